What follows belongs to an exercise in optimizing a design on an open flow for small area and a short achievable clock period; a production flow would make more cautious choices. At most, simulation tests tie the RTL to the original design; equivalence was not proved. The runs stand in the order in which they began. Some may have run side by side, so a run need not build on the results above it, and the first need not be the original design. The series may have gaps, and a smaller design here may also do less where the tests do not look. Only the layout flow was run in runs 1 to 8, 12, 15, 19, 20, 26 and 31; the RTL was not checked for function there. Power and IR drop assume default switching activity.

===== run.sh =====
#!/bin/bash
# synth_recipe.tcl (not shown) runs the flow's synth.tcl, then flattens the netlist and writes it again
# the make line also repeats each setting of config.mk as NAME=value (left out here)
make -C /OpenROAD-flow-scripts/flow DESIGN_CONFIG=/design/flow/config.mk WORK_HOME=/design/flow/orfs CLKGATE_MAP_FILE= SYNTH_SCRIPT=/design/flow/synth_recipe.tcl finish

===== design.v =====
module konya(DIN, Resetn, Clock, Run, Done, BusWires);
	input [15:0] DIN;
	input Resetn, Clock, Run;
	output Done;
	output [15:0] BusWires;
	reg [1:0] Tstep;
	reg L, b0;             
	reg [2:0] W, Y;        
	reg [7:0] rsel;        
	reg gsel, dseln;       
	reg Done;
	reg [15:0] R [0:7];
	reg [15:0] A, G;
	reg zf;                
	wire t0 = (Tstep == 2'd0);
	wire t1 = (Tstep == 2'd1);
	wire t2 = (Tstep == 2'd2);
	wire [2:0] op = DIN[15:13];
	wire [2:0] x = DIN[12:10];
	wire [2:0] y = DIN[9:7];
	wire op_mv  = (op == 3'd0);
	wire op_add = (op == 3'd2) | (op == 3'd3);
	wire op_st  = (op == 3'd4) | (op == 3'd5);
	wire op_nz  = (op == 3'd6);
	wire op_long = op_add | (op == 3'd7);
	reg [15:0] Rs;
	integer i;
	always @(*) begin
		Rs = 16'd0;
		for (i = 0; i < 8; i = i + 1)
			Rs = Rs | ({16{rsel[i]}} & R[i]);
	end
	assign BusWires = Rs | ({16{gsel}} & G) | ({16{~dseln}} & DIN);
	reg [1:0] Tn;
	reg [7:0] rsel_n;
	reg gsel_n, dsel_n, Done_n;
	always @(*) begin
		Tn = 2'd0; rsel_n = 8'd0; gsel_n = 1'b0; dsel_n = 1'b1; Done_n = 1'b0;
		case (Tstep)
			2'd0: if (Run) begin
				Tn = 2'd1;
				Done_n = ~op_long;
				if (op_add | op_st) begin
					rsel_n = 8'd1 << x; dsel_n = 1'b0;
				end else if (op_mv | (op_nz & zf)) begin
					rsel_n = 8'd1 << y; dsel_n = 1'b0;
				end
			end
			2'd1: if (L) begin
				Tn = 2'd2;
				rsel_n = 8'd1 << Y; dsel_n = 1'b0;
			end
			2'd2: begin
				Tn = 2'd3;
				gsel_n = b0; dsel_n = ~b0; Done_n = b0;
			end
			2'd3: ;
		endcase
	end
	always @(posedge Clock, negedge Resetn)
		if (!Resetn) begin
			Tstep <= 2'd0; rsel <= 8'd0; gsel <= 1'b0; dseln <= 1'b0; Done <= 1'b0;
		end else begin
			Tstep <= Tn; rsel <= rsel_n; gsel <= gsel_n; dseln <= ~dsel_n; Done <= Done_n;
		end
	wire [15:0] sum = A + BusWires;
	wire [15:0] gv = b0 ? sum : (A ^ BusWires);
	always @(posedge Clock) begin
		if (t0) begin
			L  <= op_long;
			b0 <= op_add;
			W  <= op_st ? y : x;
			Y  <= y;
		end
		if (Done)
			R[W] <= BusWires;
		if (t1 & L & b0)
			A <= BusWires;
		G <= gv;
		if (t2)
			zf <= ~|gv;
	end
endmodule

===== config.mk =====
export PLATFORM = sky130hd
export DESIGN_NAME = konya
export DESIGN_NICKNAME = konya
export VERILOG_FILES = /design/flow/design.v
export SDC_FILE = /design/flow/constraint.sdc
export NUM_CORES = 4
export LEC_CHECK = 0
export CAP_MARGIN = 20
export CORE_MARGIN = 2
export CORE_UTILIZATION = 40
export SLEW_MARGIN = 20

===== constraint.sdc =====
create_clock -name core_clock -period 6.0 [get_ports {Clock}]
set_input_delay 1.2000 -clock core_clock [delete_from_list [all_inputs] [get_ports {Clock}]]
set_output_delay 1.2000 -clock core_clock [all_outputs]
set_load 0.01 [all_outputs]

==> results of run 1 <==
==> worst register-to-register path, delay by kind of cell, from the launching register on <==
family,cells,cell delay [ps]
adder cells (fa/ha/maj),2,840
AO/OA/AOI/OAI,3,820
AND/OR/NAND/NOR,6,1780
flip-flops,1,680
XOR/XNOR,1,150
==> sequential cells by signal, indices dropped and copies added, names as in the netlist, named ones only <==
| signal | cells |
|---|---|
| G | 16 |
| rsel | 8 |
| b0 | 1 |
| A | 16 |
| gsel | 1 |
| dseln | 1 |
| Tstep | 1 |
| W | 3 |
| zf | 1 |
| Y | 3 |
| Done | 1 |
| R | 128 |
| L | 1 |
==> routing by layer <==
metal  GRT usage  up-vias
met5           0        -
met4      0.0709        0
met3      0.0412       29
met2       0.297      216
met1       0.269     2312
li1            -     2044
==> stage by stage <==
stage	worst slack, ps	instance area, µm²	hold WS, ps	utilization	total power, W
global route	1080	8590	547	0.482	0.00440
finish	1370	8590	519	0.482	0.00420
CTS	1340	8590	520	0.482	0.00422
floorplan	1700	7220	465	-	0.00251
global placement	1080	7960	499	0.446	0.00300
detailed placement	952	7960	511	0.446	0.00303
==> power by group through the flow <==
| stage | Sequential [W] | Combinational, W | Clock, W |
|---|---|---|---|
| 2_1_floorplan | 0.00179 | 0.000720 | 0 |
| 3_3_place_gp | 0.00184 | 0.00115 | 0 |
| 3_5_place_dp | 0.00185 | 0.00118 | 0 |
| 4_1_cts | 0.00182 | 0.00119 | 0.00121 |
| 5_1_grt | 0.00184 | 0.00130 | 0.00126 |
| 6_report | 0.00182 | 0.00119 | 0.00120 |
==> cells in the mapped netlist (2+ instances only) <==
| master | n |
|---|---|
| a21o_1 | 4 |
| nor2b_1 | 4 |
| nor3_1 | 10 |
| mux2_2 | 2 |
| nand2b_1 | 8 |
| o32ai_1 | 2 |
| nand4_1 | 17 |
| o31ai_1 | 3 |
| a221oi_1 | 17 |
| xor2_1 | 5 |
| dfxtp_1 | 16 |
| o211a_1 | 2 |
| xnor2_1 | 10 |
| a22o_1 | 13 |
| or2_2 | 2 |
| ha_1 | 15 |
| inv_1 | 9 |
| dfrtp_1 | 13 |
| nor2_1 | 21 |
| a22oi_1 | 48 |
| a32oi_1 | 4 |
| nand3_1 | 5 |
| o21ai_0 | 15 |
| nand2_1 | 21 |
| a21oi_1 | 8 |
| or4_1 | 3 |
| clkbuf_1 | 21 |
| o22ai_1 | 9 |
| edfxtp_1 | 153 |
| a31oi_1 | 5 |
==> kinds of logic after synthesis <==
| family | count (synthesis) |
|---|---|
| flip-flops | 182 |
| AO/OA/AOI/OAI | 136 |
| AND/OR/NAND/NOR | 96 |
| buffers and inverters | 31 |
| adder cells (fa/ha/maj) | 16 |
| XOR/XNOR | 15 |
| multiplexers | 2 |
==> area by class of cell <==
type / count / area, µm² / share of cell area
inverters: 9 / 33.8 / 0.00393
clock buffers: 18 / 429 / 0.0499
clock inverters: 14 / 205 / 0.0239
flip-flops and latches: 182 / 5240 / 0.610
well taps: 229 / 287 / 0.0333
repair buffers: 59 / 531 / 0.0617
multi-input cells: 265 / 1870 / 0.217
==> worst paths after layout <==
check                          from                         end  slack [ps]  depth (start not counted)
hold / removal             Tstep[0]                    Tstep[0]         520                          1
min in group asynchronous    Resetn  asynchronous set/reset pin        1140                          1
hold reg to reg            Tstep[0]                    Tstep[0]         520                          1
setup / recovery             DIN[8]                 BusWires[8]        1370                          6
setup reg to reg            rsel[2]                          zf        1600                         12
max in group asynchronous    Resetn                     rsel[5]        4470                          1
==> implementation parameters, run 1 <==
Parameter                              Value

Place
  RePlAce Congestion ... 0.925
  Buffers on Ports ... 35
  Placed insts ... 744
  Post-DP HPWL ... 11500 µm

Floorplanning
  Floorplan die height ... 138 µm
  Floorplan die area ... 0.0191 mm²
  Core Region ... 0.0178 mm²
  Std-Cell Rows ... 49
  Initial cell density of the core ... 0.404
  DIE WIDTH ... 138 µm
  I/O pin count ... 36

GRT
  Number of antenna violations at the first check in global routing ... 0
  Remaining Overflow, GRT ... 0
  Maximum number of pins on one net before global-route repair ... 17
  Via count of the first global-routing pass ... 4440
  Global router's overall resource usage ... 0.192
  First-pass GRT wire length ... 27300 µm

CTS
  Clock buffer count from CTS ... 17
  Number of buffers added to fix hold violations after cts ... 0
  TritonCTS clock tree ... yes
  Root buffer cell ... clkbuf_16
  TritonCTS Sinks ... 182
  Clock slew seen by the registers of the worst setup and hold paths ... 70 ps
  Insertion delay to the later sink of the worst-skew pair ... 430 ps
  Maximum clock path buffer count ... 2
  Post-CTS resize count ... 0
  H-tree level count ... 4
  Post-CTS setup-driven buffer insertion count ... 0

Worst setup path
  Cell family contributing the most delay on the critical path ... buffers and inverters
  Cell type of the slowest stage on the worst timing path ... clkdlybuf4s50_1
  Critical path cell sequence ... clkdlybuf4s50_1 -> inv_1 -> o21ai_0 -> a221oi_1 -> nand4_1 -> clkdlybuf4s50_1
  Startpoint type of the worst setup path ... input port
  Critical Path End Type ... primary output
  Critical Path Fanout Max ... 11
  Critical path buffer and inverter count ... 3
  Crit path arrival time ... 3430 ps
  Delay of the slowest cell on the worst path ... 660 ps
  CP Data Required Time ... 4800 ps
  Most used cell, CP ... clkdlybuf4s50_1
  Worst Setup Path Type ... input port to primary output

Finish
  Final-stage net count ... 569
  Layout fillers ... 1473
  Syn-to-layout area delta ... 19.1%
  Share of cells above drive strength 1 ... 0.112
  N_diodes ... 0
  Non-filler cells in the finished layout ... 776
  Most frequent cells in the layout ... edfxtp_1, a22oi_1, clkdlybuf4s50_1, buf_4
  Most common cell after layout, fill and taps aside ... edfxtp_1

Drt
  Detailed-route via count ... 4601
  Routed length on met3 ... 1290 µm
  Highest metal used ... met4
  Vias/cell ... 5.93
  Post-route DRC violation count ... 0
  DR WL met2 ... 8490 µm
  M1 wire length ... 7860 µm
  Number of DRC violations after detailed-routing iteration 0 ... 453
  Initial DRT Pass Iterations ... 5
  Routed wire length ... 18000 µm
  ANT nets after route ... 0
  Final routed wire length divided by cell count ... 23.2 µm

Timing
  Share of the cycle needed by the critical path after routing ... 0.771
  Hold Vio Cnt, Final ... 0
  Aggregate negative setup slack ... 0 ps
  Slew HR ... 0.300
  Unrepaired setup endpoints after global routing ... false
  Worst-case clock skew ... 8.55 ps
  Final count of pins violating max slew ... 0
  Slew at the pin closest to its max-slew limit ... 1040 ps
  Upper clock frequency limit ... 0.216 GHz
  Minimum period implied by the final worst setup slack ... 4630 ps
  Final setup violating endpoints ... 0

Power
  Clock network fraction of total power ... 0.284
  Int Power ... 0.00290 W
  Relative contribution of sequential cells to total power ... 0.434
  Combinational cell fraction of total power ... 0.282
  Total net switching power ... 0.00130 W
  Pleak ... 2.90 nW
  VDD IR max ... 0.245 mV
  Switch share ... 0.310
  Ratio of total power to cell area ... 489 mW/mm²

Yosys
  Yosys top cell by area ... edfxtp_1
  Avg Cell Area, Syn ... 15.1 µm²
  Count of mapped cells out of synthesis ... 478
  Mux contribution to synthesized area ... 0.00312
  Main area contributors after synthesis ... edfxtp_1, a22oi_1, dfrtp_1
  EDFF count, synth ... 153
  Largest family of logic cells by synthesized area ... compound AO/OA/AOI/OAI gates
  Async set-reset flop share out of synthesis ... 0.0714
  Seq/Total Area, Yosys ... 0.726
  Simple-gate share of the synthesized area ... 0.0685
  Distinct cell type count after synthesis ... 43
  Synth top area share ... 0.637
  Share of the synthesized netlist area taken by xor and xnor gates ... 0.0182
  Top FF cell, synth ... edfxtp_1
  Compound-gate portion of the synthesized area ... 0.139
  Number of synthesis warnings ... 1
  Count of state elements after synthesis ... 182
  Summed instance area of the synthesized netlist ... 0.00722 mm²
  Adder-cell area share of the yosys netlist ... 0.0288
  Post-Synthesis Net Count ... 513

Run
  Number of max-capacitance violations reported ... 0

Outcome
  Run status ... finished clean

Hold path
  Type of the tightest min-delay check ... flop to flop
==> run 2: changes to the inputs <==
--- a/config.mk
+++ b/config.mk
@@ -9,3 +9,4 @@
 export CORE_MARGIN = 2
 export CORE_UTILIZATION = 40
+export SETUP_SLACK_MARGIN = 2.8
 export SLEW_MARGIN = 20
==> run 2 against run 1 <==
Area after synthesis unchanged; combinational power grew 76%; still clean; critical path type is now input port to flop; first-iteration DRC count grew 4.9%; clock power decreased by 7%; critical path depth grew 6; sequential share of layout area is 8.5 points lower.
==> implementation parameters, run 2 <==
Parameter                              Value

Yosys
  Leading post-synthesis cells by instance count ... edfxtp_1, a22oi_1, clkbuf_1, nand2_1, nor2_1
  Number of synthesis warnings ... 1
  Count of state elements after synthesis ... 182
  Main area contributors after synthesis ... edfxtp_1, a22oi_1, dfrtp_1
  EDFF count, synth ... 153
  Leading cell type by number of instances after synthesis ... edfxtp_1
  Summed instance area of the synthesized netlist ... 0.00722 mm²
  Yosys top cell by area ... edfxtp_1
  Top FF cell, synth ... edfxtp_1
  Distinct cell type count after synthesis ... 43
  Avg Cell Area, Syn ... 15.1 µm²
  Async set-reset flop share out of synthesis ... 0.0714
  Seq/Total Area, Yosys ... 0.726
  Synth top area share ... 0.637
  Post-Synthesis Net Count ... 513
  Count of mapped cells out of synthesis ... 478

Finish
  Most flops, register ... R
  Footprint of the flip-flops and latches ... 0.00525 mm²
  Flip-flop count of the largest register after layout ... 128
  Most frequent cells in the layout ... edfxtp_1, buf_4, buf_6, a22oi_1, nor2_1
  Share of cells above drive strength 1 ... 0.401
  Most common cell after layout, fill and taps aside ... edfxtp_1
  Syn-to-layout area delta ... 38.8%
  Layout fillers ... 1375
  Combined area of the multi-input logic cells ... 0.00227 mm²
  Final Util ... 0.561
  Final-stage net count ... 680
  N_diodes ... 0
  Largest registers ranked by flip-flop count ... R: 128 flops, A: 16 flops, G: 16 flops

Hold path
  Type of the tightest min-delay check ... flop to flop

Timing
  Slew at the pin closest to its max-slew limit ... 1050 ps
  Final setup violating endpoints ... 0
  Tightest hold margin ... 513 ps
  Minimum period implied by the final worst setup slack ... 3900 ps
  Worst setup margin ... 2100 ps
  Hold Vio Cnt, Final ... 0
  Unrepaired setup endpoints after global routing ... true
  Final count of pins violating max slew ... 0
  Share of the cycle needed by the critical path after routing ... 0.649
  Worst-case clock skew ... 7.74 ps
  Upper clock frequency limit ... 0.257 GHz
  Aggregate negative setup slack ... 0 ps
  Slew HR ... 0.291

CTS
  TritonCTS clock tree ... yes
  Number of buffers added to fix hold violations after cts ... 0
  H-tree level count ... 4
  Clock slew seen by the registers of the worst setup and hold paths ... 70 ps
  Clock buffer count from CTS ... 17
  Insertion delay to the later sink of the worst-skew pair ... 430 ps
  TritonCTS Sinks ... 182
  Root buffer cell ... clkbuf_16
  Maximum clock path buffer count ... 2

GRT
  First-pass GRT wire length ... 31600 µm
  Remaining Overflow, GRT ... 0
  Met3 global-route usage ... 0.0478
  Met2 routing resource usage after global routing ... 0.362
  Global router's overall resource usage ... 0.225
  Via count of the first global-routing pass ... 5035
  Number of antenna violations at the first check in global routing ... 0
  Maximum number of pins on one net before global-route repair ... 19
  Met1 global-route usage ... 0.312
  Routing layer with the top usage in global route ... met2

Drt
  ANT nets after route ... 0
  Number of DRC violations after detailed-routing iteration 0 ... 475
  Post-route DRC violation count ... 0
  Routed wire length ... 21700 µm
  Detailed-route via count ... 5198
  Initial DRT Pass Iterations ... 5
  Final routed wire length divided by cell count ... 24.5 µm
  Vias/cell ... 5.86

Floorplanning
  I/O pin count ... 36
  Floorplan die area ... 0.0191 mm²
  Floorplan die height ... 138 µm
  Std-Cell Rows ... 49
  Initial cell density of the core ... 0.404
  Core Region ... 0.0178 mm²
  DIE WIDTH ... 138 µm

Place
  Worst slack at placement ... 930 ps
  RePlAce Congestion ... 0.883
  Post-DP HPWL ... 11800 µm
  Buffers on Ports ... 35

Power
  Total power of the final layout ... 0.00503 W
  VDD IR max ... 0.261 mV
  Ratio of total power to cell area ... 503 mW/mm²
  Pleak ... 3.61 nW

Worst setup path
  Crit path arrival time ... 4190 ps
  CP Data Required Time ... 6300 ps
  Critical Path Fanout Max ... 2
  Startpoint type of the worst setup path ... input port
  Worst Setup Path Type ... input port to flop
  Critical Path End Type ... flop

Outcome
  Run status ... finished clean

Run
  Number of max-capacitance violations reported ... 0
-- run 2: report_power, final --
| part | total, W | internal (W) | switching, W |
|---|---|---|---|
| sequential | 0.00183 | 0.00172 | 0.000108 |
| clock | 0.00111 | 0.000591 | 0.000517 |
| combinational | 0.00210 | 0.00104 | 0.00106 |
-- run 2: routing by layer --
layer	wire length [µm]	vias to the layer above	part of all wire
met5	0	-	0
met4	482	0	0.022
met3	1750	37	0.080
met2	10400	240	0.48
met1	9110	2650	0.42
li1	-	2271	-
-- run 2: critical path: stages --
cell,delay (ps)
buf_6,90
a221oi_2,220
nand4_1,190
ha_2,240
fa_2,370
a211oi_4,230
nor2_1,90
xor2_1,180
or4_1,430
or4_4,540
nor4_2,200
and4b_1,210
-- run 2: logic make-up (layout without fill, tap and decap cells) --
kind of cell	count (synthesis)	in the layout	synth area share
DFF	182	182	0.726
AOI/OAI and AO/OA	136	136	0.139
and+or+nand+nor	96	96	0.0685
buffers and inverters	31	211	0.0163
adders and majority gates	16	16	0.0288
xor gates and xnor gates	15	15	0.0182
muxes	2	2	0.00312
-- run 2: final timing paths --
kind                           from        to  slack [ps]  depth (start not counted)
max                          DIN[0]        zf        2100                         12
min                        Tstep[0]  Tstep[0]         510                          1
max reg2reg                 rsel[1]        zf        2140                         12
min reg2reg                Tstep[0]  Tstep[0]         510                          1
max in group asynchronous    Resetn   rsel[5]        4390                          1
min in group asynchronous    Resetn  Tstep[0]        1150                          1
-- run 2: timing repair --
item / CTS / global route
cloned: 1 / 1
endpoints found under the setup margin: 28 / 24
gates resized for setup: 232 / 49
pin swaps: 48 / 23
buffers inserted: 74 / 38
-- run 2: per-stage QoR --
step	instances	instance area, µm²
5_1_grt	887	10000
4_1_cts	848	9470
2_1_floorplan	478	7280
3_5_place_dp	741	8000
6_report	887	10000
3_3_place_gp	741	8000
-- run 2: cell type report --
class                   count  area share
multi-input cells         265       0.226
well taps                 229      0.0286
clock buffers              17      0.0425
clock inverters            15      0.0164
repair buffers            170       0.155
inverters                   9     0.00600
flip-flops and latches    182       0.525
==> run 3: changes to the inputs <==
--- a/design.v
+++ b/design.v
@@ -13,4 +13,5 @@
 	reg [15:0] A, G;
 	reg zf;                
+	reg gnew;              
 	wire t0 = (Tstep == 2'd0);
 	wire t1 = (Tstep == 2'd1);
@@ -43,5 +44,5 @@
 				if (op_add | op_st) begin
 					rsel_n = 8'd1 << x; dsel_n = 1'b0;
-				end else if (op_mv | (op_nz & zf)) begin
+				end else if (op_mv | (op_nz & zf_now)) begin
 					rsel_n = 8'd1 << y; dsel_n = 1'b0;
 				end
@@ -66,4 +67,5 @@
 	wire [15:0] sum = A + BusWires;
 	wire [15:0] gv = b0 ? sum : (A ^ BusWires);
+	wire zf_now = gnew ? ~|G : zf;
 	always @(posedge Clock) begin
 		if (t0) begin
@@ -78,6 +80,6 @@
 			A <= BusWires;
 		G <= gv;
-		if (t2)
-			zf <= ~|gv;
+		gnew <= t2;
+		zf <= zf_now;
 	end
 endmodule
==> run 3 against run 2 <==
Highest routed layer unchanged; register-to-register slack improved by 680 ps; critical path depth decreased by 5; combinational power decreased by about 30%; final cell count decreased by 4.8%; largest cell class unchanged; flip-flop and latch count increased by 1; non-clock buffer count decreased by 47; still clean on timing, DRC and antenna.
==> implementation parameters, run 3 <==
Parameter                              Value

Yosys
  Top FF cell, synth ... edfxtp_1
  Number of synthesis warnings ... 1
  Yosys top cell by area ... edfxtp_1
  Leading post-synthesis cells by instance count ... edfxtp_1, a22oi_1, nand2_1
  Count of state elements after synthesis ... 183
  Synth top area share ... 0.631
  Leading cell type by number of instances after synthesis ... edfxtp_1
  Async set-reset flop share out of synthesis ... 0.0710
  Count of mapped cells out of synthesis ... 481
  Avg Cell Area, Syn ... 15.0 µm²
  Post-Synthesis Net Count ... 516
  Seq/Total Area, Yosys ... 0.726
  Summed instance area of the synthesized netlist ... 0.00723 mm²
  Main area contributors after synthesis ... edfxtp_1, dfxtp_1, a22oi_1
  Distinct cell type count after synthesis ... 46
  EDFF count, synth ... 152

Worst setup path
  Worst Reg2Reg Path Length in Cells ... 16
  Endpoint of the lowest-slack register-to-register path ... G[15]
  Worst Setup Path Type ... input port to primary output
  Critical Path Fanout Max ... 2
  Crit path arrival time ... 2040 ps
  Setup slack of the worst register-to-register path ... 2820 ps
  CP Data Required Time ... 4800 ps
  Critical Path End Type ... primary output
  Reg2reg start ... rsel[2]
  Startpoint type of the worst setup path ... input port

Timing
  Upper clock frequency limit ... 0.308 GHz
  Slew at the pin closest to its max-slew limit ... 854 ps
  Final count of pins violating max slew ... 0
  Final setup violating endpoints ... 0
  Hold Vio Cnt, Final ... 0
  Slew HR ... 0.429
  Share of the cycle needed by the critical path after routing ... 0.541
  Minimum period implied by the final worst setup slack ... 3240 ps
  Tightest hold margin ... 486 ps
  Unrepaired setup endpoints after global routing ... true
  Worst-case clock skew ... 11.8 ps
  Aggregate negative setup slack ... 0 ps

Floorplanning
  Initial cell density of the core ... 0.405
  Core Region ... 0.0178 mm²
  Floorplan die height ... 138 µm
  I/O pin count ... 36
  DIE WIDTH ... 138 µm
  Floorplan die area ... 0.0192 mm²
  Std-Cell Rows ... 49

Finish
  Flip-flop count of the largest register after layout ... 128
  Area of all placed cells without fillers ... 0.00943 mm²
  Non-filler cells in the finished layout ... 844
  N_diodes ... 0
  Largest registers ranked by flip-flop count ... R: 128 flops, A: 16 flops, G: 16 flops
  Syn-to-layout area delta ... 30.4%
  Final-stage net count ... 637
  Most flops, register ... R
  Most frequent cells in the layout ... edfxtp_1, buf_4, a22oi_1, nand2_1
  Share of cells above drive strength 1 ... 0.354
  Most common cell after layout, fill and taps aside ... edfxtp_1

Outcome
  Run status ... finished clean

Place
  Placed insts ... 734
  Buffers on Ports ... 35
  Post-DP HPWL ... 11300 µm
  RePlAce Congestion ... 0.828
  Cell area reported after detailed placement ... 0.00796 mm²

Power
  Pleak ... 3.31 nW
  Ratio of total power to cell area ... 469 mW/mm²
  VDD IR max ... 0.261 mV

CTS
  Root buffer cell ... clkbuf_16
  Clock buffer count from CTS ... 17
  Insertion delay to the later sink of the worst-skew pair ... 430 ps
  Maximum clock path buffer count ... 2
  TritonCTS Sinks ... 183
  Number of buffers added to fix hold violations after cts ... 0
  Clock slew seen by the registers of the worst setup and hold paths ... 60 ps
  TritonCTS clock tree ... yes
  H-tree level count ... 4

Drt
  Routed wire length ... 20600 µm
  ANT nets after route ... 0
  Final routed wire length divided by cell count ... 24.4 µm
  Vias/cell ... 5.74
  Detailed-route via count ... 4841
  Post-route DRC violation count ... 0
  Number of DRC violations after detailed-routing iteration 0 ... 431
  Initial DRT Pass Iterations ... 5

Hold path
  Launch instance of the worst min-delay path ... A[0]
  Type of the tightest min-delay check ... flop to flop
  Min-Delay Endpoint ... G[0]
  Number of stages on the worst hold path ... 1

GRT
  Number of antenna violations at the first check in global routing ... 0
  Via count of the first global-routing pass ... 4732
  First-pass GRT wire length ... 29900 µm
  Remaining Overflow, GRT ... 0
  Global router's overall resource usage ... 0.214
  Maximum number of pins on one net before global-route repair ... 17

Run
  Number of max-capacitance violations reported ... 0
## run 3: cell types whose count changed in the layout (fill, tap and decap cells not counted), moves of 7 or more
| cell | before | now |
|---|---|---|
| buf_4 | 104 | 77 |
| buf_2 | 5 | 12 |
| nor4_1 | 0 | 10 |
| buf_6 | 47 | 15 |
| nor3_1 | 8 | 0 |
| o21ai_2 | 2 | 9 |
## run 3: what timing repair did
item,CTS,global route
resized for setup,172,63
hold endpoints to repair,0,0
pin swaps,31,29
cloned,0,1
setup endpoints to repair,28,20
setup buffers,48,29
## run 3: layout make-up
type,instances,area [µm²]
Clock buffer,20,447
Clock inverter,12,118
Fill cell,1434,8410
Inverter,11,81.3
Multi-Input combinational cell,266,2160
Sequential cell,183,5280
Tap cell,229,287
Timing Repair Buffer,123,1060
## run 3: critical path: stages
cell,delay [ps]
buf_8,100
inv_4,50
o21ai_2,60
a221oi_2,170
nand4_1,170
buf_4,170
buf_6,110
## run 3: worst max path at each step
stage                     slack, ps    start  depth (start not counted)           end
after floorplan                2750   DIN[0]                         10         G[14]
after detailed placement       1440   DIN[7]                          6   BusWires[7]
final                          2760  DIN[10]                          7  BusWires[10]
after global routing           2650  rsel[2]                         16         G[15]
after CTS                      2670   DIN[7]                          7   BusWires[7]
after global placement         1470   DIN[9]                          6   BusWires[9]
## run 3: routing by layer
layer | part of all wire | GRT usage | wire [µm] | vias to the layer above
met5 | 0 | 0 | 0 | -
met3 | 0.054 | 0.0402 | 1110 | 34
met2 | 0.49 | 0.341 | 10000 | 157
met1 | 0.44 | 0.295 | 8980 | 2462
met4 | 0.022 | 0.0800 | 446 | 0
li1 | - | - | - | 2188
## run 3: per-stage QoR
step                setup slack (ps)  utilization  total power, W
floorplan                       2750            -         0.00251
global placement                1470        0.446         0.00292
detailed placement              1440        0.446         0.00295
CTS                             2670        0.501         0.00425
global route                    2650        0.528         0.00462
finish                          2760        0.528         0.00442
## run 3: power breakdown
part           total, W  internal [W]  switching [W]
Combinational   0.00147      0.000689       0.000784
Clock           0.00106      0.000589       0.000475
Sequential      0.00189       0.00172       0.000163
Total           0.00442       0.00300        0.00142
## run 3: logic make-up (layout without fill, tap and decap cells)
kind of cell / count (synthesis) / count (layout) / share of synthesized area
muxes: 1 / 1 / 0.00156
buffers and inverters: 32 / 166 / 0.0168
DFF: 183 / 183 / 0.726
and+or+nand+nor: 98 / 98 / 0.0705
xor gates and xnor gates: 15 / 15 / 0.0182
AOI/OAI and AO/OA: 136 / 136 / 0.138
adders and majority gates: 16 / 16 / 0.0287
==> run 4: changes to the inputs <==
--- a/config.mk
+++ b/config.mk
@@ -9,4 +9,7 @@
 export CORE_MARGIN = 2
 export CORE_UTILIZATION = 40
+export CTS_BUF_LIST = sky130_fd_sc_hd__clkbuf_8
+export CTS_CLUSTER_DIAMETER = 80
+export CTS_CLUSTER_SIZE = 30
 export SETUP_SLACK_MARGIN = 2.8
 export SLEW_MARGIN = 20
==> run 4 against run 3 <==
Cell area fell by 1.7%; power down 5.5%; largest power group unchanged; clock skew is 4.0 ps higher; die area unchanged; flip-flop and latch count unchanged; via count grew 0.37%; highest routed layer unchanged; final cell count rose by 0.71%.
==> implementation parameters, run 4 <==
Parameter                              Value

CTS
  TritonCTS clock tree ... yes
  Clock buffer count from CTS ... 17
  TritonCTS Sinks ... 183
  Number of buffers added to fix hold violations after cts ... 0
  Insertion delay to the later sink of the worst-skew pair ... 460 ps
  Maximum clock path buffer count ... 2
  Root buffer cell ... clkbuf_8
  Clock slew seen by the registers of the worst setup and hold paths ... 90 ps
  H-tree level count ... 4

Finish
  Syn-to-layout area delta ... 28.1%
  Share of cells above drive strength 1 ... 0.359
  Final-stage net count ... 643
  Flip-flop count of the largest register after layout ... 128
  Area of all placed cells without fillers ... 0.00926 mm²
  Non-filler cells in the finished layout ... 850
  Most frequent cells in the layout ... edfxtp_1, buf_4, a22oi_1, nand2_1, buf_6
  Layout fillers ... 1466
  Most common cell after layout, fill and taps aside ... edfxtp_1
  Most flops, register ... R
  N_diodes ... 0
  Largest registers ranked by flip-flop count ... R: 128 flops, A: 16 flops, G: 16 flops

Hold path
  Type of the tightest min-delay check ... flop to flop

GRT
  Met3 global-route usage ... 0.0388
  First-pass GRT wire length ... 30100 µm
  Remaining Overflow, GRT ... 0
  Maximum number of pins on one net before global-route repair ... 17
  Via count of the first global-routing pass ... 4863
  Met1 global-route usage ... 0.291
  Number of antenna violations at the first check in global routing ... 0
  Global router's overall resource usage ... 0.215
  Routing layer with the top usage in global route ... met2
  Met2 routing resource usage after global routing ... 0.346

Worst setup path
  CP startpoint ... DIN[12]
  Cell family contributing the most delay on the critical path ... buffers and inverters
  Timing endpoint of the critical path ... BusWires[12]
  Crit path arrival time ... 2070 ps
  CP Data Required Time ... 4800 ps
  Worst Setup Path Type ... input port to primary output
  Endpoint of the lowest-slack register-to-register path ... G[14]
  Critical Path End Type ... primary output
  Delay of the slowest cell on the worst path ... 190 ps
  Startpoint type of the worst setup path ... input port
  Critical path buffer and inverter count ... 4
  Reg2reg start ... rsel[2]
  Cell type of the slowest stage on the worst timing path ... a221oi_2
  Setup slack of the worst register-to-register path ... 2920 ps
  Critical Path Fanout Max ... 3
  Critical path cell sequence ... buf_8 -> inv_6 -> o21ai_2 -> a221oi_2 -> nand4_1 -> buf_4 -> buf_6
  Worst Reg2Reg Path Length in Cells ... 15
  Crit path depth ... 7

Timing
  Final setup violating endpoints ... 0
  Hold Vio Cnt, Final ... 0
  Unrepaired setup endpoints after global routing ... true
  Upper clock frequency limit ... 0.306 GHz
  Final count of pins violating max slew ... 0
  Aggregate negative setup slack ... 0 ps
  Minimum period implied by the final worst setup slack ... 3270 ps
  Slew HR ... 0.440
  Worst-case clock skew ... 15.8 ps
  Slew at the pin closest to its max-slew limit ... 836 ps
  Share of the cycle needed by the critical path after routing ... 0.545

Yosys
  Leading post-synthesis cells by instance count ... edfxtp_1, a22oi_1, nand2_1
  Summed instance area of the synthesized netlist ... 0.00723 mm²
  Post-Synthesis Net Count ... 516
  Seq/Total Area, Yosys ... 0.726
  EDFF count, synth ... 152
  Avg Cell Area, Syn ... 15.0 µm²
  Count of state elements after synthesis ... 183
  Synth top area share ... 0.631
  Yosys top cell by area ... edfxtp_1
  Number of synthesis warnings ... 1
  Top FF cell, synth ... edfxtp_1
  Leading cell type by number of instances after synthesis ... edfxtp_1
  Main area contributors after synthesis ... edfxtp_1, dfxtp_1, a22oi_1
  Distinct cell type count after synthesis ... 46
  Count of mapped cells out of synthesis ... 481
  Async set-reset flop share out of synthesis ... 0.0710

Power
  VDD IR max ... 0.197 mV
  Ratio of total power to cell area ... 451 mW/mm²
  Pleak ... 3.25 nW
  Total power of the final layout ... 0.00418 W

Floorplanning
  Floorplan die height ... 138 µm
  DIE WIDTH ... 138 µm
  Floorplan die area ... 0.0192 mm²
  Initial cell density of the core ... 0.405
  Core Region ... 0.0178 mm²
  Std-Cell Rows ... 49
  I/O pin count ... 36

Drt
  Post-route DRC violation count ... 0
  Number of DRC violations after detailed-routing iteration 0 ... 460
  Initial DRT Pass Iterations ... 5
  Detailed-route via count ... 4859
  Vias/cell ... 5.72
  Routed wire length ... 20500 µm
  ANT nets after route ... 0
  Final routed wire length divided by cell count ... 24.1 µm

Place
  Placed insts ... 734
  Buffers on Ports ... 35
  RePlAce Congestion ... 0.828
  Cell area reported after detailed placement ... 0.00796 mm²
  Post-DP HPWL ... 11300 µm

Run
  Number of max-capacitance violations reported ... 0

Outcome
  Run status ... finished clean
run 4: cell counts after synthesis:
No cell type changed its count.
run 4: what timing repair did:
action / in CTS / in global routing
resized for setup: 184 / 51
setup endpoints to repair: 28 / 19
buffers inserted: 64 / 20
hold endpoints to repair: 0 / 0
pin swaps: 33 / 30
run 4: layout make-up:
class                      instances  area (µm²)  share of cell area
tap                              229         287              0.0309
clock inverter                    14         125              0.0135
clock buffer                      18         248              0.0267
timing repair buffer             129        1100               0.118
multi-input combinational        266        2150               0.232
sequential                       183        5280               0.569
inverter                          11        78.8             0.00851
run 4: routing by layer:
| layer | wire, µm | share of wire | vias up |
|---|---|---|---|
| met2 | 9860 | 0.48 | 179 |
| li1 | - | - | 2182 |
| met4 | 560 | 0.027 | 0 |
| met5 | 0 | 0 | - |
| met3 | 1360 | 0.067 | 37 |
| met1 | 8700 | 0.42 | 2461 |
run 4: worst register-to-register path, delay by kind of cell (launching register included):
kind,cells,cell delay [ps]
xor+xnor,1,150
flops,1,530
fa+ha+maj,1,300
buf+inv,5,750
compound gates,4,540
simple gates,4,700
run 4: cell families (layout without fill, tap and decap cells):
group           count (synthesis)  count (layout)  share of synthesized area
compound gates                136             136                      0.138
xor+xnor                       15              15                     0.0182
mux                             1               1                    0.00156
fa+ha+maj                      16              16                     0.0287
flops                         183             183                      0.726
simple gates                   98              98                     0.0705
buf+inv                        32             172                     0.0168
run 4: power by group:
| part | internal, W | leakage [nW] | switching (W) | total [W] |
|---|---|---|---|---|
| clock | 0.000342 | 0.190 | 0.000447 | 0.000789 |
| sequential | 0.00172 | 1.69 | 0.000150 | 0.00187 |
| combinational | 0.000717 | 1.37 | 0.000802 | 0.00152 |
run 4: metrics by stage:
| step | hold slack [ps] | utilization | setup WS [ps] |
|---|---|---|---|
| 2_1_floorplan | 461 | - | 2750 |
| 3_3_place_gp | 468 | 0.446 | 1470 |
| 3_5_place_dp | 476 | 0.446 | 1440 |
| 4_1_cts | 496 | 0.499 | 2660 |
| 5_1_grt | 511 | 0.519 | 2700 |
| 6_report | 494 | 0.519 | 2730 |
run 4: worst min path at each step:
| stage | to | cells after the start | from | slack, ps |
|---|---|---|---|---|
| floorplan | zf | 2 | zf | 460 |
| global placement | G[0] | 1 | A[0] | 470 |
| finish | G[0] | 1 | A[0] | 490 |
| global route | G[0] | 1 | A[0] | 510 |
| CTS | G[0] | 1 | A[0] | 500 |
| detailed placement | zf | 2 | zf | 480 |
==> run 5: changes to the inputs <==
--- a/design.v
+++ b/design.v
@@ -32,5 +32,6 @@
 			Rs = Rs | ({16{rsel[i]}} & R[i]);
 	end
-	assign BusWires = Rs | ({16{gsel}} & G) | ({16{~dseln}} & DIN);
+	wire [15:0] RG = Rs | ({16{gsel}} & G);      
+	assign BusWires = RG | ({16{~dseln}} & DIN);
 	reg [1:0] Tn;
 	reg [7:0] rsel_n;
@@ -65,6 +66,6 @@
 			Tstep <= Tn; rsel <= rsel_n; gsel <= gsel_n; dseln <= ~dsel_n; Done <= Done_n;
 		end
-	wire [15:0] sum = A + BusWires;
-	wire [15:0] gv = b0 ? sum : (A ^ BusWires);
+	wire [15:0] sum = A + RG;
+	wire [15:0] gv = b0 ? sum : (A ^ RG);
 	wire zf_now = gnew ? ~|G : zf;
 	always @(posedge Clock) begin
@@ -78,5 +79,5 @@
 			R[W] <= BusWires;
 		if (t1 & L & b0)
-			A <= BusWires;
+			A <= RG;
 		G <= gv;
 		gnew <= t2;
==> run 5 against run 4 <==
Critical endpoint is now BusWires[13]; count of clock-buffer cells in the layout shrank 1; non-clock buffer count up 6; largest cell class unchanged; clock power increased by 1%.
==> implementation parameters, run 5 <==
Parameter                              Value

Floorplanning
  Floorplan die area ... 0.0195 mm²
  Core Region ... 0.0180 mm²
  Initial cell density of the core ... 0.409
  Floorplan die height ... 140 µm
  Std-Cell Rows ... 49
  DIE WIDTH ... 140 µm
  I/O pin count ... 36

Worst setup path
  Endpoint of the lowest-slack register-to-register path ... G[6]
  Startpoint type of the worst setup path ... flop
  Reg2reg start ... rsel[1]
  CP startpoint ... rsel[1]
  CP Data Required Time ... 4800 ps
  Critical Path End Type ... primary output
  Timing endpoint of the critical path ... BusWires[13]
  Worst Setup Path Type ... flop to primary output
  Setup slack of the worst register-to-register path ... 2860 ps
  Critical Path Fanout Max ... 4
  Crit path arrival time ... 2400 ps
  Worst Reg2Reg Path Length in Cells ... 16

Place
  Worst slack at placement ... 1960 ps
  RePlAce Congestion ... 0.870
  Post-DP HPWL ... 11200 µm
  Buffers on Ports ... 35

GRT
  Number of antenna violations at the first check in global routing ... 0
  Remaining Overflow, GRT ... 0
  Global router's overall resource usage ... 0.207
  Maximum number of pins on one net before global-route repair ... 18
  Via count of the first global-routing pass ... 5064
  First-pass GRT wire length ... 30000 µm

Finish
  Syn-to-layout area delta ... 27.1%
  Layout fillers ... 1523
  Share of cells above drive strength 1 ... 0.308
  Most frequent cells in the layout ... edfxtp_1, buf_4, a22oi_1, nand3_1, buf_6
  Final-stage net count ... 661
  Most flops, register ... R
  N_diodes ... 0
  Final Util ... 0.520
  Largest registers ranked by flip-flop count ... R: 128 flops, A: 16 flops, G: 16 flops
  Flip-flop count of the largest register after layout ... 128
  Most common cell after layout, fill and taps aside ... edfxtp_1

Yosys
  EDFF count, synth ... 152
  Number of synthesis warnings ... 1
  Count of mapped cells out of synthesis ... 496
  Yosys top cell by area ... edfxtp_1
  Leading post-synthesis cells by instance count ... edfxtp_1, a22oi_1, nand3_1
  Main area contributors after synthesis ... edfxtp_1, dfxtp_1, dfrtp_1
  Avg Cell Area, Syn ... 14.9 µm²
  Summed instance area of the synthesized netlist ... 0.00737 mm²
  Seq/Total Area, Yosys ... 0.712
  Top FF cell, synth ... edfxtp_1
  Leading cell type by number of instances after synthesis ... edfxtp_1
  Count of state elements after synthesis ... 183
  Post-Synthesis Net Count ... 532
  Distinct cell type count after synthesis ... 52
  Synth top area share ... 0.619
  Async set-reset flop share out of synthesis ... 0.0710

Timing
  Worst-case clock skew ... 13.9 ps
  Minimum period implied by the final worst setup slack ... 3600 ps
  Final setup violating endpoints ... 0
  Slew at the pin closest to its max-slew limit ... 1000 ps
  Worst setup margin ... 2400 ps
  Share of the cycle needed by the critical path after routing ... 0.601
  Hold Vio Cnt, Final ... 0
  Slew HR ... 0.330
  Final count of pins violating max slew ... 0
  Aggregate negative setup slack ... 0 ps
  Upper clock frequency limit ... 0.277 GHz
  Unrepaired setup endpoints after global routing ... true
  Tightest hold margin ... 507 ps

Drt
  Initial DRT Pass Iterations ... 5
  Vias/cell ... 5.83
  Detailed-route via count ... 5039
  Routed wire length ... 19900 µm
  Final routed wire length divided by cell count ... 23.0 µm
  Number of DRC violations after detailed-routing iteration 0 ... 487
  ANT nets after route ... 0
  Post-route DRC violation count ... 0

Hold path
  Type of the tightest min-delay check ... flop to flop
  Launch instance of the worst min-delay path ... zf

CTS
  H-tree level count ... 4
  Root buffer cell ... clkbuf_8
  TritonCTS Sinks ... 183
  Maximum clock path buffer count ... 2
  Insertion delay to the later sink of the worst-skew pair ... 470 ps
  Clock buffer count from CTS ... 17
  Clock slew seen by the registers of the worst setup and hold paths ... 90 ps
  TritonCTS clock tree ... yes

Power
  Pleak ... 3.42 nW
  Ratio of total power to cell area ... 436 mW/mm²
  VDD IR max ... 0.164 mV
  Total power of the final layout ... 0.00409 W

Run
  Number of max-capacitance violations reported ... 0

Outcome
  Run status ... finished clean
==> run 5: cell count changes in the layout (fill, tap and decap cells not counted), moves of 14 or more <==
cell and delta:
a22oi_1 -22, a221o_1 +15, a221oi_2 -14, a222oi_1 +16, nand4_1 -15, nand3_1 +21
==> run 5: kinds of logic (layout without fill, tap and decap cells) <==
logic type,count (synthesis),after routing,synth area share
compound gates,143,143,0.150
xor+xnor,13,13,0.0154
fa+ha+maj,17,17,0.0299
buf+inv,37,177,0.0207
flops,183,183,0.712
mux,2,2,0.00305
simple gates,101,101,0.0691
==> run 5: through the flow <==
step	cell area, µm²	instances
2_1_floorplan	7370	496
3_3_place_gp	7990	745
3_5_place_dp	7990	745
4_1_cts	9250	856
5_1_grt	9380	865
6_report	9380	865
==> run 5: final cells by class <==
type	count	area, µm²	area share
Clock buffer	17	234	0.0250
Clock inverter	13	131	0.0140
Inverter	12	45.0	0.00480
Multi-Input combinational cell	276	2200	0.234
Sequential cell	183	5280	0.563
Tap cell	229	287	0.0306
Timing Repair Buffer	135	1200	0.129
==> run 5: layer usage <==
metal | up-vias | GRT usage | part of all wire
met5 | - | 0 | 0
met4 | 0 | 0.0605 | 0.013
met3 | 21 | 0.0420 | 0.073
met2 | 245 | 0.340 | 0.50
met1 | 2526 | 0.279 | 0.41
li1 | 2247 | - | -
==> run 5: critical path, stage by stage (launching register included) <==
cell and delay [ps]:
dfrtp_4 520, buf_8 140, buf_6 110, a222oi_1 360
nand3_1 130, a221o_1 320, a21o_4 220, buf_6 130
==> run 5: power breakdown <==
group | switching, W | internal (W) | total, W
Sequential | 0.000155 | 0.00171 | 0.00187
Clock | 0.000435 | 0.000362 | 0.000797
Combinational | 0.000756 | 0.000672 | 0.00143
==> run 5: worst min path at each step <==
stage,slack [ps],endpoint,cells past startpoint
after detailed placement,460,zf,2
final,510,zf,2
after CTS,490,G[0],1
after floorplan,430,zf,2
after global routing,520,zf,2
after global placement,470,zf,2
==> run 5: repair_timing <==
item	4_1_cts	5_1_grt
endpoints found under the setup margin	23	24
gates resized for setup	148	19
setup buffers	81	9
pin swaps	33	20
hold buffers	0	0
==> run 6: changes to the inputs <==
--- a/design.v
+++ b/design.v
@@ -32,6 +32,5 @@
 			Rs = Rs | ({16{rsel[i]}} & R[i]);
 	end
-	wire [15:0] RG = Rs | ({16{gsel}} & G);      
-	assign BusWires = RG | ({16{~dseln}} & DIN);
+	assign BusWires = Rs | ({16{gsel}} & G) | ({16{~dseln}} & DIN);
 	reg [1:0] Tn;
 	reg [7:0] rsel_n;
@@ -66,6 +65,6 @@
 			Tstep <= Tn; rsel <= rsel_n; gsel <= gsel_n; dseln <= ~dsel_n; Done <= Done_n;
 		end
-	wire [15:0] sum = A + RG;
-	wire [15:0] gv = b0 ? sum : (A ^ RG);
+	wire [15:0] sum = A + BusWires;
+	wire [15:0] gv = b0 ? sum : (A ^ BusWires);
 	wire zf_now = gnew ? ~|G : zf;
 	always @(posedge Clock) begin
@@ -79,5 +78,5 @@
 			R[W] <= BusWires;
 		if (t1 & L & b0)
-			A <= RG;
+			A <= BusWires;
 		G <= gv;
 		gnew <= t2;
--- a/config.mk
+++ b/config.mk
@@ -6,4 +6,5 @@
 export NUM_CORES = 4
 export LEC_CHECK = 0
+export ABC_AREA = 1
 export CAP_MARGIN = 20
 export CORE_MARGIN = 2
==> run 6 against run 5 <==
Still clean on timing, DRC and antenna; synthesized cell count is 28% higher; critical endpoint unchanged; sequential power is 4% higher; highest routed layer unchanged; power is 7.5% higher.
==> implementation parameters, run 6 <==
Parameter                              Value

Worst setup path
  Setup slack of the worst register-to-register path ... 3080 ps
  Crit path arrival time ... 1980 ps
  Worst Reg2Reg Path Length in Cells ... 16
  Cell type of the slowest stage on the worst timing path ... dfrtp_4
  Delay of the slowest cell on the worst path ... 560 ps
  Most used cell, CP ... buf_6
  Startpoint type of the worst setup path ... flop
  Critical path buffer and inverter count ... 3
  Worst Setup Path Type ... flop to primary output
  Endpoint of the lowest-slack register-to-register path ... G[12]
  Critical Path Fanout Max ... 6
  Cell family contributing the most delay on the critical path ... flip-flops
  Critical path cell sequence ... buf_6 -> buf_6 -> a22o_1 -> a221oi_2 -> nand2_2 -> buf_6
  CP Data Required Time ... 4800 ps
  Critical Path End Type ... primary output
  Reg2reg start ... rsel[3]

Hold path
  Number of stages on the worst hold path ... 2
  Min-Delay Endpoint ... zf
  Launch instance of the worst min-delay path ... zf
  Type of the tightest min-delay check ... flop to flop

Timing
  Slew at the pin closest to its max-slew limit ... 967 ps
  Worst setup margin ... 2820 ps
  Minimum period implied by the final worst setup slack ... 3180 ps
  Share of the cycle needed by the critical path after routing ... 0.530
  Worst-case clock skew ... 15.4 ps
  Final setup violating endpoints ... 0
  Hold Vio Cnt, Final ... 0
  Final count of pins violating max slew ... 0
  Slew HR ... 0.356
  Unrepaired setup endpoints after global routing ... true
  Upper clock frequency limit ... 0.314 GHz
  Aggregate negative setup slack ... 0 ps

Yosys
  Distinct cell type count after synthesis ... 42
  Count of mapped cells out of synthesis ... 633
  Main area contributors after synthesis ... edfxtp_1, nand2_1, dfxtp_1
  Synth top area share ... 0.592
  Largest family of logic cells by synthesized area ... simple AND/OR/NAND/NOR gates
  Count of state elements after synthesis ... 183
  Summed instance area of the synthesized netlist ... 0.00771 mm²
  Mux contribution to synthesized area ... 0
  Top FF cell, synth ... edfxtp_1
  Share of the synthesized netlist area taken by xor and xnor gates ... 0.0112
  Async set-reset flop share out of synthesis ... 0.0710
  Avg Cell Area, Syn ... 12.2 µm²
  Leading cell type by number of instances after synthesis ... edfxtp_1
  Compound-gate portion of the synthesized area ... 0.101
  Yosys top cell by area ... edfxtp_1
  Post-Synthesis Net Count ... 668
  Adder-cell area share of the yosys netlist ... 0.0269
  Leading post-synthesis cells by instance count ... edfxtp_1, nand2_1, nand3_1
  EDFF count, synth ... 152
  Seq/Total Area, Yosys ... 0.681
  Simple-gate share of the synthesized area ... 0.145
  Number of synthesis warnings ... 1

GRT
  Via count of the first global-routing pass ... 5158
  Global router's overall resource usage ... 0.210
  Maximum number of pins on one net before global-route repair ... 23
  First-pass GRT wire length ... 30700 µm
  Remaining Overflow, GRT ... 0
  Number of antenna violations at the first check in global routing ... 0

Power
  Ratio of total power to cell area ... 470 mW/mm²
  Pleak ... 3.63 nW
  VDD IR max ... 0.250 mV

Finish
  Flip-flop count of the largest register after layout ... 128
  Most common cell after layout, fill and taps aside ... edfxtp_1
  Most frequent cells in the layout ... edfxtp_1, nand2_1, buf_4, inv_1, nand3_1
  Final Util ... 0.497
  Non-filler cells in the finished layout ... 995
  Most flops, register ... R
  Syn-to-layout area delta ... 21.4%
  Largest registers ranked by flip-flop count ... R: 128 flops, A: 16 flops, G: 16 flops
  Final-stage net count ... 757
  Share of cells above drive strength 1 ... 0.248
  N_diodes ... 0

CTS
  Insertion delay to the later sink of the worst-skew pair ... 470 ps
  Number of buffers added to fix hold violations after cts ... 0
  Root buffer cell ... clkbuf_8
  TritonCTS clock tree ... yes
  Clock slew seen by the registers of the worst setup and hold paths ... 90 ps
  Clock buffer count from CTS ... 17
  Maximum clock path buffer count ... 2
  H-tree level count ... 4
  TritonCTS Sinks ... 183

Drt
  Final routed wire length divided by cell count ... 20.9 µm
  Post-route DRC violation count ... 0
  Initial DRT Pass Iterations ... 6
  ANT nets after route ... 0
  Detailed-route via count ... 5379
  Routed wire length ... 20800 µm
  Vias/cell ... 5.41
  Number of DRC violations after detailed-routing iteration 0 ... 513

Floorplanning
  Std-Cell Rows ... 50
  Floorplan die height ... 143 µm
  DIE WIDTH ... 143 µm
  Core Region ... 0.0188 mm²
  Initial cell density of the core ... 0.409
  I/O pin count ... 36
  Floorplan die area ... 0.0204 mm²

Outcome
  Run status ... finished clean

Place
  RePlAce Congestion ... 0.868
  Post-DP HPWL ... 11900 µm
  Buffers on Ports ... 35
  Placed insts ... 916
  Worst slack at placement ... 1790 ps

Run
  Number of max-capacitance violations reported ... 0
run 6: cell count changes in the layout (fill, tap and decap cells not counted), moves of 16 or more:
| cell | previous run | this run |
|---|---|---|
| buf_4 | 82 | 48 |
| a22o_1 | 0 | 23 |
| a22oi_1 | 24 | 1 |
| nand2_1 | 20 | 143 |
| a222oi_1 | 16 | 0 |
| a221oi_2 | 0 | 20 |
| inv_1 | 12 | 39 |
run 6: logic make-up after synthesis:
logic type / Yosys count
and+or+nand+nor: 258
DFF: 183
AOI/OAI and AO/OA: 104
buffers and inverters: 63
adders and majority gates: 16
xor gates and xnor gates: 9
run 6: tightest hold or removal path, cell delays in order (launching register included):
cell     delay (ps)
dfxtp_1         320
nand2_1          60
nand2_1          60
run 6: stage by stage:
stage               hold slack (ps)  total power [W]  cell area [µm²]
finish                          468          0.00440             9360
global route                    500          0.00463             9360
CTS                             469          0.00434             9190
detailed placement              445          0.00329             8350
global placement                437          0.00325             8350
floorplan                       422          0.00276             7710
run 6: how the worst max path moves through the flow:
stage	startpoint	end	slack, ps	cells after the start
after floorplan	DIN[0]	G[12]	3020	12
after global placement	DIN[7]	BusWires[7]	1840	4
after detailed placement	DIN[7]	BusWires[7]	1790	4
after CTS	rsel[0]	BusWires[13]	2710	5
after global routing	rsel[3]	BusWires[13]	2740	6
final	rsel[3]	BusWires[13]	2820	6
run 6: where the power goes:
part	internal (W)	switching, W	total, W
clock	0.000372	0.000450	0.000822
sequential	0.00177	0.000171	0.00194
combinational	0.000644	0.000996	0.00164
total	0.00278	0.00162	0.00440
run 6: repair_timing:
action                                  4_1_cts  5_1_grt
endpoints found under the setup margin       21       13
resized for setup                           153       22
setup buffers                                36       11
pin swaps                                    25       10
run 6: layout make-up:
class                   count  area, µm²
fillers                  1639       9470
flip-flops and latches    183       5280
multi-input cells         387       2400
repair buffers             93        807
well taps                 260        325
clock buffers              17        234
clock inverters            15        155
inverters                  40        155
run 6: metal layers:
| metal | part of all wire | vias up | GRT usage |
|---|---|---|---|
| li1 | - | 2471 | - |
| met3 | 0.073 | 30 | 0.0402 |
| met2 | 0.47 | 209 | 0.331 |
| met1 | 0.44 | 2669 | 0.296 |
| met4 | 0.020 | 0 | 0.0703 |
| met5 | 0 | - | 0 |
==> run 7: changes to the inputs <==
--- a/config.mk
+++ b/config.mk
@@ -6,8 +6,7 @@
 export NUM_CORES = 4
 export LEC_CHECK = 0
-export ABC_AREA = 1
 export CAP_MARGIN = 20
 export CORE_MARGIN = 2
-export CORE_UTILIZATION = 40
+export CORE_UTILIZATION = 60
 export CTS_BUF_LIST = sky130_fd_sc_hd__clkbuf_8
 export CTS_CLUSTER_DIAMETER = 80
==> run 7 against run 6 <==
First-iteration DRC count increased by 0.78%; critical path depth unchanged; area after synthesis is 6.2% lower; setup slack got worse by 110 ps; global-route usage is 10 points higher; register-to-register slack lost 290 ps; sequential power shrank 4%; flip-flop and latch count is the same; clock power decreased by 7.4%; critical endpoint is now BusWires[7].
==> implementation parameters, run 7 <==
Parameter                              Value

Finish
  Most frequent cells in the layout ... edfxtp_1, buf_4, a22oi_1, nand2_1
  Most flops, register ... R
  Final-stage net count ... 651
  Flip-flop count of the largest register after layout ... 128
  Most common cell after layout, fill and taps aside ... edfxtp_1
  Share of cells above drive strength 1 ... 0.358
  Syn-to-layout area delta ... 26.8%
  Layout fillers ... 699
  N_diodes ... 0
  Largest registers ranked by flip-flop count ... R: 128 flops, A: 16 flops, G: 16 flops
  Final Util ... 0.773

GRT
  Remaining Overflow, GRT ... 0
  Maximum number of pins on one net before global-route repair ... 17
  First-pass GRT wire length ... 28600 µm
  Via count of the first global-routing pass ... 4724
  Global router's overall resource usage ... 0.315
  Number of antenna violations at the first check in global routing ... 0

Floorplanning
  Floorplan die area ... 0.0129 mm²
  Std-Cell Rows ... 40
  DIE WIDTH ... 114 µm
  Floorplan die height ... 114 µm
  Core Region ... 0.0119 mm²
  I/O pin count ... 36
  Initial cell density of the core ... 0.609

Worst setup path
  CP Data Required Time ... 4800 ps
  Reg2reg start ... rsel[2]
  Startpoint type of the worst setup path ... input port
  Worst Reg2Reg Path Length in Cells ... 14
  Crit path arrival time ... 2100 ps
  Critical Path Fanout Max ... 2
  Endpoint of the lowest-slack register-to-register path ... G[15]
  Setup slack of the worst register-to-register path ... 2790 ps
  CP startpoint ... DIN[7]
  Worst Setup Path Type ... input port to primary output
  Critical Path End Type ... primary output

Hold path
  Type of the tightest min-delay check ... flop to flop
  Launch instance of the worst min-delay path ... A[0]
  Number of stages on the worst hold path ... 1
  Min-Delay Endpoint ... G[0]

Yosys
  Count of mapped cells out of synthesis ... 481
  Post-Synthesis Net Count ... 516
  Distinct cell type count after synthesis ... 46
  Count of state elements after synthesis ... 183
  Summed instance area of the synthesized netlist ... 0.00723 mm²
  EDFF count, synth ... 152
  Synth top area share ... 0.631
  Seq/Total Area, Yosys ... 0.726
  Async set-reset flop share out of synthesis ... 0.0710
  Top FF cell, synth ... edfxtp_1
  Leading post-synthesis cells by instance count ... edfxtp_1, a22oi_1, nand2_1
  Yosys top cell by area ... edfxtp_1
  Number of synthesis warnings ... 1
  Avg Cell Area, Syn ... 15.0 µm²
  Leading cell type by number of instances after synthesis ... edfxtp_1
  Main area contributors after synthesis ... edfxtp_1, dfxtp_1, a22oi_1

CTS
  Clock buffer count from CTS ... 17
  TritonCTS clock tree ... yes
  Number of buffers added to fix hold violations after cts ... 0
  Clock slew seen by the registers of the worst setup and hold paths ... 90 ps
  TritonCTS Sinks ... 183
  H-tree level count ... 4
  Maximum clock path buffer count ... 2
  Root buffer cell ... clkbuf_8
  Insertion delay to the later sink of the worst-skew pair ... 460 ps

Timing
  Unrepaired setup endpoints after global routing ... true
  Worst-case clock skew ... 9.02 ps
  Tightest hold margin ... 494 ps
  Final count of pins violating max slew ... 0
  Hold Vio Cnt, Final ... 0
  Aggregate negative setup slack ... 0 ps
  Upper clock frequency limit ... 0.303 GHz
  Slew at the pin closest to its max-slew limit ... 898 ps
  Share of the cycle needed by the critical path after routing ... 0.549
  Slew HR ... 0.399
  Minimum period implied by the final worst setup slack ... 3300 ps
  Final setup violating endpoints ... 0

Drt
  ANT nets after route ... 0
  Post-route DRC violation count ... 0
  Detailed-route via count ... 5008
  Initial DRT Pass Iterations ... 6
  Routed wire length ... 20300 µm
  Vias/cell ... 6.45
  Number of DRC violations after detailed-routing iteration 0 ... 517
  Final routed wire length divided by cell count ... 26.1 µm

Power
  VDD IR max ... 0.282 mV
  Pleak ... 3.30 nW
  Ratio of total power to cell area ... 439 mW/mm²

Place
  Post-DP HPWL ... 10800 µm
  Buffers on Ports ... 35
  RePlAce Congestion ... 0.877

Run
  Number of max-capacitance violations reported ... 0

Outcome
  Run status ... finished clean
## run 7: cell types whose count changed after synthesis, sizes merged, moves of 14 or more
cell	previous run	this run
a22oi	7	48
nor2	34	19
nand2	156	26
inv	38	10
nand3	45	3
a22o	23	9
buf	16	1
## run 7: where the power goes
part | internal, W | switching [W] | total (W)
clock | 0.000357 | 0.000404 | 0.000761
combinational | 0.000614 | 0.000774 | 0.00139
sequential | 0.00172 | 0.000154 | 0.00187
total | 0.00269 | 0.00133 | 0.00402
## run 7: cells by family (layout without fill, tap and decap cells)
group,after synthesis,in the layout,synth area share
simple gates,98,98,0.0705
buf+inv,32,180,0.0168
fa+ha+maj,16,16,0.0287
flops,183,183,0.726
mux,1,1,0.00156
compound gates,136,136,0.138
xor+xnor,15,15,0.0182
## run 7: how the worst max path moves through the flow
stage,endpoint,slack (ps),cells after the start
floorplan,G[14],2750,10
global placement,BusWires[11],1490,6
detailed placement,BusWires[11],1340,6
CTS,BusWires[2],2660,4
global route,BusWires[5],2680,6
finish,BusWires[7],2700,6
## run 7: cell type report
| class | instances | area [µm²] | share of cell area |
|---|---|---|---|
| flip-flops and latches | 183 | 5280 | 0.576 |
| repair buffers | 137 | 1140 | 0.124 |
| inverters | 11 | 86.3 | 0.00942 |
| multi-input cells | 266 | 2120 | 0.232 |
| well taps | 147 | 184 | 0.0201 |
| clock buffers | 17 | 234 | 0.0255 |
| clock inverters | 15 | 126 | 0.0138 |
## run 7: routing by layer
layer / global-route usage / vias to the layer above / part of all wire
li1: - / 2201 / -
met1: 0.458 / 2477 / 0.40
met2: 0.472 / 284 / 0.46
met3: 0.0845 / 46 / 0.11
met4: 0.105 / 0 / 0.027
met5: 0 / - / 0
## run 7: through the flow
stage          setup slack, ps  total power [W]  std cells  cell area (µm²)
2_1_floorplan             2750          0.00251        481             7320
5_1_grt                   2680          0.00419        776             9170
3_5_place_dp              1340          0.00294        652             7860
6_report                  2700          0.00402        776             9170
3_3_place_gp              1490          0.00291        652             7860
4_1_cts                   2660          0.00387        750             8780
## run 7: timing repair
| action | in CTS | in global routing |
|---|---|---|
| setup endpoints to repair | 28 | 23 |
| gates resized for setup | 178 | 52 |
| pin swaps | 21 | 24 |
| endpoints found under the hold margin | 0 | 0 |
| setup buffers | 66 | 26 |
## run 7: critical path, cell delays in order
cell      delay, ps
buf_8           100
inv_4            50
o21ai_2          50
a221oi_2        180
nand4_1         270
buf_2           240
==> run 8: changes to the inputs <==
--- a/config.mk
+++ b/config.mk
@@ -6,10 +6,11 @@
 export NUM_CORES = 4
 export LEC_CHECK = 0
+export ABC_AREA = 1
 export CAP_MARGIN = 20
 export CORE_MARGIN = 2
-export CORE_UTILIZATION = 60
+export CORE_UTILIZATION = 40
 export CTS_BUF_LIST = sky130_fd_sc_hd__clkbuf_8
 export CTS_CLUSTER_DIAMETER = 80
 export CTS_CLUSTER_SIZE = 30
-export SETUP_SLACK_MARGIN = 2.8
+export SETUP_SLACK_MARGIN = 3.2
 export SLEW_MARGIN = 20
==> run 8 against run 7 <==
Sequential share of layout area shrank 4.0 points; maximum frequency grew 4.7%; critical path type is now flop to primary output; largest power group is now combinational logic; still clean; register-to-register slack gained 400 ps; clock power shrank 1%.
==> implementation parameters, run 8 <==
Parameter                              Value

Timing
  Slew HR ... 0.417
  Minimum period implied by the final worst setup slack ... 3150 ps
  Final count of pins violating max slew ... 0
  Unrepaired setup endpoints after global routing ... true
  Final setup violating endpoints ... 0
  Share of the cycle needed by the critical path after routing ... 0.524
  Upper clock frequency limit ... 0.318 GHz
  Worst-case clock skew ... 9.87 ps
  Hold Vio Cnt, Final ... 0
  Aggregate negative setup slack ... 0 ps
  Slew at the pin closest to its max-slew limit ... 874 ps

Place
  Post-DP HPWL ... 12300 µm
  Buffers on Ports ... 35
  RePlAce Congestion ... 0.887
  Cell area reported after detailed placement ... 0.00845 mm²

Yosys
  Largest family of logic cells by synthesized area ... simple AND/OR/NAND/NOR gates
  Top FF cell, synth ... edfxtp_1
  Seq/Total Area, Yosys ... 0.681
  Mux contribution to synthesized area ... 0
  Leading post-synthesis cells by instance count ... edfxtp_1, nand2_1, nand3_1
  Simple-gate share of the synthesized area ... 0.145
  Avg Cell Area, Syn ... 12.2 µm²
  Distinct cell type count after synthesis ... 42
  Post-Synthesis Net Count ... 668
  Main area contributors after synthesis ... edfxtp_1, nand2_1, dfxtp_1
  Number of synthesis warnings ... 1
  Leading cell type by number of instances after synthesis ... edfxtp_1
  Compound-gate portion of the synthesized area ... 0.101
  Count of mapped cells out of synthesis ... 633
  Adder-cell area share of the yosys netlist ... 0.0269
  Async set-reset flop share out of synthesis ... 0.0710
  Synth top area share ... 0.592
  EDFF count, synth ... 152
  Summed instance area of the synthesized netlist ... 0.00771 mm²
  Share of the synthesized netlist area taken by xor and xnor gates ... 0.0112
  Count of state elements after synthesis ... 183
  Yosys top cell by area ... edfxtp_1

Drt
  DR WL met2 ... 10200 µm
  Routed wire length ... 21200 µm
  Highest metal used ... met4
  Routed length on met3 ... 1390 µm
  Post-route DRC violation count ... 0
  Vias/cell ... 5.36
  ANT nets after route ... 0
  Detailed-route via count ... 5405
  Initial DRT Pass Iterations ... 5
  Final routed wire length divided by cell count ... 21.0 µm
  Number of DRC violations after detailed-routing iteration 0 ... 567
  M1 wire length ... 9290 µm

GRT
  First-pass GRT wire length ... 31400 µm
  Remaining Overflow, GRT ... 0
  Global router's overall resource usage ... 0.214
  Maximum number of pins on one net before global-route repair ... 23
  Number of antenna violations at the first check in global routing ... 1
  Via count of the first global-routing pass ... 5228

Worst setup path
  CP Data Required Time ... 4800 ps
  Cell family contributing the most delay on the critical path ... flip-flops
  Worst Setup Path Type ... flop to primary output
  Critical Path Fanout Max ... 6
  Critical Path End Type ... primary output
  Critical path cell sequence ... buf_12 -> a22o_1 -> a221oi_2 -> nand3_2 -> buf_6
  Delay of the slowest cell on the worst path ... 500 ps
  Crit path arrival time ... 1950 ps
  Critical path buffer and inverter count ... 2
  Startpoint type of the worst setup path ... flop
  Cell type of the slowest stage on the worst timing path ... dfrtp_4

Floorplanning
  I/O pin count ... 36
  Floorplan die height ... 143 µm
  Std-Cell Rows ... 50
  Initial cell density of the core ... 0.409
  Core Region ... 0.0188 mm²
  Floorplan die area ... 0.0204 mm²
  DIE WIDTH ... 143 µm

Finish
  Final-stage net count ... 770
  Combined area of the multi-input logic cells ... 0.00272 mm²
  Share of cells above drive strength 1 ... 0.330
  Most common cell after layout, fill and taps aside ... edfxtp_1
  Largest registers ranked by flip-flop count ... R: 128 flops, A: 16 flops, G: 16 flops
  Area of all placed cells without fillers ... 0.00985 mm²
  Most flops, register ... R
  Footprint of the flip-flops and latches ... 0.00528 mm²
  Syn-to-layout area delta ... 27.9%
  Flip-flop count of the largest register after layout ... 128
  Layout fillers ... 1589
  Most frequent cells in the layout ... edfxtp_1, nand2_1, buf_4, inv_1, buf_6
  N_diodes ... 0

CTS
  Number of buffers added to fix hold violations after cts ... 0
  Clock slew seen by the registers of the worst setup and hold paths ... 80 ps
  Root buffer cell ... clkbuf_8
  Clock buffer count from CTS ... 17
  Maximum clock path buffer count ... 2
  TritonCTS clock tree ... yes
  Insertion delay to the later sink of the worst-skew pair ... 470 ps
  H-tree level count ... 4
  TritonCTS Sinks ... 183

Power
  Pleak ... 3.73 nW
  Ratio of total power to cell area ... 478 mW/mm²
  VDD IR max ... 0.249 mV

Outcome
  Run status ... finished clean

Hold path
  Type of the tightest min-delay check ... flop to flop

Run
  Number of max-capacitance violations reported ... 0
[run 8: cell types whose count changed after synthesis, sizes merged, moves of 14 or more]
cell / previous run / this run
nand2: 26 / 156
nand3: 3 / 45
a22oi: 48 / 7
inv: 10 / 38
buf: 1 / 16
nor2: 19 / 34
a22o: 9 / 23
[run 8: kinds of logic (layout without fill, tap and decap cells)]
group	after synthesis	in the layout
AO/OA/AOI/OAI	104	104
XOR/XNOR	9	9
adder cells (fa/ha/maj)	16	16
buffers and inverters	63	178
flip-flops	183	183
AND/OR/NAND/NOR	258	258
[run 8: through the flow]
stage / std cells / total power (W) / hold WS (ps) / utilization / setup WS (ps)
3_3_place_gp: 914 / 0.00329 / 438 / 0.449 / 1880
4_1_cts: 994 / 0.00443 / 469 / 0.501 / 2840
3_5_place_dp: 914 / 0.00334 / 448 / 0.449 / 1830
6_report: 1008 / 0.00471 / 474 / 0.523 / 2850
2_1_floorplan: 633 / 0.00280 / 422 / - / 3200
5_1_grt: 1008 / 0.00497 / 510 / 0.523 / 2780
[run 8: timing repair]
| item | in CTS | in global routing |
|---|---|---|
| pin swaps | 36 | 30 |
| endpoints found under the setup margin | 27 | 35 |
| buffers inserted | 48 | 14 |
| hold endpoints to repair | 0 | 0 |
| gates resized for setup | 184 | 75 |
[run 8: layer usage]
| metal | vias up | global-route usage |
|---|---|---|
| met5 | - | 0 |
| met4 | 0 | 0.0657 |
| met3 | 24 | 0.0302 |
| met2 | 195 | 0.344 |
| met1 | 2696 | 0.305 |
| li1 | 2490 | - |
[run 8: worst register-to-register path, stage by stage, from the launching register on]
cell	delay, ps
dfrtp_4	500
buf_12	150
buf_4	140
a22o_1	240
a211oi_2	170
nand2_2	130
buf_4	150
buf_4	170
ha_4	310
nand2_2	90
or2_0	230
nand3_1	90
nand2_1	60
nand2_1	80
nand2_1	50
nand2_1	90
nand2_1	60
[run 8: final cells by class]
type	instances	area share
clock inverters	15	0.0113
inverters	40	0.0157
repair buffers	106	0.104
clock buffers	17	0.0237
flip-flops and latches	183	0.536
multi-input cells	387	0.276
well taps	260	0.0330
[run 8: power by group]
group	switching, W	leakage [nW]	internal, W
logic	0.00112	1.87	0.000887
registers	0.000181	1.69	0.00177
clock network	0.000432	0.177	0.000321
total	0.00173	3.73	0.00298
[run 8: final timing paths]
| check | from | endpoint | slack, ps | depth (start not counted) |
|---|---|---|---|---|
| max | rsel[0] | BusWires[14] | 2850 | 5 |
| min | zf | zf | 470 | 2 |
| min reg2reg | zf | zf | 470 | 2 |
| max in group asynchronous | Resetn | gsel | 4430 | 1 |
| min in group asynchronous | Resetn | rsel[7] | 1110 | 1 |
| max reg2reg | rsel[0] | G[12] | 3190 | 16 |
==> run 9: changes to the inputs <==
==> design.v (replaced) <==
module konya(DIN, Resetn, Clock, Run, Done, BusWires);
	input [15:0] DIN;
	input Resetn, Clock, Run;
	output Done;
	output [15:0] BusWires;
	reg [1:0] Tstep;
	reg L, b0;             
	reg [2:0] W, Y;        
	reg dsel;              
	reg Done;
	reg [15:0] R [0:7];
	reg [15:0] A;
	reg [15:0] BR;         
	reg zf;                
	reg gnew;              
	wire t0 = (Tstep == 2'd0);
	wire t1 = (Tstep == 2'd1);
	wire t2 = (Tstep == 2'd2);
	wire [2:0] op = DIN[15:13];
	wire [2:0] x = DIN[12:10];
	wire [2:0] y = DIN[9:7];
	wire op_mvi = (op == 3'd1);
	wire op_add = (op == 3'd2) | (op == 3'd3);
	wire op_st  = (op == 3'd4) | (op == 3'd5);
	wire op_nz  = (op == 3'd6);
	wire op_long = op_add | (op == 3'd7);
	assign BusWires = dsel ? DIN : BR;
	wire zf_now = gnew ? ~|BR : zf;
	reg [1:0] Tn;
	reg dsel_n, Done_n;
	always @(*) begin
		Tn = 2'd0; dsel_n = 1'b1; Done_n = 1'b0;
		case (Tstep)
			2'd0: if (Run) begin
				Tn = 2'd1;
				Done_n = ~op_long;
				dsel_n = op_mvi | (op == 3'd7) | (op_nz & ~zf_now);
			end
			2'd1: if (L) begin
				Tn = 2'd2;
				dsel_n = 1'b0;
			end
			2'd2: begin
				Tn = 2'd3;
				dsel_n = ~b0; Done_n = b0;
			end
			2'd3: ;
		endcase
	end
	always @(posedge Clock, negedge Resetn)
		if (!Resetn) begin
			Tstep <= 2'd0; dsel <= 1'b1; Done <= 1'b0;
		end else begin
			Tstep <= Tn; dsel <= dsel_n; Done <= Done_n;
		end
	wire [2:0] ridx = t0 ? ((op_add | op_st) ? x : y) : Y;
	wire [7:0] rsel = {8{~t2}} & (8'd1 << ridx);
	wire [15:0] sum = A + BR;
	wire [15:0] gv = b0 ? sum : (A ^ BR);
	wire [15:0] BRn;
	konya_andor9 rd (.sel({t2, rsel}),
		.d({gv, R[7], R[6], R[5], R[4], R[3], R[2], R[1], R[0]}), .q(BRn));
	always @(posedge Clock) begin
		if (t0) begin
			L  <= op_long;
			b0 <= op_add;
			W  <= op_st ? y : x;
			Y  <= y;
		end
		if (Done)
			R[W] <= BusWires;
		if (t1 & L & b0)
			A <= BR;
		BR <= BRn;
		gnew <= t2;
		zf <= zf_now;
	end
endmodule
module konya_andor9(sel, d, q);
	input [8:0] sel;
	input [9*16-1:0] d;
	output [15:0] q;
	reg [15:0] q;
	integer i;
	always @(*) begin
		q = 16'd0;
		for (i = 0; i < 9; i = i + 1)
			q = q | ({16{sel[i]}} & d[16*i +: 16]);
	end
endmodule
--- a/config.mk
+++ b/config.mk
@@ -13,4 +13,6 @@
 export CTS_CLUSTER_DIAMETER = 80
 export CTS_CLUSTER_SIZE = 30
-export SETUP_SLACK_MARGIN = 3.2
+export SETUP_SLACK_MARGIN = 2.8
 export SLEW_MARGIN = 20
+export SYNTH_HIERARCHICAL = 1
+export SYNTH_MINIMUM_KEEP_SIZE = 0
==> run 9 against run 8 <==
Still clean; sequential power down 7%; critical path depth down 2; hold slack worse by 8.9 ps; critical path type is now input port to primary output.
==> implementation parameters, run 9 <==
Parameter                              Value

Outcome
  Run status ... finished clean

Finish
  Layout fillers ... 1836
  Largest registers ranked by flip-flop count ... R: 128 flops, A: 16 flops, BR: 16 flops
  Syn-to-layout area delta ... 15.9%
  Non-filler cells in the finished layout ... 1095
  Most frequent cells in the layout ... nand2_1, edfxtp_1, nor2_1, inv_1, nand3_1
  Area of all placed cells without fillers ... 0.00901 mm²
  N_diodes ... 0
  Most common cell after layout, fill and taps aside ... nand2_1
  Final-stage net count ... 852
  Flip-flop count of the largest register after layout ... 128
  Most flops, register ... R
  Share of cells above drive strength 1 ... 0.166

Power
  Total power of the final layout ... 0.00450 W
  Ratio of total power to cell area ... 500 mW/mm²
  Pleak ... 3.75 nW
  VDD IR max ... 0.193 mV

Timing
  Worst-case clock skew ... 18.1 ps
  Unrepaired setup endpoints after global routing ... false
  Share of the cycle needed by the critical path after routing ... 0.531
  Aggregate negative setup slack ... 0 ps
  Minimum period implied by the final worst setup slack ... 3180 ps
  Final setup violating endpoints ... 0
  Hold Vio Cnt, Final ... 0
  Slew HR ... 0.315
  Upper clock frequency limit ... 0.314 GHz
  Slew at the pin closest to its max-slew limit ... 1030 ps
  Final count of pins violating max slew ... 0

Drt
  Post-route DRC violation count ... 0
  Number of DRC violations after detailed-routing iteration 0 ... 409
  Detailed-route via count ... 5170
  Routed wire length ... 18300 µm
  Final routed wire length divided by cell count ... 16.7 µm
  ANT nets after route ... 0
  Initial DRT Pass Iterations ... 5
  Vias/cell ... 4.72

Worst setup path
  Startpoint type of the worst setup path ... input port
  Critical Path Fanout Max ... 5
  Setup slack of the worst register-to-register path ... 3570 ps
  Critical Path End Type ... primary output
  Worst Setup Path Type ... input port to primary output
  Crit path arrival time ... 1980 ps
  CP Data Required Time ... 4800 ps

Yosys
  Leading post-synthesis cells by instance count ... nand2_1, edfxtp_1, nor2_1
  Top FF cell, synth ... edfxtp_1
  Async set-reset flop share out of synthesis ... 0.0230
  Distinct cell type count after synthesis ... 34
  Number of synthesis warnings ... 8
  EDFF count, synth ... 152
  Avg Cell Area, Syn ... 10.4 µm²
  Count of mapped cells out of synthesis ... 751
  Leading cell type by number of instances after synthesis ... nand2_1
  Summed instance area of the synthesized netlist ... 0.00778 mm²
  Count of state elements after synthesis ... 174
  Post-Synthesis Net Count ... 786
  Seq/Total Area, Yosys ... 0.646
  Synth top area share ... 0.587
  Yosys top cell by area ... edfxtp_1
  Main area contributors after synthesis ... edfxtp_1, nand2_1, dfxtp_1

CTS
  Root buffer cell ... clkbuf_8
  Clock buffer count from CTS ... 17
  TritonCTS clock tree ... yes
  Clock slew seen by the registers of the worst setup and hold paths ... 100 ps
  Maximum clock path buffer count ... 2
  Number of buffers added to fix hold violations after cts ... 0
  TritonCTS Sinks ... 174
  Insertion delay to the later sink of the worst-skew pair ... 470 ps
  H-tree level count ... 4

Floorplanning
  I/O pin count ... 36
  Floorplan die height ... 143 µm
  Initial cell density of the core ... 0.404
  DIE WIDTH ... 143 µm
  Core Region ... 0.0193 mm²
  Floorplan die area ... 0.0206 mm²
  Std-Cell Rows ... 51

GRT
  First-pass GRT wire length ... 28300 µm
  Via count of the first global-routing pass ... 4877
  Global router's overall resource usage ... 0.191
  Number of antenna violations at the first check in global routing ... 0
  Maximum number of pins on one net before global-route repair ... 21
  Remaining Overflow, GRT ... 0

Place
  Cell area reported after detailed placement ... 0.00835 mm²
  Post-DP HPWL ... 11700 µm
  RePlAce Congestion ... 0.834
  Buffers on Ports ... 35
  Placed insts ... 1042

Run
  Number of max-capacitance violations reported ... 0

Hold path
  Type of the tightest min-delay check ... flop to flop
[run 9: metal layers]
| layer | routed length, µm | vias to the layer above | global-route usage | part of all wire |
|---|---|---|---|---|
| met3 | 864 | 25 | 0.0413 | 0.047 |
| met5 | 0 | - | 0 | 0 |
| met4 | 384 | 0 | 0.0645 | 0.021 |
| li1 | - | 2606 | - | - |
| met1 | 8780 | 2427 | 0.272 | 0.48 |
| met2 | 8290 | 112 | 0.292 | 0.45 |
[run 9: timing repair]
| action | 4_1_cts | 5_1_grt |
|---|---|---|
| pin swaps | 2 | 0 |
| gates resized for setup | 111 | 7 |
| gates cloned | 4 | 0 |
| buffers inserted | 14 | 3 |
| endpoints found under the setup margin | 16 | 14 |
[run 9: cell families (layout without fill, tap and decap cells)]
logic type | Yosys count | in the layout | synth area share
AND/OR/NAND/NOR | 441 | 441 | 0.227
flip-flops | 174 | 174 | 0.646
buffers and inverters | 73 | 148 | 0.0534
AO/OA/AOI/OAI | 30 | 30 | 0.0241
adder cells (fa/ha/maj) | 16 | 16 | 0.0267
multiplexers | 10 | 14 | 0.0145
XOR/XNOR | 7 | 7 | 0.00788
[run 9: critical path: stages]
cell	delay, ps
clkdlybuf4s15_2	230
mux2_4	310
clkdlybuf4s15_2	240
[run 9: report_power, final]
part | leakage (nW) | internal, W | total (W) | switching (W)
Combinational | 1.96 | 0.000685 | 0.00186 | 0.00117
Sequential | 1.58 | 0.00167 | 0.00182 | 0.000146
Clock | 0.207 | 0.000384 | 0.000834 | 0.000450
[run 9: cell type report]
type / instances / area [µm²] / area share
tap: 265 / 332 / 0.0368
clock inverter: 15 / 175 / 0.0194
inverter: 50 / 188 / 0.0208
clock buffer: 17 / 234 / 0.0260
timing repair buffer: 66 / 574 / 0.0637
sequential: 174 / 5030 / 0.558
multi-input combinational: 508 / 2480 / 0.275
[run 9: path summary, 6_finish.rpt]
check,depth (start not counted),from,to
min in group asynchronous,1,Resetn,Done
worst max register to register,9,Tstep[0],BR[5]
max in group asynchronous,1,Resetn,dsel
worst max-delay path,3,DIN[11],BusWires[11]
worst min-delay path,2,zf,zf
worst min register to register,2,zf,zf
[run 9: Yosys stat by module, one instance, submodules excluded]
module | cells inside | times used | area (µm²)
konya_andor9 | 274 | 1 | 1190
konya | 477 | 1 | 6590
[run 9: stage by stage]
stage	setup slack (ps)	hold slack [ps]	util
3_5_place_dp	1730	445	0.434
4_1_cts	2800	470	0.467
2_1_floorplan	3150	423	-
6_report	2820	465	0.468
5_1_grt	2800	489	0.468
3_3_place_gp	1790	438	0.434
==> run 10: changes to the inputs <==
--- a/config.mk
+++ b/config.mk
@@ -6,5 +6,4 @@
 export NUM_CORES = 4
 export LEC_CHECK = 0
-export ABC_AREA = 1
 export CAP_MARGIN = 20
 export CORE_MARGIN = 2
==> run 10 against run 9 <==
Still clean; via count shrank 15%; critical path depth is the same; global-route usage shrank 0.35 points; final cell count shrank 30%; sequential share of layout area grew 3.5 points; cell area shrank 6.0%; area after synthesis shrank 7.1%; power shrank 8.1%; wire length shrank 2.8%; flip-flop and latch count is the same; maximum frequency is essentially flat; largest cell class unchanged.
==> implementation parameters, run 10 <==
Parameter                              Value

Timing
  Hold Vio Cnt, Final ... 0
  Slew HR ... 0.299
  Share of the cycle needed by the critical path after routing ... 0.531
  Unrepaired setup endpoints after global routing ... true
  Final count of pins violating max slew ... 0
  Final setup violating endpoints ... 0
  Slew at the pin closest to its max-slew limit ... 1050 ps
  Minimum period implied by the final worst setup slack ... 3190 ps
  Worst setup margin ... 2810 ps
  Tightest hold margin ... 460 ps
  Upper clock frequency limit ... 0.314 GHz
  Aggregate negative setup slack ... 0 ps
  Worst-case clock skew ... 12.5 ps

Finish
  Flip-flop count of the largest register after layout ... 128
  Most frequent cells in the layout ... edfxtp_1, buf_4, nor2_1, nand3_1
  Syn-to-layout area delta ... 17.2%
  Most flops, register ... R
  Final-stage net count ... 563
  Most common cell after layout, fill and taps aside ... edfxtp_1
  Largest registers ranked by flip-flop count ... R: 128 flops, A: 16 flops, BR: 16 flops
  Non-filler cells in the finished layout ... 770
  N_diodes ... 0
  Share of cells above drive strength 1 ... 0.238

Yosys
  Seq/Total Area, Yosys ... 0.695
  Distinct cell type count after synthesis ... 56
  Number of synthesis warnings ... 8
  Summed instance area of the synthesized netlist ... 0.00723 mm²
  Count of mapped cells out of synthesis ... 466
  Count of state elements after synthesis ... 174
  Top FF cell, synth ... edfxtp_1
  Async set-reset flop share out of synthesis ... 0.0230
  Leading cell type by number of instances after synthesis ... edfxtp_1
  EDFF count, synth ... 152
  Post-Synthesis Net Count ... 501
  Yosys top cell by area ... edfxtp_1
  Main area contributors after synthesis ... edfxtp_1, dfxtp_1, mux2_2
  Synth top area share ... 0.631
  Leading post-synthesis cells by instance count ... edfxtp_1, nor2_1, mux2_2
  Avg Cell Area, Syn ... 15.5 µm²

Worst setup path
  Endpoint of the lowest-slack register-to-register path ... BR[15]
  CP startpoint ... DIN[3]
  Critical Path Fanout Max ... 2
  Worst Reg2Reg Path Length in Cells ... 6
  Worst Setup Path Type ... input port to primary output
  Setup slack of the worst register-to-register path ... 3170 ps
  Critical Path End Type ... primary output
  Startpoint type of the worst setup path ... input port
  Crit path arrival time ... 1990 ps
  Reg2reg start ... Tstep[0]
  CP Data Required Time ... 4800 ps
  Timing endpoint of the critical path ... BusWires[3]

Place
  Worst slack at placement ... 1870 ps
  Placed insts ... 722
  RePlAce Congestion ... 0.781
  Buffers on Ports ... 35
  Post-DP HPWL ... 11000 µm

GRT
  Number of antenna violations at the first check in global routing ... 0
  Maximum number of pins on one net before global-route repair ... 21
  First-pass GRT wire length ... 26700 µm
  Global router's overall resource usage ... 0.188
  Remaining Overflow, GRT ... 0
  Via count of the first global-routing pass ... 4448

Drt
  ANT nets after route ... 0
  Initial DRT Pass Iterations ... 6
  Final routed wire length divided by cell count ... 23.1 µm
  Post-route DRC violation count ... 0
  Detailed-route via count ... 4416
  Routed wire length ... 17800 µm
  Number of DRC violations after detailed-routing iteration 0 ... 367
  Vias/cell ... 5.74

CTS
  TritonCTS clock tree ... yes
  H-tree level count ... 4
  TritonCTS Sinks ... 174
  Clock slew seen by the registers of the worst setup and hold paths ... 90 ps
  Maximum clock path buffer count ... 2
  Clock buffer count from CTS ... 17
  Insertion delay to the later sink of the worst-skew pair ... 460 ps
  Root buffer cell ... clkbuf_8

Run
  Number of max-capacitance violations reported ... 0

Power
  Clock network fraction of total power ... 0.210
  Switch share ... 0.351
  Combinational cell fraction of total power ... 0.355
  Relative contribution of sequential cells to total power ... 0.435
  Int Power ... 0.00269 W
  Total net switching power ... 0.00145 W
  VDD IR max ... 0.229 mV
  Pleak ... 3.03 nW
  Ratio of total power to cell area ... 489 mW/mm²

Floorplanning
  DIE WIDTH ... 138 µm
  Floorplan die height ... 138 µm
  Core Region ... 0.0178 mm²
  Initial cell density of the core ... 0.405
  Std-Cell Rows ... 49
  I/O pin count ... 36
  Floorplan die area ... 0.0192 mm²

Outcome
  Run status ... finished clean

Hold path
  Type of the tightest min-delay check ... flop to flop
[run 10: cell types whose count changed after synthesis, moves of 12 or more]
cell	before	now
a22oi_1	0	18
inv_1	35	2
nand2_1	321	18
nor2_1	69	23
nand3_1	35	19
inv_2	12	0
buf_6	17	4
a222oi_1	0	16
a22o_1	0	12
[run 10: layer usage]
layer | part of all wire | track usage
met1 | 0.42 | 0.253
met2 | 0.50 | 0.314
met3 | 0.066 | 0.0281
met4 | 0.017 | 0.0628
met5 | 0 | 0
[run 10: power by group through the flow]
stage / sequential (W) / combinational [W] / clock (W)
2_1_floorplan: 0.00170 / 0.000965 / 0
6_report: 0.00180 / 0.00147 / 0.000870
3_5_place_dp: 0.00182 / 0.00137 / 0
3_3_place_gp: 0.00182 / 0.00134 / 0
5_1_grt: 0.00183 / 0.00158 / 0.000924
4_1_cts: 0.00180 / 0.00145 / 0.000880
[run 10: worst min-delay path by stage]
stage	cells past startpoint	slack [ps]	end	startpoint
floorplan	2	420	zf	zf
global placement	2	450	BR[14]	R[7][14]
detailed placement	2	450	BR[14]	R[7][14]
CTS	2	470	BR[14]	R[7][14]
global route	2	480	BR[14]	R[7][14]
finish	2	460	BR[14]	R[7][14]
[run 10: cell type report]
type | instances | area [µm²]
sequential | 174 | 5030
timing repair buffer | 67 | 578
fill | 1507 | 9370
inverter | 2 | 7.51
clock inverter | 15 | 194
tap | 229 | 287
clock buffer | 17 | 234
multi-input combinational | 266 | 2140
[run 10: metrics by stage]
stage	cell area [µm²]	utilization	power [W]
2_1_floorplan	7230	-	0.00267
3_3_place_gp	7870	0.441	0.00316
3_5_place_dp	7870	0.441	0.00319
4_1_cts	8460	0.474	0.00413
5_1_grt	8470	0.475	0.00433
6_report	8470	0.475	0.00414
[run 10: worst max-delay path, stage by stage]
cell,delay [ps]
clkdlybuf4s50_1,390
mux2_4,270
buf_6,120
[run 10: modules after synthesis (local to each module, per instance)]
module,times used,flip-flops and latches
konya_andor9,1,0
konya,1,174
[run 10: cell families (layout without fill, tap and decap cells)]
kind of cell	after synthesis	in the layout	synth area share
buffers and inverters	26	101	0.0204
AO/OA/AOI/OAI	118	118	0.133
multiplexers	24	24	0.0381
adder cells (fa/ha/maj)	16	16	0.0287
flip-flops	174	174	0.695
AND/OR/NAND/NOR	93	93	0.0653
XOR/XNOR	15	15	0.0192
[run 10: timing repair]
item | 4_1_cts | 5_1_grt
hold endpoints to repair | 0 | 0
gates cloned | 0 | 0
pin swaps | 0 | 0
gates resized for setup | 93 | 13
setup buffers | 16 | 0
hold buffers | 0 | 0
endpoints found under the setup margin | 32 | 26
==> run 11: changes to the inputs <==
--- a/config.mk
+++ b/config.mk
@@ -12,5 +12,5 @@
 export CTS_CLUSTER_DIAMETER = 80
 export CTS_CLUSTER_SIZE = 30
-export SETUP_SLACK_MARGIN = 2.8
+export SETUP_SLACK_MARGIN = 3.3
 export SLEW_MARGIN = 20
 export SYNTH_HIERARCHICAL = 1
==> run 11 against run 10 <==
Final cell count up 3.4%; wire length up 0.11%; area after synthesis unchanged; still clean on timing, DRC and antenna; non-clock buffer count up 26; clock power down 16%.
==> implementation parameters, run 11 <==
Parameter                              Value

Outcome
  Run status ... finished clean

Run
  Number of max-capacitance violations reported ... 0

Timing
  Final setup violating endpoints ... 0
  Aggregate negative setup slack ... 0 ps
  Slew at the pin closest to its max-slew limit ... 1010 ps
  Final count of pins violating max slew ... 0
  Worst setup margin ... 2980 ps
  Slew HR ... 0.325
  Minimum period implied by the final worst setup slack ... 3020 ps
  Upper clock frequency limit ... 0.331 GHz
  Unrepaired setup endpoints after global routing ... true
  Share of the cycle needed by the critical path after routing ... 0.503
  Worst-case clock skew ... 9.62 ps
  Hold Vio Cnt, Final ... 0

Finish
  Share of cells above drive strength 1 ... 0.316
  Flip-flop count of the largest register after layout ... 128
  Final-stage net count ... 589
  Non-filler cells in the finished layout ... 796
  Most common cell after layout, fill and taps aside ... edfxtp_1
  Largest registers ranked by flip-flop count ... R: 128 flops, A: 16 flops, BR: 16 flops
  N_diodes ... 0
  Layout fillers ... 1466
  Combined area of the multi-input logic cells ... 0.00229 mm²
  Most flops, register ... R
  Area of all placed cells without fillers ... 0.00887 mm²
  Footprint of the flip-flops and latches ... 0.00503 mm²
  Syn-to-layout area delta ... 22.7%
  Most frequent cells in the layout ... edfxtp_1, buf_4, buf_6, clkbuf_8, nand3_1

Worst setup path
  Startpoint type of the worst setup path ... flop
  Worst Setup Path Type ... flop to primary output
  CP Data Required Time ... 4800 ps
  Setup slack of the worst register-to-register path ... 3470 ps
  Worst Reg2Reg Path Length in Cells ... 10
  Endpoint of the lowest-slack register-to-register path ... BR[14]
  Critical Path Fanout Max ... 6
  Critical Path End Type ... primary output
  Crit path arrival time ... 1820 ps
  Critical path cell sequence ... buf_8 -> mux2_4 -> buf_6
  Delay of the slowest cell on the worst path ... 710 ps
  Reg2reg start ... A[0]
  Cell type of the slowest stage on the worst timing path ... dfstp_4

Drt
  Post-route DRC violation count ... 0
  Number of DRC violations after detailed-routing iteration 0 ... 398
  ANT nets after route ... 0
  Final routed wire length divided by cell count ... 22.4 µm
  Routed wire length ... 17800 µm
  Vias/cell ... 5.59
  Initial DRT Pass Iterations ... 5
  Detailed-route via count ... 4452

Yosys
  EDFF count, synth ... 152
  Yosys top cell by area ... edfxtp_1
  Leading cell type by number of instances after synthesis ... edfxtp_1
  Summed instance area of the synthesized netlist ... 0.00723 mm²
  Distinct cell type count after synthesis ... 56
  Synth top area share ... 0.631
  Post-Synthesis Net Count ... 501
  Seq/Total Area, Yosys ... 0.695
  Main area contributors after synthesis ... edfxtp_1, dfxtp_1, mux2_2
  Count of state elements after synthesis ... 174
  Number of synthesis warnings ... 8
  Leading post-synthesis cells by instance count ... edfxtp_1, nor2_1, mux2_2
  Async set-reset flop share out of synthesis ... 0.0230
  Count of mapped cells out of synthesis ... 466
  Top FF cell, synth ... edfxtp_1
  Avg Cell Area, Syn ... 15.5 µm²

Hold path
  Number of stages on the worst hold path ... 2
  Min-Delay Endpoint ... BR[11]
  Launch instance of the worst min-delay path ... R[5][11]
  Type of the tightest min-delay check ... flop to flop

CTS
  H-tree level count ... 4
  Root buffer cell ... clkbuf_8
  Insertion delay to the later sink of the worst-skew pair ... 460 ps
  Number of buffers added to fix hold violations after cts ... 0
  Clock slew seen by the registers of the worst setup and hold paths ... 80 ps
  Maximum clock path buffer count ... 2
  Clock buffer count from CTS ... 17
  TritonCTS Sinks ... 174
  TritonCTS clock tree ... yes

Place
  Placed insts ... 720
  Worst slack at placement ... 1690 ps
  Buffers on Ports ... 35
  Post-DP HPWL ... 11300 µm
  Cell area reported after detailed placement ... 0.00797 mm²
  RePlAce Congestion ... 0.784

Power
  Pleak ... 3.18 nW
  VDD IR max ... 0.253 mV
  Ratio of total power to cell area ... 482 mW/mm²

GRT
  Global router's overall resource usage ... 0.185
  Number of antenna violations at the first check in global routing ... 0
  Maximum number of pins on one net before global-route repair ... 21
  Via count of the first global-routing pass ... 4465
  Remaining Overflow, GRT ... 0
  First-pass GRT wire length ... 26600 µm

Floorplanning
  Floorplan die height ... 138 µm
  Initial cell density of the core ... 0.405
  Std-Cell Rows ... 49
  Core Region ... 0.0178 mm²
  DIE WIDTH ... 138 µm
  Floorplan die area ... 0.0192 mm²
  I/O pin count ... 36
==> run 11: timing repair <==
item / CTS / global route
setup endpoints to repair: 32 / 33
pin swaps: 7 / 17
resized for setup: 150 / 26
buffers inserted: 31 / 11
cloned: 0 / 2
==> run 11: through the flow <==
stage | hold WS, ps | util | power (W)
global placement | 457 | 0.446 | 0.00320
finish | 479 | 0.497 | 0.00428
detailed placement | 464 | 0.447 | 0.00324
floorplan | 422 | - | 0.00273
CTS | 480 | 0.485 | 0.00416
global route | 493 | 0.497 | 0.00449
==> run 11: kinds of logic after synthesis <==
| group | count (synthesis) | synth area share |
|---|---|---|
| adder cells (fa/ha/maj) | 16 | 0.0287 |
| flip-flops | 174 | 0.695 |
| AND/OR/NAND/NOR | 93 | 0.0653 |
| buffers and inverters | 26 | 0.0204 |
| AO/OA/AOI/OAI | 118 | 0.133 |
| XOR/XNOR | 15 | 0.0192 |
| multiplexers | 24 | 0.0381 |
==> run 11: metal layers <==
metal	share of wire	GRT usage
met3	0.066	0.0471
met2	0.48	0.301
met5	0	0
met4	0.020	0.0575
met1	0.43	0.247
==> run 11: modules after synthesis (local to each module, per instance) <==
module | flip-flops and latches | cell area [µm²]
konya | 174 | 6430
konya_andor9 | 0 | 801
==> run 11: cell type report <==
cell class | count | area share
clock buffers | 20 | 0.0310
clock inverters | 12 | 0.00931
inverters | 2 | 0.000847
multi-input cells | 266 | 0.259
flip-flops and latches | 174 | 0.567
well taps | 229 | 0.0323
repair buffers | 93 | 0.100
==> run 11: power breakdown <==
group,internal (W),switching (W),total (W)
Combinational,0.000798,0.000959,0.00176
Sequential,0.00161,0.000170,0.00178
Clock,0.000350,0.000386,0.000735
==> run 11: critical path, delay by kind of cell (launching register included) <==
family	cells	cell delay (ps)
flops	1	710
mux	1	360
buf+inv	2	300
==> run 11: worst max path at each step <==
stage,start,end,cells past startpoint
after detailed placement,DIN[14],BR[14],9
after CTS,dsel,BusWires[14],3
after global placement,DIN[14],BR[14],9
after floorplan,DIN[14],BR[10],10
final,dsel,BusWires[14],3
after global routing,dsel,BusWires[14],3
==> run 12: changes to the inputs <==
--- a/design.v
+++ b/design.v
@@ -56,6 +56,11 @@
 	wire [2:0] ridx = t0 ? ((op_add | op_st) ? x : y) : Y;
 	wire [7:0] rsel = {8{~t2}} & (8'd1 << ridx);
-	wire [15:0] sum = A + BR;
-	wire [15:0] gv = b0 ? sum : (A ^ BR);
+	wire [16:0] c;
+	assign c[0] = 1'b0;
+	genvar k;
+	generate for (k = 0; k < 16; k = k + 1) begin : add
+		assign c[k+1] = (A[k] & BR[k]) | (c[k] & (A[k] ^ BR[k]));
+	end endgenerate
+	wire [15:0] gv = A ^ BR ^ (c[15:0] & {16{b0}});
 	wire [15:0] BRn;
 	konya_andor9 rd (.sel({t2, rsel}),
@@ -81,10 +86,16 @@
 	input [9*16-1:0] d;
 	output [15:0] q;
-	reg [15:0] q;
-	integer i;
-	always @(*) begin
-		q = 16'd0;
-		for (i = 0; i < 9; i = i + 1)
-			q = q | ({16{sel[i]}} & d[16*i +: 16]);
-	end
+	genvar b;
+	generate for (b = 0; b < 16; b = b + 1) begin : bt
+		wire [2:0] n;
+		konya_aoi222 g0 (.s(sel[2:0]), .d({d[32+b], d[16+b], d[b]}), .y(n[0]));
+		konya_aoi222 g1 (.s(sel[5:3]), .d({d[80+b], d[64+b], d[48+b]}), .y(n[1]));
+		konya_aoi222 g2 (.s(sel[8:6]), .d({d[128+b], d[112+b], d[96+b]}), .y(n[2]));
+		assign q[b] = ~&n;
+	end endgenerate
 endmodule
+module konya_aoi222(s, d, y);
+	input [2:0] s, d;
+	output y;
+	assign y = ~|(s & d);
+endmodule
==> run 12 against run 11 <==
Still clean; die area is 4.2% lower; register-to-register slack better by 60 ps; setup slack improved by 2.9 ps; cell area down 2.6%; final cell count is 4.6% lower; area after synthesis shrank 4.3%; clock power grew 3.7%; non-clock buffer count shrank 2; power fell by 3.1%; clock skew rose by 2.4 ps; synthesized cell count decreased by 11%; critical path type is now input port to primary output.
==> implementation parameters, run 12 <==
Parameter                              Value

Finish
  Most flops, register ... R
  Syn-to-layout area delta ... 24.8%
  Final-stage net count ... 555
  Most common cell after layout, fill and taps aside ... edfxtp_1
  N_diodes ... 0
  Final Util ... 0.504
  Largest registers ranked by flip-flop count ... R: 128 flops, A: 16 flops, BR: 16 flops
  Share of cells above drive strength 1 ... 0.292
  Flip-flop count of the largest register after layout ... 128
  Most frequent cells in the layout ... edfxtp_1, a222oi_1, buf_4, nand3_1, nand2_1
  Footprint of the flip-flops and latches ... 0.00503 mm²
  Layout fillers ... 1427
  Combined area of the multi-input logic cells ... 0.00202 mm²

Drt
  Post-route DRC violation count ... 0
  Final routed wire length divided by cell count ... 23.3 µm
  Vias/cell ... 5.75
  Number of DRC violations after detailed-routing iteration 0 ... 604
  Initial DRT Pass Iterations ... 7
  Routed wire length ... 17700 µm
  ANT nets after route ... 0
  Detailed-route via count ... 4363

Timing
  Aggregate negative setup slack ... 0 ps
  Final setup violating endpoints ... 0
  Hold Vio Cnt, Final ... 0
  Minimum period implied by the final worst setup slack ... 3010 ps
  Slew at the pin closest to its max-slew limit ... 1040 ps
  Unrepaired setup endpoints after global routing ... true
  Tightest hold margin ... 472 ps
  Worst-case clock skew ... 12.0 ps
  Share of the cycle needed by the critical path after routing ... 0.502
  Slew HR ... 0.304
  Upper clock frequency limit ... 0.332 GHz
  Final count of pins violating max slew ... 0

Yosys
  Top FF cell, synth ... edfxtp_1
  Distinct cell type count after synthesis ... 54
  Number of synthesis warnings ... 7
  Leading cell type by number of instances after synthesis ... edfxtp_1
  Avg Cell Area, Syn ... 16.6 µm²
  Summed instance area of the synthesized netlist ... 0.00692 mm²
  Synth top area share ... 0.660
  EDFF count, synth ... 152
  Leading post-synthesis cells by instance count ... edfxtp_1, a222oi_1, nor2_1
  Count of state elements after synthesis ... 174
  Async set-reset flop share out of synthesis ... 0.0230
  Main area contributors after synthesis ... edfxtp_1, a222oi_1, dfxtp_1
  Count of mapped cells out of synthesis ... 416
  Yosys top cell by area ... edfxtp_1
  Seq/Total Area, Yosys ... 0.726
  Post-Synthesis Net Count ... 450

Worst setup path
  Worst Setup Path Type ... input port to primary output
  Cell type of the slowest stage on the worst timing path ... mux2_4
  Critical Path End Type ... primary output
  Crit path arrival time ... 1810 ps
  Critical path cell sequence ... dlygate4sd2_1 -> mux2_4 -> buf_6
  CP Data Required Time ... 4800 ps
  Critical Path Fanout Max ... 2
  Delay of the slowest cell on the worst path ... 260 ps
  Startpoint type of the worst setup path ... input port

Place
  RePlAce Congestion ... 0.848
  Buffers on Ports ... 35
  Post-DP HPWL ... 10400 µm

Power
  Total power of the final layout ... 0.00415 W
  Pleak ... 3.06 nW
  VDD IR max ... 0.197 mV
  Ratio of total power to cell area ... 480 mW/mm²

Outcome
  Run status ... finished clean

Floorplanning
  Core Region ... 0.0171 mm²
  Floorplan die area ... 0.0184 mm²
  Floorplan die height ... 136 µm
  I/O pin count ... 36
  Initial cell density of the core ... 0.404
  DIE WIDTH ... 136 µm
  Std-Cell Rows ... 48

Hold path
  Type of the tightest min-delay check ... flop to flop

GRT
  Number of antenna violations at the first check in global routing ... 0
  Remaining Overflow, GRT ... 0
  Via count of the first global-routing pass ... 4299
  Maximum number of pins on one net before global-route repair ... 21
  Global router's overall resource usage ... 0.198
  First-pass GRT wire length ... 26100 µm

CTS
  Maximum clock path buffer count ... 2
  Clock buffer count from CTS ... 17
  TritonCTS Sinks ... 174
  Clock slew seen by the registers of the worst setup and hold paths ... 80 ps
  H-tree level count ... 4
  Root buffer cell ... clkbuf_8
  Number of buffers added to fix hold violations after cts ... 0
  TritonCTS clock tree ... yes
  Insertion delay to the later sink of the worst-skew pair ... 450 ps

Run
  Number of max-capacitance violations reported ... 0
## run 12: changes by cell type in the layout (fill, tap and decap cells not counted), moves of 4 or more
cell	change
a21oi_1	-7
nor2_4	+4
a222oi_1	+32
and3_1	-4
a22oi_1	-12
nand4_1	-4
o21ai_0	-11
buf_6	-8
a22o_1	-11
buf_12	+5
a22o_2	-6
a221oi_2	-16
## run 12: cells by family (layout without fill, tap and decap cells)
logic type      after synthesis  count (layout)  share of synthesized area
compound gates               89              89                      0.117
xor+xnor                     17              17                     0.0226
buf+inv                       9             127                    0.00687
flops                       174             174                      0.726
simple gates                 89              89                     0.0629
fa+ha+maj                    15              15                     0.0271
mux                          23              23                     0.0374
## run 12: worst max-delay path: cells and delay by family
family,cells,cell delay [ps]
buf+inv,2,350
mux,1,260
## run 12: stage by stage
step / instance area, µm² / worst slack (ps) / instances
after floorplan: 6990 / 3270 / 416
after global placement: 7670 / 1940 / 680
after detailed placement: 7670 / 1860 / 680
after CTS: 8450 / 2980 / 748
after global routing: 8630 / 2950 / 759
final: 8630 / 2990 / 759
## run 12: worst paths after layout
kind / depth (start not counted) / slack (ps) / endpoint / startpoint
worst max-delay path: 3 / 2990 / BusWires[4] / DIN[4]
worst min-delay path: 2 / 470 / zf / zf
worst max register to register: 7 / 3530 / BR[9] / b0
worst min register to register: 2 / 470 / zf / zf
max in group asynchronous: 1 / 4800 / dsel / Resetn
min in group asynchronous: 1 / 940 / Done / Resetn
## run 12: power breakdown
group | internal [W] | total (W) | switching, W
registers | 0.00161 | 0.00176 | 0.000147
clock network | 0.000359 | 0.000762 | 0.000402
logic | 0.000749 | 0.00163 | 0.000876
total | 0.00272 | 0.00415 | 0.00143
## run 12: area by class of cell
type                            count  area share
Tap cell                          225      0.0326
Clock inverter                     15      0.0149
Inverter                            4     0.00174
Timing Repair Buffer               91       0.107
Multi-Input combinational cell    233       0.234
Clock buffer                       17      0.0271
Sequential cell                   174       0.583
## run 12: per-module statistics from Yosys (local to each module, per instance)
module | cell area [µm²] | copies in the design
konya_aoi222 | 10.0 | 48
konya_andor9 | 80.1 | 1
konya | 6360 | 1
## run 12: repair_timing
action                                  in CTS  in global routing
pin swaps                                    4                 22
hold endpoints to repair                     0                  0
endpoints found under the setup margin      32                 29
buffers inserted                            36                 10
gates resized for setup                    151                 14
cloned                                       0                  1
## run 12: per-layer routing
layer  track usage  share of wire  wire [µm]  vias up
met2         0.324           0.50       8800      162
met5             0              0          0        -
li1              -              -          -     1957
met4        0.0660          0.018        310        0
met3        0.0412          0.064       1140       25
met1         0.265           0.42       7420     2219
==> run 13: changes to the inputs <==
--- a/design.v
+++ b/design.v
@@ -8,4 +8,5 @@
 	reg [2:0] W, Y;        
 	reg dsel;              
+	reg dn;                
 	reg Done;
 	reg [15:0] R [0:7];
@@ -25,5 +26,8 @@
 	wire op_nz  = (op == 3'd6);
 	wire op_long = op_add | (op == 3'd7);
-	assign BusWires = dsel ? DIN : BR;
+	wire [15:0] nd, nb;
+	konya_nand2 bus_d [15:0] (.a(DIN), .b({16{dsel}}), .y(nd));
+	konya_nand2 bus_b [15:0] (.a(BR), .b({16{dn}}), .y(nb));
+	konya_nand2 bus_o [15:0] (.a(nd), .b(nb), .y(BusWires));
 	wire zf_now = gnew ? ~|BR : zf;
 	reg [1:0] Tn;
@@ -50,7 +54,7 @@
 	always @(posedge Clock, negedge Resetn)
 		if (!Resetn) begin
-			Tstep <= 2'd0; dsel <= 1'b1; Done <= 1'b0;
+			Tstep <= 2'd0; dsel <= 1'b1; dn <= 1'b0; Done <= 1'b0;
 		end else begin
-			Tstep <= Tn; dsel <= dsel_n; Done <= Done_n;
+			Tstep <= Tn; dsel <= dsel_n; dn <= ~dsel_n; Done <= Done_n;
 		end
 	wire [2:0] ridx = t0 ? ((op_add | op_st) ? x : y) : Y;
@@ -100,2 +104,7 @@
 	assign y = ~|(s & d);
 endmodule
+module konya_nand2(a, b, y);
+	input a, b;
+	output y;
+	assign y = ~(a & b);
+endmodule
==> flow/run.sh (new file) <==
#!/bin/bash
# The standard layout (standard.sh: the ORFS flow, with the standard
# synthesis), with three changes to how the layout is made:
#  - the port buffers are buf_4 cells instead of the delay cells that
#    buffer_ports picks by default,
#  - the timing repair may resize a cell to one with another footprint,
#  - clock tree synthesis adds no dummy loads.
# make's own output goes to standard.log; each ORFS step keeps its log
# under orfs/logs.
set -euo pipefail
bash standard.sh \
  "BUFFER_PORTS_ARGS=-buffer_cell sky130_fd_sc_hd__buf_4" \
  "MATCH_CELL_FOOTPRINT=0" \
  "CTS_ARGS=-sink_clustering_enable -repair_clock_nets -dont_use_dummy_load -sink_clustering_size 30 -sink_clustering_max_diameter 80 -buf_list sky130_fd_sc_hd__clkbuf_8" \
  finish > standard.log 2>&1
==> standard.sh (new file) <==
#!/bin/bash
# synth_recipe.tcl (not shown) runs the flow's synth.tcl, then flattens the netlist and writes it again
# the make line also repeats each setting of config.mk as NAME=value (left out here)
make -C /OpenROAD-flow-scripts/flow DESIGN_CONFIG=/design/flow/config.mk WORK_HOME=/design/flow/orfs CLKGATE_MAP_FILE= SYNTH_SCRIPT=/design/flow/synth_recipe.tcl "${@:-finish}"
removed: run.sh
==> run 13 against run 12 <==
First-iteration DRC count up 21%; via count grew 6.2%; hold slack worse by 11 ps; sequential power about the same; count of clock-buffer cells in the layout unchanged; area after synthesis fell by 0.54%; synthesized cell count rose by 7.5%; combinational power is 9% higher; cell area grew 0.90%; wire length increased by 1.5%; maximum frequency up 7.7%; clock skew rose by 4.7 ps; critical path type is now input port to flop; critical endpoint is now BR[6]; highest routed layer unchanged.
==> implementation parameters, run 13 <==
Parameter                              Value

GRT
  Global router's overall resource usage ... 0.197
  Remaining Overflow, GRT ... 0
  Maximum number of pins on one net before global-route repair ... 23
  First-pass GRT wire length ... 26200 µm
  Number of antenna violations at the first check in global routing ... 0
  Via count of the first global-routing pass ... 4430

Yosys
  Leading cell type by number of instances after synthesis ... edfxtp_1
  Async set-reset flop share out of synthesis ... 0.0286
  Distinct cell type count after synthesis ... 51
  Top FF cell, synth ... edfxtp_1
  Number of synthesis warnings ... 7
  Yosys top cell by area ... edfxtp_1
  Post-Synthesis Net Count ... 481
  Synth top area share ... 0.663
  Count of mapped cells out of synthesis ... 447
  Leading post-synthesis cells by instance count ... edfxtp_1, nand2_1, a222oi_1
  Seq/Total Area, Yosys ... 0.734
  Avg Cell Area, Syn ... 15.4 µm²
  Summed instance area of the synthesized netlist ... 0.00688 mm²
  Count of state elements after synthesis ... 175
  Main area contributors after synthesis ... edfxtp_1, a222oi_1, dfxtp_1
  EDFF count, synth ... 152

Finish
  Most flops, register ... R
  Share of cells above drive strength 1 ... 0.322
  Most common cell after layout, fill and taps aside ... edfxtp_1
  Most frequent cells in the layout ... edfxtp_1, buf_4, a222oi_1, nand2_1
  Largest registers ranked by flip-flop count ... R: 128 flops, A: 16 flops, BR: 16 flops
  Layout fillers ... 1357
  Syn-to-layout area delta ... 26.6%
  Final-stage net count ... 595
  Non-filler cells in the finished layout ... 779
  N_diodes ... 0
  Flip-flop count of the largest register after layout ... 128

CTS
  Clock slew seen by the registers of the worst setup and hold paths ... 80 ps
  Insertion delay to the later sink of the worst-skew pair ... 450 ps
  Clock buffer count from CTS ... 17
  Maximum clock path buffer count ... 2
  H-tree level count ... 4
  TritonCTS Sinks ... 175
  Number of buffers added to fix hold violations after cts ... 0
  TritonCTS clock tree ... yes
  Root buffer cell ... clkbuf_8

Floorplanning
  Core Region ... 0.0167 mm²
  Floorplan die area ... 0.0183 mm²
  Std-Cell Rows ... 47
  I/O pin count ... 36
  Floorplan die height ... 135 µm
  DIE WIDTH ... 135 µm
  Initial cell density of the core ... 0.412

Drt
  Post-route DRC violation count ... 0
  Final routed wire length divided by cell count ... 23.0 µm
  Routed wire length ... 17900 µm
  ANT nets after route ... 0
  Detailed-route via count ... 4634
  Number of DRC violations after detailed-routing iteration 0 ... 731
  Initial DRT Pass Iterations ... 6
  Vias/cell ... 5.95

Timing
  Minimum period implied by the final worst setup slack ... 2800 ps
  Upper clock frequency limit ... 0.357 GHz
  Worst-case clock skew ... 16.7 ps
  Slew at the pin closest to its max-slew limit ... 789 ps
  Share of the cycle needed by the critical path after routing ... 0.466
  Aggregate negative setup slack ... 0 ps
  Final count of pins violating max slew ... 0
  Slew HR ... 0.474
  Hold Vio Cnt, Final ... 0
  Final setup violating endpoints ... 0
  Unrepaired setup endpoints after global routing ... true

Worst setup path
  Crit path arrival time ... 3110 ps
  Reg2reg start ... Tstep[0]
  Critical path buffer and inverter count ... 1
  Endpoint of the lowest-slack register-to-register path ... BR[15]
  Setup slack of the worst register-to-register path ... 3420 ps
  Critical Path End Type ... flop
  Cell family contributing the most delay on the critical path ... compound AO/OA/AOI/OAI gates
  Worst Reg2Reg Path Length in Cells ... 8
  Worst Setup Path Type ... input port to flop
  Cell type of the slowest stage on the worst timing path ... a222oi_1
  Critical Path Fanout Max ... 8
  Startpoint type of the worst setup path ... input port
  Delay of the slowest cell on the worst path ... 600 ps
  Critical path cell sequence ... buf_12 -> xnor2_4 -> mux2_4 -> a22oi_2 -> or2_4 -> nor2_4 -> a222oi_1 -> nand3_1
  CP Data Required Time ... 6320 ps

Place
  Post-DP HPWL ... 10700 µm
  Buffers on Ports ... 35
  RePlAce Congestion ... 0.765
  Placed insts ... 709

Hold path
  Type of the tightest min-delay check ... flop to flop
  Launch instance of the worst min-delay path ... R[4][11]
  Min-Delay Endpoint ... BR[11]
  Number of stages on the worst hold path ... 2

Power
  Pleak ... 3.13 nW
  Ratio of total power to cell area ... 477 mW/mm²
  Total power of the final layout ... 0.00415 W
  VDD IR max ... 0.159 mV

Outcome
  Run status ... finished clean

Run
  Number of max-capacitance violations reported ... 0
==> run 13: changes by cell type in the layout (fill, tap and decap cells not counted), moves of 6 or more <==
cell,delta
buf_2,-7
buf_4,+13
buf_6,+15
clkdlybuf4s15_1,-6
mux2_4,-16
nand2_1,+14
nand2_4,+29
==> run 13: logic make-up (layout without fill, tap and decap cells) <==
| family | Yosys count | in the layout | share of synthesized area |
|---|---|---|---|
| flip-flops | 175 | 175 | 0.734 |
| AND/OR/NAND/NOR | 138 | 139 | 0.0889 |
| multiplexers | 7 | 7 | 0.0115 |
| AO/OA/AOI/OAI | 89 | 89 | 0.112 |
| buffers and inverters | 6 | 117 | 0.00345 |
| adder cells (fa/ha/maj) | 15 | 15 | 0.0273 |
| XOR/XNOR | 17 | 17 | 0.0227 |
==> run 13: final cells by class <==
type	instances	area, µm²	area share
clock buffers	17	234	0.0269
multi-input cells	267	2180	0.250
repair buffers	97	960	0.110
inverters	3	11.3	0.00129
well taps	220	275	0.0316
flip-flops and latches	175	5060	0.580
==> run 13: timing repair <==
action                                  CTS  global route
pin swaps                                34            24
setup buffers                            37            15
endpoints found under the setup margin   32            32
gates cloned                              0             1
gates resized for setup                 108            18
==> run 13: modules after synthesis, one instance, submodules excluded <==
module	copies in the design	area [µm²]	flip-flops and latches	cells inside
konya	1	6140	175	335
konya_andor9	1	80.1	0	16
konya_aoi222	48	10.0	0	1
konya_nand2	48	3.75	0	1
==> run 13: worst max-delay path by stage <==
stage / endpoint / slack [ps] / depth (start not counted) / from
6_report: BR[6] / 3200 / 8 / DIN[14]
5_1_grt: BR[15] / 3160 / 9 / DIN[14]
4_1_cts: BusWires[7] / 3210 / 4 / dsel
3_5_place_dp: BR[15] / 2520 / 8 / DIN[14]
3_3_place_gp: BR[15] / 2550 / 7 / DIN[14]
2_1_floorplan: BR[0] / 3200 / 7 / DIN[14]
==> run 13: worst min-delay path, stage by stage (launching register included) <==
cell	delay, ps
edfxtp_1	320
a222oi_1	60
nand3_1	60
==> run 13: stage by stage <==
step / setup slack [ps] / utilization / hold slack, ps / instance area [µm²]
6_report: 3200 / 0.522 / 461 / 8710
2_1_floorplan: 3200 / - / 419 / 6930
4_1_cts: 3210 / 0.509 / 463 / 8500
3_5_place_dp: 2520 / 0.452 / 454 / 7540
5_1_grt: 3160 / 0.522 / 490 / 8710
3_3_place_gp: 2550 / 0.452 / 446 / 7540
==> run 13: power by group <==
group,switching [W],leakage [nW],internal [W],total [W]
combinational,0.00100,1.41,0.000762,0.00177
sequential,0.000160,1.60,0.00163,0.00179
clock,0.000347,0.122,0.000250,0.000598
==> run 13: layer usage <==
metal,GRT usage,routed length (µm),vias to the layer above
met4,0.0747,329,0
met3,0.0464,1260,25
met5,0,0,-
met2,0.303,8530,216
met1,0.275,7820,2350
li1,-,-,2043
==> run 14: changes to the inputs <==
==> run.sh (new file) <==
#!/bin/bash
# synth_recipe.tcl (not shown) runs the flow's synth.tcl, then flattens the netlist and writes it again
# the make line also repeats each setting of config.mk as NAME=value (left out here)
make -C /OpenROAD-flow-scripts/flow DESIGN_CONFIG=/design/flow/config.mk WORK_HOME=/design/flow/orfs CLKGATE_MAP_FILE= SYNTH_SCRIPT=/design/flow/synth_recipe.tcl finish
removed: flow/run.sh
removed: standard.sh
==> run 14 against run 13 <==
Still clean on timing, DRC and antenna; count of clock-buffer cells in the layout stayed put; wire length down 4.0%; combinational power fell by 7%; non-clock buffer count fell by 23; die area is the same; maximum frequency rose by 0.62%; final cell count shrank 1.2%; critical endpoint is now BusWires[10]; largest power group unchanged; highest routed layer unchanged.
==> implementation parameters, run 14 <==
Parameter                              Value

Outcome
  Run status ... finished clean

Drt
  Final routed wire length divided by cell count ... 22.4 µm
  Detailed-route via count ... 4432
  Initial DRT Pass Iterations ... 5
  Vias/cell ... 5.76
  Post-route DRC violation count ... 0
  Routed wire length ... 17200 µm
  Number of DRC violations after detailed-routing iteration 0 ... 534
  ANT nets after route ... 0

Timing
  Final count of pins violating max slew ... 0
  Minimum period implied by the final worst setup slack ... 2780 ps
  Share of the cycle needed by the critical path after routing ... 0.464
  Final setup violating endpoints ... 0
  Slew HR ... 0.298
  Hold Vio Cnt, Final ... 0
  Upper clock frequency limit ... 0.360 GHz
  Worst-case clock skew ... 11.6 ps
  Tightest hold margin ... 472 ps
  Slew at the pin closest to its max-slew limit ... 1050 ps
  Aggregate negative setup slack ... 0 ps
  Worst setup margin ... 3220 ps
  Unrepaired setup endpoints after global routing ... true

Power
  Pleak ... 3.09 nW
  Ratio of total power to cell area ... 497 mW/mm²
  Relative contribution of sequential cells to total power ... 0.417
  VDD IR max ... 0.208 mV
  Total net switching power ... 0.00154 W
  Clock network fraction of total power ... 0.204
  Int Power ... 0.00279 W
  Switch share ... 0.355
  Combinational cell fraction of total power ... 0.378

Finish
  Flip-flop count of the largest register after layout ... 128
  Most common cell after layout, fill and taps aside ... edfxtp_1
  Largest registers ranked by flip-flop count ... R: 128 flops, A: 16 flops, BR: 16 flops
  Syn-to-layout area delta ... 26.4%
  Non-filler cells in the finished layout ... 770
  Final-stage net count ... 571
  Most frequent cells in the layout ... edfxtp_1, a222oi_1, nand2_1, nand2_4, buf_4
  N_diodes ... 0
  Share of cells above drive strength 1 ... 0.300
  Most flops, register ... R

Yosys
  Avg Cell Area, Syn ... 15.4 µm²
  Largest family of logic cells by synthesized area ... compound AO/OA/AOI/OAI gates
  Compound-gate portion of the synthesized area ... 0.112
  Count of state elements after synthesis ... 175
  Leading post-synthesis cells by instance count ... edfxtp_1, nand2_1, a222oi_1
  Top FF cell, synth ... edfxtp_1
  Simple-gate share of the synthesized area ... 0.0889
  Count of mapped cells out of synthesis ... 447
  Post-Synthesis Net Count ... 481
  Seq/Total Area, Yosys ... 0.734
  Async set-reset flop share out of synthesis ... 0.0286
  Yosys top cell by area ... edfxtp_1
  Synth top area share ... 0.663
  EDFF count, synth ... 152
  Distinct cell type count after synthesis ... 51
  Summed instance area of the synthesized netlist ... 0.00688 mm²
  Adder-cell area share of the yosys netlist ... 0.0273
  Main area contributors after synthesis ... edfxtp_1, a222oi_1, dfxtp_1
  Share of the synthesized netlist area taken by xor and xnor gates ... 0.0227
  Leading cell type by number of instances after synthesis ... edfxtp_1
  Number of synthesis warnings ... 7
  Mux contribution to synthesized area ... 0.0115

Floorplanning
  Std-Cell Rows ... 47
  Core Region ... 0.0167 mm²
  I/O pin count ... 36
  Floorplan die area ... 0.0183 mm²
  Initial cell density of the core ... 0.412
  Floorplan die height ... 135 µm
  DIE WIDTH ... 135 µm

GRT
  Via count of the first global-routing pass ... 4480
  Maximum number of pins on one net before global-route repair ... 20
  First-pass GRT wire length ... 25700 µm
  Number of antenna violations at the first check in global routing ... 0
  Global router's overall resource usage ... 0.194
  Remaining Overflow, GRT ... 0

CTS
  Number of buffers added to fix hold violations after cts ... 0
  Insertion delay to the later sink of the worst-skew pair ... 450 ps
  Root buffer cell ... clkbuf_8
  Clock slew seen by the registers of the worst setup and hold paths ... 80 ps
  TritonCTS clock tree ... yes
  H-tree level count ... 4
  Clock buffer count from CTS ... 17
  TritonCTS Sinks ... 175
  Maximum clock path buffer count ... 2

Worst setup path
  Worst Reg2Reg Path Length in Cells ... 8
  Worst Setup Path Type ... input port to primary output
  Endpoint of the lowest-slack register-to-register path ... BR[9]
  CP startpoint ... DIN[10]
  Startpoint type of the worst setup path ... input port
  Crit path arrival time ... 1580 ps
  Reg2reg start ... A[1]
  CP Data Required Time ... 4800 ps
  Setup slack of the worst register-to-register path ... 3440 ps
  Timing endpoint of the critical path ... BusWires[10]
  Critical Path End Type ... primary output
  Critical Path Fanout Max ... 3

Place
  RePlAce Congestion ... 0.761
  Buffers on Ports ... 35
  Post-DP HPWL ... 10500 µm
  Worst slack at placement ... 1890 ps
  Placed insts ... 704

Run
  Number of max-capacitance violations reported ... 0

Hold path
  Type of the tightest min-delay check ... flop to flop
==> run 14: critical path, stage by stage <==
cell	delay [ps]
buf_6	100
nand2_4	80
nand2_4	70
buf_6	120
==> run 14: how the worst min path moves through the flow <==
stage | start | endpoint | depth (start not counted)
after CTS | R[4][9] | BR[9] | 2
after global routing | R[4][2] | BR[2] | 2
final | R[4][9] | BR[9] | 2
after floorplan | zf | zf | 2
after detailed placement | R[4][9] | BR[9] | 2
after global placement | R[4][8] | BR[8] | 2
==> run 14: cell families (layout without fill, tap and decap cells) <==
family,after synthesis,after routing
AOI/OAI and AO/OA,89,89
xor gates and xnor gates,17,17
adders and majority gates,15,15
buffers and inverters,6,109
DFF,175,175
muxes,7,7
and+or+nand+nor,138,138
==> run 14: area by class of cell <==
cell class | count | area (µm²)
Tap cell | 220 | 275
Sequential cell | 175 | 5060
Inverter | 3 | 11.3
Clock buffer | 17 | 234
Timing Repair Buffer | 74 | 744
Fill cell | 1354 | 8000
Clock inverter | 15 | 204
Multi-Input combinational cell | 266 | 2170
==> run 14: metal layers <==
| layer | global-route usage | vias up | part of all wire |
|---|---|---|---|
| met5 | 0 | - | 0 |
| met2 | 0.331 | 142 | 0.51 |
| met1 | 0.251 | 2260 | 0.41 |
| li1 | - | 2010 | - |
| met4 | 0.0648 | 0 | 0.015 |
| met3 | 0.0367 | 20 | 0.062 |
==> run 14: modules after synthesis (local to each module, per instance) <==
module	cells inside	copies in the design	cell area, µm²
konya_nand2	1	48	3.75
konya_andor9	16	1	80.1
konya	335	1	6140
konya_aoi222	1	48	10.0
==> run 14: metrics by stage <==
stage / total power (W) / area, µm² / util
6_report: 0.00432 / 8700 / 0.521
5_1_grt: 0.00453 / 8700 / 0.521
4_1_cts: 0.00429 / 8630 / 0.517
3_5_place_dp: 0.00310 / 7610 / 0.456
3_3_place_gp: 0.00306 / 7610 / 0.456
2_1_floorplan: 0.00258 / 6930 / -
==> run 14: power groups by stage <==
stage / Combinational, W / Clock [W] / Sequential, W
5_1_grt: 0.00176 / 0.000945 / 0.00182
3_5_place_dp: 0.00126 / 0 / 0.00184
3_3_place_gp: 0.00123 / 0 / 0.00183
2_1_floorplan: 0.000843 / 0 / 0.00174
4_1_cts: 0.00159 / 0.000898 / 0.00180
6_report: 0.00164 / 0.000884 / 0.00180
==> run 14: repair_timing <==
item	4_1_cts	5_1_grt
setup buffers	31	3
setup endpoints to repair	32	32
pin swaps	38	13
resized for setup	236	12
==> run 15: changes to the inputs <==
--- a/design.v
+++ b/design.v
@@ -58,6 +58,9 @@
 			Tstep <= Tn; dsel <= dsel_n; dn <= ~dsel_n; Done <= Done_n;
 		end
-	wire [2:0] ridx = t0 ? ((op_add | op_st) ? x : y) : Y;
-	wire [7:0] rsel = {8{~t2}} & (8'd1 << ridx);
+	wire rxf = op[2] ^ op[1];
+	wire [7:0] xdec = 8'd1 << x;
+	wire [7:0] ydec = 8'd1 << y;
+	wire [7:0] Ydec = 8'd1 << Y;
+	wire [7:0] rsel = t0 ? (rxf ? xdec : ydec) : ({8{~t2}} & Ydec);
 	wire [16:0] c;
 	assign c[0] = 1'b0;
==> run 15 against run 14 <==
Still clean; first-iteration DRC count decreased by 8.4%; hold slack about the same; power decreased by 6.2%; count of clock-buffer cells in the layout unchanged; critical path type unchanged; largest cell class unchanged; largest power group unchanged.
==> implementation parameters, run 15 <==
Parameter                              Value

Floorplanning
  DIE WIDTH ... 136 µm
  Floorplan die area ... 0.0184 mm²
  Core Region ... 0.0171 mm²
  I/O pin count ... 36
  Std-Cell Rows ... 48
  Initial cell density of the core ... 0.404
  Floorplan die height ... 136 µm

Yosys
  Distinct cell type count after synthesis ... 51
  Count of mapped cells out of synthesis ... 450
  Seq/Total Area, Yosys ... 0.730
  Synth top area share ... 0.659
  EDFF count, synth ... 152
  Leading post-synthesis cells by instance count ... edfxtp_1, nand2_1, a222oi_1
  Main area contributors after synthesis ... edfxtp_1, a222oi_1, dfxtp_1
  Count of state elements after synthesis ... 175
  Number of synthesis warnings ... 7
  Async set-reset flop share out of synthesis ... 0.0286
  Leading cell type by number of instances after synthesis ... edfxtp_1
  Yosys top cell by area ... edfxtp_1
  Top FF cell, synth ... edfxtp_1
  Avg Cell Area, Syn ... 15.4 µm²
  Post-Synthesis Net Count ... 484
  Summed instance area of the synthesized netlist ... 0.00692 mm²

Power
  Ratio of total power to cell area ... 457 mW/mm²
  Total power of the final layout ... 0.00406 W
  Pleak ... 3.15 nW
  VDD IR max ... 0.225 mV

Worst setup path
  Crit path arrival time ... 1580 ps
  CP Data Required Time ... 4800 ps
  Worst Setup Path Type ... input port to primary output
  Critical Path End Type ... primary output
  Startpoint type of the worst setup path ... input port
  Critical Path Fanout Max ... 5

Timing
  Share of the cycle needed by the critical path after routing ... 0.464
  Upper clock frequency limit ... 0.359 GHz
  Final count of pins violating max slew ... 0
  Slew at the pin closest to its max-slew limit ... 966 ps
  Tightest hold margin ... 472 ps
  Unrepaired setup endpoints after global routing ... true
  Worst-case clock skew ... 13.7 ps
  Minimum period implied by the final worst setup slack ... 2780 ps
  Final setup violating endpoints ... 0
  Hold Vio Cnt, Final ... 0
  Slew HR ... 0.356
  Aggregate negative setup slack ... 0 ps

Drt
  Detailed-route via count ... 4616
  Vias/cell ... 5.75
  Initial DRT Pass Iterations ... 5
  Final routed wire length divided by cell count ... 22.4 µm
  Number of DRC violations after detailed-routing iteration 0 ... 489
  Routed wire length ... 18000 µm
  ANT nets after route ... 0
  Post-route DRC violation count ... 0

CTS
  Maximum clock path buffer count ... 2
  TritonCTS Sinks ... 175
  TritonCTS clock tree ... yes
  Clock slew seen by the registers of the worst setup and hold paths ... 80 ps
  Clock buffer count from CTS ... 17
  H-tree level count ... 4
  Root buffer cell ... clkbuf_8
  Insertion delay to the later sink of the worst-skew pair ... 470 ps
  Number of buffers added to fix hold violations after cts ... 0

Place
  Post-DP HPWL ... 10300 µm
  RePlAce Congestion ... 0.843
  Buffers on Ports ... 35

Finish
  Flip-flop count of the largest register after layout ... 128
  Final-stage net count ... 599
  Most common cell after layout, fill and taps aside ... edfxtp_1
  Syn-to-layout area delta ... 28.3%
  Share of cells above drive strength 1 ... 0.324
  Final Util ... 0.519
  N_diodes ... 0
  Most flops, register ... R
  Largest registers ranked by flip-flop count ... R: 128 flops, A: 16 flops, BR: 16 flops
  Most frequent cells in the layout ... edfxtp_1, buf_4, a222oi_1, nand2_1

Hold path
  Type of the tightest min-delay check ... flop to flop

GRT
  First-pass GRT wire length ... 27100 µm
  Number of antenna violations at the first check in global routing ... 0
  Remaining Overflow, GRT ... 0
  Global router's overall resource usage ... 0.206
  Via count of the first global-routing pass ... 4630
  Maximum number of pins on one net before global-route repair ... 24

Run
  Number of max-capacitance violations reported ... 0

Outcome
  Run status ... finished clean
[run 15: cells by family after synthesis]
kind of cell	Yosys count	share of synthesized area
flops	175	0.730
xor+xnor	17	0.0226
fa+ha+maj	15	0.0271
simple gates	133	0.0866
compound gates	98	0.121
buf+inv	7	0.00488
mux	5	0.00777
[run 15: cell type report]
type	instances	area, µm²
Multi-Input combinational cell	269	2240
Clock inverter	15	125
Inverter	5	18.8
Sequential cell	175	5060
Clock buffer	17	234
Fill cell	1425	8230
Tap cell	225	282
Timing Repair Buffer	97	921
[run 15: path summary, 6_finish.rpt]
check	cells after the start	endpoint	startpoint	slack, ps
setup / recovery	4	BusWires[9]	DIN[9]	3220
hold / removal	2	BR[4]	R[4][4]	470
setup reg to reg	7	BR[13]	b0	3460
hold reg to reg	2	BR[4]	R[4][4]	470
max in group asynchronous	1	dsel	Resetn	4800
min in group asynchronous	1	Done	Resetn	950
[run 15: power by group]
| group | leakage [nW] | total [W] | internal (W) | switching (W) |
|---|---|---|---|---|
| clock network | 0.173 | 0.000752 | 0.000298 | 0.000454 |
| registers | 1.60 | 0.00179 | 0.00163 | 0.000160 |
| logic | 1.39 | 0.00151 | 0.000674 | 0.000839 |
[run 15: routing by layer]
| layer | global-route usage | wire [µm] |
|---|---|---|
| met2 | 0.331 | 8820 |
| met1 | 0.274 | 7720 |
| met4 | 0.0770 | 482 |
| met5 | 0 | 0 |
| met3 | 0.0468 | 994 |
[run 15: repair_timing]
item | CTS | global route
pin swaps | 36 | 12
setup buffers | 35 | 17
cloned | 1 | 0
setup endpoints to repair | 32 | 32
resized for setup | 235 | 9
[run 15: stage by stage]
step                std cells  cell area, µm²  setup slack [ps]
floorplan                 450            6990              3300
global placement          718            7720              1980
detailed placement        718            7720              1940
CTS                       786            8670              3230
global route              803            8880              3190
finish                    803            8880              3220
[run 15: per-module statistics from Yosys, one instance, submodules excluded]
module	cells inside	area, µm²	times used
konya	338	6180	1
konya_aoi222	1	10.0	48
konya_andor9	16	80.1	1
konya_nand2	1	3.75	48
[run 15: worst max-delay path: stages]
cell	delay (ps)
buf_6	110
nand2_4	70
nand2_4	70
buf_6	120
==> run 16: changes to the inputs <==
--- a/design.v
+++ b/design.v
@@ -58,9 +58,6 @@
 			Tstep <= Tn; dsel <= dsel_n; dn <= ~dsel_n; Done <= Done_n;
 		end
-	wire rxf = op[2] ^ op[1];
-	wire [7:0] xdec = 8'd1 << x;
-	wire [7:0] ydec = 8'd1 << y;
-	wire [7:0] Ydec = 8'd1 << Y;
-	wire [7:0] rsel = t0 ? (rxf ? xdec : ydec) : ({8{~t2}} & Ydec);
+	wire [2:0] ridx = t0 ? ((op_add | op_st) ? x : y) : Y;
+	wire [7:0] rsel = {8{~t2}} & (8'd1 << ridx);
 	wire [16:0] c;
 	assign c[0] = 1'b0;
--- a/config.mk
+++ b/config.mk
@@ -12,5 +12,5 @@
 export CTS_CLUSTER_DIAMETER = 80
 export CTS_CLUSTER_SIZE = 30
-export SETUP_SLACK_MARGIN = 3.3
+export SETUP_SLACK_MARGIN = 3.15
 export SLEW_MARGIN = 20
 export SYNTH_HIERARCHICAL = 1
==> run 16 against run 15 <==
Sequential share of layout area up 3.0 points; still clean on timing, DRC and antenna; clock skew down 4.1 ps; maximum frequency down 1.9%; non-clock buffer count down 28; count of clock-buffer cells in the layout unchanged; largest cell class unchanged; power up 2.7%; area after synthesis down 0.60%; largest power group unchanged; critical path depth unchanged; combinational power up 3%.
==> implementation parameters, run 16 <==
Parameter                              Value

Power
  Pleak ... 2.97 nW
  Ratio of total power to cell area ... 493 mW/mm²
  VDD IR max ... 0.232 mV

Finish
  Syn-to-layout area delta ... 22.7%
  Most frequent cells in the layout ... edfxtp_1, a222oi_1, nand2_1, buf_4, nand3_1
  Final-stage net count ... 566
  Share of cells above drive strength 1 ... 0.270
  Most common cell after layout, fill and taps aside ... edfxtp_1
  Most flops, register ... R
  N_diodes ... 0
  Layout fillers ... 1455
  Non-filler cells in the finished layout ... 765
  Final Util ... 0.505
  Flip-flop count of the largest register after layout ... 128
  Largest registers ranked by flip-flop count ... R: 128 flops, A: 16 flops, BR: 16 flops

Worst setup path
  Worst Setup Path Type ... input port to primary output
  Reg2reg start ... BR[1]
  Endpoint of the lowest-slack register-to-register path ... BR[14]
  Worst Reg2Reg Path Length in Cells ... 8
  Crit path arrival time ... 1640 ps
  CP Data Required Time ... 4800 ps
  Setup slack of the worst register-to-register path ... 3420 ps
  Startpoint type of the worst setup path ... input port
  Critical Path Fanout Max ... 2
  Critical Path End Type ... primary output

Place
  Post-DP HPWL ... 10300 µm
  Placed insts ... 704
  RePlAce Congestion ... 0.750
  Buffers on Ports ... 35

Timing
  Final count of pins violating max slew ... 0
  Aggregate negative setup slack ... 0 ps
  Worst-case clock skew ... 9.61 ps
  Hold Vio Cnt, Final ... 0
  Slew at the pin closest to its max-slew limit ... 1050 ps
  Minimum period implied by the final worst setup slack ... 2840 ps
  Upper clock frequency limit ... 0.353 GHz
  Slew HR ... 0.296
  Share of the cycle needed by the critical path after routing ... 0.473
  Tightest hold margin ... 470 ps
  Unrepaired setup endpoints after global routing ... false
  Final setup violating endpoints ... 0

Yosys
  Distinct cell type count after synthesis ... 51
  EDFF count, synth ... 152
  Yosys top cell by area ... edfxtp_1
  Adder-cell area share of the yosys netlist ... 0.0273
  Count of mapped cells out of synthesis ... 447
  Leading cell type by number of instances after synthesis ... edfxtp_1
  Post-Synthesis Net Count ... 481
  Leading post-synthesis cells by instance count ... edfxtp_1, nand2_1, a222oi_1
  Async set-reset flop share out of synthesis ... 0.0286
  Avg Cell Area, Syn ... 15.4 µm²
  Seq/Total Area, Yosys ... 0.734
  Largest family of logic cells by synthesized area ... compound AO/OA/AOI/OAI gates
  Count of state elements after synthesis ... 175
  Top FF cell, synth ... edfxtp_1
  Simple-gate share of the synthesized area ... 0.0889
  Share of the synthesized netlist area taken by xor and xnor gates ... 0.0227
  Number of synthesis warnings ... 7
  Main area contributors after synthesis ... edfxtp_1, a222oi_1, dfxtp_1
  Compound-gate portion of the synthesized area ... 0.112
  Summed instance area of the synthesized netlist ... 0.00688 mm²
  Synth top area share ... 0.663
  Mux contribution to synthesized area ... 0.0115

Floorplanning
  Floorplan die height ... 135 µm
  I/O pin count ... 36
  DIE WIDTH ... 135 µm
  Std-Cell Rows ... 47
  Initial cell density of the core ... 0.412
  Core Region ... 0.0167 mm²
  Floorplan die area ... 0.0183 mm²

Drt
  Number of DRC violations after detailed-routing iteration 0 ... 442
  Post-route DRC violation count ... 0
  Initial DRT Pass Iterations ... 6
  Vias/cell ... 5.73
  Routed wire length ... 16900 µm
  Detailed-route via count ... 4382
  Final routed wire length divided by cell count ... 22.1 µm
  ANT nets after route ... 0

CTS
  TritonCTS Sinks ... 175
  Maximum clock path buffer count ... 2
  H-tree level count ... 4
  Insertion delay to the later sink of the worst-skew pair ... 460 ps
  Number of buffers added to fix hold violations after cts ... 0
  TritonCTS clock tree ... yes
  Clock slew seen by the registers of the worst setup and hold paths ... 90 ps
  Clock buffer count from CTS ... 17
  Root buffer cell ... clkbuf_8

GRT
  First-pass GRT wire length ... 25300 µm
  Remaining Overflow, GRT ... 0
  Number of antenna violations at the first check in global routing ... 0
  Global router's overall resource usage ... 0.191
  Via count of the first global-routing pass ... 4445
  Maximum number of pins on one net before global-route repair ... 23

Run
  Number of max-capacitance violations reported ... 0

Outcome
  Run status ... finished clean

Hold path
  Launch instance of the worst min-delay path ... R[4][6]
  Number of stages on the worst hold path ... 2
  Type of the tightest min-delay check ... flop to flop
  Min-Delay Endpoint ... BR[6]
-- run 16: Yosys stat by module, one instance, submodules excluded --
module	copies in the design	cells inside	area, µm²
konya_andor9	1	16	80.1
konya	1	335	6140
konya_aoi222	48	1	10.0
konya_nand2	48	1	3.75
-- run 16: critical path, cell delays in order --
cell,delay [ps]
clkdlybuf4s15_1,190
nand2_2,80
nand2_4,50
buf_6,110
-- run 16: layer usage --
metal,wire [µm],up-vias,GRT usage
met4,333,0,0.0741
met5,0,-,0
met1,7070,2205,0.250
met3,1060,24,0.0333
met2,8430,151,0.321
li1,-,2002,-
-- run 16: how the worst max path moves through the flow --
stage               startpoint  cells past startpoint            to  slack (ps)
global route           DIN[15]                      4  BusWires[15]        3160
global placement       DIN[15]                      4  BusWires[15]        1930
CTS                    DIN[14]                      8        BR[11]        3150
detailed placement     DIN[15]                      4  BusWires[15]        1870
finish                  DIN[2]                      4   BusWires[2]        3160
floorplan              DIN[14]                      7         BR[0]        3160
-- run 16: power breakdown --
part           switching, W  internal [W]  total [W]
clock              0.000411      0.000410   0.000821
sequential         0.000163       0.00163    0.00179
combinational      0.000909      0.000642    0.00155
total               0.00148       0.00268    0.00417
-- run 16: layout make-up --
class,count,area (µm²),area share
well taps,220,275,0.0326
clock buffers,17,234,0.0277
clock inverters,15,166,0.0197
multi-input cells,266,2080,0.247
flip-flops and latches,175,5060,0.599
repair buffers,69,614,0.0728
inverters,3,11.3,0.00133
-- run 16: through the flow --
| stage | instance area (µm²) | setup slack (ps) | total power (W) |
|---|---|---|---|
| floorplan | 6930 | 3160 | 0.00258 |
| CTS | 8370 | 3150 | 0.00411 |
| detailed placement | 7610 | 1870 | 0.00309 |
| finish | 8440 | 3160 | 0.00417 |
| global route | 8440 | 3160 | 0.00437 |
| global placement | 7610 | 1930 | 0.00306 |
-- run 16: logic make-up after synthesis --
family,Yosys count
buffers and inverters,6
muxes,7
AOI/OAI and AO/OA,89
xor gates and xnor gates,17
adders and majority gates,15
and+or+nand+nor,138
DFF,175
-- run 16: repair_timing --
item / in CTS / in global routing
pin swaps: 29 / 6
resized for setup: 189 / 6
endpoints found under the setup margin: 32 / 18
setup buffers: 24 / 5
==> run 17: changes to the inputs <==
--- a/config.mk
+++ b/config.mk
@@ -12,5 +12,5 @@
 export CTS_CLUSTER_DIAMETER = 80
 export CTS_CLUSTER_SIZE = 30
-export SETUP_SLACK_MARGIN = 3.15
+export SETUP_SLACK_MARGIN = 3.0
 export SLEW_MARGIN = 20
 export SYNTH_HIERARCHICAL = 1
==> run 17 against run 16 <==
Still clean on timing, DRC and antenna; area after synthesis stayed put; sequential power is essentially flat; global-route usage about the same; clock skew is 3.2 ps higher; synthesized cell count is the same; first-iteration DRC count fell by 6.1%; setup slack worse by 320 ps; non-clock buffer count is 1 higher; power down 2.0%; combinational power fell by 7%; critical path depth stayed put; highest routed layer unchanged.
==> implementation parameters, run 17 <==
Parameter                              Value

Timing
  Aggregate negative setup slack ... 0 ps
  Hold Vio Cnt, Final ... 0
  Minimum period implied by the final worst setup slack ... 3150 ps
  Slew at the pin closest to its max-slew limit ... 1000 ps
  Slew HR ... 0.329
  Share of the cycle needed by the critical path after routing ... 0.526
  Unrepaired setup endpoints after global routing ... true
  Final count of pins violating max slew ... 0
  Worst-case clock skew ... 12.8 ps
  Tightest hold margin ... 477 ps
  Upper clock frequency limit ... 0.317 GHz
  Final setup violating endpoints ... 0

Power
  Pleak ... 2.98 nW
  Int Power ... 0.00265 W
  Clock network fraction of total power ... 0.203
  Combinational cell fraction of total power ... 0.352
  Total net switching power ... 0.00143 W
  Switch share ... 0.351
  Relative contribution of sequential cells to total power ... 0.445
  Ratio of total power to cell area ... 488 mW/mm²
  VDD IR max ... 0.230 mV

Finish
  Final Util ... 0.500
  Most frequent cells in the layout ... edfxtp_1, a222oi_1, nand2_1, buf_4, nor2_1
  N_diodes ... 0
  Final-stage net count ... 567
  Largest registers ranked by flip-flop count ... R: 128 flops, A: 16 flops, BR: 16 flops
  Syn-to-layout area delta ... 21.4%
  Most flops, register ... R
  Most common cell after layout, fill and taps aside ... edfxtp_1
  Share of cells above drive strength 1 ... 0.245
  Flip-flop count of the largest register after layout ... 128
  Non-filler cells in the finished layout ... 766

CTS
  Number of buffers added to fix hold violations after cts ... 0
  Maximum clock path buffer count ... 2
  TritonCTS Sinks ... 175
  Root buffer cell ... clkbuf_8
  Insertion delay to the later sink of the worst-skew pair ... 450 ps
  H-tree level count ... 4
  Clock buffer count from CTS ... 17
  Clock slew seen by the registers of the worst setup and hold paths ... 80 ps
  TritonCTS clock tree ... yes

Yosys
  Top FF cell, synth ... edfxtp_1
  Distinct cell type count after synthesis ... 51
  Post-Synthesis Net Count ... 481
  Summed instance area of the synthesized netlist ... 0.00688 mm²
  Yosys top cell by area ... edfxtp_1
  Number of synthesis warnings ... 7
  Count of mapped cells out of synthesis ... 447
  Async set-reset flop share out of synthesis ... 0.0286
  Main area contributors after synthesis ... edfxtp_1, a222oi_1, dfxtp_1
  Leading post-synthesis cells by instance count ... edfxtp_1, nand2_1, a222oi_1
  Count of state elements after synthesis ... 175
  Avg Cell Area, Syn ... 15.4 µm²
  Seq/Total Area, Yosys ... 0.734
  EDFF count, synth ... 152
  Synth top area share ... 0.663
  Leading cell type by number of instances after synthesis ... edfxtp_1

GRT
  Global router's overall resource usage ... 0.192
  Remaining Overflow, GRT ... 0
  Via count of the first global-routing pass ... 4392
  Maximum number of pins on one net before global-route repair ... 23
  Number of antenna violations at the first check in global routing ... 0
  First-pass GRT wire length ... 25500 µm

Place
  Buffers on Ports ... 35
  Post-DP HPWL ... 10500 µm
  RePlAce Congestion ... 0.824
  Placed insts ... 710

Drt
  Final routed wire length divided by cell count ... 22.1 µm
  ANT nets after route ... 0
  Post-route DRC violation count ... 0
  Detailed-route via count ... 4432
  Vias/cell ... 5.79
  Initial DRT Pass Iterations ... 7
  Number of DRC violations after detailed-routing iteration 0 ... 415
  Routed wire length ... 16900 µm

Worst setup path
  Critical Path End Type ... primary output
  Delay of the slowest cell on the worst path ... 470 ps
  Startpoint type of the worst setup path ... input port
  Critical path buffer and inverter count ... 2
  Critical Path Fanout Max ... 2
  Cell type of the slowest stage on the worst timing path ... clkdlybuf4s50_1
  Cell family contributing the most delay on the critical path ... buffers and inverters
  Crit path arrival time ... 1950 ps
  Critical path cell sequence ... clkdlybuf4s50_1 -> nand2_1 -> nand2_4 -> buf_6
  Worst Setup Path Type ... input port to primary output
  CP Data Required Time ... 4800 ps

Outcome
  Run status ... finished clean

Hold path
  Type of the tightest min-delay check ... flop to flop

Floorplanning
  Initial cell density of the core ... 0.412
  Floorplan die height ... 135 µm
  Floorplan die area ... 0.0183 mm²
  I/O pin count ... 36
  Std-Cell Rows ... 47
  DIE WIDTH ... 135 µm
  Core Region ... 0.0167 mm²

Run
  Number of max-capacitance violations reported ... 0
[run 17: logic make-up (layout without fill, tap and decap cells)]
kind of cell,Yosys count,in the layout,synth area share
DFF,175,175,0.734
and+or+nand+nor,138,138,0.0889
AOI/OAI and AO/OA,89,89,0.112
xor gates and xnor gates,17,17,0.0227
adders and majority gates,15,15,0.0273
muxes,7,7,0.0115
buffers and inverters,6,105,0.00345
[run 17: final timing paths]
path                               endpoint  depth (start not counted)  startpoint  slack (ps)
worst max-delay path            BusWires[5]                          4      DIN[5]        2850
worst min-delay path                  BR[8]                          2     R[4][8]         480
worst max register to register       BR[11]                          7          b0        3280
worst min register to register        BR[8]                          2     R[4][8]         480
max in group asynchronous              dsel                          1      Resetn        4770
min in group asynchronous          Tstep[0]                          1      Resetn         970
[run 17: Yosys stat by module, one instance, submodules excluded]
| module | flops+latches | cell area [µm²] | cells | copies in the design |
|---|---|---|---|---|
| konya_nand2 | 0 | 3.75 | 1 | 48 |
| konya_aoi222 | 0 | 10.0 | 1 | 48 |
| konya_andor9 | 0 | 80.1 | 16 | 1 |
| konya | 175 | 6140 | 335 | 1 |
[run 17: final cells by class]
cell class / instances / area (µm²)
fillers: 1447 / 8340
flip-flops and latches: 175 / 5060
multi-input cells: 266 / 2020
repair buffers: 70 / 591
well taps: 220 / 275
clock buffers: 19 / 262
clock inverters: 13 / 146
inverters: 3 / 11.3
[run 17: power by group through the flow]
stage	sequential [W]	clock [W]	combinational [W]
floorplan	0.00174	0	0.000821
finish	0.00182	0.000828	0.00144
CTS	0.00181	0.000840	0.00140
detailed placement	0.00184	0	0.00126
global placement	0.00183	0	0.00122
global route	0.00184	0.000879	0.00156
[run 17: tightest hold or removal path, delay by kind of cell (launching register included)]
kind | cells | cell delay [ps]
simple gates | 1 | 60
flops | 1 | 330
compound gates | 1 | 60
[run 17: metrics by stage]
stage	area (µm²)	total power, W	worst slack (ps)
global placement	7610	0.00306	1990
floorplan	6890	0.00256	3040
global route	8360	0.00428	2840
CTS	8290	0.00405	2750
detailed placement	7610	0.00309	1940
finish	8360	0.00408	2850
[run 17: layer usage]
layer	routed length (µm)	vias to the layer above	track usage
met5	0	-	0
met4	388	0	0.0845
met3	1030	30	0.0355
met2	8190	168	0.307
met1	7300	2229	0.258
li1	-	2005	-
[run 17: what timing repair did]
action	CTS	global route
setup endpoints to repair	32	25
buffers inserted	19	5
gates resized for setup	138	15
pin swaps	20	7
==> run 18: changes to the inputs <==
--- a/config.mk
+++ b/config.mk
@@ -8,9 +8,9 @@
 export CAP_MARGIN = 20
 export CORE_MARGIN = 2
-export CORE_UTILIZATION = 40
+export CORE_UTILIZATION = 55
 export CTS_BUF_LIST = sky130_fd_sc_hd__clkbuf_8
 export CTS_CLUSTER_DIAMETER = 80
 export CTS_CLUSTER_SIZE = 30
-export SETUP_SLACK_MARGIN = 3.0
+export SETUP_SLACK_MARGIN = 3.15
 export SLEW_MARGIN = 20
 export SYNTH_HIERARCHICAL = 1
==> run 18 against run 17 <==
Still clean; critical endpoint is now BusWires[9]; wire length down 3.5%; flip-flop and latch count unchanged; core utilization increased by 20 points; setup slack better by 320 ps; via count decreased by 0.29%; cell area grew 0.82%; final cell count is 5.9% lower; synthesized cell count did not move.
==> implementation parameters, run 18 <==
Parameter                              Value

Finish
  Most common cell after layout, fill and taps aside ... edfxtp_1
  Final Util ... 0.696
  Final-stage net count ... 575
  Combined area of the multi-input logic cells ... 0.00208 mm²
  Most frequent cells in the layout ... edfxtp_1, a222oi_1, buf_4, nand2_1, nand3_1
  Footprint of the flip-flops and latches ... 0.00506 mm²
  Largest registers ranked by flip-flop count ... R: 128 flops, A: 16 flops, BR: 16 flops
  Share of cells above drive strength 1 ... 0.284
  Most flops, register ... R
  Flip-flop count of the largest register after layout ... 128
  Syn-to-layout area delta ... 22.4%
  Layout fillers ... 841
  N_diodes ... 0

Worst setup path
  Cell family contributing the most delay on the critical path ... buffers and inverters
  Delay of the slowest cell on the worst path ... 140 ps
  CP Data Required Time ... 4800 ps
  Critical Path End Type ... primary output
  Crit path arrival time ... 1630 ps
  Cell type of the slowest stage on the worst timing path ... buf_2
  Startpoint type of the worst setup path ... input port
  Critical path cell sequence ... buf_2 -> nand2_2 -> nand2_4 -> buf_2
  Worst Setup Path Type ... input port to primary output
  Most used cell, CP ... buf_2
  Critical Path Fanout Max ... 4
  Critical path buffer and inverter count ... 2

Yosys
  EDFF count, synth ... 152
  Number of synthesis warnings ... 7
  Share of the synthesized netlist area taken by xor and xnor gates ... 0.0227
  Leading post-synthesis cells by instance count ... edfxtp_1, nand2_1, a222oi_1
  Post-Synthesis Net Count ... 481
  Summed instance area of the synthesized netlist ... 0.00688 mm²
  Top FF cell, synth ... edfxtp_1
  Yosys top cell by area ... edfxtp_1
  Leading cell type by number of instances after synthesis ... edfxtp_1
  Synth top area share ... 0.663
  Mux contribution to synthesized area ... 0.0115
  Simple-gate share of the synthesized area ... 0.0889
  Count of state elements after synthesis ... 175
  Compound-gate portion of the synthesized area ... 0.112
  Count of mapped cells out of synthesis ... 447
  Avg Cell Area, Syn ... 15.4 µm²
  Main area contributors after synthesis ... edfxtp_1, a222oi_1, dfxtp_1
  Distinct cell type count after synthesis ... 51
  Largest family of logic cells by synthesized area ... compound AO/OA/AOI/OAI gates
  Adder-cell area share of the yosys netlist ... 0.0273
  Seq/Total Area, Yosys ... 0.734
  Async set-reset flop share out of synthesis ... 0.0286

Power
  Relative contribution of sequential cells to total power ... 0.434
  Int Power ... 0.00267 W
  Combinational cell fraction of total power ... 0.378
  Switch share ... 0.358
  Clock network fraction of total power ... 0.188
  VDD IR max ... 0.299 mV
  Total net switching power ... 0.00148 W
  Ratio of total power to cell area ... 493 mW/mm²
  Pleak ... 3.02 nW

Place
  RePlAce Congestion ... 0.810
  Buffers on Ports ... 35
  Post-DP HPWL ... 10100 µm

GRT
  Via count of the first global-routing pass ... 4499
  Met3 global-route usage ... 0.0842
  Met1 global-route usage ... 0.344
  Routing layer with the top usage in global route ... met2
  First-pass GRT wire length ... 24800 µm
  Global router's overall resource usage ... 0.259
  Met2 routing resource usage after global routing ... 0.403
  Number of antenna violations at the first check in global routing ... 0
  Remaining Overflow, GRT ... 0
  Maximum number of pins on one net before global-route repair ... 23

Timing
  Final count of pins violating max slew ... 0
  Slew HR ... 0.364
  Minimum period implied by the final worst setup slack ... 2830 ps
  Upper clock frequency limit ... 0.353 GHz
  Unrepaired setup endpoints after global routing ... false
  Slew at the pin closest to its max-slew limit ... 951 ps
  Hold Vio Cnt, Final ... 0
  Worst-case clock skew ... 14.8 ps
  Share of the cycle needed by the critical path after routing ... 0.472
  Final setup violating endpoints ... 0
  Aggregate negative setup slack ... 0 ps

Drt
  Vias/cell ... 6.13
  Routed wire length ... 16300 µm
  Final routed wire length divided by cell count ... 22.6 µm
  ANT nets after route ... 0
  Initial DRT Pass Iterations ... 8
  Detailed-route via count ... 4419
  Post-route DRC violation count ... 0
  Number of DRC violations after detailed-routing iteration 0 ... 520

CTS
  Insertion delay to the later sink of the worst-skew pair ... 450 ps
  Number of buffers added to fix hold violations after cts ... 0
  Root buffer cell ... clkbuf_8
  H-tree level count ... 4
  Maximum clock path buffer count ... 2
  Clock slew seen by the registers of the worst setup and hold paths ... 80 ps
  TritonCTS Sinks ... 175
  Clock buffer count from CTS ... 17
  TritonCTS clock tree ... yes

Floorplanning
  DIE WIDTH ... 116 µm
  I/O pin count ... 36
  Floorplan die area ... 0.0134 mm²
  Floorplan die height ... 116 µm
  Core Region ... 0.0121 mm²
  Initial cell density of the core ... 0.568
  Std-Cell Rows ... 40

Outcome
  Run status ... finished clean

Run
  Number of max-capacitance violations reported ... 0

Hold path
  Type of the tightest min-delay check ... flop to flop
run 18: cell types whose count changed in the layout (fill, tap and decap cells not counted), moves of 4 or more:
cell,previous run,this run
buf_12,0,6
buf_4,36,40
clkdlybuf4s15_1,0,5
nor2_1,22,18
inv_6,0,5
nor2_4,2,8
clkdlybuf4s15_2,8,0
buf_6,7,11
nand2_1,40,35
buf_2,8,13
run 18: logic make-up (layout without fill, tap and decap cells):
kind of cell             after synthesis  in the layout
AO/OA/AOI/OAI                         89             89
XOR/XNOR                              17             17
adder cells (fa/ha/maj)               15             15
buffers and inverters                  6            112
flip-flops                           175            175
multiplexers                           7              7
AND/OR/NAND/NOR                      138            138
run 18: cell type report:
| type | count | share of cell area |
|---|---|---|
| sequential | 175 | 0.600 |
| multi-input combinational | 266 | 0.247 |
| timing repair buffer | 78 | 0.0818 |
| clock buffer | 17 | 0.0278 |
| tap | 168 | 0.0249 |
| clock inverter | 14 | 0.0172 |
| inverter | 3 | 0.00134 |
run 18: modules after synthesis (local to each module, per instance):
module        cell area (µm²)  cells  copies in the design
konya_nand2              3.75      1                    48
konya_andor9             80.1     16                     1
konya_aoi222             10.0      1                    48
konya                    6140    335                     1
run 18: worst register-to-register path, cell delays in order, from the launching register on:
cell and delay [ps]:
edfxtp_1 370, ha_1 350, a211o_1 160, nand3_1 140, o21ai_1 490, a41oi_1 220
xnor2_1 240, a222oi_1 480, nand3_1 120
run 18: through the flow:
stage | setup WS (ps) | hold slack, ps | instances | instance area (µm²) | total power [W]
after floorplan | 3160 | 419 | 447 | 6930 | 0.00258
final | 3170 | 470 | 721 | 8430 | 0.00415
after detailed placement | 1920 | 454 | 656 | 7560 | 0.00308
after global placement | 1960 | 447 | 656 | 7560 | 0.00305
after global routing | 3150 | 495 | 721 | 8430 | 0.00436
after CTS | 3110 | 470 | 711 | 8290 | 0.00405
run 18: path summary, 6_finish.rpt:
kind	start	end	slack, ps	cells after the start
min in group asynchronous	Resetn	Tstep[0]	970	1
worst max-delay path	DIN[9]	BusWires[9]	3170	4
worst min-delay path	R[4][1]	BR[1]	470	2
max in group asynchronous	Resetn	dsel	4770	1
worst min register to register	R[4][1]	BR[1]	470	2
worst max register to register	A[1]	BR[10]	3310	8
run 18: power by group through the flow:
stage | clock network, W | registers [W] | logic [W]
floorplan | 0 | 0.00174 | 0.000841
global placement | 0 | 0.00183 | 0.00122
detailed placement | 0 | 0.00183 | 0.00124
CTS | 0.000794 | 0.00180 | 0.00145
global route | 0.000832 | 0.00182 | 0.00171
finish | 0.000781 | 0.00180 | 0.00157
run 18: per-layer routing:
| metal | wire length, µm | vias to the layer above |
|---|---|---|
| met5 | 0 | - |
| met4 | 276 | 0 |
| met3 | 1160 | 27 |
| met2 | 8040 | 153 |
| met1 | 6840 | 2218 |
| li1 | - | 2021 |
run 18: repair_timing:
action / CTS / global route
endpoints found under the setup margin: 32 / 26
buffers inserted: 24 / 10
pin swaps: 28 / 7
resized for setup: 187 / 11
cloned: 0 / 0
==> run 19: changes to the inputs <==
--- a/design.v
+++ b/design.v
@@ -66,5 +66,6 @@
 		assign c[k+1] = (A[k] & BR[k]) | (c[k] & (A[k] ^ BR[k]));
 	end endgenerate
-	wire [15:0] gv = A ^ BR ^ (c[15:0] & {16{b0}});
+	wire [15:0] p = A ^ BR;
+	wire [15:0] gv = p ^ c[15:0];
 	wire [15:0] BRn;
 	konya_andor9 rd (.sel({t2, rsel}),
@@ -82,6 +83,6 @@
 			A <= BR;
 		BR <= BRn;
-		gnew <= t2;
-		zf <= zf_now;
+		gnew <= t2 & b0;
+		zf <= (t2 & ~b0) ? ~|p : zf_now;
 	end
 endmodule
--- a/config.mk
+++ b/config.mk
@@ -8,5 +8,5 @@
 export CAP_MARGIN = 20
 export CORE_MARGIN = 2
-export CORE_UTILIZATION = 55
+export CORE_UTILIZATION = 40
 export CTS_BUF_LIST = sky130_fd_sc_hd__clkbuf_8
 export CTS_CLUSTER_DIAMETER = 80
==> run 19 against run 18 <==
The layout now fails its checks (negative setup slack); area after synthesis fell by 1.8%; wire length is 5.8% higher; critical path depth increased by 16; critical endpoint is now BR[15]; clock skew is 2.6 ps lower; largest cell class unchanged; flip-flop and latch count is the same; hold slack improved by 11 ps; setup slack got worse by 3200 ps; synthesized cell count fell by 11%; global-route usage down 5.8 points; sequential power about the same; maximum frequency down 53%.
==> implementation parameters, run 19 <==
Parameter                              Value

Yosys
  Avg Cell Area, Syn ... 16.9 µm²
  Count of mapped cells out of synthesis ... 399
  Main area contributors after synthesis ... edfxtp_1, a222oi_1, dfxtp_1
  Distinct cell type count after synthesis ... 36
  EDFF count, synth ... 152
  Count of state elements after synthesis ... 175
  Yosys top cell by area ... edfxtp_1
  Top FF cell, synth ... edfxtp_1
  Async set-reset flop share out of synthesis ... 0.0286
  Seq/Total Area, Yosys ... 0.747
  Leading cell type by number of instances after synthesis ... edfxtp_1
  Summed instance area of the synthesized netlist ... 0.00676 mm²
  Leading post-synthesis cells by instance count ... edfxtp_1, nand2_1, a222oi_1
  Number of synthesis warnings ... 7
  Post-Synthesis Net Count ... 447
  Synth top area share ... 0.675

Floorplanning
  Floorplan die area ... 0.0180 mm²
  Std-Cell Rows ... 47
  Core Region ... 0.0165 mm²
  Floorplan die height ... 134 µm
  DIE WIDTH ... 134 µm
  I/O pin count ... 36
  Initial cell density of the core ... 0.409

Finish
  Flip-flop count of the largest register after layout ... 128
  Syn-to-layout area delta ... 24.5%
  Area of all placed cells without fillers ... 0.00841 mm²
  Footprint of the flip-flops and latches ... 0.00506 mm²
  Non-filler cells in the finished layout ... 733
  Share of cells above drive strength 1 ... 0.345
  Most frequent cells in the layout ... edfxtp_1, buf_4, a222oi_1, nand2_1, dfxtp_1
  Final Util ... 0.509
  Largest registers ranked by flip-flop count ... R: 128 flops, A: 16 flops, BR: 16 flops
  Layout fillers ... 1328
  Most common cell after layout, fill and taps aside ... edfxtp_1
  Most flops, register ... R
  Final-stage net count ... 548
  Combined area of the multi-input logic cells ... 0.00196 mm²
  N_diodes ... 0

Power
  Total net switching power ... 0.00143 W
  Pleak ... 2.98 nW
  Switch share ... 0.347
  VDD IR max ... 0.191 mV
  Combinational cell fraction of total power ... 0.345
  Total power of the final layout ... 0.00411 W
  Int Power ... 0.00269 W
  Ratio of total power to cell area ... 489 mW/mm²
  Relative contribution of sequential cells to total power ... 0.438
  Clock network fraction of total power ... 0.217

GRT
  Maximum number of pins on one net before global-route repair ... 18
  Number of antenna violations at the first check in global routing ... 0
  Via count of the first global-routing pass ... 4238
  Global router's overall resource usage ... 0.201
  Remaining Overflow, GRT ... 0
  First-pass GRT wire length ... 25700 µm

CTS
  Number of buffers added to fix hold violations after cts ... 0
  Root buffer cell ... clkbuf_8
  TritonCTS Sinks ... 175
  Insertion delay to the later sink of the worst-skew pair ... 460 ps
  TritonCTS clock tree ... yes
  Maximum clock path buffer count ... 2
  Clock slew seen by the registers of the worst setup and hold paths ... 90 ps
  Clock buffer count from CTS ... 17
  H-tree level count ... 4

Place
  Placed insts ... 669
  Post-DP HPWL ... 10300 µm
  RePlAce Congestion ... 0.813
  Buffers on Ports ... 35
  Cell area reported after detailed placement ... 0.00760 mm²

Timing
  Minimum period implied by the final worst setup slack ... 6040 ps
  Share of the cycle needed by the critical path after routing ... 1.01
  Final count of pins violating max slew ... 0
  Unrepaired setup endpoints after global routing ... true
  Hold Vio Cnt, Final ... 0
  Worst-case clock skew ... 12.1 ps
  Slew HR ... 0.489
  Final setup violating endpoints ... 1
  Worst setup margin ... -42.0 ps
  Upper clock frequency limit ... 0.166 GHz
  Slew at the pin closest to its max-slew limit ... 766 ps

Worst setup path
  Critical Path Fanout Max ... 1
  Cell type of the slowest stage on the worst timing path ... edfxtp_1
  Delay of the slowest cell on the worst path ... 390 ps
  Cell family contributing the most delay on the critical path ... adder cells
  Worst Setup Path Type ... flop to flop
  Startpoint type of the worst setup path ... flop
  Critical path cell sequence ... ha_2 -> fa_2 -> fa_2 -> fa_2 -> fa_2 -> fa_2 -> fa_2 -> fa_2 -> fa_2 -> fa_2 -> fa_2 -> fa_2 -> inv_2 -> fa_2 -> inv_2 -> fa_2 -> fa_2 -> xnor2_1 -> a222oi_1 -> nand3_1
  Setup slack of the worst register-to-register path ... -40 ps
  Most used cell, CP ... fa_2
  Crit path arrival time ... 6380 ps
  Critical path buffer and inverter count ... 2
  Critical Path End Type ... flop
  CP Data Required Time ... 6340 ps

Drt
  Vias/cell ... 5.69
  Number of DRC violations after detailed-routing iteration 0 ... 689
  ANT nets after route ... 0
  Final routed wire length divided by cell count ... 23.5 µm
  Detailed-route via count ... 4169
  Initial DRT Pass Iterations ... 7
  Routed wire length ... 17300 µm
  Post-route DRC violation count ... 0

Outcome
  Run status ... failed layout checks
  Layout Check Fails ... negative setup slack

Hold path
  Type of the tightest min-delay check ... flop to flop

Run
  Number of max-capacitance violations reported ... 0
run 19: cell count changes after synthesis, moves of 8 or more:
cell | before | now
xnor2_1 | 14 | 2
nand2_1 | 67 | 55
fa_1 | 0 | 14
nor3_1 | 2 | 11
nor2_1 | 26 | 14
a21oi_1 | 10 | 2
run 19: power by group through the flow:
stage	Clock [W]	Combinational, W	Sequential (W)
after floorplan	0	0.000662	0.00178
after global placement	0	0.00114	0.00184
after detailed placement	0	0.00116	0.00185
after CTS	0.000901	0.00135	0.00183
after global routing	0.000955	0.00154	0.00183
final	0.000891	0.00142	0.00180
run 19: kinds of logic (layout without fill, tap and decap cells):
logic type,after synthesis,after routing,synth area share
AOI/OAI and AO/OA,62,62,0.0868
xor gates and xnor gates,3,3,0.00500
adders and majority gates,29,29,0.0692
buffers and inverters,9,123,0.00500
DFF,175,175,0.747
muxes,6,6,0.0102
and+or+nand+nor,115,115,0.0766
run 19: per-stage QoR:
stage	setup slack (ps)	hold WS, ps	setup TNS [ps]
2_1_floorplan	213	440	0
3_3_place_gp	89.1	445	0
3_5_place_dp	-49.7	456	-49.7
4_1_cts	-61.0	478	-61.0
5_1_grt	-258	508	-421
6_report	-42.0	481	-42.0
run 19: worst reg2reg max path, stage by stage, from the launching register on:
cell      delay, ps
edfxtp_1        390
ha_2            210
fa_2            350
fa_2            350
fa_2            350
fa_2            350
fa_2            340
fa_2            360
fa_2            360
fa_2            350
fa_2            350
fa_2            340
fa_2            340
inv_2            60
fa_2            190
inv_2            40
fa_2            340
fa_2            350
xnor2_1         130
a222oi_1        290
nand3_1         110
run 19: modules after synthesis, one instance, submodules excluded:
module	area (µm²)	copies in the design	cells inside	flip-flops and latches
konya	6020	1	287	175
konya_andor9	80.1	1	16	0
konya_aoi222	10.0	48	1	0
konya_nand2	3.75	48	1	0
run 19: area by class of cell:
type / count / share of cell area
sequential: 175 / 0.601
clock inverter: 15 / 0.0245
clock buffer: 17 / 0.0278
tap: 220 / 0.0327
timing repair buffer: 82 / 0.0770
multi-input combinational: 215 / 0.233
inverter: 9 / 0.00401
run 19: timing repair:
action                     4_1_cts  5_1_grt
gates resized for setup        186        8
cloned                           0        0
pin swaps                       28       14
setup buffers                   28        4
setup endpoints to repair       32       27
run 19: final timing paths:
check,from,to,depth (start not counted)
worst max-delay path,A[0],BR[15],20
worst min-delay path,R[7][6],BR[6],2
worst max register to register,A[0],BR[15],20
worst min register to register,R[7][6],BR[6],2
max in group asynchronous,Resetn,dsel,1
min in group asynchronous,Resetn,Done,1
run 19: routing by layer:
metal  track usage  wire [µm]  up-vias
met5             0          0        -
li1              -          -     1832
met2         0.329       8530      157
met1         0.265       7250     2147
met3        0.0408       1030       33
met4        0.0762        448        0
==> run 20: changes to the inputs <==
==> flow/run.sh (new file) <==
#!/bin/bash
set -euo pipefail
bash standard.sh \
  "CTS_ARGS=-sink_clustering_enable -repair_clock_nets -dont_use_dummy_load -sink_clustering_size 30 -sink_clustering_max_diameter 80 -buf_list sky130_fd_sc_hd__clkbuf_8" \
  finish > standard.log 2>&1
==> standard.sh (new file) <==
#!/bin/bash
# synth_recipe.tcl (not shown) runs the flow's synth.tcl, then flattens the netlist and writes it again
# the make line also repeats each setting of config.mk as NAME=value (left out here)
make -C /OpenROAD-flow-scripts/flow DESIGN_CONFIG=/design/flow/config.mk WORK_HOME=/design/flow/orfs CLKGATE_MAP_FILE= SYNTH_SCRIPT=/design/flow/synth_recipe.tcl "${@:-finish}"
removed: run.sh
==> run 20 against run 19 <==
The layout still fails its checks (negative setup slack); register-to-register slack hardly changed; critical path depth did not move; hold slack lost 24 ps; count of clock-buffer cells in the layout unchanged; final cell count is 2.3% lower; synthesized cell count is the same; sequential share of layout area rose by 0.99 points; highest routed layer unchanged.
==> implementation parameters, run 20 <==
Parameter                              Value

CTS
  H-tree level count ... 4
  Root buffer cell ... clkbuf_8
  Insertion delay to the later sink of the worst-skew pair ... 470 ps
  Clock buffer count from CTS ... 17
  Maximum clock path buffer count ... 2
  TritonCTS Sinks ... 175
  Number of buffers added to fix hold violations after cts ... 0
  Clock slew seen by the registers of the worst setup and hold paths ... 80 ps
  TritonCTS clock tree ... yes

Yosys
  Async set-reset flop share out of synthesis ... 0.0286
  Share of the synthesized netlist area taken by xor and xnor gates ... 0.00500
  Post-Synthesis Net Count ... 447
  Adder-cell area share of the yosys netlist ... 0.0692
  Simple-gate share of the synthesized area ... 0.0766
  Mux contribution to synthesized area ... 0.0102
  Seq/Total Area, Yosys ... 0.747
  Count of mapped cells out of synthesis ... 399
  Compound-gate portion of the synthesized area ... 0.0868
  Yosys top cell by area ... edfxtp_1
  Summed instance area of the synthesized netlist ... 0.00676 mm²
  Top FF cell, synth ... edfxtp_1
  Main area contributors after synthesis ... edfxtp_1, a222oi_1, dfxtp_1
  EDFF count, synth ... 152
  Distinct cell type count after synthesis ... 36
  Synth top area share ... 0.675
  Largest family of logic cells by synthesized area ... compound AO/OA/AOI/OAI gates
  Leading post-synthesis cells by instance count ... edfxtp_1, nand2_1, a222oi_1
  Avg Cell Area, Syn ... 16.9 µm²
  Count of state elements after synthesis ... 175
  Leading cell type by number of instances after synthesis ... edfxtp_1
  Number of synthesis warnings ... 7

Timing
  Share of the cycle needed by the critical path after routing ... 1.01
  Worst-case clock skew ... 28.3 ps
  Slew at the pin closest to its max-slew limit ... 753 ps
  Tightest hold margin ... 457 ps
  Unrepaired setup endpoints after global routing ... true
  Hold Vio Cnt, Final ... 0
  Final setup violating endpoints ... 1
  Minimum period implied by the final worst setup slack ... 6040 ps
  Upper clock frequency limit ... 0.166 GHz
  Worst setup margin ... -36.7 ps
  Slew HR ... 0.498
  Final count of pins violating max slew ... 0

GRT
  Global router's overall resource usage ... 0.199
  Via count of the first global-routing pass ... 4203
  First-pass GRT wire length ... 25400 µm
  Number of antenna violations at the first check in global routing ... 0
  Maximum number of pins on one net before global-route repair ... 18
  Remaining Overflow, GRT ... 0

Drt
  Initial DRT Pass Iterations ... 8
  ANT nets after route ... 0
  Number of DRC violations after detailed-routing iteration 0 ... 616
  Final routed wire length divided by cell count ... 23.8 µm
  Vias/cell ... 5.71
  Post-route DRC violation count ... 0
  Routed wire length ... 17100 µm
  Detailed-route via count ... 4089

Power
  Ratio of total power to cell area ... 465 mW/mm²
  VDD IR max ... 0.188 mV
  Pleak ... 2.91 nW

Worst setup path
  Crit path arrival time ... 6360 ps
  Startpoint type of the worst setup path ... flop
  CP Data Required Time ... 6330 ps
  Worst Setup Path Type ... flop to flop
  Critical Path End Type ... flop
  Critical Path Fanout Max ... 1

Place
  Buffers on Ports ... 35
  RePlAce Congestion ... 0.813
  Cell area reported after detailed placement ... 0.00760 mm²
  Post-DP HPWL ... 10300 µm

Run
  Number of max-capacitance violations reported ... 0

Finish
  Layout fillers ... 1342
  Largest registers ranked by flip-flop count ... R: 128 flops, A: 16 flops, BR: 16 flops
  Area of all placed cells without fillers ... 0.00828 mm²
  Footprint of the flip-flops and latches ... 0.00506 mm²
  Share of cells above drive strength 1 ... 0.333
  Combined area of the multi-input logic cells ... 0.00204 mm²
  Flip-flop count of the largest register after layout ... 128
  Final-stage net count ... 546
  Most flops, register ... R
  Syn-to-layout area delta ... 22.5%
  Most common cell after layout, fill and taps aside ... edfxtp_1
  Most frequent cells in the layout ... edfxtp_1, buf_4, a222oi_1, nand2_1, nand2_4
  N_diodes ... 0

Floorplanning
  I/O pin count ... 36
  Floorplan die height ... 134 µm
  DIE WIDTH ... 134 µm
  Initial cell density of the core ... 0.409
  Core Region ... 0.0165 mm²
  Std-Cell Rows ... 47
  Floorplan die area ... 0.0180 mm²

Outcome
  Run status ... failed layout checks
  Layout Check Fails ... negative setup slack

Hold path
  Type of the tightest min-delay check ... flop to flop
[run 20: Yosys stat by module, one instance, submodules excluded]
module | flops+latches | cells inside | area (µm²) | copies in the design
konya | 175 | 287 | 6020 | 1
konya_aoi222 | 0 | 1 | 10.0 | 48
konya_nand2 | 0 | 1 | 3.75 | 48
konya_andor9 | 0 | 16 | 80.1 | 1
[run 20: power breakdown]
part	switching (W)	internal (W)
Clock	0.000355	0.000250
Sequential	0.000181	0.00164
Combinational	0.000823	0.000598
[run 20: metrics by stage]
stage	TNS [ps]	total power, W	utilization	instances	worst slack (ps)
detailed placement	-49.7	0.00300	0.460	669	-49.7
floorplan	0	0.00244	-	399	213
finish	-36.7	0.00385	0.501	716	-36.7
global route	-416	0.00405	0.501	716	-255
global placement	0	0.00297	0.460	669	89.1
CTS	-56.8	0.00378	0.493	713	-56.8
[run 20: final timing paths]
| kind | start | to | slack (ps) | depth (start not counted) |
|---|---|---|---|---|
| worst min register to register | R[4][8] | BR[8] | 460 | 2 |
| worst min-delay path | R[4][8] | BR[8] | 460 | 2 |
| worst max register to register | A[0] | BR[15] | -40 | 20 |
| worst max-delay path | A[0] | BR[15] | -40 | 20 |
| min in group asynchronous | Resetn | Done | 970 | 1 |
| max in group asynchronous | Resetn | dsel | 4770 | 1 |
[run 20: area by class of cell]
type	count	area share
clock buffers	17	0.0283
well taps	220	0.0333
inverters	9	0.00408
flip-flops and latches	175	0.611
multi-input cells	215	0.246
repair buffers	80	0.0775
[run 20: repair_timing]
action	4_1_cts	5_1_grt
gates resized for setup	185	29
pin swaps	29	20
gates cloned	0	0
setup buffers	27	3
setup endpoints to repair	32	21
[run 20: layer usage]
layer | vias to the layer above | GRT usage | part of all wire
met5 | - | 0 | 0
met4 | 0 | 0.0762 | 0.029
met3 | 38 | 0.0446 | 0.057
met2 | 162 | 0.326 | 0.49
met1 | 2072 | 0.261 | 0.43
li1 | 1817 | - | -
[run 20: kinds of logic after synthesis]
group | Yosys count
buffers and inverters | 9
XOR/XNOR | 3
AND/OR/NAND/NOR | 115
adder cells (fa/ha/maj) | 29
AO/OA/AOI/OAI | 62
multiplexers | 6
flip-flops | 175
[run 20: worst max-delay path: stages (launching register included)]
cell	delay, ps
edfxtp_1	380
ha_2	200
fa_2	350
fa_2	350
fa_2	350
fa_2	350
fa_2	340
fa_2	360
fa_2	350
fa_2	350
fa_2	350
fa_2	340
fa_2	340
inv_2	60
fa_2	190
inv_2	40
fa_2	340
fa_2	350
xnor2_1	130
a222oi_1	290
nand3_1	100
==> run 21: changes to the inputs <==
--- a/design.v
+++ b/design.v
@@ -66,6 +66,5 @@
 		assign c[k+1] = (A[k] & BR[k]) | (c[k] & (A[k] ^ BR[k]));
 	end endgenerate
-	wire [15:0] p = A ^ BR;
-	wire [15:0] gv = p ^ c[15:0];
+	wire [15:0] gv = A ^ BR ^ (c[15:0] & {16{b0}});
 	wire [15:0] BRn;
 	konya_andor9 rd (.sel({t2, rsel}),
@@ -83,6 +82,6 @@
 			A <= BR;
 		BR <= BRn;
-		gnew <= t2 & b0;
-		zf <= (t2 & ~b0) ? ~|p : zf_now;
+		gnew <= t2;
+		zf <= zf_now;
 	end
 endmodule
==> run 21 against run 20 <==
The run now finishes clean; non-clock buffer count down 11; critical path type is now input port to primary output; wire length down 1.9%; power up 2.4%; critical endpoint is now BusWires[2]; combinational power up 8%; global-route usage down 1.0 points; sequential power about the same; synthesized cell count up 12%; flip-flop and latch count unchanged; via count up 6.2%.
==> implementation parameters, run 21 <==
Parameter                              Value

Yosys
  Main area contributors after synthesis ... edfxtp_1, a222oi_1, dfxtp_1
  Yosys top cell by area ... edfxtp_1
  Summed instance area of the synthesized netlist ... 0.00688 mm²
  Avg Cell Area, Syn ... 15.4 µm²
  Top FF cell, synth ... edfxtp_1
  Number of synthesis warnings ... 7
  Synth top area share ... 0.663
  Async set-reset flop share out of synthesis ... 0.0286
  Leading post-synthesis cells by instance count ... edfxtp_1, nand2_1, a222oi_1
  EDFF count, synth ... 152
  Count of mapped cells out of synthesis ... 447
  Count of state elements after synthesis ... 175
  Post-Synthesis Net Count ... 481
  Distinct cell type count after synthesis ... 51
  Seq/Total Area, Yosys ... 0.734
  Leading cell type by number of instances after synthesis ... edfxtp_1

GRT
  Global router's overall resource usage ... 0.188
  Via count of the first global-routing pass ... 4329
  First-pass GRT wire length ... 24900 µm
  Number of antenna violations at the first check in global routing ... 0
  Maximum number of pins on one net before global-route repair ... 23
  Remaining Overflow, GRT ... 0

Finish
  Syn-to-layout area delta ... 20.2%
  Final-stage net count ... 566
  Footprint of the flip-flops and latches ... 0.00506 mm²
  Most common cell after layout, fill and taps aside ... edfxtp_1
  Largest registers ranked by flip-flop count ... R: 128 flops, A: 16 flops, BR: 16 flops
  Flip-flop count of the largest register after layout ... 128
  N_diodes ... 0
  Most frequent cells in the layout ... edfxtp_1, a222oi_1, nand2_1, buf_4, nand3_1
  Final Util ... 0.495
  Most flops, register ... R
  Share of cells above drive strength 1 ... 0.257
  Combined area of the multi-input logic cells ... 0.00208 mm²
  Layout fillers ... 1463

Floorplanning
  Floorplan die height ... 135 µm
  Std-Cell Rows ... 47
  DIE WIDTH ... 135 µm
  Initial cell density of the core ... 0.412
  Core Region ... 0.0167 mm²
  Floorplan die area ... 0.0183 mm²
  I/O pin count ... 36

Worst setup path
  Cell type of the slowest stage on the worst timing path ... clkdlybuf4s15_1
  Startpoint type of the worst setup path ... input port
  CP Data Required Time ... 4800 ps
  Delay of the slowest cell on the worst path ... 190 ps
  Timing endpoint of the critical path ... BusWires[2]
  Crit path arrival time ... 1640 ps
  Reg2reg start ... BR[1]
  Setup slack of the worst register-to-register path ... 3390 ps
  Worst Reg2Reg Path Length in Cells ... 8
  Critical path cell sequence ... clkdlybuf4s15_1 -> nand2_2 -> nand2_4 -> buf_6
  Critical Path Fanout Max ... 2
  CP startpoint ... DIN[2]
  Endpoint of the lowest-slack register-to-register path ... BR[14]
  Critical Path End Type ... primary output
  Worst Setup Path Type ... input port to primary output

Drt
  Number of DRC violations after detailed-routing iteration 0 ... 511
  Initial DRT Pass Iterations ... 7
  Vias/cell ... 5.79
  Final routed wire length divided by cell count ... 22.3 µm
  ANT nets after route ... 0
  Routed wire length ... 16700 µm
  Post-route DRC violation count ... 0
  Detailed-route via count ... 4341

CTS
  Maximum clock path buffer count ... 2
  Root buffer cell ... clkbuf_8
  H-tree level count ... 4
  Insertion delay to the later sink of the worst-skew pair ... 460 ps
  Number of buffers added to fix hold violations after cts ... 0
  TritonCTS clock tree ... yes
  TritonCTS Sinks ... 175
  Clock buffer count from CTS ... 17
  Clock slew seen by the registers of the worst setup and hold paths ... 80 ps

Power
  Ratio of total power to cell area ... 476 mW/mm²
  VDD IR max ... 0.229 mV
  Pleak ... 2.89 nW

Timing
  Minimum period implied by the final worst setup slack ... 2840 ps
  Final count of pins violating max slew ... 0
  Worst-case clock skew ... 23.9 ps
  Aggregate negative setup slack ... 0 ps
  Final setup violating endpoints ... 0
  Slew HR ... 0.283
  Unrepaired setup endpoints after global routing ... false
  Hold Vio Cnt, Final ... 0
  Slew at the pin closest to its max-slew limit ... 1070 ps
  Share of the cycle needed by the critical path after routing ... 0.473
  Upper clock frequency limit ... 0.352 GHz

Outcome
  Run status ... finished clean

Run
  Number of max-capacitance violations reported ... 0

Place
  Post-DP HPWL ... 10300 µm
  Buffers on Ports ... 35
  RePlAce Congestion ... 0.750

Hold path
  Type of the tightest min-delay check ... flop to flop
run 21: modules after synthesis, one instance, submodules excluded:
module,cells,cell area [µm²]
konya,335,6140
konya_andor9,16,80.1
konya_aoi222,1,10.0
konya_nand2,1,3.75
run 21: what timing repair did:
action / CTS / global route
resized for setup: 189 / 6
endpoints found under the setup margin: 32 / 24
setup buffers: 20 / 9
pin swaps: 29 / 6
gates cloned: 0 / 0
run 21: per-layer routing:
metal / routed length, µm / GRT usage / vias to the layer above
met3: 1420 / 0.0344 / 20
met5: 0 / 0 / -
li1: - / - / 1984
met4: 293 / 0.0718 / 0
met2: 8220 / 0.311 / 193
met1: 6810 / 0.250 / 2144
run 21: through the flow:
step	hold slack (ps)	total power (W)	area, µm²	setup WS, ps	std cells
final	465	0.00394	8270	3160	750
after global placement	452	0.00306	7610	1930	704
after global routing	489	0.00414	8270	3150	750
after CTS	453	0.00386	8170	3150	741
after floorplan	419	0.00258	6930	3160	447
after detailed placement	452	0.00309	7610	1870	704
run 21: area by class of cell:
cell class,instances,area share
flip-flops and latches,175,0.611
multi-input cells,266,0.252
repair buffers,69,0.0742
well taps,220,0.0333
clock buffers,17,0.0283
inverters,3,0.00136
run 21: report_power, final:
part	leakage [nW]	internal, W	switching (W)
logic	1.17	0.000641	0.000900
clock network	0.122	0.000250	0.000347
registers	1.60	0.00163	0.000170
total	2.89	0.00252	0.00142
run 21: worst min-delay path by stage:
stage / from / endpoint / slack, ps / cells after the start
2_1_floorplan: zf / zf / 420 / 2
3_3_place_gp: R[4][6] / BR[6] / 450 / 2
3_5_place_dp: R[4][6] / BR[6] / 450 / 2
4_1_cts: R[4][12] / BR[12] / 450 / 2
5_1_grt: R[4][12] / BR[12] / 490 / 2
6_report: R[4][12] / BR[12] / 460 / 2
run 21: cells by family after synthesis:
kind of cell / share of synthesized area
xor+xnor: 0.0227
flops: 0.734
fa+ha+maj: 0.0273
simple gates: 0.0889
compound gates: 0.112
buf+inv: 0.00345
mux: 0.0115
run 21: critical path, delay by kind of cell:
family	cells	cell delay, ps
buffers and inverters	2	300
and+or+nand+nor	2	140
==> run 22: changes to the inputs <==
==> run.sh (new file) <==
#!/bin/bash
# synth_recipe.tcl (not shown) runs the flow's synth.tcl, then flattens the netlist and writes it again
# the make line also repeats each setting of config.mk as NAME=value (left out here)
make -C /OpenROAD-flow-scripts/flow DESIGN_CONFIG=/design/flow/config.mk WORK_HOME=/design/flow/orfs CLKGATE_MAP_FILE= SYNTH_SCRIPT=/design/flow/synth_recipe.tcl finish
--- a/config.mk
+++ b/config.mk
@@ -12,5 +12,5 @@
 export CTS_CLUSTER_DIAMETER = 80
 export CTS_CLUSTER_SIZE = 30
-export SETUP_SLACK_MARGIN = 3.15
+export SETUP_SLACK_MARGIN = 3.22
 export SLEW_MARGIN = 20
 export SYNTH_HIERARCHICAL = 1
removed: flow/run.sh
removed: standard.sh
==> run 22 against run 21 <==
Still clean; setup slack better by 59 ps; highest routed layer unchanged; die area unchanged; synthesized cell count unchanged; core utilization up 1.8 points.
==> implementation parameters, run 22 <==
Parameter                              Value

Outcome
  Run status ... finished clean

Power
  Total net switching power ... 0.00152 W
  Ratio of total power to cell area ... 499 mW/mm²
  Clock network fraction of total power ... 0.207
  VDD IR max ... 0.208 mV
  Switch share ... 0.355
  Total power of the final layout ... 0.00428 W
  Relative contribution of sequential cells to total power ... 0.421
  Pleak ... 3.03 nW
  Int Power ... 0.00276 W
  Combinational cell fraction of total power ... 0.372

Timing
  Hold Vio Cnt, Final ... 0
  Worst setup margin ... 3220 ps
  Share of the cycle needed by the critical path after routing ... 0.463
  Tightest hold margin ... 473 ps
  Slew HR ... 0.301
  Slew at the pin closest to its max-slew limit ... 1050 ps
  Unrepaired setup endpoints after global routing ... true
  Worst-case clock skew ... 13.5 ps
  Upper clock frequency limit ... 0.360 GHz
  Final count of pins violating max slew ... 0
  Final setup violating endpoints ... 0
  Minimum period implied by the final worst setup slack ... 2780 ps
  Aggregate negative setup slack ... 0 ps

CTS
  Clock buffer count from CTS ... 17
  Maximum clock path buffer count ... 2
  Insertion delay to the later sink of the worst-skew pair ... 450 ps
  H-tree level count ... 4
  Clock slew seen by the registers of the worst setup and hold paths ... 90 ps
  Root buffer cell ... clkbuf_8
  TritonCTS clock tree ... yes
  TritonCTS Sinks ... 175

Hold path
  Type of the tightest min-delay check ... flop to flop

Finish
  Most common cell after layout, fill and taps aside ... edfxtp_1
  Area of all placed cells without fillers ... 0.00857 mm²
  Most frequent cells in the layout ... edfxtp_1, a222oi_1, nand2_1, buf_4, nand2_4
  Final-stage net count ... 565
  Layout fillers ... 1378
  Footprint of the flip-flops and latches ... 0.00506 mm²
  Flip-flop count of the largest register after layout ... 128
  Share of cells above drive strength 1 ... 0.283
  Syn-to-layout area delta ... 24.6%
  Most flops, register ... R
  Largest registers ranked by flip-flop count ... R: 128 flops, A: 16 flops, BR: 16 flops
  N_diodes ... 0
  Combined area of the multi-input logic cells ... 0.00212 mm²

Yosys
  Leading cell type by number of instances after synthesis ... edfxtp_1
  Count of mapped cells out of synthesis ... 447
  Main area contributors after synthesis ... edfxtp_1, a222oi_1, dfxtp_1
  Leading post-synthesis cells by instance count ... edfxtp_1, nand2_1, a222oi_1
  Avg Cell Area, Syn ... 15.4 µm²
  Top FF cell, synth ... edfxtp_1
  Number of synthesis warnings ... 7
  Synth top area share ... 0.663
  Seq/Total Area, Yosys ... 0.734
  EDFF count, synth ... 152
  Distinct cell type count after synthesis ... 51
  Post-Synthesis Net Count ... 481
  Count of state elements after synthesis ... 175
  Yosys top cell by area ... edfxtp_1
  Summed instance area of the synthesized netlist ... 0.00688 mm²
  Async set-reset flop share out of synthesis ... 0.0286

GRT
  First-pass GRT wire length ... 25200 µm
  Maximum number of pins on one net before global-route repair ... 23
  Global router's overall resource usage ... 0.190
  Remaining Overflow, GRT ... 0
  Number of antenna violations at the first check in global routing ... 0
  Via count of the first global-routing pass ... 4385

Place
  Worst slack at placement ... 1890 ps
  Buffers on Ports ... 35
  RePlAce Congestion ... 0.761
  Cell area reported after detailed placement ... 0.00761 mm²
  Post-DP HPWL ... 10500 µm

Worst setup path
  Cell type of the slowest stage on the worst timing path ... buf_6
  Critical path cell sequence ... buf_6 -> nand2_4 -> nand2_4 -> buf_6
  Worst Setup Path Type ... input port to primary output
  Critical Path Fanout Max ... 3
  Crit path arrival time ... 1580 ps
  Delay of the slowest cell on the worst path ... 120 ps
  Critical path buffer and inverter count ... 2
  CP Data Required Time ... 4800 ps
  Cell family contributing the most delay on the critical path ... buffers and inverters
  Critical Path End Type ... primary output
  Startpoint type of the worst setup path ... input port

Floorplanning
  DIE WIDTH ... 135 µm
  Floorplan die height ... 135 µm
  Initial cell density of the core ... 0.412
  Floorplan die area ... 0.0183 mm²
  I/O pin count ... 36
  Core Region ... 0.0167 mm²
  Std-Cell Rows ... 47

Drt
  ANT nets after route ... 0
  Vias/cell ... 5.74
  Initial DRT Pass Iterations ... 7
  Routed wire length ... 17000 µm
  Post-route DRC violation count ... 0
  Number of DRC violations after detailed-routing iteration 0 ... 475
  Detailed-route via count ... 4384
  Final routed wire length divided by cell count ... 22.3 µm

Run
  Number of max-capacitance violations reported ... 0
## run 22: cell types whose count changed in the layout (fill, tap and decap cells not counted), moves of 2 or more
cell and delta:
buf_6 +8, nand2_2 -7, nand2_4 +7, inv_6 +5
bufinv_16 +4, clkdlybuf4s15_1 -4, buf_2 -3, buf_4 -3
clkinvlp_4 +3, buf_12 +2, clkbuf_2 -2
## run 22: layout make-up
type,instances,share of cell area
inverters,3,0.00131
multi-input cells,266,0.247
repair buffers,68,0.0784
flip-flops and latches,175,0.590
well taps,220,0.0321
clock buffers,17,0.0273
clock inverters,15,0.0238
## run 22: final timing paths
kind / start / endpoint / slack [ps] / depth (start not counted)
setup / recovery: DIN[10] / BusWires[10] / 3220 / 4
hold / removal: R[4][12] / BR[12] / 470 / 2
setup reg to reg: A[1] / BR[14] / 3370 / 8
hold reg to reg: R[4][12] / BR[12] / 470 / 2
max in group asynchronous: Resetn / dsel / 4780 / 1
min in group asynchronous: Resetn / Tstep[0] / 960 / 1
## run 22: cells by family after synthesis
logic type	after synthesis	synth area share
buffers and inverters	6	0.00345
AOI/OAI and AO/OA	89	0.112
adders and majority gates	15	0.0273
and+or+nand+nor	138	0.0889
xor gates and xnor gates	17	0.0227
muxes	7	0.0115
DFF	175	0.734
## run 22: tightest hold or removal path, delay by kind of cell, from the launching register on
kind,cells,cell delay (ps)
AO/OA/AOI/OAI,1,60
AND/OR/NAND/NOR,1,70
flip-flops,1,330
## run 22: per-stage QoR
stage / utilization / std cells
after floorplan: - / 447
after global placement: 0.456 / 704
after detailed placement: 0.456 / 704
after CTS: 0.507 / 760
after global routing: 0.513 / 764
final: 0.513 / 764
## run 22: routing by layer
| layer | GRT usage | up-vias | wire length [µm] |
|---|---|---|---|
| li1 | - | 1995 | - |
| met1 | 0.248 | 2234 | 7080 |
| met2 | 0.321 | 132 | 8660 |
| met3 | 0.0374 | 23 | 963 |
| met4 | 0.0642 | 0 | 319 |
| met5 | 0 | - | 0 |
## run 22: what timing repair did
action                                  in CTS  in global routing
hold buffers                                 0                  0
gates cloned                                 0                  0
pin swaps                                   35                 10
endpoints found under the setup margin      32                 24
resized for setup                          217                 12
buffers inserted                            24                  4
## run 22: power by group through the flow
stage | Clock (W) | Combinational [W] | Sequential, W
after floorplan | 0 | 0.000843 | 0.00174
after global placement | 0 | 0.00123 | 0.00183
after detailed placement | 0 | 0.00126 | 0.00184
after CTS | 0.000898 | 0.00153 | 0.00180
after global routing | 0.000946 | 0.00171 | 0.00182
final | 0.000884 | 0.00159 | 0.00180
## run 22: Yosys stat by module, one instance, submodules excluded
module	cell area (µm²)	cells inside	flops+latches	copies in the design
konya_nand2	3.75	1	0	48
konya	6140	335	175	1
konya_andor9	80.1	16	0	1
konya_aoi222	10.0	1	0	48
==> run 23: changes to the inputs <==
==> flow/run.sh (new file) <==
#!/bin/bash
set -euo pipefail
bash standard.sh \
  "CTS_ARGS=-sink_clustering_enable -repair_clock_nets -dont_use_dummy_load -sink_clustering_size 30 -sink_clustering_max_diameter 80 -buf_list sky130_fd_sc_hd__clkbuf_8" \
  finish > standard.log 2>&1
==> standard.sh (new file) <==
#!/bin/bash
# synth_recipe.tcl (not shown) runs the flow's synth.tcl, then flattens the netlist and writes it again
# the make line also repeats each setting of config.mk as NAME=value (left out here)
make -C /OpenROAD-flow-scripts/flow DESIGN_CONFIG=/design/flow/config.mk WORK_HOME=/design/flow/orfs CLKGATE_MAP_FILE= SYNTH_SCRIPT=/design/flow/synth_recipe.tcl "${@:-finish}"
removed: run.sh
==> run 23 against run 22 <==
Critical path depth is the same; area after synthesis unchanged; synthesized cell count unchanged; power decreased by 6.9%; final cell count down 1.7%; combinational power barely moved; highest routed layer unchanged.
==> implementation parameters, run 23 <==
Parameter                              Value

Worst setup path
  Worst Setup Path Type ... input port to primary output
  Reg2reg start ... A[1]
  Critical Path Fanout Max ... 4
  Most used cell, CP ... nand2_4
  Crit path arrival time ... 1590 ps
  Delay of the slowest cell on the worst path ... 130 ps
  Critical Path End Type ... primary output
  CP startpoint ... DIN[8]
  Critical path buffer and inverter count ... 2
  Cell type of the slowest stage on the worst timing path ... buf_4
  Startpoint type of the worst setup path ... input port
  CP Data Required Time ... 4800 ps
  Cell family contributing the most delay on the critical path ... buffers and inverters
  Critical path cell sequence ... buf_4 -> nand2_4 -> nand2_4 -> buf_6

GRT
  Global router's overall resource usage ... 0.191
  Number of antenna violations at the first check in global routing ... 0
  Remaining Overflow, GRT ... 0
  Maximum number of pins on one net before global-route repair ... 23
  Met1 global-route usage ... 0.248
  Met2 routing resource usage after global routing ... 0.320
  First-pass GRT wire length ... 25200 µm
  Via count of the first global-routing pass ... 4418
  Met3 global-route usage ... 0.0393
  Routing layer with the top usage in global route ... met2

Yosys
  Seq/Total Area, Yosys ... 0.734
  Top FF cell, synth ... edfxtp_1
  Leading cell type by number of instances after synthesis ... edfxtp_1
  Count of state elements after synthesis ... 175
  Synth top area share ... 0.663
  Avg Cell Area, Syn ... 15.4 µm²
  Summed instance area of the synthesized netlist ... 0.00688 mm²
  Yosys top cell by area ... edfxtp_1
  Post-Synthesis Net Count ... 481
  Leading post-synthesis cells by instance count ... edfxtp_1, nand2_1, a222oi_1
  Distinct cell type count after synthesis ... 51
  Main area contributors after synthesis ... edfxtp_1, a222oi_1, dfxtp_1
  Count of mapped cells out of synthesis ... 447
  Number of synthesis warnings ... 7
  EDFF count, synth ... 152
  Async set-reset flop share out of synthesis ... 0.0286

CTS
  H-tree level count ... 4
  TritonCTS Sinks ... 175
  Clock buffer count from CTS ... 17
  TritonCTS clock tree ... yes
  Maximum clock path buffer count ... 2
  Insertion delay to the later sink of the worst-skew pair ... 460 ps
  Number of buffers added to fix hold violations after cts ... 0
  Root buffer cell ... clkbuf_8
  Clock slew seen by the registers of the worst setup and hold paths ... 80 ps

Drt
  Post-route DRC violation count ... 0
  Vias/cell ... 5.84
  Routed wire length ... 16900 µm
  Detailed-route via count ... 4385
  ANT nets after route ... 0
  Number of DRC violations after detailed-routing iteration 0 ... 451
  Initial DRT Pass Iterations ... 8
  Final routed wire length divided by cell count ... 22.4 µm

Place
  Worst slack at placement ... 1890 ps
  RePlAce Congestion ... 0.761
  Cell area reported after detailed placement ... 0.00761 mm²
  Post-DP HPWL ... 10500 µm
  Buffers on Ports ... 35

Hold path
  Launch instance of the worst min-delay path ... R[4][12]
  Type of the tightest min-delay check ... flop to flop

Floorplanning
  DIE WIDTH ... 135 µm
  Core Region ... 0.0167 mm²
  Floorplan die height ... 135 µm
  Std-Cell Rows ... 47
  Initial cell density of the core ... 0.412
  I/O pin count ... 36
  Floorplan die area ... 0.0183 mm²

Finish
  Most common cell after layout, fill and taps aside ... edfxtp_1
  N_diodes ... 0
  Largest registers ranked by flip-flop count ... R: 128 flops, A: 16 flops, BR: 16 flops
  Share of cells above drive strength 1 ... 0.269
  Most flops, register ... R
  Flip-flop count of the largest register after layout ... 128
  Syn-to-layout area delta ... 21.2%
  Final-stage net count ... 567
  Area of all placed cells without fillers ... 0.00834 mm²
  Layout fillers ... 1414
  Combined area of the multi-input logic cells ... 0.00211 mm²
  Footprint of the flip-flops and latches ... 0.00506 mm²
  Most frequent cells in the layout ... edfxtp_1, a222oi_1, nand2_1, buf_4, nand2_4

Run
  Number of max-capacitance violations reported ... 0

Timing
  Aggregate negative setup slack ... 0 ps
  Worst-case clock skew ... 27.9 ps
  Share of the cycle needed by the critical path after routing ... 0.465
  Unrepaired setup endpoints after global routing ... true
  Upper clock frequency limit ... 0.358 GHz
  Slew HR ... 0.327
  Worst setup margin ... 3210 ps
  Hold Vio Cnt, Final ... 0
  Minimum period implied by the final worst setup slack ... 2790 ps
  Final setup violating endpoints ... 0
  Slew at the pin closest to its max-slew limit ... 1010 ps
  Final count of pins violating max slew ... 0

Outcome
  Run status ... finished clean

Power
  Pleak ... 2.93 nW
  Ratio of total power to cell area ... 477 mW/mm²
  VDD IR max ... 0.195 mV
## run 23: changes by cell type in the layout (fill, tap and decap cells not counted), sizes merged
| cell | before | now |
|---|---|---|
| buf | 65 | 67 |
| bufinv | 4 | 0 |
| clkinv | 3 | 0 |
| clkinvlp | 3 | 0 |
| inv | 8 | 3 |
## run 23: repair_timing
item | CTS | global route
endpoints found under the hold margin | 0 | 0
resized for setup | 209 | 9
endpoints found under the setup margin | 32 | 31
pin swaps | 31 | 6
buffers inserted | 24 | 6
## run 23: path summary, 6_finish.rpt
check                         endpoint  depth (start not counted)  slack [ps]
hold / removal                  BR[12]                          2         460
setup reg to reg                BR[14]                          8        3410
max in group asynchronous         dsel                          1        4780
hold reg to reg                 BR[12]                          2         460
min in group asynchronous     Tstep[0]                          1         970
setup / recovery           BusWires[8]                          4        3210
## run 23: logic make-up after synthesis
family,after synthesis,synth area share
buffers and inverters,6,0.00345
XOR/XNOR,17,0.0227
AO/OA/AOI/OAI,89,0.112
AND/OR/NAND/NOR,138,0.0889
adder cells (fa/ha/maj),15,0.0273
flip-flops,175,0.734
multiplexers,7,0.0115
## run 23: metal layers
metal  vias up  routed length [µm]
met4         0                 303
met5         -                   0
li1       1988                   -
met2       170                8520
met1      2200                6730
met3        27                1300
## run 23: report_power, final
group          internal, W  switching [W]  leakage [nW]
logic             0.000668       0.000910          1.21
registers          0.00163       0.000170          1.60
clock network     0.000250       0.000348         0.122
## run 23: cell type report
type / count / area share
Clock buffer: 17 / 0.0281
Inverter: 3 / 0.00135
Multi-Input combinational cell: 266 / 0.253
Sequential cell: 175 / 0.606
Tap cell: 220 / 0.0330
Timing Repair Buffer: 70 / 0.0786
## run 23: through the flow
stage,instances,power (W),hold slack (ps),utilization
2_1_floorplan,447,0.00258,419,-
5_1_grt,751,0.00419,491,0.499
6_report,751,0.00398,461,0.499
4_1_cts,745,0.00392,464,0.493
3_3_place_gp,704,0.00306,450,0.456
3_5_place_dp,704,0.00310,451,0.456
## run 23: worst min-delay path, cell delays in order, from the launching register on
cell      delay (ps)
edfxtp_1         320
a222oi_1          60
nand3_1           70
## run 23: modules after synthesis (local to each module, per instance)
| module | flip-flops and latches | times used |
|---|---|---|
| konya | 175 | 1 |
| konya_andor9 | 0 | 1 |
| konya_aoi222 | 0 | 48 |
| konya_nand2 | 0 | 48 |
==> run 24: changes to the inputs <==
==> flow/run.sh (replaced) <==
#!/bin/bash
set -euo pipefail
bash standard.sh \
  "BUFFER_PORTS_ARGS=-buffer_cell sky130_fd_sc_hd__buf_4" \
  "CTS_ARGS=-sink_clustering_enable -repair_clock_nets -dont_use_dummy_load -sink_clustering_size 30 -sink_clustering_max_diameter 80 -buf_list sky130_fd_sc_hd__clkbuf_8" \
  finish > standard.log 2>&1
==> run 24 against run 23 <==
Flip-flop and latch count is the same; maximum frequency shrank 0.27%; sequential power is essentially flat; combinational power grew 8%; critical path type unchanged; critical endpoint is now BusWires[15]; largest cell class unchanged.
==> implementation parameters, run 24 <==
Parameter                              Value

Outcome
  Run status ... finished clean

Finish
  Flip-flop count of the largest register after layout ... 128
  Most frequent cells in the layout ... edfxtp_1, buf_4, a222oi_1, nand2_1, nand2_4
  Most flops, register ... R
  Footprint of the flip-flops and latches ... 0.00506 mm²
  Share of cells above drive strength 1 ... 0.305
  Non-filler cells in the finished layout ... 771
  Area of all placed cells without fillers ... 0.00853 mm²
  Final Util ... 0.511
  Final-stage net count ... 587
  Syn-to-layout area delta ... 24.0%
  Largest registers ranked by flip-flop count ... R: 128 flops, A: 16 flops, BR: 16 flops
  Layout fillers ... 1377
  Combined area of the multi-input logic cells ... 0.00214 mm²
  N_diodes ... 0
  Most common cell after layout, fill and taps aside ... edfxtp_1

CTS
  Clock buffer count from CTS ... 17
  TritonCTS clock tree ... yes
  TritonCTS Sinks ... 175
  Insertion delay to the later sink of the worst-skew pair ... 450 ps
  Root buffer cell ... clkbuf_8
  Number of buffers added to fix hold violations after cts ... 0
  Maximum clock path buffer count ... 2
  H-tree level count ... 4
  Clock slew seen by the registers of the worst setup and hold paths ... 70 ps

Worst setup path
  Setup slack of the worst register-to-register path ... 3370 ps
  Timing endpoint of the critical path ... BusWires[15]
  Startpoint type of the worst setup path ... input port
  Critical Path Fanout Max ... 6
  Critical path cell sequence ... buf_6 -> nand2_4 -> nand2_4 -> buf_6
  Crit path arrival time ... 1600 ps
  Reg2reg start ... BR[1]
  Endpoint of the lowest-slack register-to-register path ... BR[14]
  CP startpoint ... DIN[15]
  Delay of the slowest cell on the worst path ... 120 ps
  CP Data Required Time ... 4800 ps
  Worst Reg2Reg Path Length in Cells ... 8
  Worst Setup Path Type ... input port to primary output
  Critical Path End Type ... primary output
  Cell type of the slowest stage on the worst timing path ... buf_6

Yosys
  Distinct cell type count after synthesis ... 51
  Avg Cell Area, Syn ... 15.4 µm²
  Post-Synthesis Net Count ... 481
  Yosys top cell by area ... edfxtp_1
  EDFF count, synth ... 152
  Main area contributors after synthesis ... edfxtp_1, a222oi_1, dfxtp_1
  Top FF cell, synth ... edfxtp_1
  Count of state elements after synthesis ... 175
  Leading post-synthesis cells by instance count ... edfxtp_1, nand2_1, a222oi_1
  Seq/Total Area, Yosys ... 0.734
  Number of synthesis warnings ... 7
  Count of mapped cells out of synthesis ... 447
  Leading cell type by number of instances after synthesis ... edfxtp_1
  Async set-reset flop share out of synthesis ... 0.0286
  Synth top area share ... 0.663
  Summed instance area of the synthesized netlist ... 0.00688 mm²

Floorplanning
  DIE WIDTH ... 135 µm
  I/O pin count ... 36
  Initial cell density of the core ... 0.412
  Floorplan die area ... 0.0183 mm²
  Core Region ... 0.0167 mm²
  Floorplan die height ... 135 µm
  Std-Cell Rows ... 47

GRT
  Via count of the first global-routing pass ... 4308
  Remaining Overflow, GRT ... 0
  Maximum number of pins on one net before global-route repair ... 23
  Number of antenna violations at the first check in global routing ... 0
  Global router's overall resource usage ... 0.193
  First-pass GRT wire length ... 25600 µm

Timing
  Unrepaired setup endpoints after global routing ... true
  Minimum period implied by the final worst setup slack ... 2800 ps
  Slew HR ... 0.450
  Aggregate negative setup slack ... 0 ps
  Worst-case clock skew ... 16.7 ps
  Upper clock frequency limit ... 0.357 GHz
  Final setup violating endpoints ... 0
  Final count of pins violating max slew ... 0
  Slew at the pin closest to its max-slew limit ... 825 ps
  Hold Vio Cnt, Final ... 0
  Share of the cycle needed by the critical path after routing ... 0.467

Drt
  Final routed wire length divided by cell count ... 22.5 µm
  Post-route DRC violation count ... 0
  ANT nets after route ... 0
  Detailed-route via count ... 4510
  Initial DRT Pass Iterations ... 5
  Vias/cell ... 5.85
  Number of DRC violations after detailed-routing iteration 0 ... 557
  Routed wire length ... 17400 µm

Power
  VDD IR max ... 0.178 mV
  Ratio of total power to cell area ... 478 mW/mm²
  Pleak ... 3.06 nW

Place
  Cell area reported after detailed placement ... 0.00754 mm²
  Placed insts ... 709
  Buffers on Ports ... 35
  RePlAce Congestion ... 0.765
  Post-DP HPWL ... 10700 µm

Hold path
  Type of the tightest min-delay check ... flop to flop
  Number of stages on the worst hold path ... 2

Run
  Number of max-capacitance violations reported ... 0
[run 24: changes by cell type in the layout (fill, tap and decap cells not counted), sizes merged]
cell / previous run / this run
buf: 67 / 90
clkdlybuf4s50: 3 / 0
[run 24: repair_timing]
action / 4_1_cts / 5_1_grt
setup buffers: 22 / 23
setup endpoints to repair: 32 / 32
pin swaps: 18 / 17
resized for setup: 58 / 38
[run 24: area by class of cell]
class,count,area share
multi-input combinational,266,0.251
timing repair buffer,90,0.0957
inverter,3,0.00132
sequential,175,0.593
tap,220,0.0323
clock buffer,17,0.0274
[run 24: worst max-delay path, delay by kind of cell]
| family | cells | cell delay [ps] |
|---|---|---|
| AND/OR/NAND/NOR | 2 | 150 |
| buffers and inverters | 2 | 240 |
[run 24: modules after synthesis (local to each module, per instance)]
module,copies in the design,cells inside,area (µm²)
konya,1,335,6140
konya_andor9,1,16,80.1
konya_aoi222,48,1,10.0
konya_nand2,48,1,3.75
[run 24: per-layer routing]
layer / up-vias / track usage / wire length, µm
li1: 2027 / - / -
met1: 2240 / 0.273 / 7300
met2: 219 / 0.294 / 8240
met3: 24 / 0.0408 / 1470
met4: 0 / 0.0752 / 342
met5: - / 0 / 0
[run 24: power by group]
part           switching [W]  internal (W)
logic               0.000971      0.000725
registers           0.000151       0.00163
clock network       0.000348      0.000250
[run 24: stage by stage]
step                setup slack [ps]  total power [W]  hold WS, ps
CTS                             3130          0.00387          463
detailed placement              2520          0.00307          454
finish                          3200          0.00408          459
floorplan                       3200          0.00258          419
global route                    3150          0.00427          490
global placement                2550          0.00303          446
[run 24: cell families (layout without fill, tap and decap cells)]
logic type / after synthesis / after routing / synth area share
mux: 7 / 7 / 0.0115
buf+inv: 6 / 110 / 0.00345
simple gates: 138 / 138 / 0.0889
flops: 175 / 175 / 0.734
compound gates: 89 / 89 / 0.112
fa+ha+maj: 15 / 15 / 0.0273
xor+xnor: 17 / 17 / 0.0227
[run 24: worst min path at each step]
stage             start  endpoint
2_1_floorplan        zf        zf
3_5_place_dp   R[4][11]    BR[11]
6_report       R[4][11]    BR[11]
5_1_grt        R[4][11]    BR[11]
3_3_place_gp    R[4][4]     BR[4]
4_1_cts        R[4][11]    BR[11]
==> run 25: changes to the inputs <==
==> flow/run.sh (replaced) <==
#!/bin/bash
set -euo pipefail
bash standard.sh \
  "CTS_ARGS=-sink_clustering_enable -repair_clock_nets -dont_use_dummy_load -sink_clustering_size 30 -sink_clustering_max_diameter 80 -buf_list sky130_fd_sc_hd__clkbuf_8" \
  finish > standard.log 2>&1
--- a/config.mk
+++ b/config.mk
@@ -12,5 +12,5 @@
 export CTS_CLUSTER_DIAMETER = 80
 export CTS_CLUSTER_SIZE = 30
-export SETUP_SLACK_MARGIN = 3.22
+export SETUP_SLACK_MARGIN = 3.3
 export SLEW_MARGIN = 20
 export SYNTH_HIERARCHICAL = 1
==> run 25 against run 24 <==
Core utilization rose by 0.46 points; via count fell by 1.5%; clock skew rose by 11 ps; first-iteration DRC count fell by 15%; sequential share of layout area fell by 0.51 points; global-route usage rose by 0.40 points; largest cell class unchanged.
==> implementation parameters, run 25 <==
Parameter                              Value

Worst setup path
  CP Data Required Time ... 4800 ps
  Setup slack of the worst register-to-register path ... 3570 ps
  Worst Setup Path Type ... input port to primary output
  Critical Path Fanout Max ... 4
  Endpoint of the lowest-slack register-to-register path ... BR[9]
  Delay of the slowest cell on the worst path ... 120 ps
  Most used cell, CP ... nand2_4
  Cell type of the slowest stage on the worst timing path ... buf_12
  Worst Reg2Reg Path Length in Cells ... 8
  Crit path arrival time ... 1580 ps
  Critical Path End Type ... primary output
  Startpoint type of the worst setup path ... input port
  Critical path cell sequence ... buf_12 -> nand2_4 -> nand2_4 -> buf_6
  Reg2reg start ... BR[1]

Power
  Combinational cell fraction of total power ... 0.413
  Ratio of total power to cell area ... 475 mW/mm²
  Switch share ... 0.360
  Relative contribution of sequential cells to total power ... 0.441
  VDD IR max ... 0.195 mV
  Int Power ... 0.00262 W
  Total net switching power ... 0.00147 W
  Clock network fraction of total power ... 0.146
  Pleak ... 3.06 nW

Hold path
  Type of the tightest min-delay check ... flop to flop
  Number of stages on the worst hold path ... 2
  Launch instance of the worst min-delay path ... R[4][3]
  Min-Delay Endpoint ... BR[3]

Finish
  Most flops, register ... R
  Most frequent cells in the layout ... edfxtp_1, a222oi_1, buf_4, nand2_1, nand2_4
  Area of all placed cells without fillers ... 0.00861 mm²
  Syn-to-layout area delta ... 25.1%
  Largest registers ranked by flip-flop count ... R: 128 flops, A: 16 flops, BR: 16 flops
  Final-stage net count ... 582
  Share of cells above drive strength 1 ... 0.300
  Flip-flop count of the largest register after layout ... 128
  Most common cell after layout, fill and taps aside ... edfxtp_1
  N_diodes ... 0

Yosys
  Yosys top cell by area ... edfxtp_1
  EDFF count, synth ... 152
  Async set-reset flop share out of synthesis ... 0.0286
  Avg Cell Area, Syn ... 15.4 µm²
  Post-Synthesis Net Count ... 481
  Main area contributors after synthesis ... edfxtp_1, a222oi_1, dfxtp_1
  Leading post-synthesis cells by instance count ... edfxtp_1, nand2_1, a222oi_1
  Count of state elements after synthesis ... 175
  Synth top area share ... 0.663
  Distinct cell type count after synthesis ... 51
  Top FF cell, synth ... edfxtp_1
  Summed instance area of the synthesized netlist ... 0.00688 mm²
  Number of synthesis warnings ... 7
  Leading cell type by number of instances after synthesis ... edfxtp_1
  Seq/Total Area, Yosys ... 0.734
  Count of mapped cells out of synthesis ... 447

Drt
  Number of DRC violations after detailed-routing iteration 0 ... 474
  ANT nets after route ... 0
  Final routed wire length divided by cell count ... 22.6 µm
  Initial DRT Pass Iterations ... 7
  Detailed-route via count ... 4444
  Routed wire length ... 17300 µm
  Post-route DRC violation count ... 0
  Vias/cell ... 5.80

Floorplanning
  I/O pin count ... 36
  DIE WIDTH ... 135 µm
  Core Region ... 0.0167 mm²
  Std-Cell Rows ... 47
  Initial cell density of the core ... 0.412
  Floorplan die height ... 135 µm
  Floorplan die area ... 0.0183 mm²

Place
  Buffers on Ports ... 35
  Post-DP HPWL ... 10500 µm
  RePlAce Congestion ... 0.761
  Cell area reported after detailed placement ... 0.00761 mm²

CTS
  Root buffer cell ... clkbuf_8
  Clock slew seen by the registers of the worst setup and hold paths ... 80 ps
  Clock buffer count from CTS ... 17
  TritonCTS Sinks ... 175
  TritonCTS clock tree ... yes
  Maximum clock path buffer count ... 2
  H-tree level count ... 4
  Number of buffers added to fix hold violations after cts ... 0
  Insertion delay to the later sink of the worst-skew pair ... 460 ps

Timing
  Share of the cycle needed by the critical path after routing ... 0.463
  Final setup violating endpoints ... 0
  Slew HR ... 0.280
  Unrepaired setup endpoints after global routing ... true
  Aggregate negative setup slack ... 0 ps
  Minimum period implied by the final worst setup slack ... 2780 ps
  Upper clock frequency limit ... 0.360 GHz
  Slew at the pin closest to its max-slew limit ... 1080 ps
  Final count of pins violating max slew ... 0
  Worst-case clock skew ... 27.8 ps
  Hold Vio Cnt, Final ... 0

GRT
  Global router's overall resource usage ... 0.197
  Via count of the first global-routing pass ... 4546
  Number of antenna violations at the first check in global routing ... 0
  Maximum number of pins on one net before global-route repair ... 20
  Remaining Overflow, GRT ... 0
  First-pass GRT wire length ... 26100 µm

Run
  Number of max-capacitance violations reported ... 0

Outcome
  Run status ... finished clean
## run 25: critical path, delay by kind of cell
family | cells | cell delay, ps
buf+inv | 2 | 240
simple gates | 2 | 140
## run 25: worst max-delay path by stage
stage / to / start / slack, ps
3_5_place_dp: BusWires[15] / DIN[15] / 1890
3_3_place_gp: BusWires[15] / DIN[15] / 1930
6_report: BusWires[15] / DIN[15] / 3220
4_1_cts: BusWires[15] / DIN[15] / 3230
5_1_grt: BusWires[4] / dsel / 3200
2_1_floorplan: BR[0] / DIN[14] / 3200
## run 25: power groups by stage
stage,Sequential (W),Combinational (W),Clock [W]
3_5_place_dp,0.00184,0.00126,0
3_3_place_gp,0.00183,0.00123,0
2_1_floorplan,0.00174,0.000843,0
6_report,0.00180,0.00169,0.000597
5_1_grt,0.00182,0.00182,0.000653
4_1_cts,0.00180,0.00160,0.000608
## run 25: kinds of logic (layout without fill, tap and decap cells)
logic type      Yosys count  in the layout  share of synthesized area
flops                   175            175                      0.734
compound gates           89             89                      0.112
simple gates            138            138                     0.0889
buf+inv                   6            105                    0.00345
mux                       7              7                     0.0115
fa+ha+maj                15             15                     0.0273
xor+xnor                 17             17                     0.0227
## run 25: metal layers
layer | track usage | vias up | wire [µm]
li1 | - | 2020 | -
met1 | 0.255 | 2230 | 7030
met2 | 0.336 | 166 | 8710
met3 | 0.0370 | 28 | 1190
met4 | 0.0631 | 0 | 374
met5 | 0 | - | 0
## run 25: metrics by stage
step | setup slack (ps) | hold WS [ps] | utilization | instances | power (W)
floorplan | 3200 | 419 | - | 447 | 0.00258
global placement | 1930 | 450 | 0.456 | 704 | 0.00306
detailed placement | 1890 | 451 | 0.456 | 704 | 0.00310
CTS | 3230 | 464 | 0.507 | 756 | 0.00401
global route | 3200 | 509 | 0.516 | 766 | 0.00430
finish | 3220 | 469 | 0.516 | 766 | 0.00409
## run 25: what timing repair did
action,CTS,global route
setup buffers,35,10
endpoints found under the setup margin,32,33
resized for setup,240,10
gates cloned,0,0
pin swaps,38,11
## run 25: area by class of cell
type,count,area (µm²)
inverters,3,11.3
fillers,1372,8090
repair buffers,85,866
flip-flops and latches,175,5060
clock buffers,17,234
multi-input cells,266,2170
well taps,220,275
## run 25: Yosys stat by module (local to each module, per instance)
module | times used | flip-flops and latches | cells inside | cell area [µm²]
konya | 1 | 175 | 335 | 6140
konya_andor9 | 1 | 0 | 16 | 80.1
konya_aoi222 | 48 | 0 | 1 | 10.0
konya_nand2 | 48 | 0 | 1 | 3.75
==> run 26: changes to the inputs <==
--- a/design.v
+++ b/design.v
@@ -10,5 +10,5 @@
 	reg dn;                
 	reg Done;
-	reg [15:0] R [0:7];
+	reg [127:0] Rf;        
 	reg [15:0] A;
 	reg [15:0] BR;         
@@ -69,16 +69,22 @@
 	wire [15:0] BRn;
 	konya_andor9 rd (.sel({t2, rsel}),
-		.d({gv, R[7], R[6], R[5], R[4], R[3], R[2], R[1], R[0]}), .q(BRn));
+		.d({gv, Rf}), .q(BRn));
+	wire [7:0] rwe = {8{Done}} & (8'd1 << W);
+	wire [127:0] rwe_b, Rfn;
+	genvar r;
+	generate for (r = 0; r < 8; r = r + 1) begin : rw
+		assign rwe_b[16*r +: 16] = {16{rwe[r]}};
+	end endgenerate
+	konya_hold hR [127:0] (.d({8{BusWires}}), .we(rwe_b), .q(Rf), .wen(~rwe_b), .y(Rfn));
+	wire awe = t1 & L & b0;
+	wire [15:0] An;
+	konya_hold hA [15:0] (.d(BR), .we({16{awe}}), .q(A), .wen({16{~awe}}), .y(An));
+	wire [7:0] In;
+	konya_hold hI [7:0] (.d({op_long, op_add, (op_st ? y : x), y}), .we({8{t0}}),
+		.q({L, b0, W, Y}), .wen({8{~t0}}), .y(In));
 	always @(posedge Clock) begin
-		if (t0) begin
-			L  <= op_long;
-			b0 <= op_add;
-			W  <= op_st ? y : x;
-			Y  <= y;
-		end
-		if (Done)
-			R[W] <= BusWires;
-		if (t1 & L & b0)
-			A <= BR;
+		{L, b0, W, Y} <= In;
+		Rf <= Rfn;
+		A <= An;
 		BR <= BRn;
 		gnew <= t2;
@@ -109,2 +115,7 @@
 	assign y = ~(a & b);
 endmodule
+module konya_hold(d, we, q, wen, y);
+	input d, we, q, wen;
+	output y;
+	assign y = (d & we) | (q & wen);
+endmodule
--- a/config.mk
+++ b/config.mk
@@ -12,5 +12,5 @@
 export CTS_CLUSTER_DIAMETER = 80
 export CTS_CLUSTER_SIZE = 30
-export SETUP_SLACK_MARGIN = 3.3
+export SETUP_SLACK_MARGIN = 3.22
 export SLEW_MARGIN = 20
 export SYNTH_HIERARCHICAL = 1
==> run 26 against run 25 <==
Sequential share of layout area shrank 16 points; combinational power grew 13%; via count grew 36%; setup slack lost 3.0 ps; final cell count grew 23%; cell area shrank 3.3%; maximum frequency shrank 0.11%; critical path depth is the same; power grew 15%; critical path type unchanged.
==> implementation parameters, run 26 <==
Parameter                              Value

Outcome
  Run status ... finished clean

GRT
  Maximum number of pins on one net before global-route repair ... 26
  Via count of the first global-routing pass ... 5638
  Number of antenna violations at the first check in global routing ... 0
  Remaining Overflow, GRT ... 0
  Global router's overall resource usage ... 0.234
  First-pass GRT wire length ... 32800 µm

Worst setup path
  Startpoint type of the worst setup path ... input port
  Critical path buffer and inverter count ... 2
  Cell family contributing the most delay on the critical path ... buffers and inverters
  Cell type of the slowest stage on the worst timing path ... buf_6
  Critical Path Fanout Max ... 4
  Crit path arrival time ... 1580 ps
  Worst Setup Path Type ... input port to primary output
  Critical path cell sequence ... buf_6 -> nand2_4 -> nand2_4 -> buf_6
  Reg2reg start ... BR[1]
  CP startpoint ... DIN[7]
  CP Data Required Time ... 4800 ps
  Critical Path End Type ... primary output
  Delay of the slowest cell on the worst path ... 120 ps

Hold path
  Launch instance of the worst min-delay path ... Rf[125]
  Type of the tightest min-delay check ... flop to flop

Drt
  Vias/cell ... 6.44
  Initial DRT Pass Iterations ... 7
  Detailed-route via count ... 6061
  Final routed wire length divided by cell count ... 22.6 µm
  Number of DRC violations after detailed-routing iteration 0 ... 999
  Post-route DRC violation count ... 0
  Routed wire length ... 21300 µm
  ANT nets after route ... 0

Finish
  Final-stage net count ... 757
  Most frequent cells in the layout ... dfxtp_1, a22o_1, a222oi_1, nand2_1, buf_4
  Area of all placed cells without fillers ... 0.00832 mm²
  N_diodes ... 0
  Layout fillers ... 1478
  Combined area of the multi-input logic cells ... 0.00350 mm²
  Most common cell after layout, fill and taps aside ... dfxtp_1
  Share of cells above drive strength 1 ... 0.201
  Flip-flop count of the largest register after layout ... 128
  Largest registers ranked by flip-flop count ... Rf: 128 flops, A: 16 flops, BR: 16 flops
  Footprint of the flip-flops and latches ... 0.00354 mm²
  Most flops, register ... Rf
  Syn-to-layout area delta ... 21.4%

Floorplanning
  Core Region ... 0.0166 mm²
  Std-Cell Rows ... 47
  Floorplan die area ... 0.0182 mm²
  I/O pin count ... 36
  Initial cell density of the core ... 0.412
  Floorplan die height ... 135 µm
  DIE WIDTH ... 135 µm

CTS
  Maximum clock path buffer count ... 2
  Root buffer cell ... clkbuf_8
  H-tree level count ... 4
  Clock slew seen by the registers of the worst setup and hold paths ... 70 ps
  Number of buffers added to fix hold violations after cts ... 0
  Insertion delay to the later sink of the worst-skew pair ... 460 ps
  TritonCTS Sinks ... 175
  TritonCTS clock tree ... yes
  Clock buffer count from CTS ... 17

Yosys
  Post-Synthesis Net Count ... 663
  Count of mapped cells out of synthesis ... 629
  Leading cell type by number of instances after synthesis ... dfxtp_1
  Leading post-synthesis cells by instance count ... dfxtp_1, a22o_1, nand2_1
  Yosys top cell by area ... dfxtp_1
  Main area contributors after synthesis ... dfxtp_1, a22o_1, a222oi_1
  EDFF count, synth ... 0
  Top FF cell, synth ... dfxtp_1
  Count of state elements after synthesis ... 175
  Number of synthesis warnings ... 7
  Async set-reset flop share out of synthesis ... 0.0286
  Avg Cell Area, Syn ... 10.9 µm²
  Summed instance area of the synthesized netlist ... 0.00685 mm²
  Synth top area share ... 0.497
  Seq/Total Area, Yosys ... 0.515
  Distinct cell type count after synthesis ... 52

Power
  Pleak ... 3.64 nW
  Ratio of total power to cell area ... 564 mW/mm²
  Total power of the final layout ... 0.00469 W
  VDD IR max ... 0.193 mV

Place
  Buffers on Ports ... 35
  Post-DP HPWL ... 13700 µm
  Cell area reported after detailed placement ... 0.00759 mm²
  RePlAce Congestion ... 0.868
  Worst slack at placement ... 1910 ps

Timing
  Unrepaired setup endpoints after global routing ... true
  Slew at the pin closest to its max-slew limit ... 689 ps
  Worst-case clock skew ... 30.3 ps
  Slew HR ... 0.540
  Upper clock frequency limit ... 0.360 GHz
  Final setup violating endpoints ... 0
  Share of the cycle needed by the critical path after routing ... 0.463
  Hold Vio Cnt, Final ... 0
  Tightest hold margin ... 477 ps
  Final count of pins violating max slew ... 0
  Minimum period implied by the final worst setup slack ... 2780 ps
  Aggregate negative setup slack ... 0 ps
  Worst setup margin ... 3220 ps

Run
  Number of max-capacitance violations reported ... 0
## run 26: cell types whose count changed after synthesis, sizes merged, moves of 4 or more
| cell | delta |
|---|---|
| a22o | +152 |
| dfxtp | +152 |
| edfxtp | -152 |
| inv | +11 |
| nand2 | +8 |
| o21ai | +7 |
| xnor2 | -6 |
| a22oi | -5 |
| nor2b | +5 |
| a21oi | +4 |
## run 26: area by class of cell
| type | count | share of cell area |
|---|---|---|
| Clock buffer | 17 | 0.0281 |
| Tap cell | 220 | 0.0331 |
| Multi-Input combinational cell | 437 | 0.420 |
| Sequential cell | 175 | 0.425 |
| Inverter | 14 | 0.00631 |
| Timing Repair Buffer | 78 | 0.0874 |
## run 26: stage by stage
| step | cells | utilization |
|---|---|---|
| 2_1_floorplan | 629 | - |
| 3_3_place_gp | 897 | 0.456 |
| 3_5_place_dp | 897 | 0.456 |
| 4_1_cts | 936 | 0.493 |
| 5_1_grt | 941 | 0.500 |
| 6_report | 941 | 0.500 |
## run 26: metal layers
layer	part of all wire	up-vias	GRT usage
met5	0	-	0
met4	0.022	0	0.0801
met3	0.11	43	0.0702
met2	0.42	360	0.323
met1	0.45	2948	0.343
li1	-	2710	-
## run 26: kinds of logic after synthesis
group	count (synthesis)	share of synthesized area
muxes	7	0.0108
xor gates and xnor gates	14	0.0190
AOI/OAI and AO/OA	251	0.320
buffers and inverters	18	0.0104
DFF	175	0.515
adders and majority gates	15	0.0274
and+or+nand+nor	149	0.0970
## run 26: what timing repair did
item                                    in CTS  in global routing
pin swaps                                   24                  9
setup buffers                               21                  5
gates cloned                                 1                  0
endpoints found under the setup margin      32                 24
gates resized for setup                    220                 16
## run 26: Yosys stat by module (local to each module, per instance)
module        copies in the design  cells  cell area [µm²]
konya                            1    365             4780
konya_aoi222                    48      1             10.0
konya_nand2                     48      1             3.75
konya_andor9                     1     16             80.1
konya_hold                     152      1             8.76
## run 26: worst paths after layout
kind,end,slack [ps],cells past startpoint
hold / removal,Rf[125],480,1
setup reg to reg,BR[14],3480,8
max in group asynchronous,dsel,4770,1
setup / recovery,BusWires[7],3220,4
hold reg to reg,Rf[125],480,1
min in group asynchronous,Done,970,1
## run 26: where the power goes
group	switching, W	internal [W]
clock network	0.000363	0.000251
registers	0.000424	0.00174
logic	0.00101	0.000901
total	0.00180	0.00290
==> run 27: changes to the inputs <==
--- a/design.v
+++ b/design.v
@@ -10,5 +10,5 @@
 	reg dn;                
 	reg Done;
-	reg [127:0] Rf;        
+	reg [15:0] R [0:7];
 	reg [15:0] A;
 	reg [15:0] BR;         
@@ -69,22 +69,16 @@
 	wire [15:0] BRn;
 	konya_andor9 rd (.sel({t2, rsel}),
-		.d({gv, Rf}), .q(BRn));
-	wire [7:0] rwe = {8{Done}} & (8'd1 << W);
-	wire [127:0] rwe_b, Rfn;
-	genvar r;
-	generate for (r = 0; r < 8; r = r + 1) begin : rw
-		assign rwe_b[16*r +: 16] = {16{rwe[r]}};
-	end endgenerate
-	konya_hold hR [127:0] (.d({8{BusWires}}), .we(rwe_b), .q(Rf), .wen(~rwe_b), .y(Rfn));
-	wire awe = t1 & L & b0;
-	wire [15:0] An;
-	konya_hold hA [15:0] (.d(BR), .we({16{awe}}), .q(A), .wen({16{~awe}}), .y(An));
-	wire [7:0] In;
-	konya_hold hI [7:0] (.d({op_long, op_add, (op_st ? y : x), y}), .we({8{t0}}),
-		.q({L, b0, W, Y}), .wen({8{~t0}}), .y(In));
+		.d({gv, R[7], R[6], R[5], R[4], R[3], R[2], R[1], R[0]}), .q(BRn));
 	always @(posedge Clock) begin
-		{L, b0, W, Y} <= In;
-		Rf <= Rfn;
-		A <= An;
+		if (t0) begin
+			L  <= op_long;
+			b0 <= op_add;
+			W  <= op_st ? y : x;
+			Y  <= y;
+		end
+		if (Done)
+			R[W] <= BusWires;
+		if (t1 & L & b0)
+			A <= BR;
 		BR <= BRn;
 		gnew <= t2;
@@ -115,7 +109,2 @@
 	assign y = ~(a & b);
 endmodule
-module konya_hold(d, we, q, wen, y);
-	input d, we, q, wen;
-	output y;
-	assign y = (d & we) | (q & wen);
-endmodule
--- a/config.mk
+++ b/config.mk
@@ -16,2 +16,3 @@
 export SYNTH_HIERARCHICAL = 1
 export SYNTH_MINIMUM_KEEP_SIZE = 0
+export TNS_END_PERCENT = 10
==> run 27 against run 26 <==
Still clean on timing, DRC and antenna; wire length fell by 21%; count of clock-buffer cells in the layout did not move; cell area fell by 0.35%; maximum frequency fell by 0.99%; critical path depth did not move; core utilization fell by 0.35 points; critical path type unchanged; combinational power fell by 18%; synthesized cell count fell by 29%; sequential power fell by 17%; flip-flop and latch count did not move; first-iteration DRC count fell by 50%; sequential share of layout area rose by 18 points; critical endpoint is now BusWires[10].
==> implementation parameters, run 27 <==
Parameter                              Value

Floorplanning
  Std-Cell Rows ... 47
  Core Region ... 0.0167 mm²
  Floorplan die height ... 135 µm
  Floorplan die area ... 0.0183 mm²
  Initial cell density of the core ... 0.412
  I/O pin count ... 36
  DIE WIDTH ... 135 µm

Worst setup path
  Worst Setup Path Type ... input port to primary output
  Startpoint type of the worst setup path ... input port
  Reg2reg start ... BR[1]
  Crit path arrival time ... 1610 ps
  Critical Path Fanout Max ... 3
  Critical Path End Type ... primary output
  CP Data Required Time ... 4800 ps
  CP startpoint ... DIN[10]

Drt
  Routed wire length ... 16700 µm
  Vias/cell ... 5.77
  ANT nets after route ... 0
  Post-route DRC violation count ... 0
  Initial DRT Pass Iterations ... 5
  Final routed wire length divided by cell count ... 22.2 µm
  Detailed-route via count ... 4339
  Number of DRC violations after detailed-routing iteration 0 ... 498

Yosys
  Synth top area share ... 0.663
  Count of mapped cells out of synthesis ... 447
  Main area contributors after synthesis ... edfxtp_1, a222oi_1, dfxtp_1
  Count of state elements after synthesis ... 175
  Top FF cell, synth ... edfxtp_1
  EDFF count, synth ... 152
  Leading post-synthesis cells by instance count ... edfxtp_1, nand2_1, a222oi_1
  Summed instance area of the synthesized netlist ... 0.00688 mm²
  Number of synthesis warnings ... 7
  Post-Synthesis Net Count ... 481
  Seq/Total Area, Yosys ... 0.734
  Avg Cell Area, Syn ... 15.4 µm²
  Distinct cell type count after synthesis ... 51
  Leading cell type by number of instances after synthesis ... edfxtp_1
  Yosys top cell by area ... edfxtp_1
  Async set-reset flop share out of synthesis ... 0.0286

Power
  VDD IR max ... 0.195 mV
  Ratio of total power to cell area ... 478 mW/mm²
  Pleak ... 2.91 nW
  Total power of the final layout ... 0.00397 W

Hold path
  Type of the tightest min-delay check ... flop to flop
  Launch instance of the worst min-delay path ... R[4][12]

Place
  Buffers on Ports ... 35
  RePlAce Congestion ... 0.761
  Post-DP HPWL ... 10500 µm

Finish
  Footprint of the flip-flops and latches ... 0.00506 mm²
  Layout fillers ... 1424
  Most flops, register ... R
  N_diodes ... 0
  Final-stage net count ... 568
  Share of cells above drive strength 1 ... 0.271
  Most common cell after layout, fill and taps aside ... edfxtp_1
  Largest registers ranked by flip-flop count ... R: 128 flops, A: 16 flops, BR: 16 flops
  Combined area of the multi-input logic cells ... 0.00210 mm²
  Syn-to-layout area delta ... 20.5%
  Most frequent cells in the layout ... edfxtp_1, a222oi_1, nand2_1, buf_4, nand3_1
  Flip-flop count of the largest register after layout ... 128

GRT
  Via count of the first global-routing pass ... 4426
  Maximum number of pins on one net before global-route repair ... 23
  First-pass GRT wire length ... 25100 µm
  Number of antenna violations at the first check in global routing ... 0
  Remaining Overflow, GRT ... 0
  Global router's overall resource usage ... 0.190

Timing
  Aggregate negative setup slack ... 0 ps
  Slew HR ... 0.333
  Share of the cycle needed by the critical path after routing ... 0.468
  Final setup violating endpoints ... 0
  Upper clock frequency limit ... 0.356 GHz
  Slew at the pin closest to its max-slew limit ... 999 ps
  Worst-case clock skew ... 27.6 ps
  Minimum period implied by the final worst setup slack ... 2810 ps
  Tightest hold margin ... 463 ps
  Hold Vio Cnt, Final ... 0
  Unrepaired setup endpoints after global routing ... true
  Final count of pins violating max slew ... 0

Run
  Number of max-capacitance violations reported ... 0

CTS
  Maximum clock path buffer count ... 2
  TritonCTS Sinks ... 175
  Number of buffers added to fix hold violations after cts ... 0
  Clock buffer count from CTS ... 17
  Root buffer cell ... clkbuf_8
  Insertion delay to the later sink of the worst-skew pair ... 460 ps
  TritonCTS clock tree ... yes
  H-tree level count ... 4
  Clock slew seen by the registers of the worst setup and hold paths ... 80 ps

Outcome
  Run status ... finished clean
-- run 27: cell count changes after synthesis, moves of 6 or more --
cell,before,now
o21ai_0,7,1
edfxtp_1,0,152
a22o_1,153,1
inv_1,14,3
nand2_1,75,67
dfxtp_1,170,18
-- run 27: per-layer routing --
metal	wire (µm)	track usage
met1	6900	0.246
met4	297	0.0654
met2	8450	0.320
met3	1070	0.0393
met5	0	0
-- run 27: timing repair --
action,4_1_cts,5_1_grt
pin swaps,30,9
endpoints found under the hold margin,0,0
endpoints found under the setup margin,32,32
cloned,0,0
buffers inserted,23,8
resized for setup,194,10
-- run 27: per-stage QoR --
step	setup WS (ps)	utilization	instance area, µm²	instances
after floorplan	3200	-	6930	447
after global placement	1930	0.456	7610	704
after detailed placement	1890	0.456	7610	704
after CTS	3180	0.492	8220	744
after global routing	3180	0.497	8290	752
final	3190	0.497	8290	752
-- run 27: logic make-up (layout without fill, tap and decap cells) --
logic type / count (synthesis) / in the layout / share of synthesized area
and+or+nand+nor: 138 / 138 / 0.0889
DFF: 175 / 175 / 0.734
xor gates and xnor gates: 17 / 17 / 0.0227
AOI/OAI and AO/OA: 89 / 89 / 0.112
buffers and inverters: 6 / 91 / 0.00345
adders and majority gates: 15 / 15 / 0.0273
muxes: 7 / 7 / 0.0115
-- run 27: where the power goes --
part,internal (W),switching (W),total [W]
sequential,0.00163,0.000171,0.00180
clock,0.000250,0.000350,0.000600
combinational,0.000658,0.000905,0.00156
-- run 27: cell type report --
class / instances / share of cell area
sequential: 175 / 0.610
multi-input combinational: 266 / 0.253
timing repair buffer: 71 / 0.0745
tap: 220 / 0.0332
clock buffer: 17 / 0.0282
inverter: 3 / 0.00136
-- run 27: worst paths after layout --
kind	end	slack [ps]	depth (start not counted)
max	BusWires[10]	3190	4
min	BR[12]	460	2
max reg2reg	BR[14]	3430	8
min reg2reg	BR[12]	460	2
max in group asynchronous	dsel	4780	1
min in group asynchronous	Tstep[0]	960	1
-- run 27: modules after synthesis, one instance, submodules excluded --
module / area, µm² / flops+latches / copies in the design
konya: 6140 / 175 / 1
konya_andor9: 80.1 / 0 / 1
konya_aoi222: 10.0 / 0 / 48
konya_nand2: 3.75 / 0 / 48
-- run 27: critical path, cell delays in order --
cell     delay, ps
buf_2          130
nand2_4         80
nand2_4         70
buf_6          120
==> run 28: changes to the inputs <==
--- a/config.mk
+++ b/config.mk
@@ -12,7 +12,7 @@
 export CTS_CLUSTER_DIAMETER = 80
 export CTS_CLUSTER_SIZE = 30
+export PLACE_DENSITY = 0.75
 export SETUP_SLACK_MARGIN = 3.22
 export SLEW_MARGIN = 20
 export SYNTH_HIERARCHICAL = 1
 export SYNTH_MINIMUM_KEEP_SIZE = 0
-export TNS_END_PERCENT = 10
==> run 28 against run 27 <==
Area after synthesis did not move; clock power fell by 1%; flip-flop and latch count did not move; first-iteration DRC count rose by 27%; via count rose by 4.1%; cell area rose by 1.9%; combinational power rose by 4%; non-clock buffer count rose by 9; clock skew fell by 11 ps; sequential power barely moved; count of clock-buffer cells in the layout did not move.
==> implementation parameters, run 28 <==
Parameter                              Value

Power
  Combinational cell fraction of total power ... 0.405
  Total net switching power ... 0.00144 W
  Relative contribution of sequential cells to total power ... 0.448
  VDD IR max ... 0.170 mV
  Int Power ... 0.00258 W
  Switch share ... 0.358
  Clock network fraction of total power ... 0.147
  Pleak ... 2.99 nW
  Ratio of total power to cell area ... 476 mW/mm²

Finish
  Share of cells above drive strength 1 ... 0.286
  Most flops, register ... R
  Footprint of the flip-flops and latches ... 0.00506 mm²
  Combined area of the multi-input logic cells ... 0.00211 mm²
  Flip-flop count of the largest register after layout ... 128
  N_diodes ... 0
  Most common cell after layout, fill and taps aside ... edfxtp_1
  Largest registers ranked by flip-flop count ... R: 128 flops, A: 16 flops, BR: 16 flops
  Layout fillers ... 1336
  Syn-to-layout area delta ... 22.7%
  Final-stage net count ... 578
  Most frequent cells in the layout ... edfxtp_1, a222oi_1, buf_4, nand2_1, nand2_4

Yosys
  Leading cell type by number of instances after synthesis ... edfxtp_1
  EDFF count, synth ... 152
  Synth top area share ... 0.663
  Summed instance area of the synthesized netlist ... 0.00688 mm²
  Seq/Total Area, Yosys ... 0.734
  Top FF cell, synth ... edfxtp_1
  Main area contributors after synthesis ... edfxtp_1, a222oi_1, dfxtp_1
  Async set-reset flop share out of synthesis ... 0.0286
  Post-Synthesis Net Count ... 481
  Avg Cell Area, Syn ... 15.4 µm²
  Number of synthesis warnings ... 7
  Count of state elements after synthesis ... 175
  Yosys top cell by area ... edfxtp_1
  Distinct cell type count after synthesis ... 51
  Leading post-synthesis cells by instance count ... edfxtp_1, nand2_1, a222oi_1
  Count of mapped cells out of synthesis ... 447

Floorplanning
  Floorplan die area ... 0.0183 mm²
  Core Region ... 0.0167 mm²
  I/O pin count ... 36
  Initial cell density of the core ... 0.412
  Std-Cell Rows ... 47
  DIE WIDTH ... 135 µm
  Floorplan die height ... 135 µm

CTS
  Number of buffers added to fix hold violations after cts ... 0
  TritonCTS Sinks ... 175
  TritonCTS clock tree ... yes
  Root buffer cell ... clkbuf_8
  Clock buffer count from CTS ... 17
  H-tree level count ... 4
  Maximum clock path buffer count ... 2
  Insertion delay to the later sink of the worst-skew pair ... 440 ps
  Clock slew seen by the registers of the worst setup and hold paths ... 70 ps

GRT
  Global router's overall resource usage ... 0.184
  Number of antenna violations at the first check in global routing ... 0
  Via count of the first global-routing pass ... 4444
  First-pass GRT wire length ... 24800 µm
  Remaining Overflow, GRT ... 0
  Maximum number of pins on one net before global-route repair ... 23

Drt
  ANT nets after route ... 0
  Routed wire length ... 16800 µm
  Final routed wire length divided by cell count ... 22.0 µm
  Number of DRC violations after detailed-routing iteration 0 ... 630
  Initial DRT Pass Iterations ... 7
  Post-route DRC violation count ... 0
  Detailed-route via count ... 4515
  Vias/cell ... 5.93

Timing
  Hold Vio Cnt, Final ... 0
  Worst-case clock skew ... 16.8 ps
  Aggregate negative setup slack ... 0 ps
  Tightest hold margin ... 461 ps
  Minimum period implied by the final worst setup slack ... 2820 ps
  Upper clock frequency limit ... 0.354 GHz
  Share of the cycle needed by the critical path after routing ... 0.471
  Slew at the pin closest to its max-slew limit ... 1020 ps
  Slew HR ... 0.319
  Final setup violating endpoints ... 0
  Unrepaired setup endpoints after global routing ... true
  Final count of pins violating max slew ... 0

Place
  Post-DP HPWL ... 10600 µm
  Buffers on Ports ... 35
  RePlAce Congestion ... 0.822

Worst setup path
  Setup slack of the worst register-to-register path ... 3420 ps
  Startpoint type of the worst setup path ... input port
  Reg2reg start ... BR[1]
  Worst Setup Path Type ... input port to flop
  Critical Path End Type ... flop
  Crit path arrival time ... 3120 ps
  Endpoint of the lowest-slack register-to-register path ... BR[14]
  CP Data Required Time ... 6300 ps
  Critical Path Fanout Max ... 16
  Worst Reg2Reg Path Length in Cells ... 8

Hold path
  Min-Delay Endpoint ... BR[9]
  Number of stages on the worst hold path ... 2
  Launch instance of the worst min-delay path ... R[4][9]
  Type of the tightest min-delay check ... flop to flop

Run
  Number of max-capacitance violations reported ... 0

Outcome
  Run status ... finished clean
run 28: cell counts after synthesis:
Identical to the previous run, type by type.
run 28: power groups by stage:
stage / Sequential [W] / Combinational (W) / Clock, W
2_1_floorplan: 0.00174 / 0.000843 / 0
3_3_place_gp: 0.00182 / 0.00120 / 0
3_5_place_dp: 0.00183 / 0.00125 / 0
4_1_cts: 0.00181 / 0.00146 / 0.000597
5_1_grt: 0.00182 / 0.00175 / 0.000638
6_report: 0.00180 / 0.00163 / 0.000592
run 28: logic make-up after synthesis:
family | share of synthesized area
adder cells (fa/ha/maj) | 0.0273
flip-flops | 0.734
AO/OA/AOI/OAI | 0.112
AND/OR/NAND/NOR | 0.0889
XOR/XNOR | 0.0227
multiplexers | 0.0115
buffers and inverters | 0.00345
run 28: modules after synthesis (local to each module, per instance):
module,flops+latches,cell area [µm²],cells
konya_nand2,0,3.75,1
konya_andor9,0,80.1,16
konya,175,6140,335
konya_aoi222,0,10.0,1
run 28: worst max-delay path by stage:
stage / start / endpoint / slack (ps) / depth (start not counted)
2_1_floorplan: DIN[14] / BR[0] / 3200 / 7
3_3_place_gp: DIN[15] / BusWires[15] / 1940 / 4
3_5_place_dp: DIN[15] / BusWires[15] / 1910 / 4
4_1_cts: DIN[15] / BusWires[15] / 3170 / 4
5_1_grt: DIN[14] / BR[13] / 3130 / 8
6_report: DIN[14] / BR[13] / 3180 / 8
run 28: metrics by stage:
| step | cells | total power [W] | setup WS [ps] | instance area [µm²] | util |
|---|---|---|---|---|---|
| final | 762 | 0.00402 | 3180 | 8450 | 0.506 |
| after global routing | 762 | 0.00420 | 3130 | 8450 | 0.506 |
| after CTS | 749 | 0.00387 | 3170 | 8230 | 0.493 |
| after detailed placement | 706 | 0.00308 | 1910 | 7610 | 0.456 |
| after global placement | 706 | 0.00302 | 1940 | 7610 | 0.456 |
| after floorplan | 447 | 0.00258 | 3200 | 6930 | - |
run 28: repair_timing:
action | CTS | global route
setup buffers | 25 | 13
pin swaps | 21 | 12
gates resized for setup | 213 | 18
setup endpoints to repair | 32 | 29
cloned | 1 | 0
run 28: layer usage:
metal,GRT usage,share of wire,up-vias,routed length [µm]
met3,0.0355,0.084,24,1410
met4,0.0677,0.022,0,367
li1,-,-,2014,-
met5,0,0,-,0
met1,0.226,0.38,2245,6390
met2,0.324,0.51,232,8640
run 28: area by class of cell:
class | count | area share
sequential | 175 | 0.599
multi-input combinational | 267 | 0.250
timing repair buffer | 80 | 0.0895
tap | 220 | 0.0326
inverter | 3 | 0.00133
clock buffer | 17 | 0.0277
run 28: critical path, cell delays in order:
cell      delay [ps]
buf_6            120
xnor2_4          240
mux2_4           350
a22oi_2          280
or2_4            220
nor2_4           100
a222oi_1         460
nand3_1          140
==> run 29: changes to the inputs <==
--- a/config.mk
+++ b/config.mk
@@ -6,5 +6,5 @@
 export NUM_CORES = 4
 export LEC_CHECK = 0
-export CAP_MARGIN = 20
+export CAP_MARGIN = 5
 export CORE_MARGIN = 2
 export CORE_UTILIZATION = 40
@@ -12,7 +12,6 @@
 export CTS_CLUSTER_DIAMETER = 80
 export CTS_CLUSTER_SIZE = 30
-export PLACE_DENSITY = 0.75
 export SETUP_SLACK_MARGIN = 3.22
-export SLEW_MARGIN = 20
+export SLEW_MARGIN = 5
 export SYNTH_HIERARCHICAL = 1
 export SYNTH_MINIMUM_KEEP_SIZE = 0
==> run 29 against run 28 <==
Still clean; setup slack better by 32 ps; maximum frequency is 1.1% higher; sequential share of layout area is 0.76 points higher; die area stayed put; largest cell class unchanged.
==> implementation parameters, run 29 <==
Parameter                              Value

Outcome
  Run status ... finished clean

CTS
  Clock buffer count from CTS ... 17
  Root buffer cell ... clkbuf_8
  Number of buffers added to fix hold violations after cts ... 0
  Clock slew seen by the registers of the worst setup and hold paths ... 80 ps
  H-tree level count ... 4
  Insertion delay to the later sink of the worst-skew pair ... 460 ps
  TritonCTS Sinks ... 175
  TritonCTS clock tree ... yes
  Maximum clock path buffer count ... 2

Hold path
  Launch instance of the worst min-delay path ... R[4][12]
  Min-Delay Endpoint ... BR[12]
  Type of the tightest min-delay check ... flop to flop
  Number of stages on the worst hold path ... 2

Yosys
  EDFF count, synth ... 152
  Yosys top cell by area ... edfxtp_1
  Post-Synthesis Net Count ... 481
  Main area contributors after synthesis ... edfxtp_1, a222oi_1, dfxtp_1
  Number of synthesis warnings ... 7
  Async set-reset flop share out of synthesis ... 0.0286
  Leading cell type by number of instances after synthesis ... edfxtp_1
  Top FF cell, synth ... edfxtp_1
  Count of state elements after synthesis ... 175
  Synth top area share ... 0.663
  Avg Cell Area, Syn ... 15.4 µm²
  Leading post-synthesis cells by instance count ... edfxtp_1, nand2_1, a222oi_1
  Summed instance area of the synthesized netlist ... 0.00688 mm²
  Seq/Total Area, Yosys ... 0.734
  Count of mapped cells out of synthesis ... 447
  Distinct cell type count after synthesis ... 51

GRT
  First-pass GRT wire length ... 25200 µm
  Number of antenna violations at the first check in global routing ... 0
  Global router's overall resource usage ... 0.191
  Remaining Overflow, GRT ... 0
  Via count of the first global-routing pass ... 4418
  Maximum number of pins on one net before global-route repair ... 23

Drt
  Routed wire length ... 16900 µm
  Post-route DRC violation count ... 0
  ANT nets after route ... 0
  Final routed wire length divided by cell count ... 22.4 µm
  Detailed-route via count ... 4385
  Number of DRC violations after detailed-routing iteration 0 ... 451
  Vias/cell ... 5.84
  Initial DRT Pass Iterations ... 8

Timing
  Final count of pins violating max slew ... 0
  Slew at the pin closest to its max-slew limit ... 1010 ps
  Upper clock frequency limit ... 0.358 GHz
  Share of the cycle needed by the critical path after routing ... 0.465
  Worst setup margin ... 3210 ps
  Minimum period implied by the final worst setup slack ... 2790 ps
  Hold Vio Cnt, Final ... 0
  Unrepaired setup endpoints after global routing ... true
  Aggregate negative setup slack ... 0 ps
  Worst-case clock skew ... 27.9 ps
  Final setup violating endpoints ... 0
  Slew HR ... 0.327

Worst setup path
  Worst Setup Path Type ... input port to primary output
  Endpoint of the lowest-slack register-to-register path ... BR[14]
  Worst Reg2Reg Path Length in Cells ... 8
  Critical Path End Type ... primary output
  Setup slack of the worst register-to-register path ... 3410 ps
  Startpoint type of the worst setup path ... input port
  Reg2reg start ... A[1]
  CP Data Required Time ... 4800 ps
  Crit path arrival time ... 1590 ps
  Critical Path Fanout Max ... 4

Floorplanning
  Initial cell density of the core ... 0.412
  Std-Cell Rows ... 47
  I/O pin count ... 36
  Floorplan die area ... 0.0183 mm²
  DIE WIDTH ... 135 µm
  Floorplan die height ... 135 µm
  Core Region ... 0.0167 mm²

Finish
  Most flops, register ... R
  Most common cell after layout, fill and taps aside ... edfxtp_1
  Share of cells above drive strength 1 ... 0.269
  N_diodes ... 0
  Flip-flop count of the largest register after layout ... 128
  Most frequent cells in the layout ... edfxtp_1, a222oi_1, nand2_1, buf_4, nand2_4
  Largest registers ranked by flip-flop count ... R: 128 flops, A: 16 flops, BR: 16 flops
  Syn-to-layout area delta ... 21.2%
  Final-stage net count ... 567

Power
  Pleak ... 2.93 nW
  Ratio of total power to cell area ... 477 mW/mm²
  VDD IR max ... 0.195 mV

Place
  Post-DP HPWL ... 10500 µm
  RePlAce Congestion ... 0.761
  Worst slack at placement ... 1890 ps
  Buffers on Ports ... 35

Run
  Number of max-capacitance violations reported ... 0
[run 29: changes by cell type in the layout (fill, tap and decap cells not counted), sizes merged]
| cell | change |
|---|---|
| nand2 | -1 |
| buf | -10 |
[run 29: worst max path at each step]
stage / startpoint / endpoint / slack [ps] / cells past startpoint
6_report: DIN[8] / BusWires[8] / 3210 / 4
5_1_grt: dsel / BusWires[6] / 3180 / 4
4_1_cts: dsel / BusWires[6] / 3180 / 4
3_5_place_dp: DIN[15] / BusWires[15] / 1890 / 4
3_3_place_gp: DIN[15] / BusWires[15] / 1930 / 4
2_1_floorplan: DIN[14] / BR[0] / 3200 / 7
[run 29: per-module statistics from Yosys, one instance, submodules excluded]
module,flip-flops and latches,area [µm²],copies in the design
konya_andor9,0,80.1,1
konya,175,6140,1
konya_aoi222,0,10.0,48
konya_nand2,0,3.75,48
[run 29: routing by layer]
layer	vias up	routed length (µm)	global-route usage
met2	170	8520	0.320
met4	0	303	0.0654
met5	-	0	0
met1	2200	6730	0.248
li1	1988	-	-
met3	27	1300	0.0393
[run 29: power by group]
| part | leakage (nW) | switching (W) | internal [W] | total (W) |
|---|---|---|---|---|
| registers | 1.60 | 0.000170 | 0.00163 | 0.00180 |
| clock network | 0.122 | 0.000348 | 0.000250 | 0.000599 |
| logic | 1.21 | 0.000910 | 0.000668 | 0.00158 |
| total | 2.93 | 0.00143 | 0.00255 | 0.00398 |
[run 29: critical path, stage by stage]
cell and delay [ps]:
buf_4 130, nand2_4 70, nand2_4 60, buf_6 120
[run 29: layout make-up]
type | count | area (µm²)
tap | 220 | 275
multi-input combinational | 266 | 2110
timing repair buffer | 70 | 656
fill | 1414 | 8360
clock buffer | 17 | 234
inverter | 3 | 11.3
sequential | 175 | 5060
[run 29: logic make-up after synthesis]
kind of cell	after synthesis	synth area share
buffers and inverters	6	0.00345
adders and majority gates	15	0.0273
DFF	175	0.734
xor gates and xnor gates	17	0.0227
muxes	7	0.0115
AOI/OAI and AO/OA	89	0.112
and+or+nand+nor	138	0.0889
[run 29: through the flow]
stage	power (W)	std cells	cell area (µm²)	hold slack (ps)	util
3_5_place_dp	0.00310	704	7610	451	0.456
6_report	0.00398	751	8340	461	0.499
3_3_place_gp	0.00306	704	7610	450	0.456
4_1_cts	0.00392	745	8230	464	0.493
5_1_grt	0.00419	751	8340	491	0.499
2_1_floorplan	0.00258	447	6930	419	-
[run 29: timing repair]
item                       in CTS  in global routing
setup buffers                  24                  6
pin swaps                      31                  6
setup endpoints to repair      32                 31
resized for setup             209                  9
==> run 30: changes to the inputs <==
--- a/config.mk
+++ b/config.mk
@@ -6,5 +6,5 @@
 export NUM_CORES = 4
 export LEC_CHECK = 0
-export CAP_MARGIN = 5
+export CAP_MARGIN = 20
 export CORE_MARGIN = 2
 export CORE_UTILIZATION = 40
@@ -12,6 +12,8 @@
 export CTS_CLUSTER_DIAMETER = 80
 export CTS_CLUSTER_SIZE = 30
+export GPL_ROUTABILITY_DRIVEN = 0
 export SETUP_SLACK_MARGIN = 3.22
-export SLEW_MARGIN = 5
+export SLEW_MARGIN = 20
 export SYNTH_HIERARCHICAL = 1
 export SYNTH_MINIMUM_KEEP_SIZE = 0
+export TNS_END_PERCENT = 10
==> run 30 against run 29 <==
Global-route usage decreased by 0.089 points; count of clock-buffer cells in the layout unchanged; critical endpoint is now BusWires[10]; highest routed layer unchanged; clock skew about the same; combinational power about the same; core utilization decreased by 0.28 points; register-to-register slack improved by 20 ps.
==> implementation parameters, run 30 <==
Parameter                              Value

Yosys
  Async set-reset flop share out of synthesis ... 0.0286
  Count of mapped cells out of synthesis ... 447
  Distinct cell type count after synthesis ... 51
  Synth top area share ... 0.663
  Leading post-synthesis cells by instance count ... edfxtp_1, nand2_1, a222oi_1
  Leading cell type by number of instances after synthesis ... edfxtp_1
  Summed instance area of the synthesized netlist ... 0.00688 mm²
  Post-Synthesis Net Count ... 481
  Main area contributors after synthesis ... edfxtp_1, a222oi_1, dfxtp_1
  Avg Cell Area, Syn ... 15.4 µm²
  EDFF count, synth ... 152
  Seq/Total Area, Yosys ... 0.734
  Number of synthesis warnings ... 7
  Top FF cell, synth ... edfxtp_1
  Yosys top cell by area ... edfxtp_1
  Count of state elements after synthesis ... 175

Floorplanning
  Core Region ... 0.0167 mm²
  Floorplan die height ... 135 µm
  DIE WIDTH ... 135 µm
  I/O pin count ... 36
  Std-Cell Rows ... 47
  Initial cell density of the core ... 0.412
  Floorplan die area ... 0.0183 mm²

Timing
  Worst-case clock skew ... 27.6 ps
  Hold Vio Cnt, Final ... 0
  Aggregate negative setup slack ... 0 ps
  Final count of pins violating max slew ... 0
  Slew at the pin closest to its max-slew limit ... 999 ps
  Minimum period implied by the final worst setup slack ... 2810 ps
  Final setup violating endpoints ... 0
  Share of the cycle needed by the critical path after routing ... 0.468
  Slew HR ... 0.333
  Upper clock frequency limit ... 0.356 GHz
  Unrepaired setup endpoints after global routing ... true

Power
  Clock network fraction of total power ... 0.151
  Int Power ... 0.00254 W
  Total net switching power ... 0.00143 W
  Pleak ... 2.91 nW
  VDD IR max ... 0.195 mV
  Switch share ... 0.359
  Relative contribution of sequential cells to total power ... 0.455
  Ratio of total power to cell area ... 478 mW/mm²
  Combinational cell fraction of total power ... 0.394

GRT
  Via count of the first global-routing pass ... 4426
  Maximum number of pins on one net before global-route repair ... 23
  Number of antenna violations at the first check in global routing ... 0
  First-pass GRT wire length ... 25100 µm
  Global router's overall resource usage ... 0.190
  Remaining Overflow, GRT ... 0

CTS
  Root buffer cell ... clkbuf_8
  Maximum clock path buffer count ... 2
  TritonCTS Sinks ... 175
  TritonCTS clock tree ... yes
  Clock slew seen by the registers of the worst setup and hold paths ... 80 ps
  Clock buffer count from CTS ... 17
  Insertion delay to the later sink of the worst-skew pair ... 460 ps
  H-tree level count ... 4

Drt
  ANT nets after route ... 0
  Detailed-route via count ... 4339
  Initial DRT Pass Iterations ... 5
  Final routed wire length divided by cell count ... 22.2 µm
  Number of DRC violations after detailed-routing iteration 0 ... 498
  Vias/cell ... 5.77
  Post-route DRC violation count ... 0
  Routed wire length ... 16700 µm

Finish
  Syn-to-layout area delta ... 20.5%
  Non-filler cells in the finished layout ... 752
  Final Util ... 0.497
  Share of cells above drive strength 1 ... 0.271
  Most flops, register ... R
  Most common cell after layout, fill and taps aside ... edfxtp_1
  Most frequent cells in the layout ... edfxtp_1, a222oi_1, nand2_1, buf_4, nand3_1
  Final-stage net count ... 568
  Largest registers ranked by flip-flop count ... R: 128 flops, A: 16 flops, BR: 16 flops
  Flip-flop count of the largest register after layout ... 128
  N_diodes ... 0

Worst setup path
  Cell type of the slowest stage on the worst timing path ... buf_2
  Startpoint type of the worst setup path ... input port
  Critical path cell sequence ... buf_2 -> nand2_4 -> nand2_4 -> buf_6
  Reg2reg start ... BR[1]
  Worst Setup Path Type ... input port to primary output
  CP Data Required Time ... 4800 ps
  Critical Path End Type ... primary output
  CP startpoint ... DIN[10]
  Delay of the slowest cell on the worst path ... 130 ps
  Crit path arrival time ... 1610 ps
  Critical Path Fanout Max ... 3
  Most used cell, CP ... nand2_4

Place
  Post-DP HPWL ... 10500 µm
  Placed insts ... 704
  Buffers on Ports ... 35

Hold path
  Launch instance of the worst min-delay path ... R[4][12]
  Type of the tightest min-delay check ... flop to flop

Run
  Number of max-capacitance violations reported ... 0

Outcome
  Run status ... finished clean
## run 30: cell count changes in the layout (fill, tap and decap cells not counted), sizes merged
cell,previous run,this run
buf,67,62
clkbuf,17,23
## run 30: layout make-up
type                            count  area [µm²]
Timing Repair Buffer               71         618
Inverter                            3        11.3
Clock buffer                       17         234
Sequential cell                   175        5060
Tap cell                          220         275
Multi-Input combinational cell    266        2100
Fill cell                        1424        8410
## run 30: worst max-delay path, delay by kind of cell
family / cells / cell delay (ps)
simple gates: 2 / 150
buf+inv: 2 / 250
## run 30: final timing paths
kind / slack [ps] / endpoint / cells after the start
max reg2reg: 3430 / BR[14] / 8
max: 3190 / BusWires[10] / 4
max in group asynchronous: 4780 / dsel / 1
min reg2reg: 460 / BR[12] / 2
min: 460 / BR[12] / 2
min in group asynchronous: 960 / Tstep[0] / 1
## run 30: cell families after synthesis
family | share of synthesized area
adder cells (fa/ha/maj) | 0.0273
AND/OR/NAND/NOR | 0.0889
XOR/XNOR | 0.0227
multiplexers | 0.0115
flip-flops | 0.734
AO/OA/AOI/OAI | 0.112
buffers and inverters | 0.00345
## run 30: stage by stage
step / cell area (µm²) / power, W / setup WS [ps] / hold WS, ps
after global routing: 8290 / 0.00417 / 3180 / 491
final: 8290 / 0.00397 / 3190 / 463
after detailed placement: 7610 / 0.00310 / 1890 / 451
after CTS: 8220 / 0.00390 / 3180 / 464
after global placement: 7610 / 0.00306 / 1930 / 450
after floorplan: 6930 / 0.00258 / 3200 / 419
## run 30: what timing repair did
item	CTS	global route
hold endpoints to repair	0	0
hold buffers	0	0
pin swaps	30	9
setup buffers	23	8
endpoints found under the setup margin	32	32
resized for setup	194	10
## run 30: layer usage
| layer | part of all wire | vias up | GRT usage |
|---|---|---|---|
| li1 | - | 1988 | - |
| met1 | 0.41 | 2191 | 0.246 |
| met2 | 0.51 | 135 | 0.320 |
| met3 | 0.064 | 25 | 0.0393 |
| met4 | 0.018 | 0 | 0.0654 |
| met5 | 0 | - | 0 |
## run 30: power groups by stage
stage	clock network (W)	logic, W	registers [W]
2_1_floorplan	0	0.000843	0.00174
3_3_place_gp	0	0.00123	0.00183
3_5_place_dp	0	0.00126	0.00184
4_1_cts	0.000608	0.00149	0.00181
5_1_grt	0.000654	0.00169	0.00183
6_report	0.000600	0.00156	0.00180
## run 30: Yosys stat by module, one instance, submodules excluded
module / flip-flops and latches / cell area [µm²] / cells inside / times used
konya_andor9: 0 / 80.1 / 16 / 1
konya: 175 / 6140 / 335 / 1
konya_nand2: 0 / 3.75 / 1 / 48
konya_aoi222: 0 / 10.0 / 1 / 48
==> run 31: changes to the inputs <==
--- a/design.v
+++ b/design.v
@@ -30,4 +30,6 @@
 	konya_nand2 bus_b [15:0] (.a(BR), .b({16{dn}}), .y(nb));
 	konya_nand2 bus_o [15:0] (.a(nd), .b(nb), .y(BusWires));
+	wire [15:0] wd;
+	konya_nand2 bus_w [15:0] (.a(nd), .b(nb), .y(wd));
 	wire zf_now = gnew ? ~|BR : zf;
 	reg [1:0] Tn;
@@ -78,5 +80,5 @@
 		end
 		if (Done)
-			R[W] <= BusWires;
+			R[W] <= wd;
 		if (t1 & L & b0)
 			A <= BR;
--- a/config.mk
+++ b/config.mk
@@ -12,8 +12,6 @@
 export CTS_CLUSTER_DIAMETER = 80
 export CTS_CLUSTER_SIZE = 30
-export GPL_ROUTABILITY_DRIVEN = 0
 export SETUP_SLACK_MARGIN = 3.22
 export SLEW_MARGIN = 20
 export SYNTH_HIERARCHICAL = 1
 export SYNTH_MINIMUM_KEEP_SIZE = 0
-export TNS_END_PERCENT = 10
==> run 31 against run 30 <==
Count of clock-buffer cells in the layout stayed put; final cell count is 7.6% higher; sequential share of layout area is 1.7 points lower; hold slack worse by 7.3 ps; die area is 0.85% higher; sequential power hardly changed; non-clock buffer count is 36 higher; synthesized cell count is 3.6% higher; register-to-register slack worse by 140 ps; clock skew is 3.1 ps lower; global-route usage is 0.054 points lower; critical path type is now flop to primary output; largest power group unchanged.
==> implementation parameters, run 31 <==
Parameter                              Value

Outcome
  Run status ... finished clean

Floorplanning
  DIE WIDTH ... 136 µm
  Floorplan die height ... 136 µm
  Std-Cell Rows ... 48
  Core Region ... 0.0171 mm²
  Floorplan die area ... 0.0184 mm²
  I/O pin count ... 36
  Initial cell density of the core ... 0.406

Yosys
  Leading post-synthesis cells by instance count ... edfxtp_1, nand2_1, a222oi_1
  Count of mapped cells out of synthesis ... 463
  Count of state elements after synthesis ... 175
  Top FF cell, synth ... edfxtp_1
  Summed instance area of the synthesized netlist ... 0.00694 mm²
  EDFF count, synth ... 152
  Distinct cell type count after synthesis ... 51
  Seq/Total Area, Yosys ... 0.728
  Post-Synthesis Net Count ... 497
  Main area contributors after synthesis ... edfxtp_1, a222oi_1, dfxtp_1
  Yosys top cell by area ... edfxtp_1
  Synth top area share ... 0.658
  Async set-reset flop share out of synthesis ... 0.0286
  Number of synthesis warnings ... 7
  Avg Cell Area, Syn ... 15.0 µm²
  Leading cell type by number of instances after synthesis ... edfxtp_1

Power
  VDD IR max ... 0.149 mV
  Switch share ... 0.357
  Int Power ... 0.00255 W
  Total power of the final layout ... 0.00397 W
  Clock network fraction of total power ... 0.151
  Pleak ... 3.13 nW
  Total net switching power ... 0.00142 W
  Combinational cell fraction of total power ... 0.396
  Ratio of total power to cell area ... 465 mW/mm²
  Relative contribution of sequential cells to total power ... 0.453

CTS
  Number of buffers added to fix hold violations after cts ... 0
  Maximum clock path buffer count ... 2
  Root buffer cell ... clkbuf_8
  TritonCTS Sinks ... 175
  Insertion delay to the later sink of the worst-skew pair ... 450 ps
  Clock buffer count from CTS ... 17
  TritonCTS clock tree ... yes
  Clock slew seen by the registers of the worst setup and hold paths ... 90 ps
  H-tree level count ... 4

Worst setup path
  Crit path arrival time ... 1620 ps
  Worst Setup Path Type ... flop to primary output
  Startpoint type of the worst setup path ... flop
  Critical Path Fanout Max ... 16
  Critical Path End Type ... primary output
  CP Data Required Time ... 4800 ps

Drt
  Number of DRC violations after detailed-routing iteration 0 ... 672
  Initial DRT Pass Iterations ... 6
  Post-route DRC violation count ... 0
  Routed wire length ... 16900 µm
  ANT nets after route ... 0
  Final routed wire length divided by cell count ... 20.8 µm
  Vias/cell ... 5.63
  Detailed-route via count ... 4558

Finish
  Non-filler cells in the finished layout ... 809
  Final-stage net count ... 620
  Most flops, register ... R
  Most common cell after layout, fill and taps aside ... edfxtp_1
  N_diodes ... 0
  Flip-flop count of the largest register after layout ... 128
  Most frequent cells in the layout ... edfxtp_1, buf_4, nand2_1, a222oi_1, nand3_1
  Syn-to-layout area delta ... 23.0%
  Largest registers ranked by flip-flop count ... R: 128 flops, A: 16 flops, BR: 16 flops
  Share of cells above drive strength 1 ... 0.291

Hold path
  Type of the tightest min-delay check ... flop to flop

Place
  Placed insts ... 730
  Post-DP HPWL ... 10700 µm
  RePlAce Congestion ... 0.797
  Worst slack at placement ... 2130 ps
  Buffers on Ports ... 35

GRT
  Global router's overall resource usage ... 0.189
  Number of antenna violations at the first check in global routing ... 0
  Maximum number of pins on one net before global-route repair ... 23
  Via count of the first global-routing pass ... 4561
  First-pass GRT wire length ... 25400 µm
  Remaining Overflow, GRT ... 0

Timing
  Minimum period implied by the final worst setup slack ... 2820 ps
  Worst setup margin ... 3180 ps
  Worst-case clock skew ... 24.6 ps
  Final setup violating endpoints ... 0
  Aggregate negative setup slack ... 0 ps
  Tightest hold margin ... 456 ps
  Share of the cycle needed by the critical path after routing ... 0.469
  Slew at the pin closest to its max-slew limit ... 755 ps
  Upper clock frequency limit ... 0.355 GHz
  Final count of pins violating max slew ... 0
  Hold Vio Cnt, Final ... 0
  Slew HR ... 0.496
  Unrepaired setup endpoints after global routing ... true

Run
  Number of max-capacitance violations reported ... 0
==> run 31: routing by layer <==
| metal | global-route usage | part of all wire | vias to the layer above | routed length, µm |
|---|---|---|---|---|
| met3 | 0.0389 | 0.063 | 27 | 1060 |
| li1 | - | - | 2108 | - |
| met5 | 0 | 0 | - | 0 |
| met4 | 0.0706 | 0.024 | 0 | 402 |
| met2 | 0.325 | 0.51 | 174 | 8660 |
| met1 | 0.236 | 0.40 | 2249 | 6730 |
==> run 31: worst max-delay path, stage by stage, from the launching register on <==
cell and delay [ps]:
dfstp_4 770, buf_4 170, nand2_4 70, nand2_4 70, buf_6 100
==> run 31: area by class of cell <==
class                   count  area [µm²]
inverters                   3        11.3
multi-input cells         282        2060
fillers                  1413        8580
repair buffers            107         890
flip-flops and latches    175        5060
clock buffers              17         234
well taps                 225         282
==> run 31: worst paths after layout <==
kind                         start          end  slack (ps)  cells after the start
min                        R[4][4]        BR[4]         460                      2
max in group asynchronous   Resetn         dsel        4770                      1
max                           dsel  BusWires[7]        3180                      4
min reg2reg                R[4][4]        BR[4]         460                      2
max reg2reg                   dsel     R[1][11]        3290                     13
min in group asynchronous   Resetn           dn         980                      1
==> run 31: what timing repair did <==
item / in CTS / in global routing
endpoints found under the setup margin: 32 / 62
pin swaps: 22 / 6
setup buffers: 56 / 6
resized for setup: 178 / 12
==> run 31: per-stage QoR <==
stage               area (µm²)  utilization
floorplan                 6990            -
global placement          7690        0.450
detailed placement        7690        0.450
CTS                       8430        0.492
global route              8540        0.499
finish                    8540        0.499
==> run 31: Yosys stat by module (local to each module, per instance) <==
module	flops+latches	cells	cell area, µm²	times used
konya	175	335	6140	1
konya_andor9	0	16	80.1	1
konya_aoi222	0	1	10.0	48
konya_nand2	0	1	3.75	64
==> run 31: power groups by stage <==
stage / Clock [W] / Combinational (W) / Sequential (W)
floorplan: 0 / 0.000863 / 0.00174
global placement: 0 / 0.00125 / 0.00181
CTS: 0.000598 / 0.00148 / 0.00180
detailed placement: 0 / 0.00129 / 0.00182
global route: 0.000657 / 0.00170 / 0.00182
finish: 0.000598 / 0.00157 / 0.00180
==> run 31: logic make-up (layout without fill, tap and decap cells) <==
group,count (synthesis),in the layout,share of synthesized area
buffers and inverters,6,127,0.00342
AOI/OAI and AO/OA,89,89,0.111
xor gates and xnor gates,17,17,0.0225
and+or+nand+nor,154,154,0.0968
DFF,175,175,0.728
muxes,7,7,0.0114
adders and majority gates,15,15,0.0270
==> run 32: changes to the inputs <==
--- a/design.v
+++ b/design.v
@@ -30,6 +30,4 @@
 	konya_nand2 bus_b [15:0] (.a(BR), .b({16{dn}}), .y(nb));
 	konya_nand2 bus_o [15:0] (.a(nd), .b(nb), .y(BusWires));
-	wire [15:0] wd;
-	konya_nand2 bus_w [15:0] (.a(nd), .b(nb), .y(wd));
 	wire zf_now = gnew ? ~|BR : zf;
 	reg [1:0] Tn;
@@ -80,5 +78,5 @@
 		end
 		if (Done)
-			R[W] <= wd;
+			R[W] <= BusWires;
 		if (t1 & L & b0)
 			A <= BR;
--- a/config.mk
+++ b/config.mk
@@ -8,10 +8,11 @@
 export CAP_MARGIN = 20
 export CORE_MARGIN = 2
-export CORE_UTILIZATION = 40
+export CORE_UTILIZATION = 35
 export CTS_BUF_LIST = sky130_fd_sc_hd__clkbuf_8
 export CTS_CLUSTER_DIAMETER = 80
 export CTS_CLUSTER_SIZE = 30
-export SETUP_SLACK_MARGIN = 3.22
+export SETUP_SLACK_MARGIN = 3.25
 export SLEW_MARGIN = 20
 export SYNTH_HIERARCHICAL = 1
 export SYNTH_MINIMUM_KEEP_SIZE = 0
+export TNS_END_PERCENT = 10
==> run 32 against run 31 <==
Still clean on timing, DRC and antenna; area after synthesis down 0.87%; die area is 13% higher; combinational power rose by 4%; critical path depth did not move; sequential share of layout area rose by 0.18 points; register-to-register slack improved by 200 ps; via count is 5.7% lower; clock power decreased by 1%; count of clock-buffer cells in the layout did not move; largest cell class unchanged.
==> implementation parameters, run 32 <==
Parameter                              Value

Outcome
  Run status ... finished clean

Drt
  Routed wire length ... 16700 µm
  Post-route DRC violation count ... 0
  Initial DRT Pass Iterations ... 8
  ANT nets after route ... 0
  Vias/cell ... 5.34
  Detailed-route via count ... 4296
  Final routed wire length divided by cell count ... 20.7 µm
  Number of DRC violations after detailed-routing iteration 0 ... 482

Timing
  Upper clock frequency limit ... 0.359 GHz
  Hold Vio Cnt, Final ... 0
  Minimum period implied by the final worst setup slack ... 2790 ps
  Share of the cycle needed by the critical path after routing ... 0.464
  Worst setup margin ... 3210 ps
  Final count of pins violating max slew ... 0
  Slew at the pin closest to its max-slew limit ... 1110 ps
  Final setup violating endpoints ... 0
  Unrepaired setup endpoints after global routing ... true
  Aggregate negative setup slack ... 0 ps
  Worst-case clock skew ... 26.5 ps
  Slew HR ... 0.261

Worst setup path
  Worst Reg2Reg Path Length in Cells ... 9
  Worst Setup Path Type ... input port to primary output
  Startpoint type of the worst setup path ... input port
  Critical Path End Type ... primary output
  Critical Path Fanout Max ... 5
  Crit path arrival time ... 1590 ps
  CP Data Required Time ... 4800 ps

CTS
  Root buffer cell ... clkbuf_8
  Maximum clock path buffer count ... 2
  Clock buffer count from CTS ... 17
  H-tree level count ... 4
  Number of buffers added to fix hold violations after cts ... 0
  Insertion delay to the later sink of the worst-skew pair ... 430 ps
  TritonCTS Sinks ... 175
  TritonCTS clock tree ... yes
  Clock slew seen by the registers of the worst setup and hold paths ... 80 ps

Run
  Number of max-capacitance violations reported ... 0

Yosys
  Count of mapped cells out of synthesis ... 447
  Async set-reset flop share out of synthesis ... 0.0286
  EDFF count, synth ... 152
  Seq/Total Area, Yosys ... 0.734
  Leading cell type by number of instances after synthesis ... edfxtp_1
  Count of state elements after synthesis ... 175
  Yosys top cell by area ... edfxtp_1
  Synth top area share ... 0.663
  Post-Synthesis Net Count ... 481
  Number of synthesis warnings ... 7
  Leading post-synthesis cells by instance count ... edfxtp_1, nand2_1, a222oi_1
  Summed instance area of the synthesized netlist ... 0.00688 mm²
  Main area contributors after synthesis ... edfxtp_1, a222oi_1, dfxtp_1
  Avg Cell Area, Syn ... 15.4 µm²
  Distinct cell type count after synthesis ... 51
  Top FF cell, synth ... edfxtp_1

Floorplanning
  DIE WIDTH ... 144 µm
  Core Region ... 0.0194 mm²
  I/O pin count ... 36
  Floorplan die height ... 144 µm
  Floorplan die area ... 0.0208 mm²
  Std-Cell Rows ... 51
  Initial cell density of the core ... 0.355

Hold path
  Number of stages on the worst hold path ... 2
  Type of the tightest min-delay check ... flop to flop

Finish
  Layout fillers ... 1759
  Largest registers ranked by flip-flop count ... R: 128 flops, A: 16 flops, BR: 16 flops
  Syn-to-layout area delta ... 23.7%
  Final-stage net count ... 576
  Most flops, register ... R
  Area of all placed cells without fillers ... 0.00852 mm²
  Most common cell after layout, fill and taps aside ... edfxtp_1
  Share of cells above drive strength 1 ... 0.289
  N_diodes ... 0
  Flip-flop count of the largest register after layout ... 128
  Most frequent cells in the layout ... edfxtp_1, a222oi_1, nand2_1, buf_4

GRT
  Met3 global-route usage ... 0.0301
  Met1 global-route usage ... 0.208
  Maximum number of pins on one net before global-route repair ... 23
  Global router's overall resource usage ... 0.166
  Remaining Overflow, GRT ... 0
  Met2 routing resource usage after global routing ... 0.294
  Number of antenna violations at the first check in global routing ... 0
  Routing layer with the top usage in global route ... met2
  Via count of the first global-routing pass ... 4488
  First-pass GRT wire length ... 25300 µm

Place
  Post-DP HPWL ... 10400 µm
  Worst slack at placement ... 1880 ps
  Cell area reported after detailed placement ... 0.00767 mm²
  RePlAce Congestion ... 0.741
  Buffers on Ports ... 35

Power
  Total power of the final layout ... 0.00401 W
  Ratio of total power to cell area ... 471 mW/mm²
  VDD IR max ... 0.158 mV
  Pleak ... 2.98 nW
-- run 32: cell types whose count changed after synthesis, sizes merged --
cell   change
nand2     -16
-- run 32: final cells by class --
cell class	instances	area, µm²	share of cell area
well taps	265	332	0.0389
inverters	3	11.3	0.00132
flip-flops and latches	175	5060	0.594
repair buffers	76	731	0.0858
clock buffers	17	234	0.0275
multi-input cells	269	2150	0.252
-- run 32: timing repair --
item	CTS	global route
pin swaps	31	7
gates cloned	3	0
gates resized for setup	223	4
buffers inserted	25	10
setup endpoints to repair	32	32
-- run 32: routing by layer --
layer,part of all wire,wire length (µm),vias to the layer above
met2,0.52,8700,129
met4,0.014,227,0
li1,-,-,2007
met5,0,0,-
met1,0.41,6800,2150
met3,0.056,933,10
-- run 32: cells by family after synthesis --
group                      synth area share
DFF                                   0.734
xor gates and xnor gates             0.0227
and+or+nand+nor                      0.0889
AOI/OAI and AO/OA                     0.112
adders and majority gates            0.0273
muxes                                0.0115
buffers and inverters               0.00345
-- run 32: per-stage QoR --
stage               hold WS [ps]  cells  utilization
CTS                          460    795        0.432
detailed placement           452    750        0.396
global route                 489    805        0.439
finish                       461    805        0.439
global placement             449    750        0.396
floorplan                    419    447            -
-- run 32: critical path, cell delays in order --
cell and delay, ps:
buf_8 100, nand2_4 80, nand2_4 70, buf_6 130
-- run 32: per-module statistics from Yosys, one instance, submodules excluded --
module | cells | cell area, µm²
konya_aoi222 | 1 | 10.0
konya_andor9 | 16 | 80.1
konya_nand2 | 1 | 3.75
konya | 335 | 6140
-- run 32: worst paths after layout --
path                       startpoint     endpoint  slack [ps]
hold reg to reg              R[4][13]       BR[13]         460
setup reg to reg             Tstep[0]        BR[9]        3490
hold / removal               R[4][13]       BR[13]         460
min in group asynchronous      Resetn         Done        1000
max in group asynchronous      Resetn         dsel        4750
setup / recovery               DIN[7]  BusWires[7]        3210
-- run 32: report_power, final --
group | total, W | switching, W | internal (W) | leakage [nW]
Clock | 0.000591 | 0.000340 | 0.000251 | 0.122
Sequential | 0.00179 | 0.000157 | 0.00163 | 1.60
Combinational | 0.00163 | 0.000929 | 0.000702 | 1.26

-- afterwards: timing with drivers on the ports --
Ports are ideal in the flow. The routed layouts listed here were re-timed in OpenROAD. Step 1 (the two cells are an assumption about what drives the block):
set clk [get_ports {Clock}]
set_driving_cell -lib_cell sky130_fd_sc_hd__clkbuf_16 $clk
set_driving_cell -lib_cell sky130_fd_sc_hd__buf_2 [delete_from_list [all_inputs] $clk]
Step 2 adds t to the input delays and takes it off the output delays; t is the mean of the earliest and latest rising clock arrival at the registers after step 1. Input paths then give back, and output paths get back, about the clock's delay inside the block. Three values: no drivers, after step 1, after step 2; two values: the first two.
run | t (ns) | setup slack, ns | worst setup path after step 2 | worst register clock-pin slew, ns | pins driven straight from the clock port
run 1 | 0.464 | 1.372 / 1.341 / 0.959 | input to register | 0.07 / 0.07 | 1
run 2 | 0.471 | 2.105 / 2.117 / 1.646 | input to register | 0.07 / 0.07 | 1
run 3 | 0.465 | 2.755 / 2.715 / 2.300 | input to register | 0.07 / 0.07 | 1
run 4 | 0.497 | 2.730 / 2.692 / 2.273 | input to register | 0.10 / 0.10 | 1
run 5 | 0.498 | 2.396 / 2.358 / 2.578 | input to output | 0.09 / 0.09 | 1
run 6 | 0.500 | 2.818 / 2.779 / 2.605 | input to register | 0.10 / 0.10 | 1
run 7 | 0.494 | 2.704 / 2.663 / 2.298 | input to register | 0.09 / 0.09 | 1
run 8 | 0.496 | 2.853 / 2.819 / 2.685 | input to register | 0.09 / 0.09 | 1
run 9 | 0.494 | 2.816 / 2.787 / 2.529 | input to register | 0.10 / 0.10 | 1
run 10 | 0.495 | 2.813 / 2.785 / 2.347 | input to register | 0.09 / 0.09 | 1
run 11 | 0.491 | 2.982 / 2.944 / 2.846 | input to register | 0.08 / 0.08 | 1
run 12 | 0.482 | 2.985 / 2.968 / 2.679 | input to register | 0.09 / 0.09 | 1
run 13 | 0.483 | 3.201 / 3.178 / 2.712 | input to register | 0.08 / 0.08 | 1
run 14 | 0.481 | 3.219 / 3.186 / 2.848 | input to register | 0.09 / 0.09 | 1
run 15 | 0.499 | 3.217 / 3.161 / 2.784 | input to register | 0.10 / 0.10 | 1
run 16 | 0.484 | 3.163 / 3.136 / 2.766 | input to register | 0.09 / 0.09 | 1
run 17 | 0.480 | 2.846 / 2.822 / 2.608 | input to register | 0.09 / 0.09 | 1
run 18 | 0.481 | 3.170 / 3.149 / 2.732 | input to register | 0.09 / 0.09 | 1
run 19 | 0.493 | -0.042 / -0.042 / -0.042 | register to register | 0.09 / 0.09 | 1
run 20 | 0.486 | -0.037 / -0.037 / -0.037 | register to register | 0.09 / 0.09 | 1
run 21 | 0.482 | 3.162 / 3.140 / 2.697 | input to register | 0.09 / 0.09 | 1
run 22 | 0.479 | 3.221 / 3.174 / 2.794 | input to register | 0.09 / 0.09 | 1
run 23 | 0.478 | 3.207 / 3.177 / 2.809 | input to register | 0.09 / 0.09 | 1
run 24 | 0.484 | 3.200 / 3.168 / 2.749 | input to register | 0.08 / 0.08 | 1
run 25 | 0.479 | 3.224 / 3.177 / 2.859 | input to register | 0.09 / 0.09 | 1
run 26 | 0.480 | 3.221 / 3.179 / 2.743 | input to register | 0.09 / 0.09 | 1
run 27 | 0.478 | 3.193 / 3.162 / 2.794 | input to register | 0.09 / 0.09 | 1
run 28 | 0.467 | 3.175 / 3.180 / 2.714 | input to register | 0.08 / 0.08 | 1
run 29 | 0.478 | 3.207 / 3.177 / 2.809 | input to register | 0.09 / 0.09 | 1
run 30 | 0.478 | 3.193 / 3.162 / 2.794 | input to register | 0.09 / 0.09 | 1
run 31 | 0.471 | 3.184 / 3.145 / 2.774 | input to register | 0.09 / 0.09 | 1
run 32 | 0.450 | 3.214 / 3.172 / 2.850 | input to register | 0.09 / 0.09 | 1
For run 13, which loses most, drivers alone change the setup slack by -0.023 ns; drivers and shift together by -0.489 ns.
